Context: an optimization exercise on an open-source flow, tuned for small area. The choices shown serve that exercise and are no tape-out recipe. RTL that was checked went through simulation tests only; none was proved equivalent to the original. Order is by start time. A run may have started before the one above it ended, and the first run may already hold edits. Not every run is shown, and edits may drop behaviour that the tests do not exercise. The RTL of runs 6 to 8 was laid out without a check of its function. No driver is modelled on the clock port, so clocking that relies on it looks cheaper here than on a real chip. Power and IR drop assume default switching activity.

==> design/flow/design.v <==
`timescale 1ns / 1ps
module clock_div(
    input clk, rst,
    input en,
    output tick
    );
    parameter period = 4;
    parameter width = 1;
    reg [width-1:0] cnt;
    reg clk_out;
    assign tick = en & (cnt == ((period >> 1) - 1)) & ~clk_out;
    always @(posedge clk or posedge rst)
    begin
        if (rst) begin
            cnt <= 0;
            clk_out <= 0;
            end
        else if (en)
            if (cnt == ((period >> 1) - 1)) begin
                clk_out <= ~clk_out;
                cnt <= 0;
            end
            else begin
                cnt <= cnt + 1;
            end
    end
endmodule
module clock_div_bps(input clk,
                     input rst,
                     output clk_bps,
                     output bps_tick);
    reg [13:0]cnt_first,cnt_second;
    always @(posedge clk or posedge rst)begin
        if (rst)
            cnt_first <= 14'd0;
        else if (cnt_first == 14'd100)
            cnt_first <= 14'd0;
        else
            cnt_first <= cnt_first + 1'b1;
    end
    always @(posedge clk or posedge rst)begin
        if (rst)
            cnt_second <= 14'd0;
        else if (cnt_second == 14'd25)
            cnt_second <= 14'd0;
        else if (cnt_first == 14'd100)
            cnt_second <= cnt_second + 1'b1;
        else
            cnt_second <= cnt_second;
    end
    assign clk_bps = cnt_second == 14'd25 ? 1'b1 : 1'b0;
    assign bps_tick = (cnt_first == 14'd100) && (cnt_second == 14'd24);
endmodule
module bottomFlag(
	input key,clk,clr,
	output key_changed2
    );
	wire key_changed1;
	reg [2:0] count;  
	reg sample1, sample_locked1, sample2, sample_locked2;
	always @(posedge clk or posedge clr)
		if(clr) sample1 <= 0;
		else sample1 <= key;
	always @(posedge clk or posedge clr)
		if(clr) sample_locked1 <= 0;
		else sample_locked1 <= sample1;	
	assign key_changed1 = ~sample_locked1 & sample1;
	always @(posedge clk or posedge clr)
		if(clr) count <= 0;
		else if(key_changed1) count <= 0;
		else count <= count + 1;
	always @(posedge clk or posedge clr)
		if(clr) sample2 <= 0;
		else if(count == 2)  
			sample2 <= key;	
	always @(posedge clk or posedge clr)
		if(clr) sample_locked2 <= 0;
		else sample_locked2 <= sample2;	
	assign key_changed2 = ~sample_locked2 & sample2;
endmodule
module flowLED (input clk,
                input rst,
                input en,
                output reg [5:0]led);
    wire clk_bps, bps_tick;
    clock_div_bps clkbps(clk,rst,clk_bps,bps_tick);
    reg[5:0]led_reg;
    always @(posedge clk or posedge rst)begin
        if (rst)
            led_reg <= 6'b100_000;
        else if (bps_tick) begin
            if (led_reg != 6'b000_001)
                led_reg <= led_reg >> 1'b1;
            else
                led_reg <= 6'b100_000;
        end
    end
      always @(posedge clk or posedge rst)begin
          if(rst)
          led<=6'b000_000;
          else if(en)
          led<=led_reg;
          else
          led<=6'b000_000;
      end
endmodule
`timescale 1ns / 1ps
module seg_tube(
    input [31:0] nums,
    input sys_clk, rst,
    output reg [7:0] seg_out,
    output reg [7:0] seg_en
);
    wire tick, tick_t;
    clock_div #(.period(4), .width(2)) cda(sys_clk, rst, 1'b1, tick_t);
    clock_div #(.period(4), .width(2)) cd(sys_clk, rst, tick_t, tick);
    reg [2:0] cnt;
    reg [3:0] data;
    always @(posedge sys_clk or posedge rst)
    begin
        if (rst) begin 
            cnt <= 0;
            data <= 0;
            seg_en <= 8'b1111_1111;
            seg_out <= 8'b1111_1111;
        end
        else if (tick) begin
            cnt <= cnt + 1;
            case(cnt)
                0: seg_en <= 8'b1111_1110;
                1: seg_en <= 8'b1111_1101;
                2: seg_en <= 8'b1111_1011;
                3: seg_en <= 8'b1111_0111;
                4: seg_en <= 8'b1110_1111;
                5: seg_en <= 8'b1101_1111;
                6: seg_en <= 8'b1011_1111;
                default: seg_en <= 8'b0111_1111;
            endcase
            case(cnt)
                6: data <= nums[31:28];
                5: data <= nums[27:24];
                4: data <= nums[23:20];
                3: data <= nums[19:16];
                2: data <= nums[15:12];
                1: data <= nums[11:8];
                0: data <= nums[7:4];
                default: data <= nums[3:0];
            endcase
            if (cnt == 2)
                case(data)
                    4'd0: seg_out<=8'b0100_0000;   
                    4'd1: seg_out<=8'b0111_1001;   
                    4'd2: seg_out<=8'b0010_0100;   
                    4'd3: seg_out<=8'b0011_0000;   
                    4'd4: seg_out<=8'b0001_1001;   
                    4'd5: seg_out<=8'b0001_0010;   
                    4'd6: seg_out<=8'b0000_0010;   
                    4'd7: seg_out<=8'b0111_1000;   
                    4'd8: seg_out<=8'b0000_0000;   
                    4'd9: seg_out<=8'b0001_0000;   
                    4'ha: seg_out=8'b0000_1000;   
                    4'hb: seg_out=8'b0000_0011;   
                    4'hc: seg_out=8'b0100_0110;   
                    4'hd: seg_out=8'b0010_0001;   
                    4'he: seg_out=8'b0000_0110;   
                    4'hf: seg_out=8'b0000_1110;   
                    default: seg_out <= 8'b1111_1111;
                endcase
            else
                case(data)
                    4'd0: seg_out<=8'b1100_0000;   
                    4'd1: seg_out<=8'b1111_1001;   
                    4'd2: seg_out<=8'b1010_0100;   
                    4'd3: seg_out<=8'b1011_0000;   
                    4'd4: seg_out<=8'b1001_1001;   
                    4'd5: seg_out<=8'b1001_0010;   
                    4'd6: seg_out<=8'b1000_0010;   
                    4'd7: seg_out<=8'b1111_1000;   
                    4'd8: seg_out<=8'b1000_0000;   
                    4'd9: seg_out<=8'b1001_0000;   
                    4'ha: seg_out=8'b0000_1000;   
                    4'hb: seg_out=8'b0000_0011;   
                    4'hc: seg_out=8'b0100_0110;   
                    4'hd: seg_out=8'b0010_0001;   
                    4'he: seg_out=8'b0000_0110;   
                    4'hf: seg_out=8'b0000_1110;   
                    default: seg_out <= 8'b1111_1111;
                endcase
        end
    end
endmodule
`timescale 1ns / 1ps
module seg_functions(
    input sys_clk, rst, timer_en,
    input [13:0] steps,
    input [1:0]  game_status,
    output [7:0] seg_out,
    output [7:0] seg_en
);
reg [5:0] min;
reg [5:0] sec;
reg [31:0] nums;
wire tick_a, tick_b, tick;
clock_div #(.period(10), .width(4)) cda(sys_clk, rst, 1'b1, tick_a);
clock_div #(.period(10), .width(4)) cdb(sys_clk, rst, tick_a, tick_b);
clock_div #(.period(10), .width(4)) cd(sys_clk, rst, tick_b, tick);
always @(posedge sys_clk or posedge rst)
begin
    if(rst)
    nums<=0;
    else begin
    nums[3:0] <= sec % 10;
    nums[7:4] <= sec / 10;
    nums[11:8] <= min % 10;
    nums[15:12] <= min / 10;
    nums[19:16] <= steps % 10;
    nums[23:20] <= (steps / 10) % 10;
    nums[27:24] <= (steps / 100) % 10;
    nums[31:28] <= steps / 1000;
    end
end
always @(posedge sys_clk or posedge rst)
begin
    if (rst) begin
        min <= 0;
        sec <= 0;
    end
    else if (!tick) begin
    end
    else if(game_status==2'b00)begin
         min <= 0;
         sec <= 0;
    end
    else begin
        if (timer_en) begin
           if (sec == 59) begin
                min <= min + 1;
                sec <= 0;
           end 
           else sec <= sec + 1;
       end
    end
end
seg_tube st(nums, sys_clk, rst, seg_out, seg_en);
endmodule
module fsm (input clk_d,
            input rst,
            input start_sw,
            input win_flag,
            input active,
            output reg [1:0]game_status,
            output reg[13:0]step_number,
            output reg timer_en);
    localparam CHOSE_BOARD  = 2'b00;
    localparam GAMING       = 2'b01;
    localparam GAME_INITIAL = 2'b10;
    localparam WINNED       = 2'b11;
    always @(posedge clk_d,posedge rst) begin
        if (rst)
            step_number <= 8'b0;
        else if (game_status == GAMING|game_status == GAME_INITIAL)begin
            if (active)begin
                if (step_number < 8'b1111_1111)
                    step_number <= step_number+1'b1;
                else
                    step_number <= 8'b0;
            end
            else
                step_number <= step_number;
        end
        else if(game_status==WINNED)
            step_number <= step_number;
        else
            step_number <= 8'b0;
    end
    always @(posedge clk_d,posedge rst) begin
        if (rst)
            game_status <= CHOSE_BOARD;
        else if (~start_sw)
            game_status <= CHOSE_BOARD;
        else if (start_sw&win_flag)
            game_status <= WINNED;
        else if (start_sw&step_number == 8'b0&!win_flag)
            game_status <= GAME_INITIAL;
        else
            game_status <= GAMING;
    end
    always @(posedge clk_d,posedge rst) begin
        if (rst)
            timer_en <= 0;
        else if (game_status == GAME_INITIAL|game_status == GAMING) begin
            timer_en <= 1;
        end
        else
            timer_en <= 0;
    end
endmodule
module play (input [1:0]game_status,
                       input clk_d,
                       rst,
                       input[3:0]act,
					   input random,
						input set,
						input[4:0] num,
						output reg possible_led,
                       output reg [11:0]out_game,
                       output reg win_flag);
localparam CHOSE_BOARD  = 2'b00;
localparam GAMING       = 2'b01;
localparam GAME_INITIAL = 2'b10;
localparam WINNED       = 2'b11;
localparam LEFT_UP    = 2'b00;
localparam LEFT_DOWN  = 2'b10;
localparam RIGHT_UP   = 2'b01;
localparam RIGHT_DOWN = 2'b11;
reg[11:0]out;        
reg [1:0]black_pos; 
wire[11:0]rand_gen; 
random rd(clk_d,rst,rand_gen); 
always @(posedge clk_d,posedge rst) begin
    if (rst)begin
        black_pos <= LEFT_DOWN;
        out       <= 12'b000_001_010_011;
    end
    else  begin
        case(game_status)
            CHOSE_BOARD:begin
			if (set&~random)begin
            case(num)
                5'b00000:out <= 12'b000_001_011_010;  
                5'b00001:out <= 12'b000_010_011_001;  
                5'b00010:out <= 12'b001_000_011_010;  
                5'b00011:out <= 12'b001_010_011_000;  
                5'b00100:out <= 12'b010_000_011_001;  
                5'b00101:out <= 12'b010_001_011_000;  
                5'b00110:out <= 12'b000_001_010_011;  
                5'b00111:out <= 12'b000_011_010_001;  
                5'b01000:out <= 12'b001_000_010_011;  
                5'b01001:out <= 12'b001_011_010_000;  
                5'b01010:out <= 12'b011_000_010_001;  
                5'b01011:out <= 12'b011_001_010_000;  
                5'b01100:out <= 12'b000_010_001_011;  
                5'b01101:out <= 12'b000_011_001_010;  
                5'b01110:out <= 12'b010_000_001_011;  
                5'b01111:out <= 12'b010_011_001_000;  
                5'b10000:out <= 12'b011_000_001_010;  
                5'b10001:out <= 12'b011_010_001_000;  
                5'b10010:out <= 12'b001_010_000_011;  
                5'b10011:out <= 12'b001_011_000_010;  
                5'b10100:out <= 12'b010_001_000_011;  
                5'b10101:out <= 12'b010_011_000_001;  
                5'b10110:out <= 12'b011_001_000_010;  
                5'b10111:out <= 12'b011_010_000_001;  
                default:out <= out;
                endcase
			end
			else if (set&random)  begin
				out <= rand_gen;
			end
			else begin
				out <= out;
				end
				end
            GAME_INITIAL:begin
                out <= out;
                casex(out)
                12'b011_xxx_xxx_xxx:black_pos<=LEFT_UP;
                12'bxxx_011_xxx_xxx:black_pos<=RIGHT_UP;
                12'bxxx_xxx_011_xxx:black_pos<=LEFT_DOWN;
                12'bxxx_xxx_xxx_011:black_pos<=RIGHT_DOWN;
                default: black_pos <= LEFT_DOWN;
                endcase
            end
            GAMING:begin
                case(black_pos)
                    LEFT_UP:begin
                        if (act[1])begin
                            out       <= {out[8:6],out[11:9],out[5:0]};
                            black_pos <= RIGHT_UP;
                        end
                        else if (act[2])begin
                            out       <= {out[5:3],out[8:6],out[11:9],out[2:0]};
                            black_pos <= LEFT_DOWN;
                        end
                        else begin
                            out       <= out;
                            black_pos <= black_pos;
                        end
                    end
                    RIGHT_UP:begin
                        if (act[3])begin
                            out       <= {out[8:6],out[11:9],out[5:0]};
                            black_pos <= LEFT_UP;
                        end
                        else if (act[2])begin
                            out       <= {out[11:9],out[2:0],out[5:3],out[8:6]};
                            black_pos <= RIGHT_DOWN;
                        end
                        else begin
                            out       <= out;
                            black_pos <= black_pos;
                        end
                    end
                    LEFT_DOWN:begin
                        if (act[0])begin
                            out       <= {out[5:3],out[8:6],out[11:9],out[2:0]};
                            black_pos <= LEFT_UP;
                        end
                        else if (act[1]) begin
                            out       <= {out[11:6],out[2:0],out[5:3]};
                            black_pos <= RIGHT_DOWN;
                        end
                        else begin
                            out       <= out;
                            black_pos <= black_pos;
                        end
                    end
                    RIGHT_DOWN:begin
                        if (act[0])begin
                            out       <= {out[11:9],out[2:0],out[5:3],out[8:6]};
                            black_pos <= RIGHT_UP;
                        end
                        else if (act[3])begin
                            out       <= {out[11:6],out[2:0],out[5:3]};
                            black_pos <= LEFT_DOWN;
                        end
                        else begin
                            out       <= out;
                            black_pos <= black_pos;
                        end
                    end
                    default:begin
                        out       <= out;
                        black_pos <= black_pos;
                    end
                endcase
            end
            WINNED:begin
                black_pos <= black_pos;
                out       <= out;
            end
            default:begin
                black_pos <= black_pos;
                out       <= out;
            end
        endcase
    end
end
always @(posedge clk_d,posedge rst) begin
    if (rst) possible_led <= 1'b1;
    else
    case(out)
        12'b000_001_010_011:possible_led <= 1'b1;
        12'b010_000_011_001:possible_led <= 1'b1;
        12'b011_010_001_000:possible_led <= 1'b1;
        12'b001_011_000_010:possible_led <= 1'b1;
        12'b010_000_001_011:possible_led <= 1'b1;
        12'b001_010_011_000:possible_led <= 1'b1;
        12'b011_001_000_010:possible_led <= 1'b1;
        12'b010_011_001_000:possible_led <= 1'b1;
        12'b001_010_000_011:possible_led <= 1'b1;
        12'b000_001_011_010:possible_led <= 1'b1;
        12'b011_000_010_001:possible_led <= 1'b1;
        12'b000_011_010_001:possible_led <= 1'b1;
        default:            possible_led <= 1'b0;
    endcase
end
always @(posedge clk_d,posedge rst) begin
    if (rst) win_flag <= 1'b0;
    else
    case(out_game)
        12'b000_001_010_100:win_flag <= 1'b1;
        default:            win_flag <= 1'b0;
    endcase
end
always @(posedge clk_d,posedge rst) begin
    if(rst)out_game<=12'b000_001_010_011;
    else begin
        if(game_status==GAME_INITIAL|game_status==GAMING)begin
            case(black_pos)
            LEFT_UP:out_game<={3'b100,(out[8:0])};
            LEFT_DOWN:out_game<={(out[11:6]),3'b100,(out[2:0])};
            RIGHT_DOWN:out_game<={(out[11:3]),3'b100};
            RIGHT_UP:out_game<={(out[11:9]),3'b100,(out[5:0])};
            default:out_game<=out_game;
            endcase
        end
        else if(game_status==WINNED)
        out_game<=out_game;
        else 
        out_game<=out;
    end
end
endmodule
module random (
    input clk_d,rst,
    output reg[11:0]rand_out
    );
    reg[4:0] regi;
    always @(posedge clk_d,posedge rst) begin
        if (rst)
            regi <= 0;
        else if (regi>=5'b11000)
            regi <= 0;
        else
            regi <= regi+1'b1;
    end
    always @(posedge clk_d,posedge rst) begin
        if (rst)
            rand_out <= 12'b000_001_010_011;
        else begin
            case(regi)
                5'b00000:rand_out <= 12'b000_001_011_010;  
                5'b00001:rand_out <= 12'b000_010_011_001;  
                5'b00010:rand_out <= 12'b001_000_011_010;  
                5'b00011:rand_out <= 12'b001_010_011_000;  
                5'b00100:rand_out <= 12'b010_000_011_001;  
                5'b00101:rand_out <= 12'b010_001_011_000;  
                5'b00110:rand_out <= 12'b000_001_010_011;  
                5'b00111:rand_out <= 12'b000_011_010_001;  
                5'b01000:rand_out <= 12'b001_000_010_011;  
                5'b01001:rand_out <= 12'b001_011_010_000;  
                5'b01010:rand_out <= 12'b011_000_010_001;  
                5'b01011:rand_out <= 12'b011_001_010_000;  
                5'b01100:rand_out <= 12'b000_010_001_011;  
                5'b01101:rand_out <= 12'b000_011_001_010;  
                5'b01110:rand_out <= 12'b010_000_001_011;  
                5'b01111:rand_out <= 12'b010_011_001_000;  
                5'b10000:rand_out <= 12'b011_000_001_010;  
                5'b10001:rand_out <= 12'b011_010_001_000;  
                5'b10010:rand_out <= 12'b001_010_000_011;  
                5'b10011:rand_out <= 12'b001_011_000_010;  
                5'b10100:rand_out <= 12'b010_001_000_011;  
                5'b10101:rand_out <= 12'b010_011_000_001;  
                5'b10110:rand_out <= 12'b011_001_000_010;  
                5'b10111:rand_out <= 12'b011_010_000_001;  
                default:rand_out <= rand_out;
            endcase
        end
    end
endmodule
module gameControl (input clk_d,
                    input rst,
                    input [4:0] board_num_sw,
                    input start_sw,
                    input set_bt,
                    input [3:0] act_bt,
                    input random_sw,
                    output possi_led,
                    output [7:0]DIG,
                    output [7:0]Y,
                    output [5:0]flow_led,
                    output [11:0]out);
    localparam CHOSE_BOARD  = 2'b00;
    localparam GAMING       = 2'b01;
    localparam GAME_INITIAL = 2'b10;
    localparam WINNED       = 2'b11;
    wire set_flag;
    wire[3:0] act_flag;
    bottomFlag stF(set_bt,clk_d,rst,set_flag);
    bottomFlag actF0(act_bt[0],clk_d,rst,act_flag[0]);
    bottomFlag actF1(act_bt[1],clk_d,rst,act_flag[1]);
    bottomFlag actF2(act_bt[2],clk_d,rst,act_flag[2]);
    bottomFlag actF3(act_bt[3],clk_d,rst,act_flag[3]);
    wire active;
    assign active = act_flag[0]|act_flag[1]|act_flag[2]|act_flag[3];
    wire [1:0] game_status;
    wire win_flag;
    wire [13:0]step_number;
    wire timer_en;
    fsm fsm(clk_d,rst,start_sw,win_flag,active,game_status,step_number,timer_en);
    play pC(game_status,clk_d,rst,act_flag,random_sw,set_flag,board_num_sw,possi_led,out,win_flag);
    flowLED fled(clk_d,rst,win_flag,flow_led);
    seg_functions sf(clk_d, rst,timer_en, step_number,game_status, Y, DIG);
endmodule
`timescale 1ns / 1ps
module vga_sync
(
    input clk, rst,
    output reg [11:0] h_cnt,
    output reg [11:0] v_cnt,
    output hsync, vsync, active_flag
);
always @(posedge clk or posedge rst)
begin
    if(rst)
        h_cnt <= 12'd0;
    else if(h_cnt == 799)
        h_cnt <= 12'd0;
    else
        h_cnt <= h_cnt + 1;
end
assign hsync = (h_cnt < 96) ? 0 : 1;
always @(posedge clk or posedge rst)
begin
    if(rst)
        v_cnt <= 12'd0;
    else if(v_cnt == 524)
        v_cnt <= 12'd0;
    else if(h_cnt == 799)
        v_cnt <= v_cnt + 1;
    else
        v_cnt <= v_cnt;
end
assign vsync = (v_cnt < 2) ? 1'b0 : 1'b1;
assign active_flag = (h_cnt >= 144) && (h_cnt <= 624) && (v_cnt >= 35) && (v_cnt <= 515);
endmodule
`timescale 1ns / 1ps
module vga (input clk,
            rst,
            input [11:0] img_nums,
            input [11:0] rom_data,
            output reg [3:0] red,
            output reg [3:0] green,
            output reg [3:0] blue,
            output hsync,
            vsync,
            output [17:0] rom_addr);
    wire [11:0] h_cnt;
    wire [11:0] v_cnt;
    wire active_flag;
    wire [11:0] data;
    reg [17:0] addr;
    vga_sync sync(clk, rst, h_cnt, v_cnt, hsync, vsync, active_flag);
    reg [17:0] rom_addr_q;
    reg [11:0] rom_q;
    always @(posedge clk or posedge rst)
    begin
        if (rst) begin
            rom_addr_q <= 18'd0;
            rom_q      <= 12'd0;
        end
        else begin
            rom_addr_q <= addr;
            rom_q      <= rom_data;
        end
    end
    assign rom_addr = rom_addr_q;
    assign data     = rom_q;
    always @(posedge clk or posedge rst)
    begin
        if (rst) begin
            addr  <= 18'd0;
            red   <= 4'b0000;
            green <= 4'b0000;
            blue  <= 4'b0000;
        end
        else if (active_flag && h_cnt - 144 <= 480) begin
            if (h_cnt - 144 <= 240) begin
                if (v_cnt - 35 <= 240) begin
                    case(img_nums[11:9])
                        3'b000: addr  <= (v_cnt - 35) * 480 + (h_cnt - 144);
                        3'b001: addr  <= (v_cnt - 35) * 480 + (h_cnt - 144) + 240;
                        3'b010: addr  <= (v_cnt - 35) * 480 + (h_cnt - 144) + 115200;
                        3'b011: addr  <= (v_cnt - 35) * 480 + (h_cnt - 144) + 115440;
                        default: addr <= 230400;
                    endcase
                end
                else begin
                    case(img_nums[5:3])
                        3'b000: addr  <= (v_cnt - 35) * 480 + (h_cnt - 144) - 115200;
                        3'b001: addr  <= (v_cnt - 35) * 480 + (h_cnt - 144) - 114960;
                        3'b010: addr  <= (v_cnt - 35) * 480 + (h_cnt - 144);
                        3'b011: addr  <= (v_cnt - 35) * 480 + (h_cnt - 144) + 240;
                        default: addr <= 230400;
                    endcase
                end
            end
            else begin
                if (v_cnt - 35 <= 240) begin
                    case(img_nums[8:6])
                    3'b000: addr  <= (v_cnt - 35) * 480 + (h_cnt - 144) - 240;
                    3'b001: addr  <= (v_cnt - 35) * 480 + (h_cnt - 144);
                    3'b010: addr  <= (v_cnt - 35) * 480 + (h_cnt - 144) + 114960;
                    3'b011: addr  <= (v_cnt - 35) * 480 + (h_cnt - 144) + 115200;
                    default: addr <= 230400;
                    endcase
                end
                else begin
                    case(img_nums[2:0])
                        3'b000: addr  <= (v_cnt - 35) * 480 + (h_cnt - 144) - 115440;
                        3'b001: addr  <= (v_cnt - 35) * 480 + (h_cnt - 144) - 115200;
                        3'b010: addr  <= (v_cnt - 35) * 480 + (h_cnt - 144) - 240;
                        3'b011: addr  <= (v_cnt - 35) * 480 + (h_cnt - 144);
                        default: addr <= 230400;
                    endcase
                end
            end
            if (data != 230400) begin
                red   <= data[11:8];
                green <= data[7:4];
                blue  <= data[3:0];
            end
            else begin
                red   <= 4'b0000;
                green <= 4'b0000;
                blue  <= 4'b0000;
            end
        end
        else begin
            red   <= 4'b0000;
            green <= 4'b0000;
            blue  <= 4'b0000;
        end
    end
endmodule
module top (input sys_clk,
            input rst,
            input [4:0]bottom,
            input [5:0]key,
            input random_key,
            input [11:0] rom_data,
            output possi_led,
            output [7:0]DIG,
            output [7:0]Y,
            output [5:0]flow_led,
            output [3:0] red,
            output [3:0] green,
            output [3:0] blue,
            output hsync,
            vsync,
            output [5:0]key_led,
            output rd_led,
            output [17:0] rom_addr
            );
    wire [11:0] img_nums;
    vga vga(sys_clk,rst,img_nums,rom_data,red,green,blue,hsync,vsync,rom_addr);
    gameControl gc(sys_clk,rst,key[4:0],key[5],bottom[0],bottom[4:1],random_key,possi_led,DIG,Y,flow_led,img_nums);
    assign key_led = key;
    assign rd_led  = random_key;
endmodule
==> design/flow/run.sh <==
#!/bin/bash
# synth_recipe.tcl (not shown) runs the flow's synth.tcl, then flattens the netlist and writes it again
# the make line also repeats each setting of config.mk as NAME=value (left out here)
make -C /OpenROAD-flow-scripts/flow DESIGN_CONFIG=/design/flow/config.mk WORK_HOME=/design/flow/orfs CLKGATE_MAP_FILE= SYNTH_SCRIPT=/design/flow/synth_recipe.tcl finish
==> design/flow/config.mk <==
export PLATFORM = sky130hd
export DESIGN_NAME = top
export DESIGN_NICKNAME = top
export VERILOG_FILES = /design/flow/design.v
export SDC_FILE = /design/flow/constraint.sdc
export NUM_CORES = 4
export LEC_CHECK = 0
export CAP_MARGIN = 20
export CORE_MARGIN = 2
export CORE_UTILIZATION = 40
export SLEW_MARGIN = 20
==> design/flow/constraint.sdc <==
create_clock -name core_clock -period 12.0 [get_ports {sys_clk}]
set_input_delay 2.4000 -clock core_clock [delete_from_list [all_inputs] [get_ports {sys_clk}]]
set_output_delay 2.4000 -clock core_clock [all_outputs]
set_load 0.01 [all_outputs]
==> summary.md, run 1 <==
| Metric | Value |
|---|---|
| Status | `timing/DRC/antenna clean` |
| Peak VDD IR | `just under 0.09 mV` |
| Vias/cell | `5.92` |
| GR Util All Layers | `0.207` |
| Post-synth ARST share | `1.00` |
| Synth top area cells | `dfrtp_1 (28%), ha_1 (5.6%), nor2_1 (5.1%)` |
| Top reg by flops | `gc.sf.nums` |
| Area Overhead vs Synth | `9.69%` |
| DR DRC count | `0` |
| Sequential area share after synthesis | `0.311` |
| Fmax achieved | `about 110 MHz` |
| TNS Setup | `0 ns` |
| CP endpoint kind | `register` |
| Final clock skew | `0.0273 ns` |
| Post-CTS resize count | `0` |
| Area leader, netlist | `dfrtp_1` |
| Placed insts | `between 3k and 4k` |
| Die width | `between 200 and 300 um` |
| Synth Register Bits | `about 300` |
| Final hold violation count | `0` |
| Hold Startpoint | `vga.addr[11]` |
| Final critical-path share of the clock period | `0.755` |
| Initial antenna violation count | `0` |
| Clock buffer count from CTS | `36` |
| WHS Path Cells | `0` |
| Post-synth EDFFs | `0` |
| Layout cells sized above 1 | `0.0762` |
| Slew Viols, Final | `0` |
| Count leader, synth | `nor2_1` |
| PwrDens | `roughly 120 mW/mm2` |
| Syn_area_per_cell | `8.09 um2` |
| Final non-filler cell total | `3786` |
| Pint | `2.08 mW` |
| Share of total power in combinational logic | `0.224` |
| Worst skew pair latency | `between 0.5 and 0.6 ns` |
| Fillers | `a little under 6k` |
| Pwr Total | `3.12 mW` |
| HP Class | `register to register` |
| Die area | `0.0633 mm2` |
| Io pins | `approximately 90` |
| Min-Delay Endpoint | `vga.rom_addr_q[11]` |
| Post-synth top area share | `0.278` |
| Global-route wire length before repair | `110 mm` |
| Top flop regs | `gc.sf.nums: 30 flops, vga.addr: 18 flops, vga.rom_addr_q: 18 flops` |
| Design area | `between 0.02 and 0.03 mm2` |
| RSZ-0062 raised after global routing | `false` |
| Hold buffer count at cts | `0` |
| CP Max Fanout | `21` |
| Setup Crit Path Kind | `register to register` |
| Worst r2r src | `gc.fsm.step_number[12]` |
| Post-DP HPWL | `between 40 and 50 mm` |
| Worst-margin pin slew | `1.08 ns` |
| CP Launch Type | `register` |
| Number of flip-flops in the largest register | `30` |
| Rel. slew slack | `0.270` |
| Largest net degree at the start of global routing | `156` |
| Vias in the first global route | `approximately 21k` |
| Reg power frac | `0.416` |
| Sequential cell area | `around 0.0076 mm2` |
| Synth Flop Type | `dfrtp_1` |
| Detailed-route via count | `22.4k` |
| Die Ht | `roughly 250 um` |
| CTS root buf | `clkbuf_16` |
| CP Data Arrival Time | `around 9.5 ns` |
| # Post-CTS Setup Buffers | `0` |
| R2r setup slk | `~3 ns` |
| Placed cell area | `0.0257 mm2` |
| Clock network power share | `0.360` |
| Period minus WS final | `~9 ns` |
| Mapped Area | `0.0245 mm2` |
| Worst R2R Path Depth | `25` |
| Fin Hold WS | `0.353 ns` |
| Synthesized net count | `about 3.2k` |
| Sink Count | `~300` |
| Total Wirelength | `~67 mm` |
| Area occupied by multi-input gates | `roughly 0.015 mm2` |
| Bufs on Longest Clock Path | `3` |
| H-Tree Depth | `2` |
| Antenna cell count | `0` |
| Final setup vio count | `0` |
| Initial Util | `0.406` |
| Pleak | `between 10 and 15 nW` |
| Total number of yosys warnings | `12` |
| # rows | `90` |
| Maxcap violations | `0` |
| Critical path required time | `12.41 ns` |
| Buffers on Ports | `87` |
| Clock transition at the registers of the reported paths | `0.06 ns` |
| Grt ovf | `0` |
| CTS tree | `yes` |
| Routed len/inst | `17.6 um` |
| DRT iter0 DRCs | `~2.3k` |
| Fin nets | `roughly 3.1k` |
| Switch share | `0.332` |
| FF-to-FF End | `gc.sf.nums[21]` |
| DR pass1 iterations | `9` |
| Gate Count Post-Synth | `approximately 3.0k` |
| Top cells by count, synth | `nor2_1 (333), nand2_1 (279), dfrtp_1 (272)` |
| Final GP Congestion | `slightly above 0.9` |
| Core area | `around 0.060 mm2` |
| Post-synth cell types | `about 120` |
| Final ANT Viol Nets | `0` |
| Net Sw Power | `approximately 1.0 mW` |
==> cell type report <==
| cell class | count | area share |
|---|---|---|
| clock inverters | 17 | 0.00819 |
| repair buffers | 106 | 0.0381 |
| well taps | 782 | 0.0364 |
| flip-flops and latches | 303 | 0.283 |
| inverters | 150 | 0.0215 |
| multi-input cells | 2380 | 0.575 |
| clock buffers | 48 | 0.0370 |
==> worst max-delay path, stage by stage, from the launching register on <==
cell	delay (ns)
dfrtp_1	0.65
nor2_1	0.30
inv_1	0.07
ha_1	0.33
nand2b_1	0.22
o21a_1	0.25
a21oi_4	0.19
mux2i_4	0.38
nand4_1	0.25
a211oi_1	0.38
or2_1	0.67
a22oi_1	0.32
a21oi_2	0.55
o31a_1	0.29
nand2_2	0.21
a21oi_1	0.66
nand2_1	0.47
or3_1	0.43
a2111oi_1	0.50
a2111o_1	0.21
o211a_1	0.36
and2_0	0.17
o21ai_0	0.07
a22o_1	0.27
or4_4	0.54
xnor2_1	0.14
==> power groups by stage <==
stage / registers (mW) / logic, mW / clock network, mW
2_1_floorplan: 1.17 / 0.618 / 0
3_3_place_gp: 1.31 / 0.678 / 0
3_5_place_dp: 1.31 / 0.690 / 0
4_1_cts: 1.29 / 0.694 / 1.16
5_1_grt: 1.32 / 0.782 / 1.20
6_report: 1.30 / 0.696 / 1.12
==> metrics by stage <==
stage | setup WS, ns | util
floorplan | 1.28 | -
global placement | 3.26 | 0.425
detailed placement | 3.10 | 0.425
CTS | 3.05 | 0.445
global route | 2.17 | 0.445
finish | 2.94 | 0.445
==> cells by family (layout without fill, tap and decap cells) <==
group,Yosys count,after routing,synth area share
simple gates,1099,1099,0.217
fa+ha+maj,142,142,0.0769
flops,303,303,0.311
mux,52,52,0.0236
buf+inv,349,321,0.0587
compound gates,915,915,0.251
xor+xnor,172,172,0.0620
==> cells in the final DEF (no fill, tap or decap), drive strengths merged, types with 13 or more instances in the layout <==
master	synthesis	layout
maj3	14	14
a221oi	17	17
dfstp	31	31
o22ai	30	30
clkbuf	145	48
nand2b	37	37
nor2	336	336
nand4	32	32
mux2i	24	24
o21bai	16	16
inv	144	146
and2	30	30
nand3	91	91
xnor2	124	124
o21ai	238	238
nor2b	41	41
a2111oi	15	15
a211oi	45	45
o31ai	29	29
nand2	281	281
nor4	22	22
o21a	18	18
or4	13	13
a21oi	205	205
buf	54	19
a21o	27	27
ha	109	109
clkdlybuf4s50	0	87
o211ai	35	35
fa	19	19
mux2	27	27
nor3	85	85
xor2	47	47
a31oi	49	49
clkinv	6	16
a22oi	21	21
or2	32	32
dfrtp	272	272
or3	24	24
and3	30	30
==> routing by layer <==
| metal | routed length, um | vias to the layer above | global-route usage |
|---|---|---|---|
| met4 | 1520 | 0 | 0.0585 |
| met5 | 0 | - | 0 |
| met2 | 30000 | 697 | 0.324 |
| met1 | 31400 | 10800 | 0.299 |
| li1 | - | 10800 | - |
| met3 | 3670 | 108 | 0.0253 |
==> worst max-delay path by stage <==
stage / startpoint / endpoint
after global placement: gc.fsm.step_number[12] / gc.sf.nums[22]
after floorplan: rst / gc.actF0.count[0]
final: gc.fsm.step_number[12] / gc.sf.nums[21]
after global routing: gc.fsm.step_number[12] / gc.sf.nums[19]
after detailed placement: gc.fsm.step_number[12] / gc.sf.nums[21]
after CTS: gc.fsm.step_number[12] / gc.sf.nums[21]
==> run 2, diff against run 1 <==
==> design/flow/design.v (replaced) <==
module bottomFlag(
    input  key, clk, clr,
    output reg flag
    );
    reg s1, kc, s2;
    reg [2:0] count;
    wire c2 = (count == 3'd2);
    always @(posedge clk or posedge clr)
        if (clr) begin
            s1 <= 1'b0; kc <= 1'b0; count <= 3'd0; s2 <= 1'b0; flag <= 1'b0;
        end else begin
            s1    <= key;
            kc    <= key & ~s1;
            count <= kc ? 3'd0 : count + 3'd1;
            if (c2) s2 <= key;
            flag  <= c2 & key & ~s2;
        end
endmodule
module top (input sys_clk,
            input rst,
            input [4:0] bottom,
            input [5:0] key,
            input random_key,
            input [11:0] rom_data,
            output possi_led,
            output [7:0] DIG,
            output [7:0] Y,
            output [5:0] flow_led,
            output [3:0] red,
            output [3:0] green,
            output [3:0] blue,
            output hsync,
            vsync,
            output [5:0] key_led,
            output rd_led,
            output [17:0] rom_addr);
    assign key_led = key;
    assign rd_led  = random_key;
    reg [6:0] ue;
    reg [4:0] w25;
    reg [2:0] w5;
    reg [6:0] z;
    wire w25_wrap = (w25 == 5'd24);
    always @(posedge sys_clk or posedge rst)
        if (rst) begin
            ue <= 7'd122; w25 <= 5'd0; w5 <= 3'd0; z <= 7'd0;
        end else begin
            ue  <= ue + 7'd1;
            w25 <= w25_wrap ? 5'd0 : w25 + 5'd1;
            if (w25_wrap) w5 <= (w5 == 3'd4) ? 3'd0 : w5 + 3'd1;
            z   <= (z == 7'd100) ? 7'd0 : z + 7'd1;
        end
    wire segtick = &ue[3:0];
    wire [2:0] e = ue[6:4];
    wire ttick = (ue[2:0] == 3'd6) & (w5 == 3'd2) & (w25 == 5'd19);    
    wire ftick = (w25 == 5'd0) & (z == 7'd0);                           
    wire set_flag;
    wire [3:0] act;
    bottomFlag stF (bottom[0], sys_clk, rst, set_flag);
    bottomFlag a0  (bottom[1], sys_clk, rst, act[0]);
    bottomFlag a1  (bottom[2], sys_clk, rst, act[1]);
    bottomFlag a2  (bottom[3], sys_clk, rst, act[2]);
    bottomFlag a3  (bottom[4], sys_clk, rst, act[3]);
    wire active = |act;
    wire start_sw = key[5];
    reg [1:0] gs;
    reg timer_en;
    reg [3:0] st1, st10;
    reg [1:0] st100;
    reg win_flag;
    wire playing = gs[0] ^ gs[1];
    wire st_zero = (st1 == 4'd0) & (st10 == 4'd0) & (st100 == 2'd0);
    wire st_max  = (st1 == 4'd5) & (st10 == 4'd5) & (st100 == 2'd2);
    always @(posedge sys_clk or posedge rst)
        if (rst) begin
            gs <= 2'b00; timer_en <= 1'b0;
            st1 <= 4'd0; st10 <= 4'd0; st100 <= 2'd0;
        end else begin
            if (~start_sw)     gs <= 2'b00;
            else if (win_flag) gs <= 2'b11;
            else if (st_zero)  gs <= 2'b10;
            else               gs <= 2'b01;
            timer_en <= playing;
            if (playing) begin
                if (active) begin
                    if (st_max) begin
                        st1 <= 4'd0; st10 <= 4'd0; st100 <= 2'd0;
                    end else if (st1 != 4'd9) st1 <= st1 + 4'd1;
                    else begin
                        st1 <= 4'd0;
                        if (st10 != 4'd9) st10 <= st10 + 4'd1;
                        else begin st10 <= 4'd0; st100 <= st100 + 2'd1; end
                    end
                end
            end else if (gs == 2'b00) begin
                st1 <= 4'd0; st10 <= 4'd0; st100 <= 2'd0;
            end
        end
    reg [1:0] o0, o1, o2, bp;
    wire [1:0] o3 = o0 ^ o1 ^ o2;
    reg [4:0] rc;       
    always @(posedge sys_clk or posedge rst)
        if (rst) rc <= 5'd31;
        else rc <= (rc[4] & rc[3]) ? 5'd0 : rc + 5'd1;
    wire [4:0] idx = random_key ? rc : key[4:0];
    reg [5:0] tb;
    always @* begin
        case (idx)
            5'd0:  tb = {2'd0, 2'd1, 2'd3};
            5'd1:  tb = {2'd0, 2'd2, 2'd3};
            5'd2:  tb = {2'd1, 2'd0, 2'd3};
            5'd3:  tb = {2'd1, 2'd2, 2'd3};
            5'd4:  tb = {2'd2, 2'd0, 2'd3};
            5'd5:  tb = {2'd2, 2'd1, 2'd3};
            5'd6:  tb = {2'd0, 2'd1, 2'd2};
            5'd7:  tb = {2'd0, 2'd3, 2'd2};
            5'd8:  tb = {2'd1, 2'd0, 2'd2};
            5'd9:  tb = {2'd1, 2'd3, 2'd2};
            5'd10: tb = {2'd3, 2'd0, 2'd2};
            5'd11: tb = {2'd3, 2'd1, 2'd2};
            5'd12: tb = {2'd0, 2'd2, 2'd1};
            5'd13: tb = {2'd0, 2'd3, 2'd1};
            5'd14: tb = {2'd2, 2'd0, 2'd1};
            5'd15: tb = {2'd2, 2'd3, 2'd1};
            5'd16: tb = {2'd3, 2'd0, 2'd1};
            5'd17: tb = {2'd3, 2'd2, 2'd1};
            5'd18: tb = {2'd1, 2'd2, 2'd0};
            5'd19: tb = {2'd1, 2'd3, 2'd0};
            5'd20: tb = {2'd2, 2'd1, 2'd0};
            5'd21: tb = {2'd2, 2'd3, 2'd0};
            5'd22: tb = {2'd3, 2'd1, 2'd0};
            5'd23: tb = {2'd3, 2'd2, 2'd0};
            5'd24: tb = {2'd3, 2'd2, 2'd0};
            default: tb = {2'd0, 2'd1, 2'd2};
        endcase
    end
    wire load = set_flag & (random_key | ~(key[4] & key[3]));
    always @(posedge sys_clk or posedge rst)
        if (rst) begin
            o0 <= 2'd0; o1 <= 2'd1; o2 <= 2'd2; bp <= 2'b10;
        end else begin
            case (gs)
                2'b00: if (load) {o0, o1, o2} <= tb;
                2'b10: begin
                    if (o0 == 2'd3)      bp <= 2'b00;
                    else if (o1 == 2'd3) bp <= 2'b01;
                    else if (o2 == 2'd3) bp <= 2'b10;
                    else                 bp <= 2'b11;
                end
                2'b01: case (bp)
                    2'b00: if (act[1]) begin o0 <= o1; o1 <= o0; bp <= 2'b01; end
                           else if (act[2]) begin o0 <= o2; o2 <= o0; bp <= 2'b10; end
                    2'b01: if (act[3]) begin o0 <= o1; o1 <= o0; bp <= 2'b00; end
                           else if (act[2]) begin o1 <= o3; bp <= 2'b11; end
                    2'b10: if (act[0]) begin o0 <= o2; o2 <= o0; bp <= 2'b00; end
                           else if (act[1]) begin o2 <= o3; bp <= 2'b11; end
                    2'b11: if (act[0]) begin o1 <= o3; bp <= 2'b01; end
                           else if (act[3]) begin o2 <= o3; bp <= 2'b10; end
                endcase
                default: ;
            endcase
        end
    reg poss;
    always @(posedge sys_clk or posedge rst)
        if (rst) poss <= 1'b1;
        else case ({o0, o1, o2})
            {2'd0, 2'd1, 2'd2}, {2'd2, 2'd0, 2'd3}, {2'd3, 2'd2, 2'd1}, {2'd1, 2'd3, 2'd0},
            {2'd2, 2'd0, 2'd1}, {2'd1, 2'd2, 2'd3}, {2'd3, 2'd1, 2'd0}, {2'd2, 2'd3, 2'd1},
            {2'd1, 2'd2, 2'd0}, {2'd0, 2'd1, 2'd3}, {2'd3, 2'd0, 2'd2}, {2'd0, 2'd3, 2'd2}:
                poss <= 1'b1;
            default: poss <= 1'b0;
        endcase
    assign possi_led = poss;
    reg [1:0] g0, g1, g2, gbp;
    reg gb;
    wire [1:0] g3 = g0 ^ g1 ^ g2;
    always @(posedge sys_clk or posedge rst)
        if (rst) begin
            g0 <= 2'd0; g1 <= 2'd1; g2 <= 2'd2; gbp <= 2'd0; gb <= 1'b0; win_flag <= 1'b0;
        end else begin
            if (gs != 2'b11) begin
                g0 <= o0; g1 <= o1; g2 <= o2; gbp <= bp; gb <= playing;
            end
            win_flag <= gb & (gbp == 2'b11) & (g0 == 2'd0) & (g1 == 2'd1) & (g2 == 2'd2);
        end
    reg [2:0] kk;
    reg winD;
    always @(posedge sys_clk or posedge rst)
        if (rst) begin kk <= 3'd5; winD <= 1'b0; end
        else begin
            winD <= win_flag;
            if (ftick) kk <= (kk == 3'd5) ? 3'd0 : kk + 3'd1;
        end
    assign flow_led = winD ? (6'b100000 >> kk) : 6'b0;
    reg [3:0] sec1, min1;
    reg [2:0] sec10, min10;
    always @(posedge sys_clk or posedge rst)
        if (rst) begin
            sec1 <= 4'd0; sec10 <= 3'd0; min1 <= 4'd0; min10 <= 3'd0;
        end else if (ttick) begin
            if (gs == 2'b00) begin
                sec1 <= 4'd0; sec10 <= 3'd0; min1 <= 4'd0; min10 <= 3'd0;
            end else if (timer_en) begin
                if (sec1 != 4'd9) sec1 <= sec1 + 4'd1;
                else begin
                    sec1 <= 4'd0;
                    if (sec10 != 3'd5) sec10 <= sec10 + 3'd1;
                    else begin
                        sec10 <= 3'd0;
                        if (min10 == 3'd6 && min1 == 4'd3) begin min10 <= 3'd0; min1 <= 4'd0; end
                        else if (min1 != 4'd9) min1 <= min1 + 4'd1;
                        else begin min1 <= 4'd0; min10 <= min10 + 3'd1; end
                    end
                end
            end
        end
    reg [3:0] dsel;
    always @* begin
        case (e)
            3'd7: dsel = {1'b0, sec10};
            3'd0: dsel = min1;
            3'd1: dsel = {1'b0, min10};
            3'd2: dsel = st1;
            3'd3: dsel = st10;
            3'd4: dsel = {2'b0, st100};
            3'd5: dsel = 4'd0;
            default: dsel = sec1;
        endcase
    end
    reg [3:0] pre;
    always @(posedge sys_clk) pre <= dsel;
    reg [3:0] data, shown;
    always @(posedge sys_clk or posedge rst)
        if (rst) begin data <= 4'd0; shown <= 4'hf; end
        else if (segtick) begin data <= pre; shown <= data; end
    wire blank = &shown;
    reg [6:0] seg7;
    always @* begin
        case (shown)
            4'd0: seg7 = 7'b100_0000;
            4'd1: seg7 = 7'b111_1001;
            4'd2: seg7 = 7'b010_0100;
            4'd3: seg7 = 7'b011_0000;
            4'd4: seg7 = 7'b001_1001;
            4'd5: seg7 = 7'b001_0010;
            4'd6: seg7 = 7'b000_0010;
            4'd7: seg7 = 7'b111_1000;
            4'd8: seg7 = 7'b000_0000;
            4'd9: seg7 = 7'b001_0000;
            default: seg7 = 7'b111_1111;
        endcase
    end
    assign Y = {~(e == 3'd2), seg7};
    assign DIG = {~((e == 3'd7) & ~blank), ~(7'b1 << e)};
    reg [9:0] hc, vc;
    wire h_end = (hc == 10'd655);
    always @(posedge sys_clk or posedge rst)
        if (rst) begin hc <= 10'd878; vc <= 10'd989; end
        else begin
            hc <= h_end ? 10'd880 : hc + 10'd1;
            if (vc == 10'd489) vc <= 10'd989;
            else if (h_end) vc <= vc + 10'd1;
        end
    wire h_wrap = (hc == 10'd654) | h_end;
    assign hsync = ~(((hc >= 10'd878) & (hc <= 10'd973)) | h_wrap);
    assign vsync = ~((vc == 10'd489) | ((vc == 10'd488) & h_end) | (vc == 10'd989) |
                     ((vc == 10'd990) & ~h_wrap));
    wire v_in  = ~vc[9] & (vc[8:0] <= 9'd480);
    wire A     = (~hc[9] & (hc[8:0] <= 9'd478) | (hc >= 10'd1022)) & v_in;
    wire qx_t  = ~hc[9] & (hc[8:0] >= 9'd239);
    wire qy_t  = vc[8:0] > 9'd240;
    wire [1:0] q_t = {qy_t, qx_t};
    reg  [1:0] fld;
    always @* case (q_t)
        2'd0: fld = g0; 2'd1: fld = g1; 2'd2: fld = g2; default: fld = g3;
    endcase
    wire blk = gb & (gbp == q_t);
    reg [2:0] sa, sb;
    always @(posedge sys_clk or posedge rst)
        if (rst) begin sa <= 3'b100; sb <= 3'b100; end
        else begin
            if (A) sa <= blk ? 3'b101 : {1'b0, fld};
            sb <= sa;
        end
    wire hneg     = hc[9] & hc[8];
    wire actC     = ~hc[9] & (hc[8:0] <= 9'd480) & v_in;
    wire sameline = ~hneg & ~actC & v_in;
    wire prevline = hneg & ~vc[9] & (vc[8:0] >= 9'd1) & (vc[8:0] <= 9'd481);
    wire [8:0] xs = actC ? hc[8:0] : 9'd480;
    wire [8:0] ys = (actC | sameline) ? vc[8:0] : prevline ? vc[8:0] - 9'd1 : 9'd480;
    wire qx = xs > 9'd240;
    wire qy = ys > 9'd240;
    wire [8:0] X2 = xs + (sb[0] ? 9'd240 : 9'd0) - (qx ? 9'd240 : 9'd0);
    wire [8:0] Y2 = ys + (sb[1] ? 9'd240 : 9'd0) - (qy ? 9'd240 : 9'd0);
    wire [8:0] X3 = sb[2] ? 9'd0 : X2;
    wire [8:0] Y3 = sb[2] ? (sb[0] ? 9'd480 : 9'd0) : Y2;
    assign rom_addr = {Y3, X3} - {4'd0, Y3, 5'd0};
    reg [11:0] rom_q;
    always @(posedge sys_clk) rom_q <= rom_data;
    reg [11:0] rgb;
    always @(posedge sys_clk or posedge rst)
        if (rst) rgb <= 12'd0;
        else rgb <= A ? rom_q : 12'd0;
    assign red   = rgb[11:8];
    assign green = rgb[7:4];
    assign blue  = rgb[3:0];
endmodule
--- a/design/flow/config.mk
+++ b/design/flow/config.mk
@@ -7,2 +7,3 @@
 export LEC_CHECK = 0
+export ABC_AREA = 1
 export CAP_MARGIN = 20
==> run 2 against run 1 <==
  * Still clean
  * Sequential cell count fell by 129
  * Die area decreased by 56%
  * Sequential share of layout area increased by 6.6 points
  * Critical path type is now register to primary output
  * Critical endpoint is now rom_addr[14]
  * Largest power group is now combinational logic
  * Highest routed layer unchanged
==> summary.md, run 2 <==
| Metric | Value |
|---|---|
| Final ANT Viol Nets | `0` |
| Final critical-path share of the clock period | `0.710` |
| Top cells by count, synth | `inv_1 (231), nand2_1 (215), nor2_1 (169)` |
| CP Data Arrival Time | `just over 6 ns` |
| Fin Hold WS | `0.368 ns` |
| Area leader, netlist | `dfrtp_1` |
| Post-DP HPWL | `16.4 mm` |
| Post-CTS resize count | `0` |
| Initial Util | `0.408` |
| Sequential area share after synthesis | `0.405` |
| Post-route setup slack | `3.48 ns` |
| Rel. slew slack | `0.395` |
| Hold Startpoint | `sa[2]` |
| # Post-CTS Setup Buffers | `0` |
| Mapped Area | `0.0107 mm2` |
| CP endpoint kind | `primary output` |
| Total number of yosys warnings | `2` |
| Synth Flop Type | `dfrtp_1` |
| Count leader, synth | `inv_1` |
| WHS Path Cells | `0` |
| DR pass1 iterations | `17` |
| Top flop regs | `rgb: 12 flops, rom_q: 12 flops` |
| Core area | `around 0.026 mm2` |
| Clock buffer count from CTS | `17` |
| Post-synth cell types | `56` |
| Commonest non-fill, non-tap cell in the layout | `inv_1` |
| CP max stage cell | `dfstp_2` |
| HP Class | `register to register` |
| Status | `timing/DRC/antenna clean` |
| DRT iter0 DRCs | `about 560` |
| Layout cells sized above 1 | `0.0894` |
| Critical path's largest stage delay | `0.57 ns` |
| Area Overhead vs Synth | `16.1%` |
| Maxcap violations | `0` |
| H-Tree Depth | `4` |
| CP Launch Type | `register` |
| R2r setup slk | `about 9.4 ns` |
| Fmax achieved | `117 MHz` |
| CP Max Fanout | `8` |
| Synth top area cells | `dfrtp_1 (28%), dfstp_2 (9.6%), ha_1 (9.1%)` |
| Total Wirelength | `between 20 and 25 mm` |
| Min-Delay Endpoint | `sb[2]` |
| Setup Crit Path Kind | `register to primary output` |
| Synthesized net count | `around 1.5k` |
| Most frequent cells in the layout | `inv_1 (230), nand2_1 (215), nor2_1 (169)` |
| Fin nets | `between 1.5k and 2k` |
| Synth Register Bits | `~170` |
| Clock transition at the registers of the reported paths | `around 0.06 ns` |
| FF-to-FF End | `min1[2]` |
| Grt ovf | `0` |
| Peak VDD IR | `about 0.094 mV` |
| Final GP Congestion | `0.900` |
| Io pins | `between 80 and 90` |
| Die area | `~0.028 mm2` |
| TNS Setup | `0 ns` |
| Largest net degree at the start of global routing | `101` |
| PwrDens | `199 mW/mm2` |
| Cell repeated most along the worst path | `nand2_1` |
| Placed insts | `about 1.7k` |
| Worst R2R Path Depth | `12` |
| Fillers | `between 2k and 3k` |
| Final clock skew | `roughly 0.0098 ns` |
| Period minus WS final | `approximately 8.5 ns` |
| Vias/cell | `a little under 5` |
| Critical path required time | `9.60 ns` |
| Global-route wire length before repair | `roughly 38 mm` |
| Initial antenna violation count | `0` |
| CTS tree | `yes` |
| Post-place setup slack | `slightly below 4 ns` |
| Gate Count Post-Synth | `~1.3k` |
| Final setup vio count | `0` |
| Syn_area_per_cell | `between 7 and 8 um2` |
| Die width | `~170 um` |
| Pleak | `slightly below 6 nW` |
| Fin util | `0.474` |
| Vias in the first global route | `a little over 8k` |
| Hold buffer count at cts | `0` |
| Post-synth top area share | `0.279` |
| Worst-margin pin slew | `0.908 ns` |
| Final hold violation count | `0` |
| Antenna cell count | `0` |
| Die Ht | `167 um` |
| # rows | `roughly 60` |
| Post-synth ARST share | `0.908` |
| CTS root buf | `clkbuf_16` |
| RSZ-0062 raised after global routing | `false` |
| Bufs on Longest Clock Path | `2` |
| Sink Count | `roughly 170` |
| Slew Viols, Final | `0` |
| DR DRC count | `0` |
| Post-synth EDFFs | `0` |
| Buffers on Ports | `just under 90` |
| Routed len/inst | `about 12 um` |
| Final non-filler cell total | `1778` |
| GR Util All Layers | `0.159` |
| Detailed-route via count | `approximately 8.7k` |
| Worst skew pair latency | `0.42 ns` |
| Worst r2r src | `gs[1]` |
==> run 2: cell types whose count changed after synthesis, moves of 92 or more <==
cell,delta
nor2_1,-164
dfrtp_1,-153
a21oi_1,-141
clkbuf_1,-134
o21ai_0,-130
xnor2_1,-112
inv_1,+92
==> run 2: cell type report <==
cell class | count | area, um2 | share of cell area
clock buffers | 17 | 425 | 0.0344
clock inverters | 15 | 131 | 0.0106
inverters | 240 | 907 | 0.0732
multi-input cells | 908 | 5290 | 0.427
flip-flops and latches | 174 | 4320 | 0.349
well taps | 335 | 419 | 0.0338
repair buffers | 89 | 886 | 0.0715
==> run 2: cells by family after synthesis <==
group                    Yosys count  share of synthesized area
AND/OR/NAND/NOR                  558                      0.232
buffers and inverters            267                     0.0989
AO/OA/AOI/OAI                    219                      0.118
flip-flops                       174                      0.405
adder cells (fa/ha/maj)           87                      0.108
XOR/XNOR                          40                     0.0335
multiplexers                       4                    0.00422
==> run 2: worst max-delay path, delay by kind of cell, from the launching register on <==
family	cells	cell delay [ns]
fa+ha+maj	5	1.54
flops	1	0.57
simple gates	21	1.51
xor+xnor	1	0.13
compound gates	6	0.85
buf+inv	6	1.05
==> run 2: report_power, final <==
part / leakage, nW / switching (mW) / internal [mW]
sequential: 2.04 / 0.0827 / 0.691
clock: 0.265 / 0.243 / 0.272
combinational: 3.62 / 0.657 / 0.517
total: 5.93 / 0.983 / 1.48
==> run 2: layer usage <==
metal	part of all wire	GRT usage
met5	0	0
met3	0.034	0.0248
met4	0.012	0.0427
met2	0.46	0.262
met1	0.49	0.218
==> run 2: how the worst max path moves through the flow <==
stage	from	to	slack (ns)	depth (start not counted)
after floorplan	vc[0]	rom_addr[14]	4.80	38
after global placement	vc[0]	rom_addr[14]	4.04	39
after detailed placement	vc[0]	rom_addr[14]	3.91	39
after CTS	vc[0]	rom_addr[14]	3.44	39
after global routing	vc[1]	rom_addr[14]	2.88	38
final	vc[0]	rom_addr[14]	3.48	39
==> run 2: per-stage QoR <==
| stage | cell area [um2] | total power, mW |
|---|---|---|
| after floorplan | 10700 | 1.56 |
| after global placement | 11800 | 1.94 |
| after detailed placement | 11800 | 1.96 |
| after CTS | 12400 | 2.49 |
| after global routing | 12400 | 2.69 |
| final | 12400 | 2.46 |
==> run 3, diff against run 2 <==
==> design/flow/design.v (replaced) <==
module clock_div(
    input clk, rst,
    output segtick,
    output [2:0] e,
    output ttick,       
    output ftick        
    );
    reg [6:0] ue;
    reg [4:0] w25;
    reg [2:0] w5;
    reg [6:0] z;
    reg [6:0] ue_n;
    integer i;
    reg c;
    always @* begin
        c = 1'b1;
        for (i = 0; i < 7; i = i + 1) begin ue_n[i] = ue[i] ^ c; c = c & ue[i]; end
    end
    wire w25_last = (w25 == 5'b10000);
    always @(posedge clk or posedge rst)
        if (rst) begin
            ue <= 7'd122; w25 <= 5'd0; w5 <= 3'd0; z <= 7'd0;
        end else begin
            ue  <= ue_n;
            w25 <= {w25[3:0], w25[4] ^ w25[2] ^ ~(w25[0] | w25[1])};
            if (w25_last) w5 <= {w5[1:0], ~(w5[1] | w5[2])};
            z   <= {z[5:0], z[6] ^ z[5] ^ ~(z[0] | z[1])};
        end
    assign segtick = &ue[3:0];
    assign e = ue[6:4];
    assign ttick = (ue[2:0] == 3'd6) & w5[1] & w5[0] & (w25 == 5'b00101);
    assign ftick = (w25 == 5'd0) & (z == 7'd0);
endmodule
module bottomFlag(
    input  key, clk, clr,
    output reg flag
    );
    reg s1, kc, s2;
    reg [2:0] count;
    wire c2 = ~count[2] & count[1] & ~count[0];
    always @(posedge clk or posedge clr)
        if (clr) begin
            s1 <= 1'b0; kc <= 1'b0; count <= 3'd0; s2 <= 1'b0; flag <= 1'b0;
        end else begin
            s1    <= key;
            kc    <= key & ~s1;
            count <= kc ? 3'd0 : {count[2] ^ (count[1] & count[0]), count[1] ^ count[0], ~count[0]};
            if (c2) s2 <= key;
            flag  <= c2 & key & ~s2;
        end
endmodule
module flowLED (input clk, rst,
                input en,
                input ftick,
                output [5:0] led);
    reg [2:0] kk;
    reg winD;
    always @(posedge clk or posedge rst)
        if (rst) begin kk <= 3'b100; winD <= 1'b0; end
        else begin
            winD <= en;
            if (ftick) kk <= {kk[1:0], ~kk[2]};
        end
    assign led[5] = winD & ~kk[2] & ~kk[0];
    assign led[4] = winD &  kk[0] & ~kk[1];
    assign led[3] = winD &  kk[1] & ~kk[2];
    assign led[2] = winD &  kk[2] &  kk[0];
    assign led[1] = winD &  kk[1] & ~kk[0];
    assign led[0] = winD &  kk[2] & ~kk[1];
endmodule
module seg_tube(
    input clk, rst, segtick,
    input [2:0] e,
    input [3:0] pre,
    output [7:0] seg_out,
    output [7:0] seg_en
);
    reg [3:0] data, shown;
    always @(posedge clk or posedge rst)
        if (rst) begin data <= 4'd0; shown <= 4'hf; end
        else if (segtick) begin data <= pre; shown <= data; end
    wire blank = &shown;
    reg [6:0] seg7;
    always @* begin
        case (shown)
            4'd0: seg7 = 7'b100_0000;
            4'd1: seg7 = 7'b111_1001;
            4'd2: seg7 = 7'b010_0100;
            4'd3: seg7 = 7'b011_0000;
            4'd4: seg7 = 7'b001_1001;
            4'd5: seg7 = 7'b001_0010;
            4'd6: seg7 = 7'b000_0010;
            4'd7: seg7 = 7'b111_1000;
            4'd8: seg7 = 7'b000_0000;
            4'd9: seg7 = 7'b001_0000;
            default: seg7 = 7'b111_1111;
        endcase
    end
    assign seg_out = {~(e == 3'd2), seg7};
    assign seg_en = {~((e == 3'd7) & ~blank), ~(7'b1 << e)};
endmodule
module seg_functions(
    input clk, rst, timer_en, ttick,
    input [1:0] gs,
    input [2:0] e,
    input [3:0] st1, st10,
    input [1:0] st100,
    output reg [3:0] pre
);
    reg [3:0] sec1, min1;
    reg [2:0] sec10, min10;
    always @(posedge clk or posedge rst)
        if (rst) begin
            sec1 <= 4'd0; sec10 <= 3'd0; min1 <= 4'd0; min10 <= 3'd0;
        end else if (ttick) begin
            if (gs == 2'b00) begin
                sec1 <= 4'd0; sec10 <= 3'd0; min1 <= 4'd0; min10 <= 3'd0;
            end else if (timer_en) begin
                if (~(sec1[3] & sec1[0]))
                    sec1 <= {sec1[3] ^ (sec1[2] & sec1[1] & sec1[0]), sec1[2] ^ (sec1[1] & sec1[0]), sec1[1] ^ sec1[0], ~sec1[0]};
                else begin
                    sec1 <= 4'd0;
                    if (~(sec10[2] & sec10[0]))
                        sec10 <= {sec10[2] ^ (sec10[1] & sec10[0]), sec10[1] ^ sec10[0], ~sec10[0]};
                    else begin
                        sec10 <= 3'd0;
                        if (min10[2] & min10[1] & min1[1] & min1[0]) begin min10 <= 3'd0; min1 <= 4'd0; end
                        else if (~(min1[3] & min1[0]))
                            min1 <= {min1[3] ^ (min1[2] & min1[1] & min1[0]), min1[2] ^ (min1[1] & min1[0]), min1[1] ^ min1[0], ~min1[0]};
                        else begin
                            min1 <= 4'd0;
                            min10 <= {min10[2] ^ (min10[1] & min10[0]), min10[1] ^ min10[0], ~min10[0]};
                        end
                    end
                end
            end
        end
    reg [3:0] dsel;
    always @* begin
        case (e)
            3'd7: dsel = {1'b0, sec10};
            3'd0: dsel = min1;
            3'd1: dsel = {1'b0, min10};
            3'd2: dsel = st1;
            3'd3: dsel = st10;
            3'd4: dsel = {2'b0, st100};
            3'd5: dsel = 4'd0;
            default: dsel = sec1;
        endcase
    end
    always @(posedge clk) pre <= dsel;
endmodule
module fsm (input clk, rst,
            input start_sw,
            input win_flag,
            input active,
            output reg [1:0] gs,
            output reg timer_en,
            output reg [3:0] st1,
            output reg [3:0] st10,
            output reg [1:0] st100);
    wire playing = gs[0] ^ gs[1];
    wire st_zero = (st1 == 4'd0) & (st10 == 4'd0) & (st100 == 2'd0);
    wire st_max  = (st1 == 4'd5) & (st10 == 4'd5) & st100[1];
    wire st1_9   = st1[3] & st1[0];
    wire st10_9  = st10[3] & st10[0];
    always @(posedge clk or posedge rst)
        if (rst) begin
            gs <= 2'b00; timer_en <= 1'b0;
            st1 <= 4'd0; st10 <= 4'd0; st100 <= 2'd0;
        end else begin
            if (~start_sw)     gs <= 2'b00;
            else if (win_flag) gs <= 2'b11;
            else if (st_zero)  gs <= 2'b10;
            else               gs <= 2'b01;
            timer_en <= playing;
            if (playing) begin
                if (active) begin
                    if (st_max) begin
                        st1 <= 4'd0; st10 <= 4'd0; st100 <= 2'd0;
                    end else if (~st1_9)
                        st1 <= {st1[3] ^ (st1[2] & st1[1] & st1[0]), st1[2] ^ (st1[1] & st1[0]), st1[1] ^ st1[0], ~st1[0]};
                    else begin
                        st1 <= 4'd0;
                        if (~st10_9)
                            st10 <= {st10[3] ^ (st10[2] & st10[1] & st10[0]), st10[2] ^ (st10[1] & st10[0]), st10[1] ^ st10[0], ~st10[0]};
                        else begin
                            st10 <= 4'd0;
                            st100 <= {st100[1] ^ st100[0], ~st100[0]};
                        end
                    end
                end
            end else if (~gs[1]) begin
                st1 <= 4'd0; st10 <= 4'd0; st100 <= 2'd0;
            end
        end
endmodule
module play (input clk, rst,
             input [1:0] gs,
             input [3:0] act,
             input random,
             input set,
             input [4:0] num,
             output reg possible_led,
             output reg [1:0] g0, g1, g2, gbp,
             output reg gb,
             output reg win_flag);
    reg [1:0] o0, o1, o2, bp;
    wire [1:0] o3 = o0 ^ o1 ^ o2;
    wire [4:0] rc;
    random rd (clk, rst, rc);
    wire [4:0] idx = random ? rc : num;
    reg [5:0] tb;
    always @* begin
        case (idx)
            5'd0:  tb = {2'd0, 2'd1, 2'd3};
            5'd1:  tb = {2'd0, 2'd2, 2'd3};
            5'd2:  tb = {2'd1, 2'd0, 2'd3};
            5'd3:  tb = {2'd1, 2'd2, 2'd3};
            5'd4:  tb = {2'd2, 2'd0, 2'd3};
            5'd5:  tb = {2'd2, 2'd1, 2'd3};
            5'd6:  tb = {2'd0, 2'd1, 2'd2};
            5'd7:  tb = {2'd0, 2'd3, 2'd2};
            5'd8:  tb = {2'd1, 2'd0, 2'd2};
            5'd9:  tb = {2'd1, 2'd3, 2'd2};
            5'd10: tb = {2'd3, 2'd0, 2'd2};
            5'd11: tb = {2'd3, 2'd1, 2'd2};
            5'd12: tb = {2'd0, 2'd2, 2'd1};
            5'd13: tb = {2'd0, 2'd3, 2'd1};
            5'd14: tb = {2'd2, 2'd0, 2'd1};
            5'd15: tb = {2'd2, 2'd3, 2'd1};
            5'd16: tb = {2'd3, 2'd0, 2'd1};
            5'd17: tb = {2'd3, 2'd2, 2'd1};
            5'd18: tb = {2'd1, 2'd2, 2'd0};
            5'd19: tb = {2'd1, 2'd3, 2'd0};
            5'd20: tb = {2'd2, 2'd1, 2'd0};
            5'd21: tb = {2'd2, 2'd3, 2'd0};
            5'd22: tb = {2'd3, 2'd1, 2'd0};
            5'd23: tb = {2'd3, 2'd2, 2'd0};
            5'd24: tb = {2'd3, 2'd2, 2'd0};
            default: tb = {2'd0, 2'd1, 2'd2};
        endcase
    end
    wire load = set & (random | ~(num[4] & num[3]));
    always @(posedge clk or posedge rst)
        if (rst) begin
            o0 <= 2'd0; o1 <= 2'd1; o2 <= 2'd2; bp <= 2'b10;
        end else begin
            case (gs)
                2'b00: if (load) {o0, o1, o2} <= tb;
                2'b10: begin
                    if (o0 == 2'd3)      bp <= 2'b00;
                    else if (o1 == 2'd3) bp <= 2'b01;
                    else if (o2 == 2'd3) bp <= 2'b10;
                    else                 bp <= 2'b11;
                end
                2'b01: case (bp)
                    2'b00: if (act[1]) begin o0 <= o1; o1 <= o0; bp <= 2'b01; end
                           else if (act[2]) begin o0 <= o2; o2 <= o0; bp <= 2'b10; end
                    2'b01: if (act[3]) begin o0 <= o1; o1 <= o0; bp <= 2'b00; end
                           else if (act[2]) begin o1 <= o3; bp <= 2'b11; end
                    2'b10: if (act[0]) begin o0 <= o2; o2 <= o0; bp <= 2'b00; end
                           else if (act[1]) begin o2 <= o3; bp <= 2'b11; end
                    2'b11: if (act[0]) begin o1 <= o3; bp <= 2'b01; end
                           else if (act[3]) begin o2 <= o3; bp <= 2'b10; end
                endcase
                default: ;
            endcase
        end
    always @(posedge clk or posedge rst)
        if (rst) possible_led <= 1'b1;
        else case ({o0, o1, o2})
            {2'd0, 2'd1, 2'd2}, {2'd2, 2'd0, 2'd3}, {2'd3, 2'd2, 2'd1}, {2'd1, 2'd3, 2'd0},
            {2'd2, 2'd0, 2'd1}, {2'd1, 2'd2, 2'd3}, {2'd3, 2'd1, 2'd0}, {2'd2, 2'd3, 2'd1},
            {2'd1, 2'd2, 2'd0}, {2'd0, 2'd1, 2'd3}, {2'd3, 2'd0, 2'd2}, {2'd0, 2'd3, 2'd2}:
                possible_led <= 1'b1;
            default: possible_led <= 1'b0;
        endcase
    always @(posedge clk or posedge rst)
        if (rst) begin
            g0 <= 2'd0; g1 <= 2'd1; g2 <= 2'd2; gbp <= 2'd0; gb <= 1'b0; win_flag <= 1'b0;
        end else begin
            if (gs != 2'b11) begin
                g0 <= o0; g1 <= o1; g2 <= o2; gbp <= bp; gb <= gs[0] ^ gs[1];
            end
            win_flag <= gb & (gbp == 2'b11) & (g0 == 2'd0) & (g1 == 2'd1) & (g2 == 2'd2);
        end
endmodule
module random (input clk, rst, output reg [4:0] rc);
    always @(posedge clk or posedge rst)
        if (rst) rc <= 5'd31;
        else if (rc[4] & rc[3]) rc <= 5'd0;
        else rc <= {rc[4] ^ (rc[3] & rc[2] & rc[1] & rc[0]), rc[3] ^ (rc[2] & rc[1] & rc[0]),
                    rc[2] ^ (rc[1] & rc[0]), rc[1] ^ rc[0], ~rc[0]};
endmodule
module vga_sync (
    input clk, rst,
    output reg [9:0] hc,
    output reg [9:0] vc,
    output hsync, vsync,
    output A,             
    output [1:0] q_t,     
    output actC,          
    output sameline,      
    output prevline,      
    output blank          
);
    reg [9:0] hc_n, vc_n;
    integer i;
    reg c, d;
    always @* begin
        c = 1'b1; d = 1'b1;
        for (i = 0; i < 10; i = i + 1) begin
            hc_n[i] = hc[i] ^ c; c = c & hc[i];
            vc_n[i] = vc[i] ^ d; d = d & vc[i];
        end
    end
    wire h_end = (hc == 10'd655);
    always @(posedge clk or posedge rst)
        if (rst) begin hc <= 10'd878; vc <= 10'd989; end
        else begin
            hc <= h_end ? 10'd880 : hc_n;
            if (vc == 10'd489) vc <= 10'd989;
            else if (h_end) vc <= vc_n;
        end
    wire h_wrap = (hc == 10'd654) | h_end;
    assign hsync = ~(((hc >= 10'd878) & (hc <= 10'd973)) | h_wrap);
    assign vsync = ~((vc == 10'd489) | ((vc == 10'd488) & h_end) | (vc == 10'd989) |
                     ((vc == 10'd990) & ~h_wrap));
    wire v_in  = ~vc[9] & (vc[8:0] <= 9'd480);
    assign A   = (~hc[9] & (hc[8:0] <= 9'd478) | (hc >= 10'd1022)) & v_in;
    assign q_t = {vc[8:0] > 9'd240, ~hc[9] & (hc[8:0] >= 9'd239)};
    wire hneg  = hc[9] & hc[8];
    assign actC     = ~hc[9] & (hc[8:0] <= 9'd480) & v_in;
    assign sameline = ~hneg & ~actC & v_in;
    assign prevline = hneg & ~vc[9] & (vc[8:0] >= 9'd1) & (vc[8:0] <= 9'd481);
    assign blank    = ~actC & ~sameline & ~prevline;
endmodule
module vga (input clk, rst,
            input [9:0] hc, vc,
            input A, actC, sameline, prevline, blank,
            input [1:0] q_t,
            input [1:0] g0, g1, g2, gbp,
            input gb,
            input [11:0] rom_data,
            output [3:0] red, green, blue,
            output [17:0] rom_addr);
    reg [1:0] fld;
    always @* case (q_t)
        2'd0: fld = g0; 2'd1: fld = g1; 2'd2: fld = g2; default: fld = g0 ^ g1 ^ g2;
    endcase
    wire blk = gb & (gbp == q_t);
    reg [2:0] sa, sb;
    always @(posedge clk or posedge rst)
        if (rst) begin sa <= 3'b100; sb <= 3'b100; end
        else begin
            if (A) sa <= blk ? 3'b101 : {1'b0, fld};
            sb <= sa;
        end
    function [17:0] add18(input [17:0] a, input [17:0] b, input cin);
        integer i; reg c;
        begin
            c = cin;
            for (i = 0; i < 18; i = i + 1) begin
                add18[i] = a[i] ^ b[i] ^ c;
                c = (a[i] & b[i]) | (c & (a[i] ^ b[i]));
            end
        end
    endfunction
    wire sx = sb[0], sy = sb[1];
    wire qxc = hc[8:0] > 9'd240;
    wire [4:0] kx = (sx & ~qxc) ? 5'd15 : (~sx & qxc) ? 5'd17 : 5'd0;
    wire [4:0] xh = add18({13'd0, hc[8:4]}, {13'd0, kx}, 1'b0);
    wire [8:0] X2 = actC ? {xh, hc[3:0]} : (sx ? 9'd480 : 9'd240);
    wire qy = prevline ? (vc[8:0] > 9'd241) : (vc[8:0] > 9'd240);
    wire [8:0] ky = ((sy & ~qy) ? 9'd240 : (~sy & qy) ? 9'd272 : 9'd0) + {9{prevline}};
    wire [8:0] ya = add18({9'd0, vc[8:0]}, {9'd0, ky}, 1'b0);
    wire [8:0] Y2 = blank ? (sy ? 9'd480 : 9'd240) : ya;
    wire [8:0] X3 = sb[2] ? 9'd0 : X2;
    wire [8:0] Y3 = sb[2] ? (sb[0] ? 9'd480 : 9'd0) : Y2;
    assign rom_addr = add18({Y3, X3}, ~{4'd0, Y3, 5'd0}, 1'b1);
    reg [11:0] rom_q;
    always @(posedge clk) rom_q <= rom_data;
    reg [11:0] rgb;
    always @(posedge clk or posedge rst)
        if (rst) rgb <= 12'd0;
        else rgb <= A ? rom_q : 12'd0;
    assign red   = rgb[11:8];
    assign green = rgb[7:4];
    assign blue  = rgb[3:0];
endmodule
module top (input sys_clk,
            input rst,
            input [4:0] bottom,
            input [5:0] key,
            input random_key,
            input [11:0] rom_data,
            output possi_led,
            output [7:0] DIG,
            output [7:0] Y,
            output [5:0] flow_led,
            output [3:0] red,
            output [3:0] green,
            output [3:0] blue,
            output hsync,
            vsync,
            output [5:0] key_led,
            output rd_led,
            output [17:0] rom_addr);
    assign key_led = key;
    assign rd_led  = random_key;
    wire segtick, ttick, ftick;
    wire [2:0] e;
    clock_div tbase (sys_clk, rst, segtick, e, ttick, ftick);
    wire set_flag;
    wire [3:0] act;
    bottomFlag stF (bottom[0], sys_clk, rst, set_flag);
    bottomFlag a0  (bottom[1], sys_clk, rst, act[0]);
    bottomFlag a1  (bottom[2], sys_clk, rst, act[1]);
    bottomFlag a2  (bottom[3], sys_clk, rst, act[2]);
    bottomFlag a3  (bottom[4], sys_clk, rst, act[3]);
    wire [1:0] gs;
    wire timer_en, win_flag;
    wire [3:0] st1, st10;
    wire [1:0] st100;
    fsm fsm (sys_clk, rst, key[5], win_flag, |act, gs, timer_en, st1, st10, st100);
    wire [1:0] g0, g1, g2, gbp;
    wire gb;
    play pC (sys_clk, rst, gs, act, random_key, set_flag, key[4:0], possi_led,
             g0, g1, g2, gbp, gb, win_flag);
    flowLED fled (sys_clk, rst, win_flag, ftick, flow_led);
    wire [3:0] pre;
    seg_functions sf (sys_clk, rst, timer_en, ttick, gs, e, st1, st10, st100, pre);
    seg_tube st (sys_clk, rst, segtick, e, pre, Y, DIG);
    wire [9:0] hc, vc;
    wire A, actC, sameline, prevline, blank;
    wire [1:0] q_t;
    vga_sync sync (sys_clk, rst, hc, vc, hsync, vsync, A, q_t, actC, sameline, prevline, blank);
    vga vga (sys_clk, rst, hc, vc, A, actC, sameline, prevline, blank, q_t,
             g0, g1, g2, gbp, gb, rom_data, red, green, blue, rom_addr);
endmodule
==> run 3 against run 2 <==
  * Still clean
  * Die area fell by 11%
  * Critical path depth fell by 11
  * Cell area shrank 8.9%
  * Global-route usage increased by 0.31 points
  * Clock skew shrank 0.00084 ns
  * Largest cell class unchanged
==> summary.md, run 3 <==
| Metric | Value |
|---|---|
| Status | `timing/DRC/antenna clean` |
| Share of total power in combinational logic | `0.356` |
| Placed insts | `approximately 1.5k` |
| Top flop regs | `vga.rgb: 12 flops, vga.rom_q: 12 flops` |
| FF-to-FF End | `sync.vc[8]` |
| Die Ht | `approximately 160 um` |
| Pwr Total | `roughly 2.1 mW` |
| Io pins | `a little under 90` |
| TNS Setup | `0 ns` |
| Switch share | `0.354` |
| Top cells by count, synth | `nand2_1 (193), inv_1 (176), dfrtp_1 (120)` |
| Design area | `0.0113 mm2` |
| Worst r2r src | `sync.vc[1]` |
| Global-route wire length before repair | `32.8 mm` |
| Final GP Congestion | `around 0.9` |
| Commonest non-fill, non-tap cell in the layout | `nand2_1` |
| # Post-CTS Setup Buffers | `0` |
| Final clock skew | `just under 0.009 ns` |
| Final setup vio count | `0` |
| Sequential area share after synthesis | `0.456` |
| Vias/cell | `around 4.8` |
| H-Tree Depth | `4` |
| Routed len/inst | `~12 um` |
| Initial antenna violation count | `0` |
| Synth top area cells | `dfrtp_1 (32%), dfstp_2 (11%), ha_1 (8.7%)` |
| Synth Flop Type | `dfrtp_1` |
| Bufs on Longest Clock Path | `2` |
| Final critical-path share of the clock period | `0.794` |
| CTS root buf | `clkbuf_16` |
| Pint | `between 1 and 1.5 mW` |
| Fin Hold WS | `about 0.37 ns` |
| Period minus WS final | `9.53 ns` |
| CP Capture Point | `rom_addr[17]` |
| Reg power frac | `0.372` |
| Core area | `approximately 0.023 mm2` |
| Area Overhead vs Synth | `19.0%` |
| Post-synth top area share | `0.317` |
| # rows | `56` |
| Setup Crit Path Kind | `register to primary output` |
| CP Max Fanout | `6` |
| Final non-filler cell total | `~1.5k` |
| Post-synth EDFFs | `0` |
| Worst skew pair latency | `0.43 ns` |
| Sink Count | `174` |
| Maxcap violations | `0` |
| Count leader, synth | `nand2_1` |
| Hold buffer count at cts | `0` |
| CP Data Arrival Time | `a little over 7 ns` |
| Die area | `0.0249 mm2` |
| Gate Count Post-Synth | `roughly 1.1k` |
| Post-synth cell types | `55` |
| Area leader, netlist | `dfrtp_1` |
| Syn_area_per_cell | `8.66 um2` |
| Rel. slew slack | `0.418` |
| Buffers on Ports | `87` |
| Net Sw Power | `~0.74 mW` |
| Most frequent cells in the layout | `nand2_1 (193), inv_1 (175), dfrtp_1 (120)` |
| Detailed-route via count | `7334` |
| Worst-margin pin slew | `0.873 ns` |
| DRT iter0 DRCs | `~470` |
| Total number of yosys warnings | `10` |
| Slew Viols, Final | `0` |
| DR pass1 iterations | `5` |
| Largest net degree at the start of global routing | `90` |
| Final hold violation count | `0` |
| Synth Register Bits | `174` |
| R2r setup slk | `9.53 ns` |
| Grt ovf | `0` |
| Clock buffer count from CTS | `17` |
| Layout cells sized above 1 | `0.0892` |
| Post-place setup slack | `2.90 ns` |
| Pleak | `5.50 nW` |
| Total Wirelength | `roughly 19 mm` |
| Placed cell area | `0.0107 mm2` |
| Synthesized net count | `between 1k and 1.5k` |
| Initial Util | `0.405` |
| Final ANT Viol Nets | `0` |
| Post-synth ARST share | `0.908` |
| Mapped Area | `0.00948 mm2` |
| Critical path's largest stage delay | `0.61 ns` |
| Worst R2R Path Depth | `10` |
| GR Util All Layers | `0.162` |
| CP max stage cell | `dfstp_2` |
| Clock network power share | `0.272` |
| DR DRC count | `0` |
| HP Class | `register to register` |
| Cell repeated most along the worst path | `fa_1` |
| CP endpoint kind | `primary output` |
| Die width | `158 um` |
| RSZ-0062 raised after global routing | `false` |
| Vias in the first global route | `just over 7k` |
| CTS tree | `yes` |
| Antenna cell count | `0` |
| Fmax achieved | `roughly 100 MHz` |
| Clock transition at the registers of the reported paths | `0.07 ns` |
| PwrDens | `approximately 180 mW/mm2` |
| Post-CTS resize count | `0` |
| Critical path required time | `about 9.6 ns` |
| Post-DP HPWL | `between 10 and 15 mm` |
| CP Launch Type | `register` |
| Fin util | `0.482` |
| CP Launch Point | `sync.hc[5]` |
| Peak VDD IR | `~0.12 mV` |
| Fin nets | `roughly 1.3k` |
| Post-route setup slack | `2.47 ns` |
| Fillers | `roughly 2.3k` |
[run 3: worst min path at each step]
stage          startpoint    endpoint  slack [ns]  depth (start not counted)
2_1_floorplan  tbase.z[0]  tbase.z[1]        0.35                          0
3_3_place_gp   tbase.z[1]  tbase.z[2]        0.35                          0
3_5_place_dp    vga.sa[2]   vga.sb[2]        0.36                          0
4_1_cts         vga.sa[2]   vga.sb[2]        0.37                          0
5_1_grt         vga.sa[2]   vga.sb[2]        0.37                          0
6_report        vga.sa[2]   vga.sb[2]        0.37                          0
[run 3: final cells by class]
cell class	instances	area (um2)	share of cell area
inverters	181	686	0.0608
multi-input cells	723	4380	0.388
flip-flops and latches	174	4320	0.383
repair buffers	90	893	0.0792
clock inverters	14	168	0.0149
clock buffers	18	439	0.0389
well taps	319	399	0.0354
[run 3: cells by family (layout without fill, tap and decap cells)]
kind of cell / count (synthesis) / after routing / synth area share
AO/OA/AOI/OAI: 160 / 160 / 0.0950
XOR/XNOR: 24 / 24 / 0.0222
multiplexers: 4 / 4 / 0.00475
buffers and inverters: 197 / 303 / 0.0824
flip-flops: 174 / 174 / 0.456
AND/OR/NAND/NOR: 449 / 449 / 0.210
adder cells (fa/ha/maj): 86 / 86 / 0.129
[run 3: routing by layer]
metal / global-route usage / wire (um)
met2: 0.261 / 8780
met5: 0 / 0
met1: 0.222 / 9120
met4: 0.0583 / 363
met3: 0.0246 / 557
[run 3: worst max-delay path: cells and delay by family, from the launching register on]
family          cells  cell delay, ns
fa+ha+maj          15            4.68
simple gates        7            0.60
compound gates      1            0.12
flops               1            0.61
buf+inv             5            0.70
[run 3: power groups by stage]
stage	clock network, mW	registers, mW	logic (mW)
6_report	0.566	0.775	0.741
5_1_grt	0.609	0.789	0.856
4_1_cts	0.584	0.775	0.750
3_5_place_dp	0	0.786	0.746
3_3_place_gp	0	0.784	0.741
2_1_floorplan	0	0.760	0.511
==> run 4, diff against run 3 <==
==> design/flow/flow/run.sh (new file) <==
#!/bin/bash
# Standard ORFS layout, with two changes to how it is built:
#  - port buffers use the smallest buffer cell (buf_1) instead of the default
#  - clock tree built from small clock buffers, without dummy balancing loads
set -euo pipefail
export BUFFER_PORTS_ARGS="-buffer_cell sky130_fd_sc_hd__buf_1"
export CTS_ARGS="-sink_clustering_enable -repair_clock_nets -dont_use_dummy_load -buf_list sky130_fd_sc_hd__clkbuf_8 -root_buf sky130_fd_sc_hd__clkbuf_8 -sink_clustering_size 20"
bash standard.sh finish > standard_flow.log 2>&1
==> design/flow/standard.sh (new file) <==
#!/bin/bash
# synth_recipe.tcl (not shown) runs the flow's synth.tcl, then flattens the netlist and writes it again
# the make line also repeats each setting of config.mk as NAME=value (left out here)
make -C /OpenROAD-flow-scripts/flow DESIGN_CONFIG=/design/flow/config.mk WORK_HOME=/design/flow/orfs CLKGATE_MAP_FILE= SYNTH_SCRIPT=/design/flow/synth_recipe.tcl "${@:-finish}"
removed: design/flow/run.sh
==> run 4 against run 3 <==
  * Non-clock buffer count stayed put
  * Synthesized area stayed put
  * Still clean on timing, DRC and antenna
  * Cell count is 0.99% lower
  * Largest power group unchanged
  * Largest cell class unchanged
  * Clock skew is 0.022 ns higher
  * Total power is 17% lower
==> summary.md, run 4 <==
| Metric | Value |
|---|---|
| Clock transition at the registers of the reported paths | `~0.090 ns` |
| Peak VDD IR | `about 0.1 mV` |
| Area leader, netlist | `dfrtp_1` |
| Post-synth top area share | `0.317` |
| Final clock skew | `a little over 0.03 ns` |
| Sequential area share after synthesis | `0.456` |
| Detailed-route via count | `7209` |
| Post-DP HPWL | `about 14 mm` |
| Most frequent cells in the layout | `nand2_1 (193), inv_1 (175), dfrtp_1 (120)` |
| Critical path required time | `between 9 and 10 ns` |
| Worst-margin pin slew | `~0.86 ns` |
| DRT iter0 DRCs | `around 530` |
| DR pass1 iterations | `5` |
| Final critical-path share of the clock period | `0.765` |
| Hold buffer count at cts | `0` |
| Post-synth cell types | `55` |
| Top cells by count, synth | `nand2_1 (193), inv_1 (176), dfrtp_1 (120)` |
| Gate Count Post-Synth | `between 1k and 1.5k` |
| Commonest non-fill, non-tap cell in the layout | `nand2_1` |
| Rel. slew slack | `0.425` |
| Routed len/inst | `12.3 um` |
| Period minus WS final | `between 9 and 10 ns` |
| Post-synth ARST share | `0.908` |
| GR Util All Layers | `0.155` |
| Pleak | `5.08 nW` |
| DR DRC count | `0` |
| CP Launch Type | `register` |
| Bufs on Longest Clock Path | `2` |
| Maxcap violations | `0` |
| PwrDens | `167 mW/mm2` |
| Slew Viols, Final | `0` |
| Final GP Congestion | `roughly 0.9` |
| Final ANT Viol Nets | `0` |
| Grt ovf | `0` |
| Fmax achieved | `roughly 110 MHz` |
| Count leader, synth | `nand2_1` |
| Clock buffer count from CTS | `17` |
| Synth Flop Type | `dfrtp_1` |
| CTS root buf | `clkbuf_8` |
| Final non-filler cell total | `about 1.5k` |
| Mapped Area | `around 0.0095 mm2` |
| TNS Setup | `0 ns` |
| Pwr Total | `around 1.7 mW` |
| Total Wirelength | `roughly 19 mm` |
| Vias in the first global route | `between 6k and 7k` |
| CP Data Arrival Time | `6.78 ns` |
| H-Tree Depth | `4` |
| Family with the most delay on the worst path | `adder cells` |
| Cell repeated most along the worst path | `fa_1` |
| Die Ht | `roughly 160 um` |
| Placed insts | `between 1k and 1.5k` |
| CTS tree | `yes` |
| Post-route setup slack | `about 2.8 ns` |
| Initial antenna violation count | `0` |
| Post-synth EDFFs | `0` |
| Final setup vio count | `0` |
| CP Max Fanout | `6` |
| Initial Util | `0.405` |
| Area Overhead vs Synth | `9.36%` |
| Die area | `0.0249 mm2` |
| Critical path's largest stage delay | `between 0.6 and 0.7 ns` |
| Post-CTS resize count | `0` |
| # rows | `56` |
| Total number of yosys warnings | `10` |
| Core area | `between 0.02 and 0.025 mm2` |
| Layout cells sized above 1 | `0.0776` |
| Synth Register Bits | `approximately 170` |
| HP Class | `register to register` |
| Setup Crit Path Kind | `register to primary output` |
| CP Buf/Inv Count | `5` |
| Fin nets | `roughly 1.3k` |
| Final hold violation count | `0` |
| Antenna cell count | `0` |
| Synthesized net count | `1206` |
| Worst skew pair latency | `~0.45 ns` |
| Die width | `about 160 um` |
| Largest net degree at the start of global routing | `between 80 and 90` |
| Post-place setup slack | `3.26 ns` |
| Buffers on Ports | `87` |
| Status | `timing/DRC/antenna clean` |
| Synth top area cells | `dfrtp_1 (32%), dfstp_2 (11%), ha_1 (8.7%)` |
| Sink Count | `174` |
| Top flop regs | `vga.rgb: 12 flops, vga.rom_q: 12 flops` |
| CP endpoint kind | `primary output` |
| Vias/cell | `about 4.8` |
| Io pins | `a little under 90` |
| Syn_area_per_cell | `approximately 8.7 um2` |
| # Post-CTS Setup Buffers | `0` |
| Global-route wire length before repair | `between 30 and 40 mm` |
| CP max stage cell | `dfstp_2` |
| RSZ-0062 raised after global routing | `false` |
run 4: area by class of cell:
class / count / area (um2)
flip-flops and latches: 174 / 4320
fillers: 2347 / 13000
repair buffers: 90 / 349
inverters: 181 / 686
clock buffers: 17 / 234
multi-input cells: 723 / 4380
well taps: 319 / 399
run 4: power breakdown:
group          switching (mW)  internal [mW]  leakage [nW]  total, mW
Clock                   0.177          0.125         0.122      0.302
Combinational           0.411          0.240          2.92      0.652
Sequential             0.0837          0.693          2.04      0.777
Total                   0.672           1.06          5.08       1.73
run 4: path summary, 6_finish.rpt:
| path | slack [ns] | cells after the start | from | endpoint |
|---|---|---|---|---|
| max | 2.82 | 28 | sync.hc[5] | rom_addr[17] |
| max in group asynchronous | 8.51 | 3 | rst | sf.sec10[2] |
| min | 0.35 | 0 | tbase.z[1] | tbase.z[2] |
| min in group asynchronous | 2.09 | 2 | rst | tbase.z[0] |
| max reg2reg | 9.47 | 10 | sync.vc[1] | sync.vc[8] |
| min reg2reg | 0.35 | 0 | tbase.z[1] | tbase.z[2] |
run 4: metal layers:
| layer | share of wire | GRT usage | vias to the layer above |
|---|---|---|---|
| met5 | 0 | 0 | - |
| met4 | 0.012 | 0.0412 | 0 |
| met3 | 0.033 | 0.0282 | 14 |
| met2 | 0.47 | 0.248 | 127 |
| met1 | 0.49 | 0.219 | 3359 |
| li1 | - | - | 3709 |
run 4: cell families after synthesis:
| family | share of synthesized area |
|---|---|
| and+or+nand+nor | 0.210 |
| xor gates and xnor gates | 0.0222 |
| AOI/OAI and AO/OA | 0.0950 |
| adders and majority gates | 0.129 |
| muxes | 0.00475 |
| DFF | 0.456 |
| buffers and inverters | 0.0824 |
run 4: per-stage QoR:
stage | util | instance area (um2) | hold slack (ns)
detailed placement | 0.433 | 10100 | 0.358
finish | 0.443 | 10400 | 0.352
floorplan | - | 9480 | 0.346
global route | 0.443 | 10400 | 0.367
CTS | 0.443 | 10400 | 0.360
global placement | 0.433 | 10100 | 0.350
==> run 5, diff against run 4 <==
--- a/design/flow/design.v
+++ b/design/flow/design.v
@@ -99,3 +99,4 @@
     assign seg_out = {~(e == 3'd2), seg7};
-    assign seg_en = {~((e == 3'd7) & ~blank), ~(7'b1 << e)};
+    assign seg_en = {~((e == 3'd7) & ~blank), e != 3'd6, e != 3'd5, e != 3'd4,
+                     e != 3'd3, e != 3'd2, e != 3'd1, e != 3'd0};
 endmodule
@@ -157,3 +158,3 @@
             output reg [1:0] gs,
-            output reg timer_en,
+            output reg timer_en,    
             output reg [3:0] st1,
@@ -166,5 +167,6 @@
     wire st10_9  = st10[3] & st10[0];
+    always @(posedge clk) timer_en <= playing;
     always @(posedge clk or posedge rst)
         if (rst) begin
-            gs <= 2'b00; timer_en <= 1'b0;
+            gs <= 2'b00;
             st1 <= 4'd0; st10 <= 4'd0; st100 <= 2'd0;
@@ -175,3 +177,2 @@
             else               gs <= 2'b01;
-            timer_en <= playing;
             if (playing) begin
@@ -240,3 +241,9 @@
             5'd24: tb = {2'd3, 2'd2, 2'd0};
-            default: tb = {2'd0, 2'd1, 2'd2};
+            5'd30: tb = {2'd0, 2'd1, 2'd2};    
+            5'd25: tb = {2'd3, 2'd3, 2'd0};
+            5'd26: tb = {2'd1, 2'd2, 2'd2};
+            5'd27: tb = {2'd1, 2'd3, 2'd2};
+            5'd28: tb = {2'd2, 2'd3, 2'd0};
+            5'd29: tb = {2'd2, 2'd3, 2'd0};
+            default: tb = {2'd0, 2'd3, 2'd2};
         endcase
@@ -244,2 +251,9 @@
     wire load = set & (random | ~(num[4] & num[3]));
+    wire gaming = ~gs[1] & gs[0];
+    wire b00 = bp == 2'b00, b01 = bp == 2'b01, b10 = bp == 2'b10, b11 = bp == 2'b11;
+    wire m01 = gaming & (b00 & act[1] | b01 & act[3]);
+    wire m02 = gaming & (b00 & ~act[1] & act[2] | b10 & act[0]);
+    wire m13 = gaming & (b01 & ~act[3] & act[2] | b11 & act[0]);
+    wire m23 = gaming & (b10 & ~act[0] & act[1] | b11 & ~act[0] & act[3]);
+    wire ld  = (gs == 2'b00) & load;
     always @(posedge clk or posedge rst)
@@ -248,22 +262,9 @@
         end else begin
-            case (gs)
-                2'b00: if (load) {o0, o1, o2} <= tb;
-                2'b10: begin
-                    if (o0 == 2'd3)      bp <= 2'b00;
-                    else if (o1 == 2'd3) bp <= 2'b01;
-                    else if (o2 == 2'd3) bp <= 2'b10;
-                    else                 bp <= 2'b11;
-                end
-                2'b01: case (bp)
-                    2'b00: if (act[1]) begin o0 <= o1; o1 <= o0; bp <= 2'b01; end
-                           else if (act[2]) begin o0 <= o2; o2 <= o0; bp <= 2'b10; end
-                    2'b01: if (act[3]) begin o0 <= o1; o1 <= o0; bp <= 2'b00; end
-                           else if (act[2]) begin o1 <= o3; bp <= 2'b11; end
-                    2'b10: if (act[0]) begin o0 <= o2; o2 <= o0; bp <= 2'b00; end
-                           else if (act[1]) begin o2 <= o3; bp <= 2'b11; end
-                    2'b11: if (act[0]) begin o1 <= o3; bp <= 2'b01; end
-                           else if (act[3]) begin o2 <= o3; bp <= 2'b10; end
-                endcase
-                default: ;
-            endcase
+            o0 <= ld ? tb[5:4] : m01 ? o1 : m02 ? o2 : o0;
+            o1 <= ld ? tb[3:2] : m01 ? o0 : m13 ? o3 : o1;
+            o2 <= ld ? tb[1:0] : m02 ? o0 : m23 ? o3 : o2;
+            if (gs == 2'b10)
+                bp <= (o0 == 2'd3) ? 2'b00 : (o1 == 2'd3) ? 2'b01 : (o2 == 2'd3) ? 2'b10 : 2'b11;
+            else
+                bp <= bp ^ {m02 | m13, m01 | m23};
         end
@@ -278,9 +279,11 @@
         endcase
+    always @(posedge clk)
+        if (gs != 2'b11) begin
+            g0 <= o0; g1 <= o1; g2 <= o2; gbp <= bp;
+        end
     always @(posedge clk or posedge rst)
         if (rst) begin
-            g0 <= 2'd0; g1 <= 2'd1; g2 <= 2'd2; gbp <= 2'd0; gb <= 1'b0; win_flag <= 1'b0;
+            gb <= 1'b0; win_flag <= 1'b0;
         end else begin
-            if (gs != 2'b11) begin
-                g0 <= o0; g1 <= o1; g2 <= o2; gbp <= bp; gb <= gs[0] ^ gs[1];
-            end
+            if (gs != 2'b11) gb <= gs[0] ^ gs[1];
             win_flag <= gb & (gbp == 2'b11) & (g0 == 2'd0) & (g1 == 2'd1) & (g2 == 2'd2);
@@ -290,3 +293,3 @@
     always @(posedge clk or posedge rst)
-        if (rst) rc <= 5'd31;
+        if (rst) rc <= 5'd30;
         else if (rc[4] & rc[3]) rc <= 5'd0;
@@ -323,8 +326,7 @@
             if (vc == 10'd489) vc <= 10'd989;
-            else if (h_end) vc <= vc_n;
+            else if (hc == 10'd653) vc <= vc_n;
         end
-    wire h_wrap = (hc == 10'd654) | h_end;
+    wire h_wrap = (hc == 10'd654) | h_end;    
     assign hsync = ~(((hc >= 10'd878) & (hc <= 10'd973)) | h_wrap);
-    assign vsync = ~((vc == 10'd489) | ((vc == 10'd488) & h_end) | (vc == 10'd989) |
-                     ((vc == 10'd990) & ~h_wrap));
+    assign vsync = ~((vc == 10'd989) | (vc == 10'd990));
     wire v_in  = ~vc[9] & (vc[8:0] <= 9'd480);
@@ -334,4 +336,4 @@
     assign actC     = ~hc[9] & (hc[8:0] <= 9'd480) & v_in;
-    assign sameline = ~hneg & ~actC & v_in;
-    assign prevline = hneg & ~vc[9] & (vc[8:0] >= 9'd1) & (vc[8:0] <= 9'd481);
+    assign sameline = ~hneg & ~h_wrap & ~actC & v_in;
+    assign prevline = (hneg | h_wrap) & ~vc[9] & (vc[8:0] >= 9'd1) & (vc[8:0] <= 9'd481);
     assign blank    = ~actC & ~sameline & ~prevline;
==> run 5 against run 4 <==
  * Clock skew is 0.0022 ns higher
  * Clock-buffer cell count unchanged
  * Register-to-register slack better by 0.09 ns
  * Still clean
  * Critical path type unchanged
  * Largest cell class is now flip-flops and latches
==> summary.md, run 5 <==
| Metric | Value |
|---|---|
| Status | `timing/DRC/antenna clean` |
| DR pass1 iterations | `4` |
| Total Wirelength | `18.0 mm` |
| Area leader, netlist | `dfrtp_1` |
| Synth Flop Type | `dfrtp_1` |
| Buffers on Ports | `between 80 and 90` |
| Die width | `157 um` |
| Synthesized net count | `roughly 1.2k` |
| Top cells by count, synth | `inv_1 (173), nand2_1 (163), nor2_1 (119)` |
| Post-synth EDFFs | `8` |
| CTS tree | `yes` |
| Synth Register Bits | `around 170` |
| Post-synth cell types | `53` |
| Worst skew pair latency | `about 0.47 ns` |
| PwrDens | `approximately 160 mW/mm2` |
| RSZ-0062 raised after global routing | `false` |
| Initial Util | `0.410` |
| Detailed-route via count | `about 6.9k` |
| TNS Setup | `0 ns` |
| Post-DP HPWL | `roughly 14 mm` |
| Total number of yosys warnings | `10` |
| Peak VDD IR | `around 0.097 mV` |
| Vias in the first global route | `~6.7k` |
| Count leader, synth | `inv_1` |
| Final ANT Viol Nets | `0` |
| HP Class | `register to register` |
| Vias/cell | `between 4 and 5` |
| # Post-CTS Setup Buffers | `0` |
| Mapped Area | `0.00935 mm2` |
| Post-synth top area share | `0.305` |
| Die area | `between 0.02 and 0.025 mm2` |
| Clock buffer count from CTS | `17` |
| Critical path's largest stage delay | `between 0.5 and 0.6 ns` |
| Global-route wire length before repair | `approximately 31 mm` |
| CTS root buf | `clkbuf_8` |
| Top flop regs | `vga.rgb: 12 flops, vga.rom_q: 12 flops` |
| Syn_area_per_cell | `about 8.9 um2` |
| Maxcap violations | `0` |
| Final clock skew | `about 0.033 ns` |
| Synth top area cells | `dfrtp_1 (31%), dfstp_2 (9.8%), ha_1 (8.3%)` |
| Critical path required time | `about 9.6 ns` |
| DR DRC count | `0` |
| # rows | `55` |
| Slew Viols, Final | `0` |
| CP endpoint kind | `primary output` |
| Sink Count | `~170` |
| Core area | `about 0.023 mm2` |
| Post-route setup slack | `2.52 ns` |
| Design area | `between 0.01 and 0.015 mm2` |
| DRT iter0 DRCs | `approximately 370` |
| Fin util | `0.448` |
| GR Util All Layers | `0.155` |
| Period minus WS final | `9.48 ns` |
| H-Tree Depth | `4` |
| Post-place setup slack | `~3 ns` |
| Area Overhead vs Synth | `9.14%` |
| Fin nets | `~1.3k` |
| Worst-margin pin slew | `a little over 0.8 ns` |
| Clock transition at the registers of the reported paths | `around 0.11 ns` |
| Final critical-path share of the clock period | `0.790` |
| Post-synth ARST share | `0.856` |
| Final non-filler cell total | `approximately 1.5k` |
| Placed insts | `around 1.4k` |
| Rel. slew slack | `0.458` |
| Grt ovf | `0` |
| Post-CTS resize count | `0` |
| CP Launch Type | `register` |
| Pleak | `between 4 and 5 nW` |
| Antenna cell count | `0` |
| Hold buffer count at cts | `0` |
| Routed len/inst | `between 10 and 15 um` |
| Cell repeated most along the worst path | `fa_1` |
| Most frequent cells in the layout | `inv_1 (172), nand2_1 (163), nor2_1 (119)` |
| Bufs on Longest Clock Path | `2` |
| Final GP Congestion | `between 0.8 and 0.9` |
| Final setup vio count | `0` |
| Commonest non-fill, non-tap cell in the layout | `inv_1` |
| Io pins | `between 80 and 90` |
| CP Data Arrival Time | `about 7.1 ns` |
| Fmax achieved | `roughly 110 MHz` |
| Fillers | `between 2k and 2.5k` |
| Placed cell area | `roughly 0.010 mm2` |
| Gate Count Post-Synth | `1054` |
| Largest net degree at the start of global routing | `between 90 and 100` |
| CP Max Fanout | `5` |
| Final hold violation count | `0` |
| Initial antenna violation count | `0` |
| Die Ht | `roughly 160 um` |
| Layout cells sized above 1 | `0.0945` |
| CP max stage cell | `dfstp_2` |
| Setup Crit Path Kind | `register to primary output` |
| Sequential area share after synthesis | `0.466` |
## run 5: cell types whose count changed in the layout (fill, tap and decap cells not counted), sizes merged, moves of 4 or more
cell,previous run,this run
nor2,117,125
dfrtp,120,114
ha,66,62
nand2,195,170
o211ai,3,11
inv,178,186
a21oi,42,30
nand3,59,69
edfxtp,0,8
o21ai,81,72
nand4,24,17
## run 5: layer usage
layer  track usage  share of wire
met1         0.204           0.49
met2         0.259           0.47
met3        0.0258          0.027
met4        0.0550          0.016
met5             0              0
## run 5: where the power goes
| group | switching (mW) | internal [mW] |
|---|---|---|
| Sequential | 0.0787 | 0.695 |
| Clock | 0.181 | 0.125 |
| Combinational | 0.359 | 0.207 |
## run 5: final cells by class
| cell class | instances | area, um2 | share of cell area |
|---|---|---|---|
| clock buffers | 17 | 234 | 0.0229 |
| inverters | 186 | 703 | 0.0689 |
| well taps | 313 | 392 | 0.0384 |
| multi-input cells | 678 | 4180 | 0.410 |
| repair buffers | 88 | 334 | 0.0328 |
| flip-flops and latches | 174 | 4350 | 0.427 |
## run 5: path summary, 6_finish.rpt
kind,slack (ns),to,start,cells past startpoint
worst min register to register,0.35,tbase.z[1],tbase.z[0],0
min in group asynchronous,2.12,vga.rgb[7],rst,2
max in group asynchronous,8.62,fsm.st10[2],rst,3
worst max register to register,9.56,sync.hc[8],sync.hc[0],9
worst min-delay path,0.35,tbase.z[1],tbase.z[0],0
worst max-delay path,2.52,rom_addr[17],sync.hc[6],28
## run 5: kinds of logic (layout without fill, tap and decap cells)
family | count (synthesis) | in the layout | share of synthesized area
AO/OA/AOI/OAI | 145 | 145 | 0.0925
multiplexers | 4 | 4 | 0.00482
flip-flops | 174 | 174 | 0.466
XOR/XNOR | 22 | 22 | 0.0206
AND/OR/NAND/NOR | 425 | 425 | 0.204
adder cells (fa/ha/maj) | 82 | 82 | 0.126
buffers and inverters | 202 | 291 | 0.0865
## run 5: through the flow
step,hold slack [ns],total power [mW]
after detailed placement,0.356,1.36
after global routing,0.367,1.80
final,0.354,1.65
after CTS,0.356,1.67
after floorplan,0.346,1.21
after global placement,0.351,1.35
## run 5: critical path, delay by kind of cell, from the launching register on
family	cells	cell delay [ns]
fa+ha+maj	15	4.68
simple gates	6	0.72
flops	1	0.59
buf+inv	5	0.36
compound gates	2	0.29
==> run 6, diff against run 5 <==
--- a/design/flow/design.v
+++ b/design/flow/design.v
@@ -112,2 +112,14 @@
     reg [2:0] sec10, min10;
+    function [3:0] bcd_inc(input [3:0] b);
+        bcd_inc = {(b[2] & b[1] & b[0]) | (b[3] & ~b[0]), b[2] ^ (b[1] & b[0]), ~b[3] & (b[1] ^ b[0]), ~b[0]};
+    endfunction
+    wire clr    = ttick & (gs == 2'b00);
+    wire inc    = ttick & timer_en & (gs != 2'b00);
+    wire c_s1   = sec1[3] & sec1[0];                   
+    wire c_s10  = sec10[2] & sec10[0];                 
+    wire c_m1   = min1[3] & min1[0];                   
+    wire m63    = min10[2] & min10[1] & min1[1] & min1[0];
+    wire i_s10  = inc & c_s1;
+    wire i_m1   = i_s10 & c_s10;
+    wire i_m10  = i_m1 & c_m1;
     always @(posedge clk or posedge rst)
@@ -115,24 +127,9 @@
             sec1 <= 4'd0; sec10 <= 3'd0; min1 <= 4'd0; min10 <= 3'd0;
-        end else if (ttick) begin
-            if (gs == 2'b00) begin
-                sec1 <= 4'd0; sec10 <= 3'd0; min1 <= 4'd0; min10 <= 3'd0;
-            end else if (timer_en) begin
-                if (~(sec1[3] & sec1[0]))
-                    sec1 <= {sec1[3] ^ (sec1[2] & sec1[1] & sec1[0]), sec1[2] ^ (sec1[1] & sec1[0]), sec1[1] ^ sec1[0], ~sec1[0]};
-                else begin
-                    sec1 <= 4'd0;
-                    if (~(sec10[2] & sec10[0]))
-                        sec10 <= {sec10[2] ^ (sec10[1] & sec10[0]), sec10[1] ^ sec10[0], ~sec10[0]};
-                    else begin
-                        sec10 <= 3'd0;
-                        if (min10[2] & min10[1] & min1[1] & min1[0]) begin min10 <= 3'd0; min1 <= 4'd0; end
-                        else if (~(min1[3] & min1[0]))
-                            min1 <= {min1[3] ^ (min1[2] & min1[1] & min1[0]), min1[2] ^ (min1[1] & min1[0]), min1[1] ^ min1[0], ~min1[0]};
-                        else begin
-                            min1 <= 4'd0;
-                            min10 <= {min10[2] ^ (min10[1] & min10[0]), min10[1] ^ min10[0], ~min10[0]};
-                        end
-                    end
-                end
-            end
+        end else begin
+            sec1  <= clr ? 4'd0 : inc ? bcd_inc(sec1) : sec1;
+            sec10 <= clr ? 3'd0 : i_s10 ? {(sec10[2] & ~sec10[0]) | (sec10[1] & sec10[0]),
+                                           ~sec10[2] & (sec10[1] ^ sec10[0]), ~sec10[0]} : sec10;
+            min1  <= (clr | (i_m1 & m63)) ? 4'd0 : i_m1 ? bcd_inc(min1) : min1;
+            min10 <= (clr | (i_m1 & m63)) ? 3'd0 : i_m10 ? {min10[2] ^ (min10[1] & min10[0]),
+                                           min10[1] ^ min10[0], ~min10[0]} : min10;
         end
@@ -163,6 +160,14 @@
     wire playing = gs[0] ^ gs[1];
-    wire st_zero = (st1 == 4'd0) & (st10 == 4'd0) & (st100 == 2'd0);
-    wire st_max  = (st1 == 4'd5) & (st10 == 4'd5) & st100[1];
+    wire st_zero = ~(|st1) & ~(|st10) & ~(|st100);
+    wire st1_5   = st1[2] & ~st1[1] & st1[0];
+    wire st10_5  = st10[2] & ~st10[1] & st10[0];
     wire st1_9   = st1[3] & st1[0];
     wire st10_9  = st10[3] & st10[0];
+    wire inc     = playing & active;
+    wire clr     = ~(gs[0] | gs[1]) | (inc & st100[1] & st10_5 & st1_5);
+    wire inc10   = inc & st1_9;
+    wire inc100  = inc10 & st10_9;
+    function [3:0] bcd_inc(input [3:0] b);
+        bcd_inc = {(b[2] & b[1] & b[0]) | (b[3] & ~b[0]), b[2] ^ (b[1] & b[0]), ~b[3] & (b[1] ^ b[0]), ~b[0]};
+    endfunction
     always @(posedge clk) timer_en <= playing;
@@ -177,21 +182,5 @@
             else               gs <= 2'b01;
-            if (playing) begin
-                if (active) begin
-                    if (st_max) begin
-                        st1 <= 4'd0; st10 <= 4'd0; st100 <= 2'd0;
-                    end else if (~st1_9)
-                        st1 <= {st1[3] ^ (st1[2] & st1[1] & st1[0]), st1[2] ^ (st1[1] & st1[0]), st1[1] ^ st1[0], ~st1[0]};
-                    else begin
-                        st1 <= 4'd0;
-                        if (~st10_9)
-                            st10 <= {st10[3] ^ (st10[2] & st10[1] & st10[0]), st10[2] ^ (st10[1] & st10[0]), st10[1] ^ st10[0], ~st10[0]};
-                        else begin
-                            st10 <= 4'd0;
-                            st100 <= {st100[1] ^ st100[0], ~st100[0]};
-                        end
-                    end
-                end
-            end else if (~gs[1]) begin
-                st1 <= 4'd0; st10 <= 4'd0; st100 <= 2'd0;
-            end
+            st1   <= clr ? 4'd0 : inc ? bcd_inc(st1) : st1;
+            st10  <= clr ? 4'd0 : inc10 ? bcd_inc(st10) : st10;
+            st100 <= clr ? 2'd0 : inc100 ? {st100[0], ~(st100[1] | st100[0])} : st100;
         end
==> design/flow/flow/run.sh (replaced) <==
#!/bin/bash
# Standard ORFS layout (standard.sh, standard synthesis), with changes
# to how the layout is built only:
#  - port buffers use the smallest buffer cell (buf_1) instead of the default
#  - clock tree built from clkbuf_8 cells, without dummy balancing loads
#  - after CTS, logic cells are downsized where timing, slew and load allow
#    (flow/post_cts.tcl)
# The make output goes to standard_flow.log; ORFS keeps each tool's log under
# orfs/logs/.
set -euo pipefail
here=$(pwd)
export BUFFER_PORTS_ARGS="-buffer_cell sky130_fd_sc_hd__buf_1"
export CTS_ARGS="-sink_clustering_enable -repair_clock_nets -dont_use_dummy_load -buf_list sky130_fd_sc_hd__clkbuf_8 -root_buf sky130_fd_sc_hd__clkbuf_8"
export POST_CTS_TCL="$here/flow/post_cts.tcl"
bash standard.sh finish > standard_flow.log 2>&1
==> design/flow/flow/downsize.tcl (new file) <==
# Swap standard cells (except clock-tree cells) for the smallest cell of the same
# function (same name, lower drive strength) one at a time, keeping a swap only
# if it leaves no slew or capacitance violation and positive setup slack.
proc my_downsize {min_slack} {
  set block [ord::get_db_block]
  set db [ord::get_db]
  set n 0; set saved 0
  foreach inst [$block getInsts] {
    set m [$inst getMaster]
    if {[$m getType] ne "CORE"} { continue }
    set name [$m getName]
    if {![regexp {^(sky130_fd_sc_hd__[a-z0-9]+)_([0-9]+)$} $name -> base drv]} { continue }
    if {[string match "*clkbuf*" $base] || [string match "*clkinv*" $base] || [string match "*df*" $base]} { continue }
    set cands {}
    set a0 [expr [$m getWidth]*[$m getHeight]]
    foreach lc [get_lib_cells ${base}_*] {
      set cn [get_name $lc]
      set mm [$db findMaster $cn]
      if {$mm eq "NULL"} { continue }
      set a [expr [$mm getWidth]*[$mm getHeight]]
      if {$a < $a0} { lappend cands [list $a $cn] }
    }
    foreach c [lsort -real -index 0 $cands] {
      set cn [lindex $c 1]
      replace_cell [get_cells [$inst getName]] [get_lib_cells $cn]
      estimate_parasitics -placement
      if {[sta::max_slew_violation_count] == 0 && [sta::max_capacitance_violation_count] == 0 && [sta::worst_slack_cmd max] > $min_slack} {
        incr n; set saved [expr $saved + ($a0 - [lindex $c 0])/1e6]
        break
      }
      replace_cell [get_cells [$inst getName]] [get_lib_cells $name]
    }
  }
  estimate_parasitics -placement
  puts "downsize: $n cells, [format %.1f $saved] um2"
}
==> design/flow/flow/post_cts.tcl (new file) <==
# Run by ORFS's cts step (POST_CTS_TCL) after clock tree synthesis and timing
# repair: give every logic cell the smallest drive strength that keeps the
# design free of slew, capacitance and setup violations, then re-legalise.
source [file join [file dirname [info script]] downsize.tcl]
my_downsize 1e-9
detailed_placement
check_placement -verbose
estimate_parasitics -placement
==> run 6 against run 5 <==
  * Still clean
  * First-iteration DRC count grew 25%
  * Critical path depth down 2
  * Register-to-register slack worse by 0.28 ns
  * Wire length fell by 5.9%
  * Clock skew up 0.011 ns
  * Clock-buffer cell count stayed put
  * Clock power fell by 2%
  * Combinational power down 18%
  * Via count fell by 4.1%
  * Synthesized area decreased by 2.4%
  * Global-route usage shrank 0.53 points
  * Non-clock buffer count is the same
  * Critical path type unchanged
  * Largest cell class unchanged
==> summary.md, run 6 <==
| Metric | Value |
|---|---|
| Commonest non-fill, non-tap cell in the layout | `inv_1` |
| Synth Register Bits | `about 170` |
| Global-route wire length before repair | `29.6 mm` |
| DRT met1 WL | `around 8.5 mm` |
| HP Class | `register to register` |
| Placed insts | `about 1.4k` |
| CP Max Fanout | `7` |
| Pint | `between 0.9 and 1 mW` |
| Sequential cell area | `~0.0044 mm2` |
| Worst skew pair latency | `0.46 ns` |
| GR Util All Layers | `0.150` |
| Post-synth cell types | `53` |
| Placed cell area | `around 0.0097 mm2` |
| Layout cells sized above 1 | `0.0661` |
| RSZ-0062 raised after global routing | `false` |
| Fin util | `0.437` |
| Design area | `about 0.0098 mm2` |
| Die area | `around 0.024 mm2` |
| Worst-margin pin slew | `slightly above 0.8 ns` |
| Status | `timing/DRC/antenna clean` |
| Die Ht | `around 160 um` |
| Mapped Area | `between 0.009 and 0.01 mm2` |
| CP Data Arrival Time | `around 7 ns` |
| Initial antenna violation count | `0` |
| Period minus WS final | `about 9.2 ns` |
| Syn_area_per_cell | `between 8 and 9 um2` |
| Final setup vio count | `0` |
| Slew Viols, Final | `0` |
| CP endpoint kind | `primary output` |
| DRT iter0 DRCs | `~460` |
| Highest metal used | `met4` |
| Fin nets | `1210` |
| Top cells by count, synth | `inv_1 (166), nand2_1 (151), dfrtp_1 (114)` |
| PwrDens | `between 150 and 200 mW/mm2` |
| Antenna cell count | `0` |
| Core area | `~0.023 mm2` |
| Pwr Total | `1.52 mW` |
| Post-synth EDFFs | `8` |
| Vias in the first global route | `6423` |
| Synthesized net count | `between 1k and 1.5k` |
| DR WL met3 | `approximately 570 um` |
| Routed len/inst | `12.2 um` |
| Peak VDD IR | `between 0.08 and 0.09 mV` |
| Share of total power in combinational logic | `0.305` |
| Area Overhead vs Synth | `7.80%` |
| Post-synth top area share | `0.313` |
| Synth Flop Type | `dfrtp_1` |
| Die width | `~160 um` |
| TNS Setup | `0 ns` |
| Sink Count | `roughly 170` |
| Final non-filler cell total | `1390` |
| Fin Hold WS | `0.363 ns` |
| Gate Count Post-Synth | `between 1k and 1.5k` |
| # rows | `55` |
| Net Sw Power | `around 0.53 mW` |
| Post-synth ARST share | `0.856` |
| Maxcap violations | `0` |
| Detailed-route via count | `about 6.7k` |
| Total number of yosys warnings | `10` |
| Grt ovf | `0` |
| Post-DP HPWL | `12.8 mm` |
| Switch share | `0.351` |
| Total Wirelength | `17.0 mm` |
| CTS tree | `yes` |
| Clock transition at the registers of the reported paths | `approximately 0.070 ns` |
| Reg power frac | `0.498` |
| Pleak | `between 4 and 5 nW` |
| Met2 WL | `~7.7 mm` |
| Synth top area cells | `dfrtp_1 (31%), dfstp_2 (10%), ha_1 (7.8%)` |
| Top flop regs | `vga.rgb: 12 flops, vga.rom_q: 12 flops` |
| Area leader, netlist | `dfrtp_1` |
| Setup Crit Path Kind | `register to primary output` |
| Critical path required time | `approximately 9.6 ns` |
| Io pins | `88` |
| Sequential area share after synthesis | `0.477` |
| DR DRC count | `0` |
| Count leader, synth | `inv_1` |
| Largest net degree at the start of global routing | `86` |
| Fillers | `approximately 2.2k` |
| Buffers on Ports | `between 80 and 90` |
| Vias/cell | `4.79` |
| Final critical-path share of the clock period | `0.768` |
| Initial Util | `0.405` |
| Final GP Congestion | `between 0.8 and 0.9` |
| Rel. slew slack | `0.463` |
| Final hold violation count | `0` |
| Post-route setup slack | `around 2.8 ns` |
| Clock network power share | `0.197` |
| Most frequent cells in the layout | `inv_1 (165), nand2_1 (157), nor2_1 (124)` |
| Area occupied by multi-input gates | `0.00390 mm2` |
| DR pass1 iterations | `5` |
| Post-place setup slack | `3.35 ns` |
| Fmax achieved | `about 110 MHz` |
| Final clock skew | `0.0438 ns` |
| Final ANT Viol Nets | `0` |
| CP Launch Type | `register` |
==> run 6: routing by layer <==
metal / track usage / vias to the layer above
met4: 0.0459 / 0
met2: 0.241 / 113
met5: 0 / -
met3: 0.0290 / 15
met1: 0.207 / 3079
li1: - / 3447
==> run 6: power groups by stage <==
| stage | clock (mW) | sequential, mW | combinational (mW) |
|---|---|---|---|
| 2_1_floorplan | 0 | 0.748 | 0.374 |
| 3_3_place_gp | 0 | 0.769 | 0.467 |
| 3_5_place_dp | 0 | 0.770 | 0.474 |
| 5_1_grt | 0.338 | 0.773 | 0.544 |
| 6_report | 0.300 | 0.759 | 0.465 |
==> run 6: worst paths after layout <==
check / start / end / slack, ns / cells past startpoint
worst max-delay path: sync.hc[5] / rom_addr[17] / 2.78 / 26
worst min-delay path: vga.sa[2] / vga.sb[2] / 0.36 / 0
worst max register to register: tbase.ue[1] / sf.min1[1] / 9.28 / 12
worst min register to register: vga.sa[2] / vga.sb[2] / 0.36 / 0
max in group asynchronous: rst / pC.o0[1] / 8.54 / 3
min in group asynchronous: rst / st.data[1] / 2.10 / 2
==> run 6: critical path, cell delays in order (launching register included) <==
cell and delay (ns):
dfstp_2 0.62, inv_2 0.05, nor3_1 0.34, a21oi_1 0.15, ha_1 0.30, inv_1 0.04
ha_1 0.18, fa_1 0.37, fa_1 0.43, nor2_1 0.11, nor2_1 0.07, fa_1 0.45
fa_1 0.39, fa_1 0.41, fa_1 0.40, fa_1 0.40, fa_1 0.40, fa_1 0.36
inv_1 0.07, fa_1 0.16, ha_1 0.13, ha_1 0.14, ha_1 0.15, inv_1 0.04
nand3_1 0.07, nand2_1 0.05, buf_1 0.12
==> run 6: final cells by class <==
class,instances,share of cell area
clock buffers,17,0.0238
inverters,174,0.0669
multi-input cells,652,0.397
flip-flops and latches,174,0.443
well taps,285,0.0363
repair buffers,88,0.0340
==> run 6: cell families (layout without fill, tap and decap cells) <==
logic type,count (synthesis),count (layout),share of synthesized area
xor gates and xnor gates,22,22,0.0211
DFF,174,174,0.477
muxes,5,5,0.00617
AOI/OAI and AO/OA,148,148,0.0956
and+or+nand+nor,400,400,0.197
adders and majority gates,77,77,0.122
buffers and inverters,188,279,0.0809
==> run 7, diff against run 6 <==
--- a/design/flow/design.v
+++ b/design/flow/design.v
@@ -290,12 +290,10 @@
     output reg [9:0] hc,
-    output reg [9:0] vc,
-    output hsync, vsync,
-    output A,             
+    output reg [9:0] vd,
+    output reg hsync, vsync,
+    output reg A,         
     output [1:0] q_t,     
     output actC,          
-    output sameline,      
-    output prevline,      
     output blank          
 );
-    reg [9:0] hc_n, vc_n;
+    reg [9:0] hc_n, vd_n;
     integer i;
@@ -306,24 +304,28 @@
             hc_n[i] = hc[i] ^ c; c = c & hc[i];
-            vc_n[i] = vc[i] ^ d; d = d & vc[i];
+            vd_n[i] = vd[i] ^ d; d = d & vd[i];
         end
     end
-    wire h_end = (hc == 10'd655);
+    wire h_end   = (hc == 10'd655);
+    wire h_start = &hc;                           
     always @(posedge clk or posedge rst)
-        if (rst) begin hc <= 10'd878; vc <= 10'd989; end
+        if (rst) begin hc <= 10'd878; vd <= 10'd988; end
         else begin
             hc <= h_end ? 10'd880 : hc_n;
-            if (vc == 10'd489) vc <= 10'd989;
-            else if (hc == 10'd653) vc <= vc_n;
+            if (h_start) vd <= (vd == 10'd488) ? 10'd989 : vd_n;
         end
-    wire h_wrap = (hc == 10'd654) | h_end;    
-    assign hsync = ~(((hc >= 10'd878) & (hc <= 10'd973)) | h_wrap);
-    assign vsync = ~((vc == 10'd989) | (vc == 10'd990));
-    wire v_in  = ~vc[9] & (vc[8:0] <= 9'd480);
-    assign A   = (~hc[9] & (hc[8:0] <= 9'd478) | (hc >= 10'd1022)) & v_in;
-    assign q_t = {vc[8:0] > 9'd240, ~hc[9] & (hc[8:0] >= 9'd239)};
-    wire hneg  = hc[9] & hc[8];
-    assign actC     = ~hc[9] & (hc[8:0] <= 9'd480) & v_in;
-    assign sameline = ~hneg & ~h_wrap & ~actC & v_in;
-    assign prevline = (hneg | h_wrap) & ~vc[9] & (vc[8:0] >= 9'd1) & (vc[8:0] <= 9'd481);
-    assign blank    = ~actC & ~sameline & ~prevline;
+    wire vd_in = ~vd[9] & (vd[8:0] <= 9'd480);
+    wire h799 = (hc == 10'd653);                  
+    always @(posedge clk or posedge rst)
+        if (rst) begin hsync <= 1'b0; vsync <= 1'b0; A <= 1'b0; end
+        else begin
+            if (h799) hsync <= 1'b0;
+            else if (hc == 10'd973) hsync <= 1'b1;                  
+            if ((hc == 10'd654) & (vd == 10'd488)) vsync <= 1'b0;   
+            else if (h799 & (vd == 10'd990)) vsync <= 1'b1;         
+            if ((hc == 10'd1021) & ((vd == 10'd1023) | (~vd[9] & (vd[8:0] <= 9'd479)))) A <= 1'b1;    
+            else if (hc == 10'd478) A <= 1'b0;                                                     
+        end
+    assign q_t = {hc[9] ? (~vd[9] & (vd[8:0] >= 9'd240)) : (vd[8:0] > 9'd240), ~hc[9] & (hc[8:0] >= 9'd239)};
+    assign actC  = ~hc[9] & (hc[8:0] <= 9'd480) & vd_in;
+    assign blank = ~vd_in;
 endmodule
@@ -331,3 +333,3 @@
             input [9:0] hc, vc,
-            input A, actC, sameline, prevline, blank,
+            input A, actC, blank,
             input [1:0] q_t,
@@ -365,6 +367,6 @@
     wire [8:0] X2 = actC ? {xh, hc[3:0]} : (sx ? 9'd480 : 9'd240);
-    wire qy = prevline ? (vc[8:0] > 9'd241) : (vc[8:0] > 9'd240);
-    wire [8:0] ky = ((sy & ~qy) ? 9'd240 : (~sy & qy) ? 9'd272 : 9'd0) + {9{prevline}};
-    wire [8:0] ya = add18({9'd0, vc[8:0]}, {9'd0, ky}, 1'b0);
-    wire [8:0] Y2 = blank ? (sy ? 9'd480 : 9'd240) : ya;
+    wire qy = vc[8:0] > 9'd240;
+    wire [4:0] ky = (sy & ~qy) ? 5'd15 : (~sy & qy) ? 5'd17 : 5'd0;
+    wire [4:0] yh = add18({13'd0, vc[8:4]}, {13'd0, ky}, 1'b0);
+    wire [8:0] Y2 = blank ? (sy ? 9'd480 : 9'd240) : {yh, vc[3:0]};
     wire [8:0] X3 = sb[2] ? 9'd0 : X2;
@@ -426,6 +428,6 @@
     wire [9:0] hc, vc;
-    wire A, actC, sameline, prevline, blank;
+    wire A, actC, blank;
     wire [1:0] q_t;
-    vga_sync sync (sys_clk, rst, hc, vc, hsync, vsync, A, q_t, actC, sameline, prevline, blank);
-    vga vga (sys_clk, rst, hc, vc, A, actC, sameline, prevline, blank, q_t,
+    vga_sync sync (sys_clk, rst, hc, vc, hsync, vsync, A, q_t, actC, blank);
+    vga vga (sys_clk, rst, hc, vc, A, actC, blank, q_t,
              g0, g1, g2, gbp, gb, rom_data, red, green, blue, rom_addr);
==> run 7 against run 6 <==
  * Worst setup slack got worse by 0.075 ns
  * Cell area rose by 0.38%
  * Core utilization is essentially flat
  * Register-to-register slack lost 0.51 ns
  * Sequential cell count is 3 higher
==> summary.md, run 7 <==
| Metric | Value |
|---|---|
| Status | `timing/DRC/antenna clean` |
| Reg power frac | `0.570` |
| CP Max Fanout | `6` |
| Xor and xnor area share after synthesis | `0.0239` |
| Share of total power in combinational logic | `0.193` |
| Peak VDD IR | `0.0733 mV` |
| Die width | `roughly 160 um` |
| Die Ht | `between 150 and 200 um` |
| DRT iter0 DRCs | `304` |
| Largest family of logic cells by synthesized area | `simple AND/OR/NAND/NOR gates` |
| Antenna cell count | `0` |
| Global-route wire length before repair | `29.9 mm` |
| Sink Count | `approximately 180` |
| Area Overhead vs Synth | `7.80%` |
| Post-synth EDFFs | `8` |
| Commonest non-fill, non-tap cell in the layout | `nand2_1` |
| Grt ovf | `0` |
| Clock network power share | `0.237` |
| Post-Synth Adder-Cell Area | `0.110` |
| DR pass1 iterations | `5` |
| Most frequent cells in the layout | `nand2_1 (193), inv_1 (180), dfrtp_1 (118)` |
| Final GP Congestion | `between 0.8 and 0.9` |
| Mux contribution to synthesized area | `0.00492` |
| Rel. slew slack | `0.332` |
| Post-synthesis compound-gate area fraction | `0.0892` |
| Switch share | `0.310` |
| Vias/cell | `4.82` |
| Synth Flop Type | `dfrtp_1` |
| Post-synth cell types | `55` |
| FF-to-FF End | `sf.min1[1]` |
| Detailed-route via count | `just under 7k` |
| Pleak | `between 4 and 5 nW` |
| Initial Util | `0.406` |
| Final ANT Viol Nets | `0` |
| Pint | `around 0.9 mW` |
| Final setup vio count | `0` |
| Io pins | `88` |
| HP Class | `register to register` |
| Final critical-path share of the clock period | `0.774` |
| Gate Count Post-Synth | `about 1.0k` |
| PwrDens | `between 100 and 150 mW/mm2` |
| Fin nets | `between 1k and 1.5k` |
| Synthesized net count | `1132` |
| Worst skew pair latency | `0.46 ns` |
| Final hold violation count | `0` |
| Critical path required time | `around 9.6 ns` |
| RSZ-0062 raised after global routing | `false` |
| Synth Register Bits | `roughly 180` |
| CP Launch Type | `register` |
| Worst r2r src | `tbase.ue[1]` |
| R2r setup slk | `slightly below 9 ns` |
| GR Util All Layers | `0.151` |
| Slew Viols, Final | `0` |
| Routed len/inst | `between 10 and 15 um` |
| Largest net degree at the start of global routing | `between 90 and 100` |
| Clock transition at the registers of the reported paths | `roughly 0.1 ns` |
| Count leader, synth | `nand2_1` |
| CP endpoint kind | `primary output` |
| Mapped Area | `0.00916 mm2` |
| Vias in the first global route | `6315` |
| Min-Delay Endpoint | `vga.rgb[10]` |
| Pwr Total | `1.30 mW` |
| Post-DP HPWL | `12.9 mm` |
| Fmax achieved | `roughly 110 MHz` |
| Area leader, netlist | `dfrtp_1` |
| CP Data Arrival Time | `approximately 6.9 ns` |
| Worst-margin pin slew | `slightly below 1 ns` |
| Period minus WS final | `between 9 and 10 ns` |
| Fin util | `0.437` |
| Net Sw Power | `slightly above 0.4 mW` |
| Total Wirelength | `between 15 and 20 mm` |
| TNS Setup | `0 ns` |
| DR DRC count | `0` |
| Maxcap violations | `0` |
| Initial antenna violation count | `0` |
| Die area | `0.0241 mm2` |
| Final clock skew | `0.0327 ns` |
| Layout cells sized above 1 | `0.0543` |
| Syn_area_per_cell | `8.86 um2` |
| Setup Crit Path Kind | `register to primary output` |
| Sequential area share after synthesis | `0.483` |
| Post-synth top area share | `0.322` |
| Worst R2R Path Depth | `10` |
| CTS tree | `yes` |
| Top cells by count, synth | `nand2_1 (190), inv_1 (181), dfrtp_1 (118)` |
| Core area | `between 0.02 and 0.025 mm2` |
| Post-synth ARST share | `0.859` |
| Top flop regs | `vga.rgb: 12 flops, vga.rom_q: 12 flops` |
| Total number of yosys warnings | `10` |
| Synth top area cells | `dfrtp_1 (32%), dfstp_2 (9.8%), ha_1 (7.9%)` |
| Hold Startpoint | `vga.rom_q[10]` |
| WHS Path Cells | `2` |
| Post-synthesis simple-gate area fraction | `0.204` |
| # rows | `55` |
| Buffers on Ports | `87` |
[run 7: cell count changes after synthesis, moves of 6 or more]
cell / delta
nor2_2: -9
inv_1: +15
inv_2: -6
a21oi_1: -13
fa_1: -6
nand3_1: -9
o21ai_0: +15
nand4_1: +10
nand2_1: +39
[run 7: through the flow]
| stage | cells | setup slack (ns) | hold slack, ns | area (um2) |
|---|---|---|---|---|
| after global placement | 1391 | 3.36 | 0.350 | 9760 |
| after global routing | 1408 | 2.33 | 0.374 | 9870 |
| after floorplan | 1034 | 3.63 | 0.346 | 9160 |
| after detailed placement | 1391 | 3.21 | 0.354 | 9760 |
| final | 1408 | 2.71 | 0.365 | 9870 |
[run 7: cells by family (layout without fill, tap and decap cells)]
family                     Yosys count  count (layout)
buffers and inverters              198             287
xor gates and xnor gates            25              25
and+or+nand+nor                    418             418
adders and majority gates           72              72
muxes                                4               4
AOI/OAI and AO/OA                  140             140
DFF                                177             177
[run 7: worst max-delay path, stage by stage (launching register included)]
cell and delay [ns]:
dfstp_2 0.61, nand3_1 0.10, inv_1 0.07, a31oi_1 0.11, ha_1 0.30, inv_1 0.04
ha_1 0.19, fa_1 0.41, fa_1 0.40, fa_1 0.43, nor2_1 0.11, nor2_1 0.07
fa_1 0.43, fa_1 0.40, fa_1 0.39, fa_1 0.40, fa_1 0.40, fa_1 0.41
fa_1 0.37, inv_1 0.06, ha_1 0.13, ha_1 0.15, ha_1 0.17, nand3b_1 0.11
nand2_1 0.05, buf_1 0.12
[run 7: final cells by class]
| cell class | instances | area, um2 |
|---|---|---|
| Tap cell | 285 | 357 |
| Clock buffer | 17 | 234 |
| Inverter | 182 | 688 |
| Sequential cell | 177 | 4430 |
| Multi-Input combinational cell | 659 | 3830 |
| Timing Repair Buffer | 88 | 334 |
| Fill cell | 2253 | 12700 |
[run 7: metal layers]
layer  GRT usage  routed length [um]  vias up
li1            -                   -     3489
met1       0.209                8790     3181
met2       0.244                7960       93
met3      0.0279                 478       19
met4      0.0393                 178        0
met5           0                   0        -
[run 7: power groups by stage]
stage                     registers (mW)  clock network, mW  logic, mW
after detailed placement           0.755                  0      0.257
after floorplan                    0.734                  0      0.210
after global placement             0.754                  0      0.250
after global routing               0.756              0.347      0.299
final                              0.744              0.310      0.252
[run 7: worst max path at each step]
stage / end / start / cells past startpoint
floorplan: rom_addr[17] / sync.hc[8] / 23
global placement: rom_addr[17] / sync.hc[5] / 25
detailed placement: rom_addr[17] / sync.hc[5] / 25
global route: rom_addr[17] / sync.hc[5] / 25
finish: rom_addr[17] / sync.hc[5] / 25
==> run 8, diff against run 7 <==
--- a/design/flow/design.v
+++ b/design/flow/design.v
@@ -291,4 +291,4 @@
     output reg [9:0] vd,
-    output reg hsync, vsync,
-    output reg A,         
+    output hsync, vsync,
+    output A,             
     output [1:0] q_t,     
@@ -315,14 +315,10 @@
         end
+    wire h_wrap = (hc == 10'd654) | h_end;        
+    wire early  = (hc[9] & hc[8]) | h_wrap;       
+    assign hsync = ~(((hc >= 10'd878) & (hc <= 10'd973)) | h_wrap);
+    assign vsync = ~(early ? ((vd == 10'd988) | (vd == 10'd989) | ((vd == 10'd488) & (hc != 10'd654)))
+                           : ((vd == 10'd989) | (vd == 10'd990)));
     wire vd_in = ~vd[9] & (vd[8:0] <= 9'd480);
-    wire h799 = (hc == 10'd653);                  
-    always @(posedge clk or posedge rst)
-        if (rst) begin hsync <= 1'b0; vsync <= 1'b0; A <= 1'b0; end
-        else begin
-            if (h799) hsync <= 1'b0;
-            else if (hc == 10'd973) hsync <= 1'b1;                  
-            if ((hc == 10'd654) & (vd == 10'd488)) vsync <= 1'b0;   
-            else if (h799 & (vd == 10'd990)) vsync <= 1'b1;         
-            if ((hc == 10'd1021) & ((vd == 10'd1023) | (~vd[9] & (vd[8:0] <= 9'd479)))) A <= 1'b1;    
-            else if (hc == 10'd478) A <= 1'b0;                                                     
-        end
+    assign A   = (~hc[9] & (hc[8:0] <= 9'd478) & vd_in) |
+                 ((hc >= 10'd1022) & ((vd == 10'd1023) | (~vd[9] & (vd[8:0] <= 9'd479))));
     assign q_t = {hc[9] ? (~vd[9] & (vd[8:0] >= 9'd240)) : (vd[8:0] > 9'd240), ~hc[9] & (hc[8:0] >= 9'd239)};
==> run 8 against run 7 <==
  * Still clean on timing, DRC and antenna
  * Cell count up 1.3%
  * Worst hold slack better by 0.00050 ns
  * Wire length up 0.20%
  * Core utilization about the same
  * Sequential cell count down 3
  * Register-to-register slack better by 0.71 ns
  * First-iteration DRC count up 25%
  * Worst setup slack worse by 0.10 ns
  * Synthesized area up 0.44%
  * Non-clock buffer count unchanged
  * Clock-buffer cell count unchanged
  * Largest cell class unchanged
==> summary.md, run 8 <==
| Metric | Value |
|---|---|
| Status | `timing/DRC/antenna clean` |
| Maxcap violations | `0` |
| Io pins | `88` |
| Post-synth ARST share | `0.856` |
| Synth Flop Type | `dfrtp_1` |
| Layout cells sized above 1 | `0.0631` |
| PwrDens | `~160 mW/mm2` |
| Top flop regs | `vga.rgb: 12 flops, vga.rom_q: 12 flops` |
| Antenna cell count | `0` |
| Synth Register Bits | `174` |
| Post-place setup slack | `around 3 ns` |
| # rows | `55` |
| Vias/cell | `roughly 5` |
| Final setup vio count | `0` |
| TNS Setup | `0 ns` |
| Total Wirelength | `approximately 17 mm` |
| Worst skew pair latency | `roughly 0.45 ns` |
| Count leader, synth | `inv_1` |
| Routed len/inst | `approximately 12 um` |
| CP Launch Type | `register` |
| Core area | `0.0226 mm2` |
| Cell repeated most along the worst path | `fa_1` |
| Top cells by count, synth | `inv_1 (178), nand2_1 (174), nor2_1 (120)` |
| Most frequent cells in the layout | `inv_1 (178), nand2_1 (178), nor2_1 (126)` |
| Initial antenna violation count | `0` |
| Detailed-route via count | `6926` |
| DRT iter0 DRCs | `~380` |
| Final clock skew | `around 0.036 ns` |
| Post-synth EDFFs | `8` |
| GR Util All Layers | `0.152` |
| Worst-margin pin slew | `0.872 ns` |
| Synth top area cells | `dfrtp_1 (31%), dfstp_2 (9.7%), ha_1 (8.2%)` |
| DR DRC count | `0` |
| Die area | `about 0.024 mm2` |
| Final GP Congestion | `0.876` |
| Rel. slew slack | `0.419` |
| Final ANT Viol Nets | `0` |
| Final critical-path share of the clock period | `0.783` |
| Peak VDD IR | `between 0.1 and 0.15 mV` |
| Slew Viols, Final | `0` |
| Period minus WS final | `9.40 ns` |
| Pleak | `about 4.9 nW` |
| Die width | `156 um` |
| Area leader, netlist | `dfrtp_1` |
| Fin nets | `about 1.2k` |
| Vias in the first global route | `between 6k and 7k` |
| CP Data Arrival Time | `around 7 ns` |
| Fillers | `2281` |
| Area Overhead vs Synth | `7.73%` |
| Post-DP HPWL | `13.0 mm` |
| CTS tree | `yes` |
| Buffers on Ports | `between 80 and 90` |
| Grt ovf | `0` |
| Critical path required time | `roughly 9.6 ns` |
| Sequential area share after synthesis | `0.473` |
| Post-synth cell types | `slightly above 50` |
| CP max stage cell | `dfstp_2` |
| Final hold violation count | `0` |
| Post-route setup slack | `~2.6 ns` |
| Die Ht | `between 150 and 200 um` |
| Sink Count | `~170` |
| Mapped Area | `between 0.009 and 0.01 mm2` |
| Clock transition at the registers of the reported paths | `approximately 0.080 ns` |
| Fmax achieved | `between 100 and 150 MHz` |
| Global-route wire length before repair | `30.2 mm` |
| Syn_area_per_cell | `between 8 and 9 um2` |
| DR pass1 iterations | `5` |
| CP Max Fanout | `8` |
| Post-synth top area share | `0.313` |
| RSZ-0062 raised after global routing | `false` |
| Gate Count Post-Synth | `roughly 1.1k` |
| HP Class | `register to register` |
| Setup Crit Path Kind | `register to primary output` |
| Initial Util | `0.406` |
| Synthesized net count | `around 1.2k` |
| Largest net degree at the start of global routing | `80` |
| CP endpoint kind | `primary output` |
| Critical path's largest stage delay | `0.62 ns` |
| Total number of yosys warnings | `10` |
[run 8: changes by cell type after synthesis, moves of 7 or more]
cell	delta
o21ai_1	+11
o21ai_0	-15
o22ai_1	+8
a21oi_1	+9
nand2_1	-16
nor2_1	+11
nor3_1	+7
nand4_1	-9
[run 8: area by class of cell]
class	count	area (um2)	share of cell area
clock buffers	17	234	0.0236
inverters	184	696	0.0702
multi-input cells	678	3940	0.397
repair buffers	88	334	0.0337
well taps	285	357	0.0360
flip-flops and latches	174	4350	0.439
[run 8: metal layers]
layer  up-vias  share of wire  GRT usage
li1       3554              -          -
met1      3236           0.48      0.199
met2       121           0.48      0.258
met3        15          0.032     0.0325
met4         0          0.011     0.0389
met5         -              0          0
[run 8: worst paths after layout]
path	to	from	depth (start not counted)	slack, ns
worst max-delay path	rom_addr[17]	sync.hc[6]	25	2.60
worst min-delay path	vga.sb[2]	vga.sa[2]	0	0.37
worst max register to register	sync.vd[9]	sync.vd[0]	10	9.48
worst min register to register	vga.sb[2]	vga.sa[2]	0	0.37
max in group asynchronous	pC.o0[1]	rst	3	8.52
min in group asynchronous	vga.rgb[7]	rst	2	2.05
[run 8: where the power goes]
group	internal [mW]	leakage, nW	switching [mW]
logic	0.186	2.72	0.292
clock network	0.125	0.122	0.181
registers	0.690	2.05	0.0781
total	1.00	4.89	0.552
[run 8: worst max-delay path: cells and delay by family (launching register included)]
| family | cells | cell delay [ns] |
|---|---|---|
| adders and majority gates | 15 | 4.86 |
| DFF | 1 | 0.62 |
| and+or+nand+nor | 4 | 0.46 |
| AOI/OAI and AO/OA | 2 | 0.31 |
| buffers and inverters | 4 | 0.29 |
[run 8: logic make-up after synthesis]
| kind of cell | after synthesis | synth area share |
|---|---|---|
| fa+ha+maj | 74 | 0.112 |
| xor+xnor | 24 | 0.0229 |
| buf+inv | 201 | 0.0869 |
| simple gates | 426 | 0.206 |
| mux | 4 | 0.00490 |
| compound gates | 150 | 0.0940 |
| flops | 174 | 0.473 |
[run 8: stage by stage]
step / power, mW / instances / hold slack [ns] / utilization / area, um2
after floorplan: 1.14 / 1053 / 0.346 / - / 9200
after global placement: 1.26 / 1409 / 0.351 / 0.432 / 9790
after detailed placement: 1.27 / 1409 / 0.351 / 0.432 / 9790
after global routing: 1.69 / 1426 / 0.376 / 0.438 / 9910
final: 1.55 / 1426 / 0.366 / 0.438 / 9910
==> run 9, diff against run 8 <==
--- a/design/flow/design.v
+++ b/design/flow/design.v
@@ -95,3 +95,8 @@
             4'd9: seg7 = 7'b001_0000;
-            default: seg7 = 7'b111_1111;
+            4'hf: seg7 = 7'b111_1111;
+            4'ha: seg7 = 7'b010_0110;
+            4'hb: seg7 = 7'b011_0110;
+            4'hc: seg7 = 7'b001_1001;
+            4'hd: seg7 = 7'b001_0011;
+            default: seg7 = 7'b000_0111;
         endcase
@@ -254,4 +259,4 @@
             o2 <= ld ? tb[1:0] : m02 ? o0 : m23 ? o3 : o2;
-            if (gs == 2'b10)
-                bp <= (o0 == 2'd3) ? 2'b00 : (o1 == 2'd3) ? 2'b01 : (o2 == 2'd3) ? 2'b10 : 2'b11;
+            if (gs == 2'b10)    
+                bp <= {~o0[0] & ~o1[1] | ~o0[1] & ~o1[0], ~o0[1] & ~o2[0] | ~o0[0] & ~o2[1]};
             else
@@ -259,11 +264,7 @@
         end
+    wire [5:0] o = {o0, o1, o2};
     always @(posedge clk or posedge rst)
         if (rst) possible_led <= 1'b1;
-        else case ({o0, o1, o2})
-            {2'd0, 2'd1, 2'd2}, {2'd2, 2'd0, 2'd3}, {2'd3, 2'd2, 2'd1}, {2'd1, 2'd3, 2'd0},
-            {2'd2, 2'd0, 2'd1}, {2'd1, 2'd2, 2'd3}, {2'd3, 2'd1, 2'd0}, {2'd2, 2'd3, 2'd1},
-            {2'd1, 2'd2, 2'd0}, {2'd0, 2'd1, 2'd3}, {2'd3, 2'd0, 2'd2}, {2'd0, 2'd3, 2'd2}:
-                possible_led <= 1'b1;
-            default: possible_led <= 1'b0;
-        endcase
+        else possible_led <= (~o[5] & ~o[4] & o[2] & o[1]) | (o[5] & ~o[4] & ~o[2]) | (o[4] & o[3] & o[0]) |
+                             (~o[5] & ~o[1] & ~o[0]) | (o[5] & ~o[2] & o[1]) | (o[4] & o[2] & ~o[1]) | (o[5] & o[3] & o[0]);
     always @(posedge clk)
@@ -277,3 +278,3 @@
             if (gs != 2'b11) gb <= gs[0] ^ gs[1];
-            win_flag <= gb & (gbp == 2'b11) & (g0 == 2'd0) & (g1 == 2'd1) & (g2 == 2'd2);
+            win_flag <= gb & (gbp == 2'b11) & ~g0[0] & ~g1[1] & g2[1] & ~g2[0];    
         end
@@ -291,4 +292,4 @@
     output reg [9:0] vd,
-    output hsync, vsync,
-    output A,             
+    output reg hsync, vsync,
+    output reg A,         
     output [1:0] q_t,     
@@ -297,2 +298,5 @@
 );
+    wire h_hi    = hc[9] & ~hc[8] & hc[7];             
+    wire h_end   = h_hi & (hc[3:0] == 4'b1111);        
+    wire h_start = &hc;                           
     reg [9:0] hc_n, vd_n;
@@ -301,3 +305,3 @@
     always @* begin
-        c = 1'b1; d = 1'b1;
+        c = 1'b1; d = h_start;    
         for (i = 0; i < 10; i = i + 1) begin
@@ -307,4 +311,2 @@
     end
-    wire h_end   = (hc == 10'd655);
-    wire h_start = &hc;                           
     always @(posedge clk or posedge rst)
@@ -313,12 +315,16 @@
             hc <= h_end ? 10'd880 : hc_n;
-            if (h_start) vd <= (vd == 10'd488) ? 10'd989 : vd_n;
+            vd <= (h_start & ~vd[9] & (&vd[8:5]) & vd[3]) ? 10'd989 : vd_n;    
         end
-    wire h_wrap = (hc == 10'd654) | h_end;        
-    wire early  = (hc[9] & hc[8]) | h_wrap;       
-    assign hsync = ~(((hc >= 10'd878) & (hc <= 10'd973)) | h_wrap);
-    assign vsync = ~(early ? ((vd == 10'd988) | (vd == 10'd989) | ((vd == 10'd488) & (hc != 10'd654)))
-                           : ((vd == 10'd989) | (vd == 10'd990)));
     wire vd_in = ~vd[9] & (vd[8:0] <= 9'd480);
-    assign A   = (~hc[9] & (hc[8:0] <= 9'd478) & vd_in) |
-                 ((hc >= 10'd1022) & ((vd == 10'd1023) | (~vd[9] & (vd[8:0] <= 9'd479))));
+    wire h799 = h_hi & (hc[3:0] == 4'b1101);            
+    always @(posedge clk or posedge rst)
+        if (rst) begin hsync <= 1'b0; vsync <= 1'b0; A <= 1'b0; end
+        else begin
+            if (h799) hsync <= 1'b0;
+            else if (hc == 10'd973) hsync <= 1'b1;                  
+            if (h_hi & (hc[3:0] == 4'b1110) & ~vd[9] & (&vd[8:5]) & vd[3]) vsync <= 1'b0;   
+            else if (h799 & vd[9] & ~vd[5] & vd[1] & ~vd[0]) vsync <= 1'b1;                 
+            if ((hc == 10'd1021) & ((vd == 10'd1023) | (~vd[9] & (vd[8:0] <= 9'd479)))) A <= 1'b1;    
+            else if (hc == 10'd478) A <= 1'b0;                                                     
+        end
     assign q_t = {hc[9] ? (~vd[9] & (vd[8:0] >= 9'd240)) : (vd[8:0] > 9'd240), ~hc[9] & (hc[8:0] >= 9'd239)};
==> run 9 against run 8 <==
  * Worst hold slack worse by 0.017 ns
  * Cell count fell by 5.0%
  * Clock skew is 0.0024 ns lower
  * Core utilization up 0.37 points
  * Sequential cell count grew 3
  * Critical path depth decreased by 1
  * Sequential power decreased by 2%
  * Total power down 15%
  * Via count decreased by 5.9%
  * Maximum frequency increased by 1.2%
  * Critical path type unchanged
  * Highest routed layer unchanged
==> summary.md, run 9 <==
| Metric | Value |
|---|---|
| Status | `timing/DRC/antenna clean` |
| R2r setup slk | `roughly 8.5 ns` |
| Synth Register Bits | `177` |
| Synth Flop Type | `dfrtp_1` |
| Total number of yosys warnings | `10` |
| Setup Crit Path Kind | `register to primary output` |
| Worst r2r src | `sync.hc[1]` |
| Global-route wire length before repair | `slightly below 30 mm` |
| DR pass1 iterations | `5` |
| CTS tree | `yes` |
| Grt ovf | `0` |
| Worst-margin pin slew | `roughly 0.9 ns` |
| Sink Count | `approximately 180` |
| Core area | `0.0220 mm2` |
| Area leader, netlist | `dfrtp_1` |
| Vias in the first global route | `6413` |
| CP Launch Point | `sync.hc[6]` |
| Most frequent cells in the layout | `inv_1 (169), nand2_1 (149), dfrtp_1 (118)` |
| Mapped Area | `roughly 0.0090 mm2` |
| Final critical-path share of the clock period | `0.774` |
| Final ANT Viol Nets | `0` |
| GR Util All Layers | `0.153` |
| Count leader, synth | `inv_1` |
| Slew Viols, Final | `0` |
| DRT iter0 DRCs | `about 370` |
| Worst R2R Path Depth | `15` |
| DRT met1 WL | `roughly 8.2 mm` |
| DR WL met3 | `approximately 570 um` |
| Fin nets | `~1.2k` |
| Final clock skew | `roughly 0.033 ns` |
| Pint | `0.913 mW` |
| Vias/cell | `between 4 and 5` |
| Critical path required time | `around 9.6 ns` |
| Post-place setup slack | `3.16 ns` |
| Clock network power share | `0.233` |
| Die Ht | `154 um` |
| Fmax achieved | `108 MHz` |
| Total Wirelength | `between 15 and 20 mm` |
| HP Class | `register to register` |
| Rel. slew slack | `0.401` |
| Post-route setup slack | `between 2 and 3 ns` |
| # rows | `54` |
| Largest net degree at the start of global routing | `80` |
| Fillers | `2170` |
| Gate Count Post-Synth | `between 900 and 1k` |
| CP Launch Type | `register` |
| Initial antenna violation count | `0` |
| Post-DP HPWL | `about 13 mm` |
| Area Overhead vs Synth | `7.85%` |
| Clock transition at the registers of the reported paths | `0.08 ns` |
| Post-synth ARST share | `0.859` |
| Net Sw Power | `0.401 mW` |
| Routed len/inst | `~13 um` |
| Post-synth top area share | `0.329` |
| CP Data Arrival Time | `6.88 ns` |
| Switch share | `0.305` |
| Top flop regs | `vga.rgb: 12 flops, vga.rom_q: 12 flops` |
| Buffers on Ports | `87` |
| CP endpoint kind | `primary output` |
| CP Capture Point | `rom_addr[17]` |
| Fin util | `0.441` |
| Sequential area share after synthesis | `0.493` |
| PwrDens | `136 mW/mm2` |
| Worst skew pair latency | `0.45 ns` |
| Final hold violation count | `0` |
| Pleak | `approximately 4.8 nW` |
| Reg power frac | `0.572` |
| Synthesized net count | `roughly 1.1k` |
| RSZ-0062 raised after global routing | `false` |
| Antenna cell count | `0` |
| Die width | `~150 um` |
| Die area | `~0.024 mm2` |
| Syn_area_per_cell | `just over 9 um2` |
| Fin Hold WS | `roughly 0.35 ns` |
| Post-synth cell types | `49` |
| Met2 WL | `8.06 mm` |
| Initial Util | `0.409` |
| Peak VDD IR | `approximately 0.062 mV` |
| Maxcap violations | `0` |
| Commonest non-fill, non-tap cell in the layout | `inv_1` |
| Io pins | `88` |
| TNS Setup | `0 ns` |
| CP Max Fanout | `5` |
| Synth top area cells | `dfrtp_1 (33%), dfstp_2 (9.9%), ha_1 (8.4%)` |
| Detailed-route via count | `about 6.5k` |
| Post-synth EDFFs | `8` |
| Highest metal used | `met4` |
| Final setup vio count | `0` |
| Top cells by count, synth | `inv_1 (169), nand2_1 (147), dfrtp_1 (118)` |
| Final GP Congestion | `~0.85` |
| FF-to-FF End | `sync.vd[8]` |
| DR DRC count | `0` |
| Layout cells sized above 1 | `0.0680` |
| Share of total power in combinational logic | `0.195` |
| Period minus WS final | `between 9 and 10 ns` |
run 9: cell types whose count changed in the layout (fill, tap and decap cells not counted), moves of 7 or more:
cell / delta
nand2_1: -29
nor2_1: -18
a21oi_1: -9
inv_1: -9
nand4_1: +7
run 9: metal layers:
| metal | global-route usage | vias to the layer above |
|---|---|---|
| met5 | 0 | - |
| met4 | 0.0338 | 0 |
| met3 | 0.0347 | 13 |
| met2 | 0.260 | 124 |
| met1 | 0.201 | 3037 |
| li1 | - | 3345 |
run 9: cell type report:
type	instances	area [um2]	area share
Inverter	174	656	0.0676
Sequential cell	177	4430	0.457
Multi-Input combinational cell	618	3690	0.381
Timing Repair Buffer	88	338	0.0349
Clock buffer	17	234	0.0241
Tap cell	280	350	0.0361
run 9: worst max-delay path, cell delays in order (launching register included):
cell and delay (ns):
dfstp_2 0.59, nand2_1 0.13, nor2_1 0.17, a21oi_1 0.11
ha_1 0.28, inv_1 0.04, ha_1 0.18, fa_1 0.38
fa_1 0.43, nor2_1 0.11, nor2_1 0.07, fa_1 0.44
fa_1 0.39, fa_1 0.39, fa_1 0.41, fa_1 0.40
fa_1 0.40, fa_1 0.39, fa_1 0.37, inv_1 0.06
ha_1 0.13, ha_1 0.14, ha_1 0.16, xnor2_1 0.12
buf_1 0.16
run 9: how the worst min path moves through the flow:
stage | to | slack (ns) | cells after the start | startpoint
floorplan | tbase.z[1] | 0.35 | 0 | tbase.z[0]
detailed placement | tbase.z[1] | 0.36 | 0 | tbase.z[0]
finish | vga.sb[2] | 0.35 | 0 | vga.sa[2]
global placement | tbase.z[1] | 0.36 | 0 | tbase.z[0]
global route | vga.sb[2] | 0.35 | 0 | vga.sa[2]
run 9: cell families (layout without fill, tap and decap cells):
family,after synthesis,in the layout,synth area share
compound gates,135,135,0.0905
flops,177,177,0.493
mux,4,4,0.00501
xor+xnor,25,25,0.0244
simple gates,380,380,0.190
fa+ha+maj,74,74,0.115
buf+inv,189,279,0.0830
run 9: power groups by stage:
stage / Combinational, mW / Clock (mW) / Sequential, mW
floorplan: 0.217 / 0 / 0.745
global placement: 0.266 / 0 / 0.763
detailed placement: 0.268 / 0 / 0.764
global route: 0.305 / 0.347 / 0.764
finish: 0.257 / 0.306 / 0.751
run 9: through the flow:
| step | power [mW] | instance area, um2 | cells |
|---|---|---|---|
| after floorplan | 0.962 | 8990 | 984 |
| after global placement | 1.03 | 9590 | 1337 |
| after detailed placement | 1.03 | 9590 | 1337 |
| after global routing | 1.42 | 9690 | 1354 |
| final | 1.31 | 9690 | 1354 |
==> run 10, diff against run 9 <==
--- a/design/flow/design.v
+++ b/design/flow/design.v
@@ -117,4 +117,9 @@
     reg [2:0] sec10, min10;
-    function [3:0] bcd_inc(input [3:0] b);
-        bcd_inc = {(b[2] & b[1] & b[0]) | (b[3] & ~b[0]), b[2] ^ (b[1] & b[0]), ~b[3] & (b[1] ^ b[0]), ~b[0]};
+    function [3:0] bcd_step(input [3:0] b, input ci);
+        reg w;
+        begin
+            w = ci & b[3] & b[0];
+            bcd_step = {(b[3] ^ (ci & b[2] & b[1] & b[0])) & ~w, b[2] ^ (ci & b[1] & b[0]),
+                        (b[1] ^ (ci & b[0])) & ~w, b[0] ^ ci};
+        end
     endfunction
@@ -122,9 +127,7 @@
     wire inc    = ttick & timer_en & (gs != 2'b00);
-    wire c_s1   = sec1[3] & sec1[0];                   
-    wire c_s10  = sec10[2] & sec10[0];                 
-    wire c_m1   = min1[3] & min1[0];                   
+    wire i_s10  = inc & sec1[3] & sec1[0];             
+    wire w_s10  = i_s10 & sec10[2] & sec10[0];         
     wire m63    = min10[2] & min10[1] & min1[1] & min1[0];
-    wire i_s10  = inc & c_s1;
-    wire i_m1   = i_s10 & c_s10;
-    wire i_m10  = i_m1 & c_m1;
+    wire i_m10  = w_s10 & min1[3] & min1[0];           
+    wire zm     = clr | (w_s10 & m63);
     always @(posedge clk or posedge rst)
@@ -133,8 +136,6 @@
         end else begin
-            sec1  <= clr ? 4'd0 : inc ? bcd_inc(sec1) : sec1;
-            sec10 <= clr ? 3'd0 : i_s10 ? {(sec10[2] & ~sec10[0]) | (sec10[1] & sec10[0]),
-                                           ~sec10[2] & (sec10[1] ^ sec10[0]), ~sec10[0]} : sec10;
-            min1  <= (clr | (i_m1 & m63)) ? 4'd0 : i_m1 ? bcd_inc(min1) : min1;
-            min10 <= (clr | (i_m1 & m63)) ? 3'd0 : i_m10 ? {min10[2] ^ (min10[1] & min10[0]),
-                                           min10[1] ^ min10[0], ~min10[0]} : min10;
+            sec1  <= clr ? 4'd0 : bcd_step(sec1, inc);
+            sec10 <= (clr | w_s10) ? 3'd0 : {sec10[2] ^ (i_s10 & sec10[1] & sec10[0]), sec10[1] ^ (i_s10 & sec10[0]), sec10[0] ^ i_s10};
+            min1  <= zm ? 4'd0 : bcd_step(min1, w_s10);
+            min10 <= zm ? 3'd0 : {min10[2] ^ (i_m10 & min10[1] & min10[0]), min10[1] ^ (i_m10 & min10[0]), min10[0] ^ i_m10};
         end
@@ -174,4 +175,9 @@
     wire inc100  = inc10 & st10_9;
-    function [3:0] bcd_inc(input [3:0] b);
-        bcd_inc = {(b[2] & b[1] & b[0]) | (b[3] & ~b[0]), b[2] ^ (b[1] & b[0]), ~b[3] & (b[1] ^ b[0]), ~b[0]};
+    function [3:0] bcd_step(input [3:0] b, input ci);
+        reg w;
+        begin
+            w = ci & b[3] & b[0];
+            bcd_step = {(b[3] ^ (ci & b[2] & b[1] & b[0])) & ~w, b[2] ^ (ci & b[1] & b[0]),
+                        (b[1] ^ (ci & b[0])) & ~w, b[0] ^ ci};
+        end
     endfunction
@@ -187,5 +193,5 @@
             else               gs <= 2'b01;
-            st1   <= clr ? 4'd0 : inc ? bcd_inc(st1) : st1;
-            st10  <= clr ? 4'd0 : inc10 ? bcd_inc(st10) : st10;
-            st100 <= clr ? 2'd0 : inc100 ? {st100[0], ~(st100[1] | st100[0])} : st100;
+            st1   <= clr ? 4'd0 : bcd_step(st1, inc);
+            st10  <= clr ? 4'd0 : bcd_step(st10, inc10);
+            st100 <= clr ? 2'd0 : {st100[1] | (inc100 & st100[0]), st100[0] ^ inc100};
         end
==> run 10 against run 9 <==
  * Still clean on timing, DRC and antenna
  * Register-to-register slack better by 0.27 ns
  * Sequential share of layout area is 0.57 points higher
  * Cell area is 1.2% lower
  * Critical path depth stayed put
  * Clock skew is 0.0049 ns lower
  * Wire length is 5.8% lower
  * Clock power hardly changed
  * Critical endpoint unchanged
  * Highest routed layer unchanged
==> summary.md, run 10 <==
| Metric | Value |
|---|---|
| Share of total power in combinational logic | `0.169` |
| Syn_area_per_cell | `roughly 9 um2` |
| Switch share | `0.287` |
| CP Max Fanout | `4` |
| DR pass1 iterations | `5` |
| Final critical-path share of the clock period | `0.770` |
| Area occupied by multi-input gates | `about 0.0036 mm2` |
| Initial antenna violation count | `0` |
| Family with the most delay on the worst path | `adder cells` |
| Antenna cell count | `0` |
| Fillers | `2181` |
| Vias/cell | `between 4 and 5` |
| Rel. slew slack | `0.362` |
| Mux contribution to synthesized area | `0.00511` |
| # rows | `54` |
| Critical path required time | `9.60 ns` |
| Io pins | `88` |
| PwrDens | `129 mW/mm2` |
| Peak VDD IR | `around 0.067 mV` |
| Most frequent cells in the layout | `inv_1 (167), nand2_1 (159), nor2_1 (120)` |
| Largest family of logic cells by synthesized area | `simple AND/OR/NAND/NOR gates` |
| DRT iter0 DRCs | `~260` |
| DR DRC count | `0` |
| Global-route wire length before repair | `roughly 28 mm` |
| Pwr Total | `roughly 1.2 mW` |
| Reg power frac | `0.584` |
| Fmax achieved | `between 100 and 150 MHz` |
| HP Class | `register to register` |
| Fin util | `0.440` |
| Synthesized net count | `about 1.1k` |
| Maxcap violations | `0` |
| Top flop regs | `vga.rgb: 12 flops, vga.rom_q: 12 flops` |
| Die area | `0.0233 mm2` |
| Layout cells sized above 1 | `0.0684` |
| Buffers on Ports | `87` |
| Die Ht | `152 um` |
| Pleak | `4.81 nW` |
| Status | `timing/DRC/antenna clean` |
| Area Overhead vs Synth | `8.56%` |
| Critical path's largest stage delay | `between 0.5 and 0.6 ns` |
| Synth Flop Type | `dfrtp_1` |
| Final setup vio count | `0` |
| Final GP Congestion | `0.848` |
| TNS Setup | `0 ns` |
| CP max stage cell | `dfstp_2` |
| Clock network power share | `0.246` |
| Final ANT Viol Nets | `0` |
| Area leader, netlist | `dfrtp_1` |
| Worst skew pair latency | `0.44 ns` |
| Synth Register Bits | `roughly 180` |
| Setup Crit Path Kind | `register to primary output` |
| Post-DP HPWL | `12.0 mm` |
| Post-Synth Adder-Cell Area | `0.117` |
| Cell repeated most along the worst path | `fa_1` |
| Clock transition at the registers of the reported paths | `roughly 0.080 ns` |
| Net Sw Power | `around 0.36 mW` |
| Slew Viols, Final | `0` |
| Detailed-route via count | `6242` |
| Post-synth EDFFs | `8` |
| RSZ-0062 raised after global routing | `false` |
| Mapped Area | `around 0.0088 mm2` |
| Post-synthesis compound-gate area fraction | `0.0809` |
| Total number of yosys warnings | `10` |
| Fin nets | `around 1.2k` |
| Total Wirelength | `16.0 mm` |
| Worst-margin pin slew | `roughly 0.96 ns` |
| Initial Util | `0.405` |
| CP Data Arrival Time | `6.85 ns` |
| Grt ovf | `0` |
| Sequential area share after synthesis | `0.502` |
| Post-synth top area share | `0.335` |
| Sink Count | `177` |
| CP Buf/Inv Count | `3` |
| Routed len/inst | `about 12 um` |
| Sequential cell area | `0.00443 mm2` |
| Period minus WS final | `9.25 ns` |
| GR Util All Layers | `0.146` |
| Count leader, synth | `inv_1` |
| Post-synth ARST share | `0.859` |
| Core area | `0.0218 mm2` |
| CTS tree | `yes` |
| Gate Count Post-Synth | `between 900 and 1k` |
| Largest net degree at the start of global routing | `a little under 80` |
| Final clock skew | `about 0.029 ns` |
| Die width | `152 um` |
| Commonest non-fill, non-tap cell in the layout | `inv_1` |
| Post-synthesis simple-gate area fraction | `0.183` |
| Vias in the first global route | `6140` |
| Post-synth cell types | `between 50 and 60` |
| CP endpoint kind | `primary output` |
| Critical path, cell by cell | `nand2_1, nor2_1, a21oi_1, ha_1, inv_1, ha_1, fa_1, fa_1, nor2_1, nor2_1, fa_1, fa_1, fa_1, fa_1, fa_1, fa_1, fa_1, fa_1, inv_1, ha_1, ha_1, ha_1, xnor2_1, buf_1` |
| Final hold violation count | `0` |
| Synth top area cells | `dfrtp_1 (33%), dfstp_2 (10%), ha_1 (8.5%)` |
| CP Launch Type | `register` |
| Xor and xnor area share after synthesis | `0.0298` |
| Pint | `0.884 mW` |
| Top cells by count, synth | `inv_1 (168), nand2_1 (159), dfrtp_1 (118)` |
run 10: cell families after synthesis:
group                      Yosys count
xor gates and xnor gates            30
AOI/OAI and AO/OA                  120
and+or+nand+nor                    374
muxes                                4
adders and majority gates           74
buffers and inverters              184
DFF                                177
run 10: metal layers:
metal | routed length [um] | GRT usage
met5 | 0 | 0
met4 | 184 | 0.0397
met3 | 616 | 0.0395
met2 | 7310 | 0.236
met1 | 7910 | 0.196
run 10: worst paths after layout:
check | from | endpoint | slack (ns) | depth (start not counted)
setup reg to reg | sync.hc[0] | sync.vd[8] | 8.77 | 15
hold / removal | vga.sa[2] | vga.sb[2] | 0.34 | 0
hold reg to reg | vga.sa[2] | vga.sb[2] | 0.34 | 0
min in group asynchronous | rst | stF.count[1] | 2.16 | 2
setup / recovery | sync.hc[6] | rom_addr[17] | 2.75 | 24
max in group asynchronous | rst | sync.hc[7] | 8.30 | 3
run 10: area by class of cell:
cell class,instances,area share
tap,280,0.0366
clock buffer,17,0.0244
timing repair buffer,88,0.0349
sequential,177,0.462
multi-input combinational,602,0.375
inverter,169,0.0665
run 10: through the flow:
stage / hold slack [ns] / area, um2 / worst slack [ns] / std cells
floorplan: 0.346 / 8820 / 3.58 / 963
global placement: 0.358 / 9420 / 3.28 / 1316
detailed placement: 0.355 / 9420 / 3.19 / 1316
global route: 0.355 / 9570 / 2.35 / 1333
finish: 0.340 / 9570 / 2.75 / 1333
run 10: power by group through the flow:
stage / logic (mW) / registers (mW) / clock network (mW)
2_1_floorplan: 0.172 / 0.724 / 0
3_3_place_gp: 0.211 / 0.734 / 0
3_5_place_dp: 0.214 / 0.736 / 0
5_1_grt: 0.247 / 0.736 / 0.346
6_report: 0.210 / 0.724 / 0.305
==> run 11, diff against run 10 <==
--- a/design/flow/config.mk
+++ b/design/flow/config.mk
@@ -7,3 +7,3 @@
 export LEC_CHECK = 0
-export ABC_AREA = 1
+export ABC_AREA = 0
 export CAP_MARGIN = 20
==> run 11 against run 10 <==
  * Still clean
  * Non-clock buffer count grew 1
  * Cell count down 14%
  * Sequential cell count unchanged
  * Core utilization decreased by 0.17 points
  * Critical path type unchanged
  * Largest power group unchanged
  * Highest routed layer unchanged
==> summary.md, run 11 <==
| Metric | Value |
|---|---|
| Status | `timing/DRC/antenna clean` |
| Total number of yosys warnings | `10` |
| Post-place setup slack | `3.05 ns` |
| DRT iter0 DRCs | `roughly 280` |
| Layout cells sized above 1 | `0.106` |
| Die area | `between 0.02 and 0.025 mm2` |
| Global-route wire length before repair | `approximately 27 mm` |
| Fin Hold WS | `approximately 0.37 ns` |
| Gate Count Post-Synth | `786` |
| Final setup vio count | `0` |
| Synth Flop Type | `dfrtp_1` |
| Initial Util | `0.403` |
| PwrDens | `128 mW/mm2` |
| Largest net degree at the start of global routing | `97` |
| Placed insts | `approximately 1.1k` |
| # rows | `54` |
| Die width | `between 150 and 200 um` |
| Total Wirelength | `approximately 16 mm` |
| Count leader, synth | `dfrtp_1` |
| Setup Crit Path Kind | `register to primary output` |
| CTS tree | `yes` |
| Cell repeated most along the worst path | `fa_1` |
| DR DRC count | `0` |
| Final critical-path share of the clock period | `0.782` |
| Syn_area_per_cell | `approximately 11 um2` |
| Post-synth EDFFs | `8` |
| Top cells by count, synth | `dfrtp_1 (118), nor2_1 (72), ha_1 (60)` |
| Final GP Congestion | `a little under 0.8` |
| Final clock skew | `between 0.02 and 0.03 ns` |
| Maxcap violations | `0` |
| Post-synth top area share | `0.339` |
| Grt ovf | `0` |
| Final ANT Viol Nets | `0` |
| Slew Viols, Final | `0` |
| Synth Register Bits | `roughly 180` |
| Antenna cell count | `0` |
| Detailed-route via count | `5668` |
| Peak VDD IR | `~0.072 mV` |
| Post-DP HPWL | `between 10 and 15 mm` |
| TNS Setup | `0 ns` |
| Vias in the first global route | `between 5k and 6k` |
| Sink Count | `roughly 180` |
| Die Ht | `152 um` |
| Fillers | `approximately 2.1k` |
| CP Launch Type | `register` |
| Critical path, cell by cell | `or4_1, a31oi_1, ha_1, inv_1, ha_1, fa_1, fa_1, fa_1, nor2_1, nor2_1, fa_1, fa_1, fa_1, fa_1, fa_1, fa_1, fa_1, inv_1, ha_1, ha_1, ha_1, xnor2_1, buf_1` |
| Clock transition at the registers of the reported paths | `approximately 0.070 ns` |
| Post-synth ARST share | `0.859` |
| CP Max Fanout | `8` |
| Mapped Area | `about 0.0087 mm2` |
| Commonest non-fill, non-tap cell in the layout | `dfrtp_1` |
| Vias/cell | `~4.9` |
| Pleak | `4.37 nW` |
| CP max stage cell | `or4_1` |
| Critical path's largest stage delay | `0.56 ns` |
| Critical path required time | `9.60 ns` |
| Post-route setup slack | `approximately 2.6 ns` |
| Worst-margin pin slew | `around 0.86 ns` |
| Worst skew pair latency | `approximately 0.46 ns` |
| Synth top area cells | `dfrtp_1 (34%), dfstp_2 (10%), ha_1 (8.6%)` |
| Area leader, netlist | `dfrtp_1` |
| Post-synth cell types | `68` |
| Final hold violation count | `0` |
| CP Data Arrival Time | `~7 ns` |
| DR pass1 iterations | `6` |
| Routed len/inst | `approximately 14 um` |
| Fmax achieved | `approximately 110 MHz` |
| Area Overhead vs Synth | `8.74%` |
| Top flop regs | `vga.rgb: 12 flops, vga.rom_q: 12 flops` |
| Buffers on Ports | `87` |
| GR Util All Layers | `0.146` |
| Sequential area share after synthesis | `0.508` |
| Period minus WS final | `about 9.4 ns` |
| HP Class | `register to register` |
| Initial antenna violation count | `0` |
| Synthesized net count | `about 890` |
| Final non-filler cell total | `roughly 1.1k` |
| CP endpoint kind | `primary output` |
| Fin nets | `just under 1k` |
| Io pins | `between 80 and 90` |
| Core area | `around 0.022 mm2` |
| Rel. slew slack | `0.429` |
| RSZ-0062 raised after global routing | `false` |
| Most frequent cells in the layout | `dfrtp_1 (118), buf_1 (88), nor2_1 (72)` |
-- run 11: cell types whose count changed after synthesis, moves of 19 or more --
cell     previous run  this run
and2_1              0        22
inv_1             168        54
mux2_2              4        29
mux2i_1             0        19
nand2_1           159        50
nand3_1            40        16
nor2_1            117        72
o21ai_0            53        29
-- run 11: layout make-up --
type                       instances  area (um2)  area share
sequential                       177        4430       0.467
multi-input combinational        532        3920       0.414
tap                              280         350      0.0370
timing repair buffer              89         338      0.0356
clock buffer                      17         234      0.0247
inverter                          54         208      0.0219
-- run 11: path summary, 6_finish.rpt --
path,from,end,slack [ns],cells after the start
max reg2reg,sync.hc[7],sync.vd[9],8.82,15
min,vga.sa[2],vga.sb[2],0.37,0
max in group asynchronous,rst,pC.bp[0],8.58,3
min in group asynchronous,rst,fled.kk[1],2.12,2
max,sync.hc[3],rom_addr[17],2.62,23
min reg2reg,vga.sa[2],vga.sb[2],0.37,0
-- run 11: worst max-delay path, delay by kind of cell (launching register included) --
family | cells | cell delay [ns]
buf+inv | 3 | 0.27
xor+xnor | 1 | 0.12
fa+ha+maj | 15 | 4.76
compound gates | 1 | 0.24
flops | 1 | 0.40
simple gates | 3 | 0.76
-- run 11: logic make-up after synthesis --
| group | share of synthesized area |
|---|---|
| xor+xnor | 0.0362 |
| simple gates | 0.164 |
| flops | 0.508 |
| mux | 0.0593 |
| compound gates | 0.0780 |
| fa+ha+maj | 0.118 |
| buf+inv | 0.0368 |
-- run 11: report_power, final --
group	leakage (nW)	switching, mW	internal, mW	total (mW)
Clock	0.122	0.177	0.125	0.302
Combinational	2.14	0.0875	0.0887	0.176
Sequential	2.12	0.0598	0.673	0.733
-- run 11: per-stage QoR --
stage	power [mW]	cell area, um2	utilization
global route	1.30	9480	0.438
floorplan	0.877	8710	-
global placement	0.920	9290	0.430
finish	1.21	9480	0.438
detailed placement	0.924	9290	0.430
-- run 11: routing by layer --
metal	vias up	track usage	routed length, um
met5	-	0	0
met4	0	0.0458	206
met3	17	0.0329	556
met2	99	0.234	7050
met1	2718	0.199	7700
li1	2834	-	-
==> run 12, diff against run 11 <==
--- a/design/flow/design.v
+++ b/design/flow/design.v
@@ -385,8 +385,10 @@
     reg [11:0] rgb;
+    reg Ad;
+    always @(posedge clk) rgb <= rom_q;
     always @(posedge clk or posedge rst)
-        if (rst) rgb <= 12'd0;
-        else rgb <= A ? rom_q : 12'd0;
-    assign red   = rgb[11:8];
-    assign green = rgb[7:4];
-    assign blue  = rgb[3:0];
+        if (rst) Ad <= 1'b0;
+        else Ad <= A;
+    assign red   = Ad ? rgb[11:8] : 4'd0;
+    assign green = Ad ? rgb[7:4] : 4'd0;
+    assign blue  = Ad ? rgb[3:0] : 4'd0;
 endmodule
--- a/design/flow/flow/run.sh
+++ b/design/flow/flow/run.sh
@@ -4,3 +4,4 @@
 #  - port buffers use the smallest buffer cell (buf_1) instead of the default
-#  - clock tree built from clkbuf_8 cells, without dummy balancing loads
+#  - clock tree built by hand (flow/pre_cts.tcl): register clock pins split
+#    into 12 placement groups, one clkbuf_8 each, under a clkbuf_8 root
 #  - after CTS, logic cells are downsized where timing, slew and load allow
@@ -13,2 +14,3 @@
 export CTS_ARGS="-sink_clustering_enable -repair_clock_nets -dont_use_dummy_load -buf_list sky130_fd_sc_hd__clkbuf_8 -root_buf sky130_fd_sc_hd__clkbuf_8"
+export PRE_CTS_TCL="$here/flow/pre_cts.tcl"
 export POST_CTS_TCL="$here/flow/post_cts.tcl"
==> design/flow/flow/mycts.tcl (new file) <==
# Clock tree built by hand: the register clock pins are split into nx * ny
# groups (nx slabs by x, each cut into ny pieces by y, equal counts), one
# clock buffer per group at its centre, and one root buffer driving them.
proc my_split {pts n idx} {
  set s [lsort -real -index $idx $pts]
  set m [llength $s]
  set out {}
  for {set i 0} {$i < $n} {incr i} {
    lappend out [lrange $s [expr {int($i * $m / $n)}] [expr {int(($i + 1) * $m / $n) - 1}]]
  }
  return $out
}
proc my_clock_tree {nx ny leafcell rootcell} {
  set block [ord::get_db_block]
  set dbu [$block getDbUnitsPerMicron]
  set net [$block findNet sys_clk]
  set pts {}
  foreach it [$net getITerms] {
    if {[[$it getMTerm] getName] ne "CLK"} { continue }
    set inst [$it getInst]
    set bb [$inst getBBox]
    lappend pts [list [expr {([$bb xMin] + [$bb xMax]) / 2.0}] [expr {([$bb yMin] + [$bb yMax]) / 2.0}] "[$inst getName]/CLK"]
  }
  set k 0
  set lx 0.0; set ly 0.0
  foreach slab [my_split $pts $nx 0] {
    foreach grp [my_split $slab $ny 1] {
      if {[llength $grp] == 0} { continue }
      set sx 0.0; set sy 0.0; set pins {}
      foreach p $grp {
        set sx [expr {$sx + [lindex $p 0]}]; set sy [expr {$sy + [lindex $p 1]}]
        lappend pins [get_pins [lindex $p 2]]
      }
      set cx [expr {$sx / [llength $grp] / $dbu}]; set cy [expr {$sy / [llength $grp] / $dbu}]
      insert_buffer -buffer_cell $leafcell -net sys_clk -load_pins $pins -location [list $cx $cy] \
        -buffer_name clkleaf_$k -net_name clkleaf_net_$k
      set lx [expr {$lx + $cx}]; set ly [expr {$ly + $cy}]
      incr k
    }
  }
  set pins {}
  foreach it [$net getITerms] { lappend pins [get_pins "[[$it getInst] getName]/[[$it getMTerm] getName]"] }
  insert_buffer -buffer_cell $rootcell -net sys_clk -load_pins $pins -location [list [expr {$lx / $k}] [expr {$ly / $k}]] \
    -buffer_name clkroot -net_name clkroot_net
  puts "my_clock_tree: $k leaves ($leafcell), root $rootcell"
}
==> design/flow/flow/pre_cts.tcl (new file) <==
# Run by ORFS's cts step (PRE_CTS_TCL) before clock_tree_synthesis: build the
# clock tree by hand (flow/mycts.tcl): 3 x 4 placement groups of register
# clock pins, one clkbuf_8 each, driven by a clkbuf_8 root. TritonCTS then
# finds the clock nets already buffered and leaves them as they are.
source [file join [file dirname [info script]] mycts.tcl]
my_clock_tree 3 4 sky130_fd_sc_hd__clkbuf_8 sky130_fd_sc_hd__clkbuf_8
==> run 12 against run 11 <==
  * Core utilization down 0.30 points
  * Critical endpoint unchanged
  * Sequential cell count grew 1
  * Global-route usage shrank 1.2 points
  * Critical path depth unchanged
  * First-iteration DRC count decreased by 29%
==> summary.md, run 12 <==
| Metric | Value |
|---|---|
| Status | `timing/DRC/antenna clean` |
| Worst skew pair latency | `roughly 0.45 ns` |
| Core area | `~0.022 mm2` |
| CP Data Arrival Time | `between 7 and 8 ns` |
| Die Ht | `approximately 150 um` |
| Final GP Congestion | `around 0.76` |
| Maxcap violations | `0` |
| Die width | `roughly 150 um` |
| Commonest non-fill, non-tap cell in the layout | `dfrtp_1` |
| Vias in the first global route | `5455` |
| Worst-margin pin slew | `roughly 0.90 ns` |
| Post-synthesis simple-gate area fraction | `0.168` |
| Top flop regs | `vga.rgb: 12 flops, vga.rom_q: 12 flops` |
| Post-synthesis compound-gate area fraction | `0.0867` |
| DRT iter0 DRCs | `between 150 and 200` |
| Synthesized net count | `around 910` |
| Die area | `~0.023 mm2` |
| Post-synth EDFFs | `8` |
| HP Class | `register to register` |
| Total Wirelength | `15.3 mm` |
| Largest family of logic cells by synthesized area | `simple AND/OR/NAND/NOR gates` |
| CP max stage cell | `or4_1` |
| TNS Setup | `0 ns` |
| GR Util All Layers | `0.134` |
| Routed len/inst | `13.2 um` |
| Final non-filler cell total | `between 1k and 1.5k` |
| Sequential area share after synthesis | `0.503` |
| CP endpoint kind | `primary output` |
| CP Buf/Inv Count | `3` |
| Io pins | `88` |
| Xor and xnor area share after synthesis | `0.0331` |
| Gr busiest metal | `met2` |
| Area occupied by multi-input gates | `a little under 0.004 mm2` |
| Rel. slew slack | `0.401` |
| Setup Crit Path Kind | `register to primary output` |
| Total number of yosys warnings | `10` |
| Antenna cell count | `0` |
| CP Max Fanout | `7` |
| Count leader, synth | `dfrtp_1` |
| Fraction of met2 tracks used by global routing | `0.226` |
| Post-DP HPWL | `11.1 mm` |
| Synth top area cells | `dfrtp_1 (31%), dfstp_2 (10%), ha_1 (8.6%)` |
| Post-synth ARST share | `0.792` |
| Gate Count Post-Synth | `roughly 810` |
| Period minus WS final | `between 9 and 10 ns` |
| Post-synth top area share | `0.307` |
| Final critical-path share of the clock period | `0.786` |
| Most frequent cells in the layout | `dfrtp_1 (107), buf_1 (87), nor2_1 (77)` |
| RSZ-0062 raised after global routing | `false` |
| Post-Synth Adder-Cell Area | `0.118` |
| Grt ovf | `0` |
| Area leader, netlist | `dfrtp_1` |
| Fin util | `0.435` |
| DR DRC count | `0` |
| Sequential cell area | `0.00439 mm2` |
| Slew Viols, Final | `0` |
| Critical path required time | `about 9.6 ns` |
| Vias/cell | `approximately 4.9` |
| DR pass1 iterations | `5` |
| Initial Util | `0.404` |
| Fillers | `between 2k and 2.5k` |
| Post-synth cell types | `75` |
| Mux contribution to synthesized area | `0.0520` |
| Syn_area_per_cell | `10.8 um2` |
| Final hold violation count | `0` |
| GR Util met1 | `0.194` |
| Fin nets | `slightly below 1k` |
| Buffers on Ports | `87` |
| Area Overhead vs Synth | `7.78%` |
| # rows | `between 50 and 60` |
| Critical path's largest stage delay | `0.56 ns` |
| Placed insts | `~1.1k` |
| Largest net degree at the start of global routing | `between 70 and 80` |
| Initial antenna violation count | `0` |
| Peak VDD IR | `approximately 0.067 mV` |
| PwrDens | `around 130 mW/mm2` |
| Critical path, cell by cell | `or4_1, a31oi_1, ha_1, inv_1, ha_1, fa_1, fa_1, nor2_1, nor2_1, fa_1, fa_1, fa_1, fa_1, fa_1, fa_1, fa_1, fa_1, inv_1, ha_1, ha_1, ha_1, xnor2_1, buf_1` |
| Final ANT Viol Nets | `0` |
| Fmax achieved | `between 100 and 150 MHz` |
| Synth Register Bits | `around 180` |
| CP Launch Type | `register` |
| Final setup vio count | `0` |
| Cell repeated most along the worst path | `fa_1` |
| Global-route wire length before repair | `~26 mm` |
| Layout cells sized above 1 | `0.0967` |
| Final clock skew | `0.0122 ns` |
| Clock transition at the registers of the reported paths | `0.09 ns` |
| Family with the most delay on the worst path | `adder cells` |
| Mapped Area | `0.00873 mm2` |
| Fin Hold WS | `between 0.3 and 0.4 ns` |
| Pleak | `between 4 and 5 nW` |
| Top cells by count, synth | `dfrtp_1 (107), nor2_1 (75), ha_1 (60)` |
| Global Route met3 Usage | `0.00958` |
| Synth Flop Type | `dfrtp_1` |
| Detailed-route via count | `5737` |
run 12: final timing paths:
kind	to	depth (start not counted)	slack [ns]	start
worst max-delay path	rom_addr[17]	23	2.57	sync.hc[3]
max in group asynchronous	a2.count[2]	3	8.47	rst
worst min register to register	vga.rgb[3]	0	0.32	vga.rom_q[3]
min in group asynchronous	tbase.z[5]	2	2.15	rst
worst min-delay path	vga.rgb[3]	0	0.32	vga.rom_q[3]
worst max register to register	sync.vd[8]	13	8.96	sync.hc[0]
run 12: metrics by stage:
stage / power (mW) / worst slack [ns] / cell area, um2
after floorplan: 0.880 / 3.47 / 8730
after global placement: 0.922 / 3.15 / 9280
after detailed placement: 0.927 / 3.05 / 9280
after global routing: 1.26 / 2.26 / 9410
final: 1.18 / 2.57 / 9410
run 12: logic make-up after synthesis:
logic type                 after synthesis
muxes                                   42
AOI/OAI and AO/OA                      116
and+or+nand+nor                        280
adders and majority gates               74
xor gates and xnor gates                33
buffers and inverters                   82
DFF                                    178
run 12: where the power goes:
group	switching [mW]	internal, mW
clock network	0.175	0.0969
logic	0.0850	0.0872
registers	0.0613	0.678
run 12: layer usage:
layer / up-vias / part of all wire / routed length [um]
met3: 18 / 0.025 / 381
met1: 2758 / 0.49 / 7540
met4: 0 / 0.019 / 285
met2: 67 / 0.46 / 7090
li1: 2894 / - / -
met5: - / 0 / 0
run 12: final cells by class, without the clock buffers:
class                   count  area share
flip-flops and latches    178       0.467
multi-input cells         545       0.419
well taps                 280      0.0372
repair buffers             88      0.0355
inverters                  55      0.0222
==> run 13, diff against run 12 <==
--- a/design/flow/config.mk
+++ b/design/flow/config.mk
@@ -10,3 +10,3 @@
 export CORE_MARGIN = 2
-export CORE_UTILIZATION = 40
+export CORE_UTILIZATION = 65
 export SLEW_MARGIN = 20
==> run 13 against run 12 <==
  * Clock skew up 0.0096 ns
  * Total power down 0.18%
  * Still clean
  * Combinational power about the same
  * Highest routed layer unchanged
  * Sequential power about the same
  * Largest cell class unchanged
  * Sequential share of layout area up 0.65 points
  * Synthesized cell count unchanged
==> summary.md, run 13 <==
| Metric | Value |
|---|---|
| Rel. slew slack | `0.414` |
| Largest net degree at the start of global routing | `73` |
| Total number of yosys warnings | `10` |
| Synth Flop Type | `dfrtp_1` |
| Commonest non-fill, non-tap cell in the layout | `dfrtp_1` |
| Status | `timing/DRC/antenna clean` |
| Initial Util | `0.662` |
| Vias in the first global route | `slightly below 6k` |
| Pleak | `approximately 4.3 nW` |
| Detailed-route via count | `a little under 6k` |
| Peak VDD IR | `between 0.09 and 0.1 mV` |
| Antenna cell count | `0` |
| Synthesized net count | `roughly 910` |
| Io pins | `slightly below 90` |
| Buffers on Ports | `between 80 and 90` |
| DR DRC count | `0` |
| Slew Viols, Final | `0` |
| Grt ovf | `0` |
| Mapped Area | `0.00873 mm2` |
| CP Launch Type | `register` |
| Final hold violation count | `0` |
| Cell repeated most along the worst path | `fa_1` |
| Post-DP HPWL | `around 12 mm` |
| Syn_area_per_cell | `10.8 um2` |
| Synth Register Bits | `178` |
| Synth top area cells | `dfrtp_1 (31%), dfstp_2 (10%), ha_1 (8.6%)` |
| Worst skew pair latency | `roughly 0.46 ns` |
| Worst-margin pin slew | `0.880 ns` |
| Setup Crit Path Kind | `register to primary output` |
| Initial antenna violation count | `0` |
| Largest family of logic cells by synthesized area | `simple AND/OR/NAND/NOR gates` |
| Global-route wire length before repair | `approximately 27 mm` |
| Area leader, netlist | `dfrtp_1` |
| GR Util All Layers | `0.221` |
| Post-synth cell types | `75` |
| # rows | `42` |
| Fin nets | `981` |
| DRT iter0 DRCs | `243` |
| Gate Count Post-Synth | `~800` |
| Final ANT Viol Nets | `0` |
| Sequential area share after synthesis | `0.503` |
| Final GP Congestion | `approximately 0.82` |
| Core area | `approximately 0.013 mm2` |
| Final setup vio count | `0` |
| Post-synthesis compound-gate area fraction | `0.0867` |
| CP max stage cell | `or4_1` |
| Die area | `between 0.01 and 0.015 mm2` |
| CP Data Arrival Time | `between 7 and 8 ns` |
| CP Max Fanout | `7` |
| Fmax achieved | `105 MHz` |
| HP Class | `register to register` |
| Post-synthesis simple-gate area fraction | `0.168` |
| DR pass1 iterations | `5` |
| WHS Path Cells | `0` |
| Xor and xnor area share after synthesis | `0.0331` |
| Total Wirelength | `~16 mm` |
| Post-synth EDFFs | `8` |
| Top flop regs | `vga.rgb: 12 flops, vga.rom_q: 12 flops` |
| Critical path required time | `approximately 9.6 ns` |
| Final critical-path share of the clock period | `0.794` |
| Die width | `120 um` |
| Post-synth ARST share | `0.792` |
| PwrDens | `around 130 mW/mm2` |
| Routed len/inst | `~15 um` |
| Top cells by count, synth | `dfrtp_1 (107), nor2_1 (75), ha_1 (60)` |
| Clock transition at the registers of the reported paths | `around 0.1 ns` |
| Most frequent cells in the layout | `dfrtp_1 (107), buf_1 (87), nor2_1 (77)` |
| Critical path's largest stage delay | `slightly below 0.6 ns` |
| Final clock skew | `around 0.022 ns` |
| Die Ht | `120 um` |
| RSZ-0062 raised after global routing | `false` |
| Fillers | `slightly above 1k` |
| Post-synth top area share | `0.307` |
| Fin Hold WS | `0.327 ns` |
| CP endpoint kind | `primary output` |
| Vias/cell | `5.61` |
| Mux contribution to synthesized area | `0.0520` |
| TNS Setup | `0 ns` |
| Period minus WS final | `9.53 ns` |
| Layout cells sized above 1 | `0.0967` |
| Count leader, synth | `dfrtp_1` |
| Area Overhead vs Synth | `6.29%` |
| Post-Synth Adder-Cell Area | `0.118` |
| Maxcap violations | `0` |
| Worst R2R Path Depth | `13` |
| Critical path, cell by cell | `or4_1, a31oi_1, ha_1, inv_1, ha_1, fa_1, fa_1, nor2_1, nor2_1, fa_1, fa_1, fa_1, fa_1, fa_1, fa_1, fa_1, fa_1, inv_1, ha_1, ha_1, ha_1, xnor2_1, buf_1` |
[run 13: cell counts in the layout (fill, tap and decap cells not counted)]
Identical to the previous run, type by type.
[run 13: critical path: cells and delay by family (launching register included)]
kind	cells	cell delay (ns)
adder cells (fa/ha/maj)	15	4.85
AND/OR/NAND/NOR	3	0.76
flip-flops	1	0.41
buffers and inverters	3	0.28
AO/OA/AOI/OAI	1	0.27
XOR/XNOR	1	0.11
[run 13: path summary, 6_finish.rpt]
path / start / to / slack [ns]
max reg2reg: sync.hc[0] / sync.vd[8] / 8.96
min: vga.rom_q[5] / vga.rgb[5] / 0.33
max in group asynchronous: rst / sync.vd[5] / 8.47
max: sync.hc[3] / rom_addr[17] / 2.47
min reg2reg: vga.rom_q[5] / vga.rgb[5] / 0.33
min in group asynchronous: rst / sf.sec10[0] / 2.12
[run 13: kinds of logic (layout without fill, tap and decap cells)]
kind of cell,after synthesis,in the layout
xor+xnor,33,33
mux,42,42
flops,178,178
simple gates,280,280
compound gates,116,116
buf+inv,82,156
fa+ha+maj,74,74
[run 13: layout make-up, without the clock buffers]
cell class	count	area (um2)	area share
multi-input combinational	545	3950	0.425
timing repair buffer	88	334	0.0360
sequential	178	4390	0.473
inverter	55	209	0.0225
tap	176	220	0.0237
[run 13: power by group]
group / internal, mW / leakage [nW] / switching (mW)
clock: 0.0968 / 0.0935 / 0.169
sequential: 0.678 / 2.07 / 0.0626
combinational: 0.0873 / 2.10 / 0.0873
total: 0.862 / 4.26 / 0.319
[run 13: per-layer routing]
metal,wire [um],vias to the layer above,global-route usage
li1,-,2902,-
met1,7000,2881,0.310
met2,7670,117,0.384
met3,593,17,0.0166
met4,252,0,0.0412
met5,0,-,0
[run 13: stage by stage]
step / power [mW] / cell area, um2 / std cells / setup slack, ns / utilization
3_3_place_gp: 0.916 / 9150 / 1042 / 3.22 / 0.694
5_1_grt: 1.25 / 9280 / 1055 / 2.18 / 0.704
2_1_floorplan: 0.880 / 8730 / 805 / 3.47 / -
6_report: 1.18 / 9280 / 1055 / 2.47 / 0.704
3_5_place_dp: 0.930 / 9150 / 1042 / 2.95 / 0.694
==> run 14, diff against run 13 <==
--- a/design/flow/flow/run.sh
+++ b/design/flow/flow/run.sh
@@ -5,3 +5,3 @@
 #  - clock tree built by hand (flow/pre_cts.tcl): register clock pins split
-#    into 12 placement groups, one clkbuf_8 each, under a clkbuf_8 root
+#    into 20 placement groups, one clkbuf_4 each, under a clkbuf_8 root
 #  - after CTS, logic cells are downsized where timing, slew and load allow
@@ -13,3 +13,3 @@
 export BUFFER_PORTS_ARGS="-buffer_cell sky130_fd_sc_hd__buf_1"
-export CTS_ARGS="-sink_clustering_enable -repair_clock_nets -dont_use_dummy_load -buf_list sky130_fd_sc_hd__clkbuf_8 -root_buf sky130_fd_sc_hd__clkbuf_8"
+export CTS_ARGS="-sink_clustering_enable -repair_clock_nets -dont_use_dummy_load -buf_list {sky130_fd_sc_hd__clkbuf_4 sky130_fd_sc_hd__clkbuf_8} -root_buf sky130_fd_sc_hd__clkbuf_8"
 export PRE_CTS_TCL="$here/flow/pre_cts.tcl"
==> design/flow/flow/pre_cts.tcl (replaced) <==
# Run by ORFS's cts step (PRE_CTS_TCL) before clock_tree_synthesis: build the
# clock tree by hand (flow/mycts.tcl): 4 x 5 placement groups of register
# clock pins, one clkbuf_4 each, driven by a clkbuf_8 root. TritonCTS then
# finds the clock nets already buffered and leaves them as they are.
source [file join [file dirname [info script]] mycts.tcl]
my_clock_tree 4 5 sky130_fd_sc_hd__clkbuf_4 sky130_fd_sc_hd__clkbuf_8
--- a/design/flow/config.mk
+++ b/design/flow/config.mk
@@ -10,3 +10,3 @@
 export CORE_MARGIN = 2
-export CORE_UTILIZATION = 65
+export CORE_UTILIZATION = 40
 export SLEW_MARGIN = 20
==> run 14 against run 13 <==
  * Worst setup slack better by 0.063 ns
  * Highest routed layer unchanged
  * Cell count is 11% higher
  * Die area is 60% higher
  * Clock power is 2% lower
  * Critical endpoint unchanged
  * First-iteration DRC count is 35% lower
  * Largest power group unchanged
  * Clock skew is 0.0094 ns lower
  * Largest cell class unchanged
  * Combinational power hardly changed
  * Still clean on timing, DRC and antenna
  * Wire length is 0.88% lower
  * Critical path depth stayed put
  * Critical path type unchanged
  * Synthesized cell count stayed put
==> summary.md, run 14 <==
| Metric | Value |
|---|---|
| Reg power frac | `0.630` |
| Commonest non-fill, non-tap cell in the layout | `dfrtp_1` |
| CP endpoint kind | `primary output` |
| CP Launch Type | `register` |
| Post-synth top area share | `0.307` |
| Die area | `roughly 0.023 mm2` |
| Fmax achieved | `roughly 110 MHz` |
| Vias in the first global route | `between 5k and 6k` |
| DR pass1 iterations | `4` |
| Core area | `0.0216 mm2` |
| Synth top area cells | `dfrtp_1 (31%), dfstp_2 (10%), ha_1 (8.6%)` |
| Final clock skew | `around 0.012 ns` |
| Worst-margin pin slew | `a little under 0.9 ns` |
| Total number of yosys warnings | `10` |
| Layout cells sized above 1 | `0.105` |
| Final non-filler cell total | `approximately 1.2k` |
| Sequential area share after synthesis | `0.503` |
| R2r setup slk | `approximately 9 ns` |
| Cell repeated most along the worst path | `fa_1` |
| Worst skew pair latency | `between 0.4 and 0.5 ns` |
| Worst r2r src | `sync.hc[0]` |
| Detailed-route via count | `slightly below 6k` |
| Final GP Congestion | `around 0.76` |
| Synth Register Bits | `roughly 180` |
| Synth Flop Type | `dfrtp_1` |
| Area Overhead vs Synth | `7.61%` |
| Slew Viols, Final | `0` |
| Hold Startpoint | `vga.rom_q[3]` |
| DRT iter0 DRCs | `~160` |
| Count leader, synth | `dfrtp_1` |
| Setup Crit Path Kind | `register to primary output` |
| Clock network power share | `0.223` |
| # rows | `54` |
| Buffers on Ports | `87` |
| WHS Path Cells | `0` |
| Top flop regs | `vga.rgb: 12 flops, vga.rom_q: 12 flops` |
| Die Ht | `between 150 and 200 um` |
| Vias/cell | `slightly below 5` |
| Mapped Area | `around 0.0087 mm2` |
| Initial antenna violation count | `0` |
| Net Sw Power | `about 0.32 mW` |
| Pleak | `4.27 nW` |
| DR DRC count | `0` |
| CP Data Arrival Time | `about 7 ns` |
| Post-synth EDFFs | `8` |
| Grt ovf | `0` |
| Maxcap violations | `0` |
| Most frequent cells in the layout | `dfrtp_1 (107), buf_1 (87), nor2_1 (77)` |
| Routed len/inst | `roughly 13 um` |
| Final critical-path share of the clock period | `0.789` |
| FF-to-FF End | `sync.vd[9]` |
| Worst R2R Path Depth | `14` |
| Fillers | `about 2.1k` |
| Share of total power in combinational logic | `0.147` |
| Area leader, netlist | `dfrtp_1` |
| Status | `timing/DRC/antenna clean` |
| Die width | `roughly 150 um` |
| Top cells by count, synth | `dfrtp_1 (107), nor2_1 (75), ha_1 (60)` |
| Post-synth cell types | `between 70 and 80` |
| HP Class | `register to register` |
| CP Max Fanout | `7` |
| Critical path, cell by cell | `or4_1, a31oi_1, ha_1, inv_1, ha_1, fa_1, fa_1, nor2_1, nor2_1, fa_1, fa_1, fa_1, fa_1, fa_1, fa_1, fa_1, fa_1, inv_1, ha_1, ha_1, ha_1, xnor2_1, buf_1` |
| RSZ-0062 raised after global routing | `false` |
| Pint | `0.849 mW` |
| Synthesized net count | `roughly 910` |
| Final hold violation count | `0` |
| Peak VDD IR | `roughly 0.072 mV` |
| TNS Setup | `0 ns` |
| Io pins | `88` |
| Placed insts | `around 1.1k` |
| Largest net degree at the start of global routing | `74` |
| Post-route setup slack | `2.54 ns` |
| Final ANT Viol Nets | `0` |
| Total Wirelength | `approximately 15 mm` |
| GR Util All Layers | `0.134` |
| Antenna cell count | `0` |
| Critical path required time | `~9.6 ns` |
| Fin nets | `about 990` |
| Gate Count Post-Synth | `approximately 800` |
| CP max stage cell | `or4_1` |
| Final setup vio count | `0` |
| Pwr Total | `around 1.2 mW` |
| Clock transition at the registers of the reported paths | `0.10 ns` |
| Post-synth ARST share | `0.792` |
| Period minus WS final | `9.46 ns` |
| Syn_area_per_cell | `about 11 um2` |
| Design area | `~0.0094 mm2` |
| Global-route wire length before repair | `approximately 26 mm` |
| Initial Util | `0.404` |
| Min-Delay Endpoint | `vga.rgb[3]` |
| Placed cell area | `between 0.009 and 0.01 mm2` |
| Rel. slew slack | `0.405` |
| Post-DP HPWL | `approximately 11 mm` |
| Critical path's largest stage delay | `roughly 0.57 ns` |
| Switch share | `0.277` |
| PwrDens | `between 100 and 150 mW/mm2` |
| Post-place setup slack | `between 3 and 4 ns` |
run 14: cell counts after synthesis:
Identical to the previous run, type by type.
run 14: logic make-up after synthesis:
group / after synthesis / share of synthesized area
adder cells (fa/ha/maj): 74 / 0.118
XOR/XNOR: 33 / 0.0331
AND/OR/NAND/NOR: 280 / 0.168
buffers and inverters: 82 / 0.0397
flip-flops: 178 / 0.503
multiplexers: 42 / 0.0520
AO/OA/AOI/OAI: 116 / 0.0867
run 14: through the flow:
| step | util | hold WS (ns) |
|---|---|---|
| 2_1_floorplan | - | 0.310 |
| 3_3_place_gp | 0.429 | 0.310 |
| 5_1_grt | 0.435 | 0.321 |
| 3_5_place_dp | 0.429 | 0.312 |
| 6_report | 0.435 | 0.324 |
run 14: worst max-delay path by stage:
stage / startpoint / endpoint / slack [ns]
after floorplan: sync.hc[3] / rom_addr[17] / 3.47
after global placement: sync.hc[3] / rom_addr[17] / 3.15
after detailed placement: sync.hc[3] / rom_addr[17] / 3.05
after global routing: sync.hc[3] / rom_addr[16] / 2.20
final: sync.hc[3] / rom_addr[17] / 2.54
run 14: per-layer routing:
layer  vias to the layer above  routed length (um)  GRT usage  share of wire
met5                         -                   0          0              0
met4                         0                 338     0.0282          0.022
met3                        27                 425     0.0123          0.028
met2                        76                7060      0.222           0.46
met1                      2740                7550      0.194           0.49
li1                       2920                   -          -              -
run 14: power by group through the flow:
stage / Sequential [mW] / Clock [mW] / Combinational [mW]
floorplan: 0.732 / 0 / 0.147
global placement: 0.749 / 0 / 0.173
detailed placement: 0.751 / 0 / 0.176
global route: 0.752 / 0.304 / 0.202
finish: 0.739 / 0.262 / 0.172
run 14: cell type report, without the clock buffers:
| class | count | area (um2) | area share |
|---|---|---|---|
| Sequential cell | 178 | 4390 | 0.467 |
| Inverter | 55 | 209 | 0.0222 |
| Tap cell | 280 | 350 | 0.0373 |
| Timing Repair Buffer | 88 | 334 | 0.0356 |
| Multi-Input combinational cell | 545 | 3950 | 0.420 |
run 14: worst max-delay path: cells and delay by family, from the launching register on:
family / cells / cell delay [ns]
compound gates: 1 / 0.26
flops: 1 / 0.41
buf+inv: 3 / 0.26
fa+ha+maj: 15 / 4.80
simple gates: 3 / 0.75
xor+xnor: 1 / 0.11

[afterwards: timing with drivers on the ports]
Ports are ideal in the flow. The routed layouts listed here were re-timed in OpenROAD.
Step 1: set_driving_cell puts a clkbuf_16 on sys_clk and a buf_2 on each other input, an assumption about the parent block.
Step 2, shift: input delay + t, output delay - t, t = (earliest + latest rising clock arrival at the registers) / 2. This alone moves slack from input paths to output paths.
a / b / c = ideal / step 1 / step 2; a / b = the first two.
run	t (ns)	slack for setup (ns)	hold WS [ns]	slew at the worst register clock pin (ns)	worst slew at a driven data input, ns
run 1	0.601	2.936 / 2.936 / 2.936	0.353 / 0.353 / 0.353	0.06 / 0.06	0.05
run 2	0.460	3.484 / 3.438 / 3.897	0.368 / 0.368 / 0.368	0.07 / 0.07	0.05
run 3	0.466	2.469 / 2.425 / 2.891	0.367 / 0.367 / 0.367	0.07 / 0.07	0.04
run 4	0.473	2.823 / 2.787 / 3.260	0.352 / 0.352 / 0.352	0.09 / 0.09	0.03
run 5	0.485	2.523 / 2.481 / 2.966	0.354 / 0.354 / 0.354	0.11 / 0.11	0.04
run 6	0.479	2.782 / 2.744 / 3.223	0.363 / 0.363 / 0.363	0.10 / 0.10	0.04
run 7	0.480	2.706 / 2.669 / 3.149	0.365 / 0.365 / 0.365	0.10 / 0.10	0.04
run 8	0.473	2.603 / 2.562 / 3.034	0.366 / 0.366 / 0.366	0.10 / 0.10	0.04
run 9	0.476	2.718 / 2.679 / 3.154	0.349 / 0.349 / 0.349	0.11 / 0.11	0.04
run 10	0.472	2.754 / 2.714 / 3.186	0.340 / 0.340 / 0.340	0.10 / 0.10	0.04
run 11	0.480	2.618 / 2.577 / 3.057	0.368 / 0.368 / 0.368	0.10 / 0.10	0.04
run 12	0.483	2.568 / 2.526 / 3.009	0.320 / 0.320 / 0.320	0.10 / 0.10	0.04
run 13	0.478	2.474 / 2.440 / 2.917	0.327 / 0.327 / 0.327	0.10 / 0.10	0.04
run 14	0.509	2.536 / 2.496 / 3.005	0.324 / 0.324 / 0.324	0.10 / 0.10	0.04
After both steps setup and hold are still met in every run listed.
